Source: an optimization exercise on an open RTL-to-GDS flow (aim: small area). Production flows keep margins and buffers that such runs may drop.
Only simulation tests tie the RTL to the original design; equivalence was not proved.
The runs stand in the order in which they began. Some may have run side by side, so a run need not build on the results above it, and the first need not be the original design.
Some runs may be left out. An edit can pass the tests and still lose a function that they never use.

<file path="run.sh">
#!/bin/bash
# synth_recipe.tcl (not shown) runs the flow's synth.tcl, then flattens the netlist and writes it again
# the make line also repeats each setting of config.mk as NAME=value (left out here)
make -C /OpenROAD-flow-scripts/flow DESIGN_CONFIG=/design/flow/config.mk WORK_HOME=/design/flow/orfs CLKGATE_MAP_FILE= SYNTH_SCRIPT=/design/flow/synth_recipe.tcl finish
</file>
<file path="config.mk">
export PLATFORM = sky130hd
export DESIGN_NAME = game
export DESIGN_NICKNAME = game
export VERILOG_FILES = /design/flow/design.v
export SDC_FILE = /design/flow/constraint.sdc
export NUM_CORES = 4
export LEC_CHECK = 0
export CAP_MARGIN = 20
export CORE_MARGIN = 2
export CORE_UTILIZATION = 40
export PLACE_DENSITY = 0.6
export SLEW_MARGIN = 20
</file>
<file path="constraint.sdc">
create_clock -name core_clock -period 10.0 [get_ports {clk}]
set_input_delay 2.0000 -clock core_clock [delete_from_list [all_inputs] [get_ports {clk}]]
set_output_delay 2.0000 -clock core_clock [all_outputs]
set_load 0.01 [all_outputs]
</file>
<file path="design.v">
`timescale 1ns / 1ps
module debounce(rst, in, master_clk, out);
    input rst;  
    input in;  
    input master_clk;
    output out;  
    reg meta_sync0;  
    reg meta_sync1;
    reg debouncer;  
    reg [15:0] cnt;  
    always @ (posedge master_clk) begin
        if (rst) meta_sync0 <= 1'b0;
        else meta_sync0 <= in;
    end
    always @ (posedge master_clk) begin
        if (rst) meta_sync1 <= 1'b0;
        else meta_sync1 <= meta_sync0;
    end
    always @ (posedge master_clk) begin
        if (rst) begin
            cnt <= 16'd0;
            debouncer <= 1'b0;
        end
        else if (debouncer == meta_sync1) begin
            cnt <= 16'd0;
        end
        else begin
            cnt <= cnt + 1'b1;
            if (cnt == 16'hffff) begin
                    debouncer <= ~out;
            end
        end
    end
    assign out = debouncer;
endmodule
`timescale 1ns / 1ps
module clocks(master_clk, rst, RESET, fast_clk, fast_tick);
    input master_clk;
    input rst;  
    input RESET;
    output wire fast_clk;
    output wire fast_tick;  
    reg [31:0] fast_clk_counter;
    reg curr_fast_clk;
    always @ (posedge master_clk) begin
        if (rst == 1'b1 || RESET == 1'b1) begin
            curr_fast_clk <= 1'b0;
            fast_clk_counter <= 32'd0;
        end
        else if (fast_clk_counter == 32'd83333 - 32'd1) begin
            curr_fast_clk <= ~fast_clk;
            fast_clk_counter <= 32'd0;
        end
        else begin
            fast_clk_counter <= fast_clk_counter + 1;
            curr_fast_clk <= fast_clk;
        end
    end
    assign fast_clk = curr_fast_clk;
    assign fast_tick = (RESET == 1'b0) && (fast_clk_counter == 32'd83333 - 32'd1) && (curr_fast_clk == 1'b0);
endmodule
module control(
    clk,
    rst,
    RESET,
    PROCEED,
    CONFIRM,
    num_0_db,
    num_1_db,
    num_2_db,
    num_3_db,
    num_4_db,
    num_5_db,
    num_6_db,
    num_7_db,
    num_8_db,
    num_9_db,
    dig1,
    dig2,
    dig3,
    dig4
);
input clk;
input rst;  
input PROCEED;
input RESET;
input CONFIRM;
input num_0_db;
input num_1_db;
input num_2_db;
input num_3_db;
input num_4_db;
input num_5_db;
input num_6_db;
input num_7_db;
input num_8_db;
input num_9_db;
output wire [6:0] dig1;
output wire [6:0] dig2;
output wire [6:0] dig3;
output wire [6:0] dig4;
reg [6:0] dig1_reg;
reg [6:0] dig2_reg;
reg [6:0] dig3_reg;
reg [6:0] dig4_reg;
reg [3:0] lfsr_state;  
reg [3:0] secret_reg;
reg [3:0] guess; 
reg [2:0] numTry;
localparam IDLE = 2'b00;
localparam CONFIRM_PRESSED = 2'b01;
localparam FAIL = 2'b10;
localparam SUCCESS = 2'b11;        
reg [1:0] state;
always @ (posedge clk) begin
    if (rst) begin
        dig1_reg <= 7'b0000000;
        dig2_reg <= 7'b0000000;
        dig3_reg <= 7'b0000000;
        dig4_reg <= 7'b0000000;
        state <= IDLE;
        numTry <= 0;
        lfsr_state <= 4'b1101;
        secret_reg <= 0;
        guess <= 0;
    end
    else if (RESET) begin
        dig1_reg <= 7'b1111111;
        dig2_reg <= 7'b1111111;
        dig3_reg <= 7'b1111111;
        dig4_reg <= 7'b1111111;
        state <= IDLE;
        numTry <= 4;
        lfsr_state <= lfsr_state ^ (lfsr_state << 1) ^(lfsr_state << 3);
        secret_reg <= lfsr_state % 10;
        guess <= 12;  
    end
    else begin
        case (state)
            SUCCESS: 
                begin 
                    dig1_reg <= 7'b0010010;  
                    dig2_reg <= 7'b1000110;  
                    dig3_reg <= 7'b1111111;
                    case (numTry)
                            3:
                                dig4_reg <= 7'b0110000;
                            2:
                                dig4_reg <= 7'b0100100;
                            1:
                                dig4_reg <= 7'b1111001;
                            0:                
                                dig4_reg <= 7'b1000000;    
                    endcase
                end
            FAIL:
                begin
                    dig1_reg <= 7'b0000000;
                    dig2_reg <= 7'b0000000;
                    dig3_reg <= 7'b0000000;
                    dig4_reg <= 7'b0000000;
                 end
            IDLE:
                begin
                    if(CONFIRM && guess != 12) begin
                        numTry <= numTry - 1;
                        state <= CONFIRM_PRESSED;  
                    end
                    dig1_reg <= 7'b1111111;
                    dig2_reg <= 7'b1111111;
                    if (num_0_db == 1'b1) begin
                        dig4_reg <= 7'b1000000;
                        guess <= 0;
                    end
                    else if (num_1_db == 1'b1) begin 
                        dig4_reg <= 7'b1111001;
                        guess <= 1;
                    end 
                    else if (num_2_db == 1'b1) begin 
                        dig4_reg <= 7'b0100100;
                        guess <= 2;
                    end     
                    else if (num_3_db == 1'b1) begin 
                        dig4_reg <= 7'b0110000;
                        guess <= 3;
                    end 
                    else if (num_4_db == 1'b1) begin 
                        dig4_reg <= 7'b0011001;
                        guess <= 4;
                    end     
                    else if (num_5_db == 1'b1) begin 
                        dig4_reg <= 7'b0010010;
                        guess <= 5;
                    end     
                    else if (num_6_db == 1'b1) begin 
                        dig4_reg <= 7'b0000010;
                        guess <= 6;
                    end     
                    else if (num_7_db == 1'b1) begin 
                        dig4_reg <= 7'b1111000;
                        guess <= 7;
                    end 
                    else if (num_8_db == 1'b1) begin 
                        dig4_reg <= 7'b0000000;
                        guess <= 8;
                    end     
                    else if (num_9_db == 1'b1) begin 
                        dig4_reg <= 7'b0010000;
                        guess <= 9;
                    end 
                    else begin
                        dig4_reg <= 7'b1111111;
                        guess <= 12;
                    end 
                end
            CONFIRM_PRESSED:
                begin
                    if (guess == secret_reg) begin
                        state <= SUCCESS;  
                    end
                    else if (numTry == 0) begin
                        state <= FAIL;  
                    end
                    if(PROCEED) begin
                        state <= IDLE;  
                    end
                    else if (guess < secret_reg) begin 
                        dig1_reg <= 7'b1000111;  
                        dig2_reg <= 7'b1000000;  
                        dig3_reg <= 7'b1111111;
                        dig4_reg <= 7'b1111111;         
                    end
                    else if (guess > secret_reg) begin 
                        dig1_reg <= 7'b0001001;  
                        dig2_reg <= 7'b1111001;  
                        dig3_reg <= 7'b1111111;
                        dig4_reg <= 7'b1111111;         
                    end
                 end
             endcase
        end                
    end
assign dig1 = dig1_reg;
assign dig2 = dig2_reg;
assign dig3 = dig3_reg;
assign dig4 = dig4_reg;
endmodule
`timescale 1ns / 1ps
module cathode_and_anode(clk,rst,fast_tick,dig1,dig2,dig3,dig4,cathode, anode);
    input clk;
    input rst;  
    input fast_tick;  
    input [6:0] dig1;
    input [6:0] dig2;
    input [6:0] dig3;
    input [6:0] dig4;
    output [6:0] cathode;
    output [3:0] anode;
    reg [6:0] cathode_reg; 
    reg [3:0] anode_reg;
    reg [1:0] itr;
    always @(posedge clk) begin
        if (rst) begin
            itr <= 2'b00;
            anode_reg <= 4'b0000;
            cathode_reg <= 7'b0000000;
        end
        else if (!fast_tick) begin
        end
        else if(itr == 0) begin
            itr <= itr + 2'b1;
            anode_reg <= 4'b0111;
            cathode_reg <= dig1;
        end
        else if (itr == 1) begin
            itr <= itr + 2'b1;
            anode_reg <= 4'b1011;
                cathode_reg <= dig2;
        end
        else if (itr == 2) begin
            itr <= itr + 2'b1;
            anode_reg <= 4'b1101;
                cathode_reg <= dig3;
        end
        else if (itr == 3) begin
            itr <= 2'b00;
            anode_reg <= 4'b1110;
                cathode_reg <= dig4;
        end
    end
    assign cathode = cathode_reg;
    assign anode = anode_reg;
endmodule
module game(clk,rst,btnU,btnR,btnL,sw,an,seg);
    input clk;
    input rst;  
    input btnR;
    input btnL;
    input btnU;
    input [9:0] sw;
    output [3:0] an;
    output [6:0] seg;
    wire debounced0;
    wire debounced1;
    wire debounced2;
    wire debounced3;
    wire debounced4;
    wire debounced5;
    wire debounced6;
    wire debounced7;
    wire debounced8;
    wire debounced9;
    wire debouncedRst;
    wire debouncedCfm;
    wire debouncedPcd;
    debounce debounce0(.rst(rst),.in(sw[0]),.master_clk(clk),.out(debounced0));
    debounce debounce1(.rst(rst),.in(sw[1]),.master_clk(clk),.out(debounced1));
    debounce debounce2(.rst(rst),.in(sw[2]),.master_clk(clk),.out(debounced2));
    debounce debounce3(.rst(rst),.in(sw[3]),.master_clk(clk),.out(debounced3));
    debounce debounce4(.rst(rst),.in(sw[4]),.master_clk(clk),.out(debounced4));
    debounce debounce5(.rst(rst),.in(sw[5]),.master_clk(clk),.out(debounced5));
    debounce debounce6(.rst(rst),.in(sw[6]),.master_clk(clk),.out(debounced6));
    debounce debounce7(.rst(rst),.in(sw[7]),.master_clk(clk),.out(debounced7));
    debounce debounce8(.rst(rst),.in(sw[8]),.master_clk(clk),.out(debounced8));
    debounce debounce9(.rst(rst),.in(sw[9]),.master_clk(clk),.out(debounced9));
    debounce debounceRst(.rst(rst),.in(btnR),.master_clk(clk),.out(debouncedRst));
    debounce debounceCfm(.rst(rst),.in(btnL),.master_clk(clk),.out(debouncedCfm));
    debounce debouncePcd(.rst(rst),.in(btnU),.master_clk(clk),.out(debouncedPcd));
    wire fast_clk;
    wire fast_tick;
    clocks clk_div(.master_clk(clk),.rst(rst),.RESET(debouncedRst),.fast_clk(fast_clk),.fast_tick(fast_tick));
    wire [6:0] dig1;
    wire [6:0] dig2;
    wire [6:0] dig3;
    wire [6:0] dig4;
    control controlUnit(.clk(clk),.rst(rst),.CONFIRM(debouncedCfm),.RESET(debouncedRst),.PROCEED(debouncedPcd),.num_0_db(debounced0),.num_1_db(debounced1),.num_2_db(debounced2),.num_3_db(debounced3),
    .num_4_db(debounced4),.num_5_db(debounced5),.num_6_db(debounced6),.num_7_db(debounced7),.num_8_db(debounced8),
    .num_9_db(debounced9),.dig1(dig1),.dig2(dig2),.dig3(dig3),.dig4(dig4));
    cathode_and_anode display(.clk(clk),.rst(rst),.fast_tick(fast_tick),.dig1(dig1),.dig2(dig2),.dig3(dig3),.dig4(dig4),.cathode(seg),.anode(an));
endmodule
</file>
==> results of run 1 <==
## stage by stage
stage / setup slack, ns / utilization (%) / area, sq um / std cells / hold slack, ns
floorplan: 6.699 / - / 13920 / 1558 / 0.4129
global placement: 6.034 / 42.23 / 14520 / 1984 / 0.4166
detailed placement: 5.994 / 42.23 / 14520 / 1984 / 0.4212
CTS: 6.533 / 45.81 / 15750 / 2046 / 0.4397
global route: 6.316 / 45.81 / 15750 / 2046 / 0.4591
finish: 6.561 / 45.81 / 15750 / 2046 / 0.4279
## worst paths after layout
| path | startpoint | slack (ns) | cells past startpoint | end |
|---|---|---|---|---|
| max | rst | 6.56 | 6 | clk_div.fast_clk_counter[31]$_SDFF_PP0_ |
| max reg2reg | display.itr[0]$_SDFFE_PP0P_ | 7.12 | 7 | display.itr[0]$_SDFFE_PP0P_ |
| min reg2reg | debounce5.meta_sync0$_SDFF_PP0_ | 0.43 | 1 | debounce5.meta_sync1$_SDFF_PP0_ |
| min | debounce5.meta_sync0$_SDFF_PP0_ | 0.43 | 1 | debounce5.meta_sync1$_SDFF_PP0_ |
## synthesized netlist by cell type, types with 2 or more instances
cell type  number
dfxtp_1       324
nor2_1        276
xor2_1        138
nand2_1        96
nand3_1        93
xnor2_1        70
and3_1         52
nand4_1        48
nor3_1         45
a21oi_1        44
clkbuf_1       43
inv_1          43
ha_1           39
o21ai_0        35
nor2b_1        33
and4_1         24
or3_1          22
mux2i_1        20
nor4_1         12
a211oi_2        9
a221oi_1        7
a311oi_1        6
buf_2           6
a211oi_1        5
o21bai_1        5
a21o_1          4
and2_1          4
nand2b_1        4
nor3b_1         4
o211a_1         4
o211ai_1        4
a31o_2          3
buf_1           3
buf_4           3
nor4bb_1        3
nand3b_1        2
o21a_1          2
o311ai_0        2
or4_1           2
## cell type report
cell class | count | area, sq um
Multi-Input combinational cell | 1134 | 7033
Clock inverter | 14 | 178.9
Inverter | 44 | 165.2
Clock buffer | 48 | 1050
Fill cell | 3343 | 18630
Sequential cell | 324 | 6486
Tap cell | 455 | 569.3
Timing Repair Buffer | 27 | 262.8
## routing by layer
| metal | vias to the layer above | global-route usage (%) | share of wire [%] |
|---|---|---|---|
| met5 | - | 0 | 0 |
| met4 | 0 | 4.502 | 1.9 |
| met3 | 41 | 2.963 | 3.8 |
| met2 | 121 | 23.79 | 44 |
| met1 | 4692 | 19.82 | 50 |
| li1 | 5329 | - | - |
## kinds of logic (layout without fill, tap and decap cells)
logic type	after synthesis	count (layout)	synth area share, %
and+or+nand+nor	728	728	25.68
DFF	324	324	46.59
xor gates and xnor gates	208	208	13.09
AOI/OAI and AO/OA	139	139	6.813
buffers and inverters	100	133	2.885
adders and majority gates	39	39	3.505
muxes	20	20	1.438
## worst max-delay path: cells and delay by family
family	cells	cell delay (ns)
compound gates	1	0.21
buf+inv	3	1.21
simple gates	2	0.39
==> impl_metrics.csv, run 1 <==
group,metric,value,unit
run_status,status,"finished clean",
drt,viasPerCell,4.977,
timing,timing.slew.headroom,26.22,%
min_path,worst_hold_path_type,"register to register",
clock_tree,hold_buffers,0,
floorplanning,fp.dieW,190.6,microns
setup_path,worstPathCellList,"buf_4, clkinv_1, buf_4, nand2_1, nor4_1, a31o_2",
timing,tightestPinTransition,1.098,ns
finish,top_register,"clk_div.fast_clk_counter",
setup_path,startpoint_type,"primary input",
drt,route.vias.total,10180,
clock_tree,clock-root-buffer,"clkbuf_16",
synthesis,syn-cell-area,13920,sq um
synthesis,synth_top_area_cell,"dfxtp_1",
setup_path,critPathKind,"primary input to register",
finish,nNetsFinal,1622,
setup_path,critPathSlowestCell,"buf_4",
setup_path,path_common_cell,"buf_4",
clock_tree,post-cts-setup-buffers,0,
drt,drt_iter0_drc,529,
clock_tree,post_cts_resized,0,
place,dp_hpwl,17150,microns
clock_tree,numCtsBuffers,37,
timing,final.period_utilization,34.39,%
clock_tree,htreeDepth,2,
clock_tree,cts.sinks,324,
timing,hold_viol_final,0,
timing,slew_viol_final,0,
setup_path,cp-end-kind,"register",
timing,max_freq,0.2908,GHz
setup_path,worstPathArrival,3.85,ns
timing,tns,0,ns
clock_tree,cts_tree,"built",
floorplanning,fp.dieArea,36310,sq um
global_route,antenna_found_initial,0,
synthesis,yosys_warnings,4,
clock_tree,clkTransAtPathRegs,0.06,ns
floorplanning,core_area,34370,sq um
drt,avgRoutedWirePerCell,12.65,microns
place,gp_congestion,0.8188,
finish,area_growth,13.10,%
global_route,overflow,0,
synthesis,synth_top_area_share,46.59,%
global_route,grt_pass1_wl,45480,microns
setup_path,max_stage_delay,0.60,ns
run,cap_viol_max_count,0,
synthesis,synth_area_leaders,"dfxtp_1 (47%), xor2_1 (8.7%), nor2_1 (7.4%), xnor2_1 (4.4%), ha_1 (3.5%)",
synthesis,synth.net_count,1612,
finish,final_common_cell,"dfxtp_1",
timing,rsz0062_at_grt,"no",
finish,antenna_cells,0,
synthesis,syn_inst,1558,
floorplanning,start_util,40.50,%
synthesis,async_flop_share,0,%
drt,drt_pass1_iterations,5,
finish,drive_gt1_share,5.091,%
drt,wl,25870,microns
setup_path,crit_required,10.41,ns
synthesis,seq_area_frac_synth,46.59,%
synthesis,synth-main-ff-cell,"dfxtp_1",
setup_path,cp_max_fo,72,
timing,fin_skew,0.01694,ns
clock_tree,clk_latency,0.52,ns
synthesis,ys_types,58,
global_route,grtUsageTotal,14.73,%
finish,largest_reg_flops,32,
floorplanning,ios,26,
clock_tree,clockBufferDepth,3,
global_route,grt_start_max_net_pins,73,
synthesis,ys_ff_latch,324,
timing,period_needed,3.439,ns
finish,final_cell_mix,"dfxtp_1 (324), nor2_1 (276), xor2_1 (138)",
global_route,grt_pass1_vias,9893,
synthesis,synth_edf_count,0,
timing,setup_violations,0,
place,io_buffers,25,
floorplanning,dieHeight,190.6,microns
drt,final_antenna_net_count,0,
floorplanning,fp-row-count,68,
synthesis,avgSynthCellArea,8.935,sq um
drt,drcViolationCount,0,
Power of run 1 is not shown: the default activity estimate is doubtful for this run.
==> inputs of run 2 (changes only) <==
==> design.v (replaced) <==
module debounce(rst, in, master_clk, out);
    input rst;
    input in;
    input master_clk;
    output out;
    localparam [15:0] POL = 16'hAAAA;
    reg s0n, s1n;         
    reg d;                
    reg [15:0] r;         
    wire [15:0] c = r ^ POL;
    wire mm = d ^ ~s1n;   
    wire low_zero = ~|c[14:0];
    wire fb = c[15] ^ c[13] ^ c[12] ^ c[10] ^ low_zero;
    wire term = low_zero & ~c[15];
    wire [15:0] c_next = mm ? {c[14:0], fb} : 16'h0001;
    always @(posedge master_clk) begin
        s0n <= rst | ~in;
        s1n <= s0n;
        r <= c_next ^ POL;
        d <= ~rst & (d ^ (mm & term));
    end
    assign out = d;
endmodule
module clocks(master_clk, rst, RESET, fast_tick);
    input master_clk;
    input rst;
    input RESET;
    output fast_tick;
    localparam [16:0] POL = 17'h0AAAA;
    localparam [16:0] C0 = 17'h00001;
    localparam [16:0] T  = 17'h0B4C5;    
    reg [16:0] r;       
    reg fclk;
    wire [16:0] c = r ^ POL;
    wire term = (c == T);
    wire clr = rst | RESET;
    wire [16:0] c_next = (clr | term) ? C0 : {c[15:0], c[16] ^ c[13]};
    always @(posedge master_clk) begin
        r <= c_next ^ POL;
        fclk <= ~clr & (fclk ^ term);
    end
    assign fast_tick = ~RESET & term & ~fclk;
endmodule
module control(clk, rst, RESET, PROCEED, CONFIRM, num_db, sym1, sym2, sym3, sym4);
    input clk;
    input rst;
    input RESET;
    input PROCEED;
    input CONFIRM;
    input [9:0] num_db;
    output reg [3:0] sym1;
    output reg [3:0] sym2;
    output reg [3:0] sym3;
    output reg [3:0] sym4;
    localparam IDLE = 2'b00;
    localparam CONFIRM_PRESSED = 2'b01;
    localparam FAIL = 2'b10;
    localparam SUCCESS = 2'b11;
    localparam M_ALL   = 3'd0;   
    localparam M_BALL  = 3'd1;   
    localparam M_BLANK = 3'd2;   
    localparam M_SC    = 3'd3;   
    localparam M_LO    = 3'd4;   
    localparam M_HI    = 3'd5;   
    localparam P_INIT = 3'd0;
    localparam P_A = 3'd1;
    localparam P_B = 3'd2;
    localparam P_C = 3'd3;
    localparam P_D = 3'd4;
    reg [1:0] state;
    reg [2:0] numTry;
    reg [3:0] guess;      
    reg [2:0] pos;
    reg [2:0] mode;
    reg [3:0] secret;
    reg [2:0] pos_next;
    always @(*) begin
        case (pos)
            P_A: begin secret = 4'd3; pos_next = P_B; end
            P_B: begin secret = 4'd5; pos_next = P_C; end
            P_C: begin secret = 4'd9; pos_next = P_D; end
            P_D: begin secret = 4'd3; pos_next = P_A; end
            default: begin secret = 4'd0; pos_next = P_A; end
        endcase
    end
    reg [3:0] sel;
    always @(*) begin
        if (num_db[0]) sel = 4'd0;
        else if (num_db[1]) sel = 4'd1;
        else if (num_db[2]) sel = 4'd2;
        else if (num_db[3]) sel = 4'd3;
        else if (num_db[4]) sel = 4'd4;
        else if (num_db[5]) sel = 4'd5;
        else if (num_db[6]) sel = 4'd6;
        else if (num_db[7]) sel = 4'd7;
        else if (num_db[8]) sel = 4'd8;
        else if (num_db[9]) sel = 4'd9;
        else sel = 4'd12;
    end
    always @(posedge clk) begin
        if (rst) begin
            state <= IDLE;
            numTry <= 3'd0;
            guess <= 4'd0;
            pos <= P_INIT;
            mode <= M_ALL;
        end
        else if (RESET) begin
            state <= IDLE;
            numTry <= 3'd4;
            guess <= 4'd12;
            pos <= pos_next;
            mode <= M_BLANK;
        end
        else begin
            case (state)
                SUCCESS: mode <= M_SC;
                FAIL: mode <= M_ALL;
                IDLE: begin
                    if (CONFIRM && guess != 4'd12) begin
                        numTry <= numTry - 3'd1;
                        state <= CONFIRM_PRESSED;
                    end
                    mode <= (mode == M_ALL || mode == M_BALL) ? M_BALL : M_BLANK;
                    guess <= sel;
                end
                CONFIRM_PRESSED: begin
                    if (guess == secret) state <= SUCCESS;
                    else if (numTry == 3'd0) state <= FAIL;
                    if (PROCEED) state <= IDLE;
                    else if (guess < secret) mode <= M_LO;
                    else if (guess > secret) mode <= M_HI;
                end
            endcase
        end
    end
    always @(*) begin
        case (mode)
            M_BALL:  begin sym1 = 4'd12; sym2 = 4'd12; sym3 = 4'd8;  sym4 = guess; end
            M_BLANK: begin sym1 = 4'd12; sym2 = 4'd12; sym3 = 4'd12; sym4 = guess; end
            M_SC:    begin sym1 = 4'd5;  sym2 = 4'd13; sym3 = 4'd12;
                           sym4 = numTry[2] ? guess : {2'b00, numTry[1:0]}; end
            M_LO:    begin sym1 = 4'd10; sym2 = 4'd0;  sym3 = 4'd12; sym4 = 4'd12; end
            M_HI:    begin sym1 = 4'd11; sym2 = 4'd1;  sym3 = 4'd12; sym4 = 4'd12; end
            default: begin sym1 = 4'd8;  sym2 = 4'd8;  sym3 = 4'd8;  sym4 = 4'd8; end
        endcase
    end
endmodule
module cathode_and_anode(clk, rst, fast_tick, sym1, sym2, sym3, sym4, cathode, anode);
    input clk;
    input rst;
    input fast_tick;
    input [3:0] sym1;
    input [3:0] sym2;
    input [3:0] sym3;
    input [3:0] sym4;
    output reg [6:0] cathode;
    output reg [3:0] anode;
    reg [1:0] itr;
    reg started;
    reg [3:0] sym;
    always @(posedge clk) begin
        if (rst) begin
            itr <= 2'd0;
            started <= 1'b0;
            sym <= 4'd8;
        end
        else if (fast_tick) begin
            itr <= itr + 2'd1;
            started <= 1'b1;
            case (itr)
                2'd0: sym <= sym1;
                2'd1: sym <= sym2;
                2'd2: sym <= sym3;
                default: sym <= sym4;
            endcase
        end
    end
    always @(*) begin
        if (!started) anode = 4'b0000;
        else case (itr)
            2'd1: anode = 4'b0111;
            2'd2: anode = 4'b1011;
            2'd3: anode = 4'b1101;
            default: anode = 4'b1110;
        endcase
    end
    localparam [15:0] SEG0 = 16'hDC12;
    localparam [15:0] SEG1 = 16'hF460;
    localparam [15:0] SEG2 = 16'hF404;
    localparam [15:0] SEG3 = 16'hD892;
    localparam [15:0] SEG4 = 16'hD2BA;
    localparam [15:0] SEG5 = 16'hD08E;
    localparam [15:0] SEG6 = 16'hF483;
    always @(*) begin
        cathode = {SEG6[sym], SEG5[sym], SEG4[sym], SEG3[sym], SEG2[sym], SEG1[sym], SEG0[sym]};
    end
endmodule
module game(clk,rst,btnU,btnR,btnL,sw,an,seg);
    input clk;
    input rst;  
    input btnR;
    input btnL;
    input btnU;
    input [9:0] sw;
    output [3:0] an;
    output [6:0] seg;
    wire [9:0] num_db;
    wire debouncedRst;
    wire debouncedCfm;
    wire debouncedPcd;
    genvar i;
    generate
        for (i = 0; i < 10; i = i + 1) begin : db_sw
            debounce u(.rst(rst), .in(sw[i]), .master_clk(clk), .out(num_db[i]));
        end
    endgenerate
    debounce debounceRst(.rst(rst),.in(btnR),.master_clk(clk),.out(debouncedRst));
    debounce debounceCfm(.rst(rst),.in(btnL),.master_clk(clk),.out(debouncedCfm));
    debounce debouncePcd(.rst(rst),.in(btnU),.master_clk(clk),.out(debouncedPcd));
    wire fast_tick;
    clocks clk_div(.master_clk(clk),.rst(rst),.RESET(debouncedRst),.fast_tick(fast_tick));
    wire [3:0] sym1, sym2, sym3, sym4;
    control controlUnit(.clk(clk),.rst(rst),.RESET(debouncedRst),.PROCEED(debouncedPcd),
        .CONFIRM(debouncedCfm),.num_db(num_db),.sym1(sym1),.sym2(sym2),.sym3(sym3),.sym4(sym4));
    cathode_and_anode display(.clk(clk),.rst(rst),.fast_tick(fast_tick),.sym1(sym1),.sym2(sym2),
        .sym3(sym3),.sym4(sym4),.cathode(seg),.anode(an));
endmodule
==> run 2 against run 1 <==
Compared with the run above: final area is 31% lower; synthesized cell count is 40% lower; wire length is 38% lower; largest cell class is now flip-flops and latches; die area is 32% lower; via count is 40% lower; setup slack worse by 0.87 ns; clock skew is 0.0012 ns higher; non-clock buffer count is 2 lower.
==> impl_metrics.csv, run 2 <==
group,metric,value,unit
floorplanning,fp.dieArea,24730,sq um
clock_tree,clock-root-buffer,"clkbuf_16",
synthesis,ys_ff_latch,287,
drt,route.vias.total,6139,
global_route,grt_start_max_net_pins,43,
drt,drt_pass1_iterations,4,
setup_path,worstRegToRegCells,5,
clock_tree,cts.sinks,287,
synthesis,async_flop_share,0,%
floorplanning,core_area,23260,sq um
synthesis,synth_top_area_cell,"dfxtp_1",
synthesis,avgSynthCellArea,10.00,sq um
timing,setup_ws,5.688,ns
finish,final_common_cell,"dfxtp_1",
drt,wl,15980,microns
finish,antenna_cells,0,
run,cap_viol_max_count,0,
global_route,grt_pass1_wl,27950,microns
timing,timing.slew.headroom,41.64,%
synthesis,yosys_warnings,4,
clock_tree,clk_latency,0.55,ns
timing,slew_viol_final,0,
floorplanning,ios,26,
min_path,hold_start,"db_sw[7].u.s0n$_DFF_P_",
setup_path,cp-end-kind,"output pin",
synthesis,ys_types,47,
synthesis,synth_top_area_share,61.16,%
place,gp_congestion,0.7632,
setup_path,crit_required,8.00,ns
setup_path,cp_max_fo,7,
clock_tree,htreeDepth,1,
finish,area_growth,16.45,%
clock_tree,clkTransAtPathRegs,0.06,ns
floorplanning,dieHeight,157.3,microns
synthesis,seq_area_frac_synth,61.16,%
finish,drive_gt1_share,7.315,%
synthesis,synth_area_leaders,"dfxtp_1 (61%), nand2_1 (6.3%), nor2_1 (5.3%), xnor2_1 (4.1%), xor2_1 (2.8%)",
timing,holdWs,0.3199,ns
setup_path,reg2reg_to,"display.sym[1]$_SDFFE_PP0P_",
timing,rsz0062_at_grt,"no",
global_route,overflow,0,
floorplanning,start_util,40.38,%
global_route,antenna_found_initial,0,
setup_path,startpoint_type,"register",
global_route,grtUsageTotal,13.41,%
timing,max_freq,0.2319,GHz
place,dp_hpwl,10770,microns
synthesis,syn_inst,939,
setup_path,r2r_slack,7.84,ns
place,place_area,9957,sq um
setup_path,rr_startpoint,"clk_div.r[13]$_DFF_P_",
clock_tree,post-cts-setup-buffers,0,
drt,drt_iter0_drc,286,
finish,top_register,"db_sw.u.r",
run_status,status,"finished clean",
setup_path,critPathKind,"register to output pin",
min_path,worst_hold_path_type,"register to register",
drt,viasPerCell,4.661,
finish,final_cell_mix,"dfxtp_1 (287), nand2_1 (158), nor2_1 (133)",
drt,drcViolationCount,0,
timing,final.period_utilization,43.12,%
timing,tightestPinTransition,0.8754,ns
synthesis,synth.most_common_cell,"dfxtp_1",
synthesis,syn-cell-area,9394,sq um
finish,nNetsFinal,1007,
finish,top_regs,"db_sw.u.r: 160 flops, clk_div.r: 17 flops",
finish,multiInputGateArea,3488,sq um
synthesis,synth-main-ff-cell,"dfxtp_1",
setup_path,endpoint,"seg[0]",
finish,n_fill_cell,2250,
setup_path,critPathLaunch,"display.sym[0]$_SDFFE_PP0P_",
floorplanning,fp.dieW,157.3,microns
timing,hold_viol_final,0,
clock_tree,hold_buffers,0,
clock_tree,numCtsBuffers,30,
global_route,grt_pass1_vias,6089,
drt,final_antenna_net_count,0,
clock_tree,post_cts_resized,0,
finish,seqCellArea,5746,sq um
drt,avgRoutedWirePerCell,12.13,microns
place,io_buffers,25,
finish,finalInstanceArea,10940,sq um
timing,fin_skew,0.01810,ns
timing,period_needed,4.312,ns
timing,tns,0,ns
clock_tree,clockBufferDepth,3,
place,dp_slack,6.223,ns
finish,largest_reg_flops,160,
synthesis,synth_edf_count,0,
floorplanning,fp-row-count,56,
synthesis,synth.net_count,971,
setup_path,worstPathArrival,2.31,ns
timing,setup_violations,0,
clock_tree,cts_tree,"built",
synthesis,yosys-top-cells-count,"dfxtp_1 (287), nand2_1 (158), nor2_1 (133)",
## run 2: cell types whose count changed after synthesis, sizes merged, moves of 26 or more
cell,before,now
dfxtp,324,287
nand2,96,158
nand3,93,5
and3,52,0
nor2,276,133
xor2,138,30
nor2b,34,7
xnor2,70,44
nand4,48,17
nor3,47,14
## run 2: worst min path at each step
stage	depth (start not counted)	end
finish	0	db_sw[7].u.s1n$_DFF_P_
global route	0	db_sw[7].u.s1n$_DFF_P_
CTS	0	db_sw[7].u.s1n$_DFF_P_
detailed placement	0	db_sw[7].u.s1n$_DFF_P_
global placement	0	debounceCfm.s1n$_DFF_P_
floorplan	0	db_sw[0].u.s1n$_DFF_P_
## run 2: layout make-up
class / count / share of cell area [%]
Sequential cell: 287 / 52.52
Multi-Input combinational cell: 610 / 31.89
Clock buffer: 44 / 8.258
Tap cell: 319 / 3.649
Timing Repair Buffer: 25 / 2.242
Clock inverter: 11 / 0.7206
Inverter: 21 / 0.7206
## run 2: kinds of logic (layout without fill, tap and decap cells)
| kind of cell | count (synthesis) | count (layout) | share of synthesized area (%) |
|---|---|---|---|
| simple gates | 440 | 440 | 22.47 |
| flops | 287 | 287 | 61.16 |
| compound gates | 75 | 75 | 4.795 |
| xor+xnor | 74 | 74 | 6.899 |
| buf+inv | 42 | 101 | 1.705 |
| fa+ha+maj | 17 | 17 | 2.264 |
| mux | 4 | 4 | 0.7059 |
## run 2: layer usage
layer / share of wire [%] / global-route usage (%)
met2: 44 / 21.83
met5: 0 / 0
met1: 50 / 17.79
met3: 3.5 / 2.506
met4: 2.7 / 4.892
## run 2: critical path, stage by stage (launching register included)
cell and delay (ns):
dfxtp_1 0.45, inv_1 0.16, ha_1 0.23, mux4_2 0.44, clkdlybuf4s50_1 0.49
## run 2: through the flow
step	cells	utilization (%)
final	1317	47.03
after global placement	1262	42.80
after detailed placement	1262	42.80
after floorplan	939	-
after global routing	1317	47.03
after CTS	1317	47.03
Power of run 2 is not shown: the default activity estimate is doubtful for this run.
==> inputs of run 3 (changes only) <==
--- a/config.mk
+++ b/config.mk
@@ -9,4 +9,7 @@
 export CORE_MARGIN = 2
 export CORE_UTILIZATION = 40
+export CTS_BUF_LIST = sky130_fd_sc_hd__clkbuf_8
+export CTS_CLUSTER_DIAMETER = 60
+export CTS_CLUSTER_SIZE = 20
 export PLACE_DENSITY = 0.6
 export SLEW_MARGIN = 20
==> run 3 against run 2 <==
Compared with the run above: non-clock buffer count did not move; die area did not move; critical path depth did not move; hold slack improved by 0.019 ns; final area fell by 6.1%; synthesized cell count did not move; clock skew fell by 0.0054 ns; register-to-register slack barely moved; largest cell class unchanged; highest routed layer unchanged.
==> impl_metrics.csv, run 3 <==
group,metric,value,unit
drt,avgRoutedWirePerCell,12.08,microns
place,io_buffers,25,
drt,final_antenna_net_count,0,
synthesis,ys_ff_latch,287,
synthesis,avgSynthCellArea,10.00,sq um
floorplanning,dieHeight,157.3,microns
finish,fin_cells,1290,
finish,top_regs,"db_sw.u.r: 160 flops, clk_div.r: 17 flops",
drt,drcViolationCount,0,
min_path,hold_start,"db_sw[7].u.s0n$_DFF_P_",
floorplanning,start_util,40.38,%
setup_path,crit_required,8.00,ns
timing,tightestPinTransition,0.8699,ns
place,dp_slack,6.223,ns
finish,seqCellArea,5746,sq um
drt,route.vias.total,6035,
setup_path,cp-end-kind,"output pin",
finish,finalInstanceArea,10280,sq um
clock_tree,numCtsBuffers,19,
global_route,overflow,0,
clock_tree,htreeDepth,1,
place,dp.cells,1262,
synthesis,yosys-top-cells-count,"dfxtp_1 (287), nand2_1 (158), nor2_1 (133)",
clock_tree,cts_tree,"built",
synthesis,synth_edf_count,0,
timing,max_freq,0.2317,GHz
global_route,antenna_found_initial,0,
floorplanning,fp.dieArea,24730,sq um
timing,final.period_utilization,43.17,%
finish,multiInputGateArea,3488,sq um
clock_tree,post_cts_resized,0,
synthesis,ys_types,47,
clock_tree,clock-root-buffer,"clkbuf_8",
setup_path,cp_max_fo,7,
synthesis,async_flop_share,0,%
timing,fin_skew,0.01268,ns
finish,final_cell_mix,"dfxtp_1 (287), nand2_1 (158), nor2_1 (133)",
drt,wl,15580,microns
clock_tree,post-cts-setup-buffers,0,
drt,viasPerCell,4.678,
setup_path,critPathLaunch,"display.sym[0]$_SDFFE_PP0P_",
floorplanning,ios,26,
setup_path,startpoint_type,"register",
finish,final_common_cell,"dfxtp_1",
clock_tree,clkTransAtPathRegs,0.11,ns
synthesis,synth_top_area_share,61.16,%
synthesis,synth.most_common_cell,"dfxtp_1",
synthesis,synth_top_area_cell,"dfxtp_1",
timing,period_needed,4.317,ns
drt,drt_pass1_iterations,4,
run,cap_viol_max_count,0,
synthesis,synth.net_count,971,
place,place_area,9957,sq um
timing,hold_viol_final,0,
finish,top_register,"db_sw.u.r",
global_route,grt_start_max_net_pins,43,
timing,tns,0,ns
synthesis,syn-cell-area,9394,sq um
global_route,grt_pass1_vias,5947,
floorplanning,fp.dieW,157.3,microns
setup_path,critPathKind,"register to output pin",
run_status,status,"finished clean",
finish,largest_reg_flops,160,
place,dp_hpwl,10770,microns
setup_path,worstPathArrival,2.32,ns
global_route,grtUsageTotal,13.12,%
finish,n_fill_cell,2304,
clock_tree,hold_buffers,0,
clock_tree,cts.sinks,287,
finish,drive_gt1_share,4.840,%
finish,antenna_cells,0,
timing,slew_viol_final,0,
synthesis,yosys_warnings,4,
place,gp_congestion,0.7632,
timing,timing.slew.headroom,42.00,%
finish,area_growth,9.390,%
synthesis,synth-main-ff-cell,"dfxtp_1",
synthesis,synth_area_leaders,"dfxtp_1 (61%), nand2_1 (6.3%), nor2_1 (5.3%), xnor2_1 (4.1%), xor2_1 (2.8%)",
timing,setup_ws,5.683,ns
finish,nNetsFinal,996,
setup_path,rr_startpoint,"clk_div.r[13]$_DFF_P_",
timing,rsz0062_at_grt,"no",
global_route,grt_pass1_wl,27340,microns
synthesis,syn_inst,939,
timing,setup_violations,0,
min_path,worst_hold_path_type,"register to register",
floorplanning,fp-row-count,56,
clock_tree,clockBufferDepth,3,
floorplanning,core_area,23260,sq um
drt,drt_iter0_drc,237,
clock_tree,clk_latency,0.53,ns
synthesis,seq_area_frac_synth,61.16,%
run 3: final cells by class:
class / count / share of cell area [%]
Clock buffer: 19 / 2.545
Clock inverter: 9 / 0.5601
Inverter: 21 / 0.7671
Multi-Input combinational cell: 610 / 33.95
Sequential cell: 287 / 55.91
Tap cell: 319 / 3.884
Timing Repair Buffer: 25 / 2.386
run 3: per-stage QoR:
stage               utilization [%]  hold WS (ns)
floorplan                         -        0.3096
global placement              42.80        0.3110
detailed placement            42.80        0.3121
CTS                           44.17        0.3396
global route                  44.17        0.3434
finish                        44.17        0.3385
run 3: final timing paths:
check / to / slack (ns) / depth (start not counted)
worst max-delay path: seg[0] / 5.68 / 4
worst min-delay path: db_sw[7].u.s1n$_DFF_P_ / 0.34 / 0
worst max register to register: display.sym[1]$_SDFFE_PP0P_ / 7.84 / 5
worst min register to register: db_sw[7].u.s1n$_DFF_P_ / 0.34 / 0
run 3: kinds of logic (layout without fill, tap and decap cells):
| logic type | after synthesis | in the layout | synth area share (%) |
|---|---|---|---|
| compound gates | 75 | 75 | 4.795 |
| xor+xnor | 74 | 74 | 6.899 |
| fa+ha+maj | 17 | 17 | 2.264 |
| buf+inv | 42 | 74 | 1.705 |
| flops | 287 | 287 | 61.16 |
| mux | 4 | 4 | 0.7059 |
| simple gates | 440 | 440 | 22.47 |
run 3: critical path: stages, from the launching register on:
cell and delay, ns:
dfxtp_1 0.47, inv_1 0.16, ha_1 0.23, mux4_2 0.44, clkdlybuf4s50_1 0.49
run 3: layer usage:
| layer | track usage (%) | vias to the layer above | wire [microns] |
|---|---|---|---|
| li1 | - | 3173 | - |
| met1 | 17.67 | 2789 | 7981 |
| met2 | 21.65 | 49 | 6863 |
| met3 | 2.450 | 24 | 436 |
| met4 | 3.550 | 0 | 299 |
| met5 | 0 | - | 0 |
Power of run 3 is not shown: the default activity estimate is doubtful for this run.
==> inputs of run 4 (changes only) <==
==> config.mk (replaced) <==
export PLATFORM = sky130hd
export DESIGN_NAME = game
export DESIGN_NICKNAME = game
export VERILOG_FILES = /design/flow/design.v
export SDC_FILE = /design/flow/constraint.sdc
export NUM_CORES = 4
export LEC_CHECK = 0
export CAP_MARGIN = 20
export CORE_MARGIN = 2
export CORE_UTILIZATION = 65
export CTS_BUF_LIST = sky130_fd_sc_hd__clkbuf_4
export CTS_CLUSTER_DIAMETER = 40
export CTS_CLUSTER_SIZE = 12
export PLACE_DENSITY = 0.8
export SLEW_MARGIN = 20
==> run 4 against run 3 <==
Compared with the run above: utilization rose by 29 points; still clean; fmax fell by 2.3%; critical path type unchanged; clock skew rose by 0.0034 ns.
==> impl_metrics.csv, run 4 <==
group,metric,value,unit
global_route,grtUsageTotal,20.31,%
timing,final.period_utilization,44.17,%
global_route,grt_pass1_wl,27010,microns
global_route,antenna_found_initial,1,
finish,n_fill_cell,1037,
synthesis,synth-main-ff-cell,"dfxtp_1",
drt,viasPerCell,5.275,
synthesis,yosys-top-cells-count,"dfxtp_1 (287), nand2_1 (158), nor2_1 (133)",
min_path,hold_start,"debouncePcd.s0n$_DFF_P_",
synthesis,yosys_warnings,4,
clock_tree,cts.sinks,287,
setup_path,worstPathArrival,2.42,ns
setup_path,worstPathCellList,"inv_1, ha_1, mux4_2, clkdlybuf4s50_1",
place,io_buffers,25,
run_status,status,"finished clean",
finish,top_regs,"db_sw.u.r: 160 flops, clk_div.r: 17 flops",
setup_path,cp-end-kind,"output pin",
floorplanning,fp.dieArea,15430,sq um
setup_path,cp_max_fo,7,
drt,final_antenna_net_count,0,
global_route,overflow,0,
finish,nNetsFinal,1011,
global_route,grt.met1_usage,27.67,%
place,dp_hpwl,10560,microns
clock_tree,hold_buffers,0,
min_path,worst_hold_path_type,"register to register",
timing,tns,0,ns
synthesis,synth_edf_count,0,
synthesis,ys_types,47,
drt,wl,15440,microns
clock_tree,clk_latency,0.60,ns
timing,period_needed,4.417,ns
synthesis,syn-cell-area,9394,sq um
drt,route.vias.total,6214,
floorplanning,start_util,67.16,%
synthesis,synth_top_area_share,61.16,%
timing,hold_viol_final,0,
synthesis,ys_ff_latch,287,
setup_path,critPathSlowestCell,"clkdlybuf4s50_1",
finish,final_common_cell,"dfxtp_1",
global_route,use_met3,3.787,%
setup_path,critPathKind,"register to output pin",
clock_tree,clockBufferDepth,3,
finish,final_cell_mix,"dfxtp_1 (287), nand2_1 (158), nor2_1 (133)",
finish,largest_reg_flops,160,
finish,area_growth,8.551,%
drt,avgRoutedWirePerCell,13.11,microns
synthesis,syn_inst,939,
timing,tightestPinTransition,0.8575,ns
clock_tree,cts_tree,"built",
timing,slew_viol_final,0,
global_route,grt_pass1_vias,6078,
floorplanning,fp-row-count,43,
finish,finalInstanceArea,10200,sq um
clock_tree,clkTransAtPathRegs,0.11,ns
timing,fin_skew,0.01604,ns
setup_path,rr_startpoint,"clk_div.r[13]$_DFF_P_",
floorplanning,dieHeight,124.2,microns
setup_path,max_stage_delay,0.50,ns
synthesis,seq_area_frac_synth,61.16,%
timing,timing.slew.headroom,42.83,%
clock_tree,clock-root-buffer,"clkbuf_4",
finish,drive_gt1_share,7.523,%
floorplanning,core_area,13990,sq um
timing,rsz0062_at_grt,"no",
place,gp_congestion,0.7914,
floorplanning,ios,26,
synthesis,synth.net_count,971,
timing,setup_violations,0,
synthesis,synth_top_area_cell,"dfxtp_1",
run,cap_viol_max_count,0,
synthesis,synth_area_leaders,"dfxtp_1 (61%), nand2_1 (6.3%), nor2_1 (5.3%), xnor2_1 (4.1%), xor2_1 (2.8%)",
floorplanning,fp.dieW,124.2,microns
clock_tree,numCtsBuffers,34,
global_route,use_met2,33.27,%
synthesis,avgSynthCellArea,10.00,sq um
drt,drt_pass1_iterations,4,
setup_path,critPathLaunch,"display.sym[1]$_SDFFE_PP0P_",
drt,drcViolationCount,0,
setup_path,startpoint_type,"register",
global_route,top_usage_layer,"met2",
synthesis,synth.most_common_cell,"dfxtp_1",
setup_path,crit_required,8.00,ns
clock_tree,post_cts_resized,0,
clock_tree,post-cts-setup-buffers,0,
global_route,grt_start_max_net_pins,43,
finish,top_register,"db_sw.u.r",
synthesis,async_flop_share,0,%
drt,drt_iter0_drc,328,
clock_tree,htreeDepth,2,
place,place_area,9783,sq um
timing,max_freq,0.2264,GHz
-- run 4: cell counts after synthesis --
Identical to the previous run, type by type.
-- run 4: through the flow --
| step | utilization [%] | std cells | hold slack (ns) | setup slack (ns) |
|---|---|---|---|---|
| finish | 72.90 | 1178 | 0.3362 | 5.583 |
| global route | 72.90 | 1178 | 0.3289 | 5.470 |
| CTS | 72.88 | 1177 | 0.3287 | 5.556 |
| detailed placement | 69.94 | 1123 | 0.3121 | 6.211 |
| global placement | 69.94 | 1123 | 0.3104 | 6.265 |
| floorplan | - | 939 | 0.3096 | 6.811 |
-- run 4: cells by family after synthesis --
group / share of synthesized area [%]
xor+xnor: 6.899
buf+inv: 1.705
fa+ha+maj: 2.264
simple gates: 22.47
flops: 61.16
mux: 0.7059
compound gates: 4.795
-- run 4: critical path: cells and delay by family (launching register included) --
| family | cells | cell delay [ns] |
|---|---|---|
| adder cells (fa/ha/maj) | 1 | 0.24 |
| buffers and inverters | 2 | 0.66 |
| multiplexers | 1 | 0.47 |
| flip-flops | 1 | 0.47 |
-- run 4: cell type report --
type	count	area, sq um	area share (%)
diodes	1	2.502	0.02454
clock buffers	40	300.3	2.945
clock inverters	14	111.4	1.092
inverters	21	78.83	0.7730
multi-input cells	610	3488	34.21
flip-flops and latches	287	5746	56.34
well taps	180	225.2	2.209
repair buffers	25	245.2	2.405
-- run 4: final timing paths --
check,end,slack (ns),cells past startpoint
setup / recovery,seg[0],5.58,4
hold / removal,debouncePcd.s1n$_DFF_P_,0.34,0
setup reg to reg,display.sym[1]$_SDFFE_PP0P_,7.71,5
hold reg to reg,debouncePcd.s1n$_DFF_P_,0.34,0
-- run 4: metal layers --
metal	routed length [microns]	vias to the layer above
li1	-	3209
met1	7647	2906
met2	7050	77
met3	515	22
met4	231	0
met5	0	-
Power of run 4 is not shown: the default activity estimate is doubtful for this run.
==> inputs of run 5 (changes only) <==
--- a/design.v
+++ b/design.v
@@ -5,9 +5,10 @@
     output out;
     localparam [15:0] POL = 16'hAAAA;
-    reg s0n, s1n;         
-    reg d;                
-    reg [15:0] r;         
+    reg s0n, s1n;
+    reg d;
+    reg [15:0] r;
     wire [15:0] c = r ^ POL;
-    wire mm = d ^ ~s1n;   
+    wire s1 = ~s1n;
+    wire mm = d ^ s1;
     wire low_zero = ~|c[14:0];
     wire fb = c[15] ^ c[13] ^ c[12] ^ c[10] ^ low_zero;
@@ -18,5 +19,5 @@
         s1n <= s0n;
         r <= c_next ^ POL;
-        d <= ~rst & (d ^ (mm & term));
+        d <= ~rst & (term ? s1 : d);
     end
     assign out = d;
@@ -73,15 +74,9 @@
     reg [2:0] pos;
     reg [2:0] mode;
-    reg [3:0] secret;
-    reg [2:0] pos_next;
-    always @(*) begin
-        case (pos)
-            P_A: begin secret = 4'd3; pos_next = P_B; end
-            P_B: begin secret = 4'd5; pos_next = P_C; end
-            P_C: begin secret = 4'd9; pos_next = P_D; end
-            P_D: begin secret = 4'd3; pos_next = P_A; end
-            default: begin secret = 4'd0; pos_next = P_A; end
-        endcase
-    end
+    localparam [127:0] LT = 128'h000000000000000701FF001F00070000;
+    localparam [127:0] EQ = 128'h00010001000100080200002000080001;
+    wire g_lt = LT[{pos, guess}];
+    wire g_eq = EQ[{pos, guess}];
+    wire [2:0] pos_next = (pos == P_C) ? P_D : (pos == P_B) ? P_C : (pos == P_A) ? P_B : P_A;
     reg [3:0] sel;
     always @(*) begin
@@ -126,9 +121,9 @@
                 end
                 CONFIRM_PRESSED: begin
-                    if (guess == secret) state <= SUCCESS;
+                    if (g_eq) state <= SUCCESS;
                     else if (numTry == 3'd0) state <= FAIL;
                     if (PROCEED) state <= IDLE;
-                    else if (guess < secret) mode <= M_LO;
-                    else if (guess > secret) mode <= M_HI;
+                    else if (g_lt) mode <= M_LO;
+                    else if (!g_eq) mode <= M_HI;
                 end
             endcase
@@ -162,15 +157,15 @@
     always @(posedge clk) begin
         if (rst) begin
-            itr <= 2'd0;
+            itr <= 2'b00;
             started <= 1'b0;
             sym <= 4'd8;
         end
         else if (fast_tick) begin
-            itr <= itr + 2'd1;
+            itr <= {itr[0], ~itr[1]};
             started <= 1'b1;
             case (itr)
-                2'd0: sym <= sym1;
-                2'd1: sym <= sym2;
-                2'd2: sym <= sym3;
+                2'b00: sym <= sym1;
+                2'b01: sym <= sym2;
+                2'b11: sym <= sym3;
                 default: sym <= sym4;
             endcase
@@ -180,19 +175,25 @@
         if (!started) anode = 4'b0000;
         else case (itr)
-            2'd1: anode = 4'b0111;
-            2'd2: anode = 4'b1011;
-            2'd3: anode = 4'b1101;
+            2'b01: anode = 4'b0111;
+            2'b11: anode = 4'b1011;
+            2'b10: anode = 4'b1101;
             default: anode = 4'b1110;
         endcase
     end
-    localparam [15:0] SEG0 = 16'hDC12;
-    localparam [15:0] SEG1 = 16'hF460;
-    localparam [15:0] SEG2 = 16'hF404;
-    localparam [15:0] SEG3 = 16'hD892;
-    localparam [15:0] SEG4 = 16'hD2BA;
-    localparam [15:0] SEG5 = 16'hD08E;
-    localparam [15:0] SEG6 = 16'hF483;
-    always @(*) begin
-        cathode = {SEG6[sym], SEG5[sym], SEG4[sym], SEG3[sym], SEG2[sym], SEG1[sym], SEG0[sym]};
+    always @(*) begin
+        cathode = 7'b1111111;
+        if (sym == 4'd0)  cathode = 7'b1000000;
+        if (sym == 4'd1)  cathode = 7'b1111001;
+        if (sym == 4'd2)  cathode = 7'b0100100;
+        if (sym == 4'd3)  cathode = 7'b0110000;
+        if (sym == 4'd4)  cathode = 7'b0011001;
+        if (sym == 4'd5)  cathode = 7'b0010010;
+        if (sym == 4'd6)  cathode = 7'b0000010;
+        if (sym == 4'd7)  cathode = 7'b1111000;
+        if (sym == 4'd8)  cathode = 7'b0000000;
+        if (sym == 4'd9)  cathode = 7'b0010000;
+        if (sym == 4'd10) cathode = 7'b1000111;
+        if (sym == 4'd11) cathode = 7'b0001001;
+        if (sym == 4'd13) cathode = 7'b1000110;
     end
 endmodule
==> config.mk (replaced) <==
export PLATFORM = sky130hd
export DESIGN_NAME = game
export DESIGN_NICKNAME = game
export VERILOG_FILES = /design/flow/design.v
export SDC_FILE = /design/flow/constraint.sdc
export NUM_CORES = 4
export LEC_CHECK = 0
export CAP_MARGIN = 20
export CORE_MARGIN = 2
export CORE_UTILIZATION = 40
export CTS_BUF_LIST = sky130_fd_sc_hd__clkbuf_8
export CTS_CLUSTER_DIAMETER = 60
export CTS_CLUSTER_SIZE = 20
export PLACE_DENSITY = 0.6
export SLEW_MARGIN = 20
==> run 5 against run 4 <==
Compared with the run above: sequential share of layout area down 0.90 points; global-route usage down 6.8 points; first-iteration DRC count down 14%; hold slack worse by 0.0064 ns; cell count up 8.2%; critical path type unchanged; clock skew up 0.0049 ns; via count down 3.2%; still clean on timing, DRC and antenna; die area up 59%.
==> impl_metrics.csv, run 5 <==
group,metric,value,unit
min_path,worst_hold_path_type,"register to register",
timing,fin_skew,0.02096,ns
floorplanning,start_util,40.98,%
min_path,worst_hold_path.endpoint,"db_sw[3].u.s1n$_DFF_P_",
timing,rsz0062_at_grt,"no",
clock_tree,clock-root-buffer,"clkbuf_8",
floorplanning,fp-row-count,55,
clock_tree,post-cts-setup-buffers,0,
clock_tree,cts_tree,"built",
drt,drt_pass1_iterations,4,
min_path,hold_start,"db_sw[3].u.s0n$_DFF_P_",
global_route,overflow,0,
setup_path,critPathKind,"register to output pin",
timing,tns,0,ns
setup_path,worstRegToRegCells,5,
synthesis,synth.net_count,939,
timing,period_needed,4.110,ns
clock_tree,cts.sinks,287,
setup_path,r2r_slack,8.08,ns
clock_tree,clockBufferDepth,3,
finish,top_regs,"db_sw.u.r: 160 flops, clk_div.r: 17 flops",
drt,viasPerCell,4.718,
timing,setup_violations,0,
finish,final_cell_mix,"dfxtp_1 (287), nand2_1 (169), nor2_1 (132)",
finish,nNetsFinal,967,
synthesis,synth-main-ff-cell,"dfxtp_1",
timing,max_freq,0.2433,GHz
setup_path,cp-end-kind,"output pin",
floorplanning,core_area,22780,sq um
synthesis,yosys-top-cells-count,"dfxtp_1 (287), nand2_1 (169), nor2_1 (132)",
finish,area_growth,11.00,%
global_route,grt_pass1_vias,5818,
floorplanning,ios,26,
global_route,antenna_found_initial,0,
synthesis,avgSynthCellArea,10.12,sq um
synthesis,synth_top_area_share,61.55,%
place,gp_congestion,0.7829,
drt,avgRoutedWirePerCell,12.38,microns
drt,drt_iter0_drc,282,
synthesis,syn-cell-area,9335,sq um
synthesis,synth_top_area_cell,"dfxtp_1",
drt,wl,15790,microns
drt,route.vias.total,6016,
clock_tree,post_cts_resized,0,
timing,timing.slew.headroom,47.17,%
clock_tree,htreeDepth,1,
synthesis,seq_area_frac_synth,61.55,%
clock_tree,hold_buffers,0,
setup_path,worstPathArrival,2.11,ns
finish,largest_reg_flops,160,
min_path,min_path_cells,0,
synthesis,syn_inst,922,
floorplanning,dieHeight,156.8,microns
setup_path,reg2reg_to,"display.sym[0]$_SDFFE_PP0P_",
synthesis,ys_ff_latch,287,
synthesis,yosys_warnings,4,
global_route,grtUsageTotal,13.49,%
global_route,grt_start_max_net_pins,26,
finish,seqCellArea,5746,sq um
clock_tree,clkTransAtPathRegs,0.12,ns
synthesis,synth_area_leaders,"dfxtp_1 (62%), nand2_1 (6.8%), nor2_1 (5.3%), xnor2_1 (4.2%), xor2_1 (3.0%)",
synthesis,ys_types,62,
finish,n_fill_cell,2167,
timing,slew_viol_final,0,
synthesis,synth.most_common_cell,"dfxtp_1",
drt,final_antenna_net_count,0,
finish,final_common_cell,"dfxtp_1",
setup_path,cp_max_fo,7,
place,dp_hpwl,10950,microns
drt,drcViolationCount,0,
finish,multiInputGateArea,3450,sq um
place,io_buffers,25,
floorplanning,fp.dieW,156.8,microns
setup_path,rr_startpoint,"clk_div.r[7]$_DFF_P_",
floorplanning,fp.dieArea,24580,sq um
finish,top_register,"db_sw.u.r",
run,cap_viol_max_count,0,
run_status,status,"finished clean",
clock_tree,clk_latency,0.55,ns
finish,antenna_cells,0,
finish,drive_gt1_share,5.405,%
timing,tightestPinTransition,0.7868,ns
global_route,grt_pass1_wl,27510,microns
timing,final.period_utilization,41.10,%
clock_tree,numCtsBuffers,21,
synthesis,synth_edf_count,0,
setup_path,crit_required,8.00,ns
setup_path,startpoint_type,"register",
timing,hold_viol_final,0,
synthesis,async_flop_share,0,%
==> run 5: layout make-up <==
class	count	share of cell area, %
Timing Repair Buffer	26	2.487
Inverter	16	0.5796
Clock buffer	22	2.922
Multi-Input combinational cell	598	33.29
Sequential cell	287	55.45
Clock inverter	13	1.497
Tap cell	313	3.779
==> run 5: routing by layer <==
metal,vias to the layer above,GRT usage [%],share of wire [%]
li1,3144,-,-
met1,2793,19.24,52
met2,59,20.82,44
met3,20,2.049,2.8
met4,0,4.587,2.0
met5,-,0,0
==> run 5: how the worst max path moves through the flow <==
stage,start,endpoint,slack [ns],depth (start not counted)
2_1_floorplan,display.sym[2]$_SDFFE_PP0P_,seg[3],6.88,3
3_3_place_gp,rst,clk_div.r[3]$_DFF_P_,5.72,6
3_5_place_dp,rst,clk_div.r[13]$_DFF_P_,5.64,6
4_1_cts,display.sym[2]$_SDFFE_PP0P_,seg[3],5.86,3
5_1_grt,display.sym[1]$_SDFFE_PP0P_,seg[3],5.73,4
6_report,display.sym[1]$_SDFFE_PP0P_,seg[3],5.89,4
==> run 5: metrics by stage <==
stage | setup slack [ns] | hold WS (ns) | cell area, sq um | utilization [%] | std cells
5_1_grt | 5.733 | 0.3477 | 10360 | 45.49 | 1275
4_1_cts | 5.861 | 0.3207 | 10360 | 45.49 | 1275
6_report | 5.890 | 0.3297 | 10360 | 45.49 | 1275
3_3_place_gp | 5.723 | 0.3111 | 9905 | 43.48 | 1240
2_1_floorplan | 6.879 | 0.3096 | 9335 | - | 922
3_5_place_dp | 5.644 | 0.3121 | 9905 | 43.48 | 1240
==> run 5: critical path, stage by stage (launching register included) <==
cell	delay, ns
dfxtp_1	0.37
inv_1	0.19
nor2_1	0.11
a221oi_1	0.31
clkdlybuf4s50_1	0.59
==> run 5: cell families (layout without fill, tap and decap cells) <==
family	after synthesis	after routing	synth area share, %
adders and majority gates	2	2	0.2680
and+or+nand+nor	426	426	22.69
DFF	287	287	61.55
AOI/OAI and AO/OA	87	87	6.125
buffers and inverters	37	77	1.501
xor gates and xnor gates	77	77	7.224
muxes	6	6	0.6434
Power of run 5 is not shown: the default activity estimate is doubtful for this run.
==> inputs of run 6 (changes only) <==
==> flow/run.sh (new file) <==
#!/bin/bash
# Layout flow: the standard flow with the port buffers and clock tree
# made of small cells.
set -e
bash standard.sh > standard.log 2>&1
==> standard.sh (new file) <==
#!/bin/bash
# synth_recipe.tcl (not shown) runs the flow's synth.tcl, then flattens the netlist and writes it again
# the make line also repeats each setting of config.mk as NAME=value (left out here)
make -C /OpenROAD-flow-scripts/flow DESIGN_CONFIG=/design/flow/config.mk WORK_HOME=/design/flow/orfs CLKGATE_MAP_FILE= SYNTH_SCRIPT=/design/flow/synth_recipe.tcl "${@:-finish}"
removed: run.sh
==> run 6 against run 5 <==
Compared with the run above: still clean; synthesized area unchanged; critical endpoint unchanged; register-to-register slack about the same; clock skew stayed put; first-iteration DRC count did not move; synthesized cell count unchanged; largest cell class unchanged; setup slack is the same; sequential cell count is the same.
==> impl_metrics.csv, run 6 <==
group,metric,value,unit
run_status,status,"finished clean",
drt,wl,15790,microns
timing,holdWs,0.3297,ns
drt,drt_iter0_drc,282,
clock_tree,clockBufferDepth,3,
finish,final_common_cell,"dfxtp_1",
timing,hold_viol_final,0,
floorplanning,core_area,22780,sq um
drt,avgRoutedWirePerCell,12.38,microns
clock_tree,clkTransAtPathRegs,0.12,ns
clock_tree,cts_tree,"built",
clock_tree,post-cts-setup-buffers,0,
setup_path,rr_startpoint,"clk_div.r[7]$_DFF_P_",
global_route,grt_pass1_wl,27510,microns
timing,rsz0062_at_grt,"no",
synthesis,ys_ff_latch,287,
setup_path,critPathKind,"register to output pin",
min_path,worst_hold_path_type,"register to register",
synthesis,ys_types,62,
drt,route.vias.total,6016,
floorplanning,fp.dieW,156.8,microns
synthesis,syn_inst,922,
synthesis,synth_top_area_cell,"dfxtp_1",
clock_tree,clk_latency,0.55,ns
synthesis,synth_top_area_share,61.55,%
setup_path,startpoint_type,"register",
clock_tree,clock-root-buffer,"clkbuf_8",
setup_path,reg2reg_to,"display.sym[0]$_SDFFE_PP0P_",
min_path,min_path_cells,0,
floorplanning,dieHeight,156.8,microns
drt,viasPerCell,4.718,
setup_path,worstPathArrival,2.11,ns
floorplanning,ios,26,
timing,tns,0,ns
run,cap_viol_max_count,0,
place,io_buffers,25,
min_path,hold_start,"db_sw[3].u.s0n$_DFF_P_",
finish,drive_gt1_share,5.405,%
synthesis,avgSynthCellArea,10.12,sq um
synthesis,synth-main-ff-cell,"dfxtp_1",
drt,final_antenna_net_count,0,
clock_tree,cts.sinks,287,
clock_tree,post_cts_resized,0,
setup_path,r2r_slack,8.08,ns
finish,antenna_cells,0,
finish,largest_reg_flops,160,
clock_tree,hold_buffers,0,
finish,area_growth,11.00,%
setup_path,crit_required,8.00,ns
synthesis,synth_area_leaders,"dfxtp_1 (62%), nand2_1 (6.8%), nor2_1 (5.3%), xnor2_1 (4.2%), xor2_1 (3.0%)",
synthesis,syn-cell-area,9335,sq um
clock_tree,numCtsBuffers,21,
finish,top_regs,"db_sw.u.r: 160 flops, clk_div.r: 17 flops",
place,gp_congestion,0.7829,
floorplanning,fp-row-count,55,
drt,drcViolationCount,0,
setup_path,cp-end-kind,"output pin",
place,dp_hpwl,10950,microns
global_route,grt_start_max_net_pins,26,
synthesis,synth_edf_count,0,
place,place_area,9905,sq um
timing,timing.slew.headroom,47.17,%
global_route,overflow,0,
timing,max_freq,0.2433,GHz
synthesis,yosys_warnings,4,
timing,period_needed,4.110,ns
floorplanning,start_util,40.98,%
timing,tightestPinTransition,0.7868,ns
finish,top_register,"db_sw.u.r",
finish,final_cell_mix,"dfxtp_1 (287), nand2_1 (169), nor2_1 (132)",
synthesis,yosys-top-cells-count,"dfxtp_1 (287), nand2_1 (169), nor2_1 (132)",
synthesis,seq_area_frac_synth,61.55,%
timing,setup_violations,0,
finish,finalInstanceArea,10360,sq um
min_path,worst_hold_path.endpoint,"db_sw[3].u.s1n$_DFF_P_",
timing,slew_viol_final,0,
synthesis,synth.net_count,939,
setup_path,worstRegToRegCells,5,
finish,final_util,45.49,%
setup_path,cp_max_fo,7,
synthesis,async_flop_share,0,%
finish,nNetsFinal,967,
synthesis,synth.most_common_cell,"dfxtp_1",
floorplanning,fp.dieArea,24580,sq um
global_route,grtUsageTotal,13.49,%
global_route,antenna_found_initial,0,
timing,fin_skew,0.02096,ns
clock_tree,htreeDepth,1,
timing,final.period_utilization,41.10,%
drt,drt_pass1_iterations,4,
global_route,grt_pass1_vias,5818,
run 6: cell counts after synthesis:
Identical to the previous run, type by type.
run 6: final cells by class:
| type | instances | area, sq um |
|---|---|---|
| Clock buffer | 22 | 302.8 |
| Sequential cell | 287 | 5746 |
| Inverter | 16 | 60.06 |
| Fill cell | 2167 | 12420 |
| Multi-Input combinational cell | 598 | 3450 |
| Tap cell | 313 | 391.6 |
| Clock inverter | 13 | 155.1 |
| Timing Repair Buffer | 26 | 257.7 |
run 6: worst max-delay path by stage:
stage	startpoint	endpoint	slack (ns)	cells past startpoint
6_report	display.sym[1]$_SDFFE_PP0P_	seg[3]	5.89	4
5_1_grt	display.sym[1]$_SDFFE_PP0P_	seg[3]	5.73	4
4_1_cts	display.sym[2]$_SDFFE_PP0P_	seg[3]	5.86	3
3_5_place_dp	rst	clk_div.r[13]$_DFF_P_	5.64	6
3_3_place_gp	rst	clk_div.r[3]$_DFF_P_	5.72	6
2_1_floorplan	display.sym[2]$_SDFFE_PP0P_	seg[3]	6.88	3
run 6: worst max-delay path, stage by stage, from the launching register on:
cell,delay [ns]
dfxtp_1,0.37
inv_1,0.19
nor2_1,0.11
a221oi_1,0.31
clkdlybuf4s50_1,0.59
run 6: routing by layer:
| layer | global-route usage [%] | part of all wire [%] | up-vias |
|---|---|---|---|
| met5 | 0 | 0 | - |
| met4 | 4.587 | 2.0 | 0 |
| met3 | 2.049 | 2.8 | 20 |
| met2 | 20.82 | 44 | 59 |
| met1 | 19.24 | 52 | 2793 |
| li1 | - | - | 3144 |
run 6: logic make-up (layout without fill, tap and decap cells):
kind of cell	Yosys count	in the layout	synth area share [%]
AND/OR/NAND/NOR	426	426	22.69
multiplexers	6	6	0.6434
AO/OA/AOI/OAI	87	87	6.125
buffers and inverters	37	77	1.501
XOR/XNOR	77	77	7.224
adder cells (fa/ha/maj)	2	2	0.2680
flip-flops	287	287	61.55
run 6: through the flow:
| step | worst slack [ns] | cells |
|---|---|---|
| detailed placement | 5.644 | 1240 |
| CTS | 5.861 | 1275 |
| floorplan | 6.879 | 922 |
| global route | 5.733 | 1275 |
| global placement | 5.723 | 1240 |
| finish | 5.890 | 1275 |
Power of run 6 is not shown: the default activity estimate is doubtful for this run.
==> inputs of run 7 (changes only) <==
==> flow/run.sh (replaced) <==
#!/bin/bash
# Layout flow: the standard flow (standard.sh, unchanged synthesis), with
# the port buffers made of buf_1 cells and a clock tree without dummy loads.
set -e
bash standard.sh \
  BUFFER_PORTS_ARGS="-buffer_cell sky130_fd_sc_hd__buf_1" \
  CTS_ARGS="-sink_clustering_enable -repair_clock_nets -sink_clustering_size 20 -sink_clustering_max_diameter 60 -buf_list sky130_fd_sc_hd__clkbuf_8 -dont_use_dummy_load" \
  finish > standard.log 2>&1
==> run 7 against run 6 <==
Compared with the run above: non-clock buffer count grew 1; synthesized area is the same; sequential cell count is the same; hold slack gained 0.0068 ns; setup slack gained 0.47 ns; critical path depth grew 1; final area shrank 3.2%; utilization shrank 1.5 points; die area is the same; fmax grew 13%; register-to-register slack is essentially flat; largest cell class unchanged; highest routed layer unchanged.
==> impl_metrics.csv, run 7 <==
group,metric,value,unit
global_route,overflow,0,
setup_path,crit_buf_inv,2,
floorplanning,dieHeight,156.8,microns
drt,wl,15710,microns
timing,max_freq,0.2750,GHz
clock_tree,clock-root-buffer,"clkbuf_8",
synthesis,synth_area_leaders,"dfxtp_1 (62%), nand2_1 (6.8%), nor2_1 (5.3%), xnor2_1 (4.2%), xor2_1 (3.0%)",
drt,avgRoutedWirePerCell,12.46,microns
setup_path,r2r_slack,8.09,ns
timing,timing.slew.headroom,47.43,%
clock_tree,post_cts_resized,0,
global_route,grt_start_max_net_pins,26,
synthesis,yosys-top-cells-count,"dfxtp_1 (287), nand2_1 (169), nor2_1 (132)",
min_path,min_path_cells,0,
setup_path,reg2reg_to,"display.sym[0]$_SDFFE_PP0P_",
timing,slew_viol_final,0,
min_path,worst_hold_path_type,"register to register",
clock_tree,cts.sinks,287,
global_route,grt_pass1_vias,5648,
floorplanning,fp.dieArea,24580,sq um
synthesis,synth.net_count,939,
global_route,grt_pass1_wl,26790,microns
setup_path,critPathSlowestCell,"dfxtp_1",
timing,tightestPinTransition,0.7829,ns
setup_path,cp-end-kind,"output pin",
synthesis,synth_top_area_share,61.55,%
synthesis,syn_inst,922,
clock_tree,clkTransAtPathRegs,0.09,ns
finish,area_growth,7.452,%
synthesis,synth-main-ff-cell,"dfxtp_1",
drt,route.vias.total,5981,
finish,nNetsFinal,967,
setup_path,critPathLaunch,"display.sym[1]$_SDFFE_PP0P_",
synthesis,async_flop_share,0,%
setup_path,crit_cells,5,
place,dp_hpwl,10840,microns
synthesis,ys_ff_latch,287,
setup_path,worstRegToRegCells,5,
floorplanning,ios,26,
finish,multiInputGateArea,3450,sq um
floorplanning,fp-row-count,55,
clock_tree,clockBufferDepth,3,
floorplanning,core_area,22780,sq um
timing,holdWs,0.3365,ns
global_route,antenna_found_initial,0,
synthesis,synth_top_family_by_area,"simple AND/OR/NAND/NOR gates",
synthesis,synthSimpleGateAreaFrac,22.69,%
setup_path,startpoint_type,"register",
finish,top_regs,"db_sw.u.r: 160 flops, clk_div.r: 17 flops",
finish,largest_reg_flops,160,
synthesis,seq_area_frac_synth,61.55,%
setup_path,endpoint,"seg[5]",
synthesis,synth_compound_area_share,6.125,%
floorplanning,start_util,40.98,%
synthesis,synth.most_common_cell,"dfxtp_1",
setup_path,max_stage_delay,0.43,ns
clock_tree,clk_latency,0.54,ns
timing,period_needed,3.636,ns
setup_path,crit_family,"flip-flops",
synthesis,synth_top_area_cell,"dfxtp_1",
clock_tree,htreeDepth,1,
setup_path,worstPathCellList,"inv_1, nor2_1, o21ai_0, o22ai_1, buf_1",
timing,hold_viol_final,0,
setup_path,rr_startpoint,"clk_div.r[4]$_SDFF_PP0_",
drt,drt_pass1_iterations,4,
place,gp_congestion,0.7424,
setup_path,worstPathArrival,1.64,ns
place,io_buffers,25,
clock_tree,hold_buffers,0,
clock_tree,numCtsBuffers,20,
timing,fin_skew,0.04734,ns
finish,n_fill_cell,2236,
finish,drive_gt1_share,4.325,%
setup_path,critPathKind,"register to output pin",
synthesis,synthAdderAreaFrac,0.2681,%
run_status,status,"finished clean",
finish,final_cell_mix,"dfxtp_1 (287), nand2_1 (169), nor2_1 (132)",
run,cap_viol_max_count,0,
timing,rsz0062_at_grt,"no",
finish,top_register,"db_sw.u.r",
drt,drcViolationCount,0,
synthesis,synth_xor_area_share,7.224,%
synthesis,syn-cell-area,9335,sq um
synthesis,avgSynthCellArea,10.12,sq um
setup_path,crit_required,8.00,ns
synthesis,synth_edf_count,0,
global_route,grtUsageTotal,13.11,%
synthesis,synth_mux_area_share,0.6433,%
setup_path,cp_max_fo,7,
floorplanning,fp.dieW,156.8,microns
finish,seqCellArea,5746,sq um
clock_tree,cts_tree,"built",
finish,antenna_cells,0,
timing,tns,0,ns
drt,drt_iter0_drc,305,
drt,viasPerCell,4.743,
timing,setup_violations,0,
finish,final_common_cell,"dfxtp_1",
synthesis,yosys_warnings,4,
drt,final_antenna_net_count,0,
clock_tree,post-cts-setup-buffers,0,
timing,final.period_utilization,36.36,%
synthesis,ys_types,62,
-- run 7: cell count changes in the layout (fill, tap and decap cells not counted), sizes merged --
cell,delta
buf,+26
bufinv,-2
clkbuf,-2
clkdlybuf4s50,-25
clkinv,-1
clkinvlp,-3
inv,-7
-- run 7: cell families (layout without fill, tap and decap cells) --
logic type / after synthesis / count (layout)
fa+ha+maj: 2 / 2
buf+inv: 37 / 63
mux: 6 / 6
xor+xnor: 77 / 77
compound gates: 87 / 87
flops: 287 / 287
simple gates: 426 / 426
-- run 7: how the worst min path moves through the flow --
stage,startpoint,endpoint
floorplan,db_sw[0].u.s0n$_DFF_P_,db_sw[0].u.s1n$_DFF_P_
global placement,db_sw[5].u.s0n$_DFF_P_,db_sw[5].u.s1n$_DFF_P_
detailed placement,db_sw[5].u.s0n$_DFF_P_,db_sw[5].u.s1n$_DFF_P_
CTS,db_sw[3].u.s0n$_DFF_P_,db_sw[3].u.s1n$_DFF_P_
global route,debouncePcd.s0n$_DFF_P_,debouncePcd.s1n$_DFF_P_
finish,db_sw[8].u.s0n$_DFF_P_,db_sw[8].u.s1n$_DFF_P_
-- run 7: routing by layer --
layer	vias up	global-route usage, %	wire [microns]
li1	3122	-	-
met1	2780	18.80	8021
met2	55	20.28	6868
met3	24	2.299	544
met4	0	3.670	276
met5	-	0	0
-- run 7: worst register-to-register path: cells and delay by family (launching register included) --
| kind | cells | cell delay (ns) |
|---|---|---|
| and+or+nand+nor | 4 | 1.11 |
| DFF | 1 | 0.34 |
| AOI/OAI and AO/OA | 1 | 0.31 |
-- run 7: layout make-up --
type,instances,area share (%)
clock buffers,20,2.744
inverters,16,0.5987
multi-input cells,598,34.39
flip-flops and latches,287,57.28
well taps,313,3.904
repair buffers,27,1.085
-- run 7: stage by stage --
stage / util, % / std cells / worst slack, ns / area, sq um
2_1_floorplan: - / 922 / 6.879 / 9335
3_3_place_gp: 42.83 / 1241 / 6.771 / 9756
3_5_place_dp: 42.83 / 1241 / 6.746 / 9756
4_1_cts: 44.04 / 1261 / 6.337 / 10030
5_1_grt: 44.04 / 1261 / 6.168 / 10030
6_report: 44.04 / 1261 / 6.364 / 10030
Power of run 7 is not shown: the default activity estimate is doubtful for this run.
==> inputs of run 8 (changes only) <==
==> flow/run.sh (replaced) <==
#!/bin/bash
# Layout flow: the standard flow (standard.sh, unchanged synthesis), with
# the port buffers made of buf_1 cells and a clock tree without dummy loads.
set -e
bash standard.sh \
  BUFFER_PORTS_ARGS="-buffer_cell sky130_fd_sc_hd__buf_1" \
  CTS_ARGS="-sink_clustering_enable -repair_clock_nets -sink_clustering_size 10 -sink_clustering_max_diameter 40 -buf_list sky130_fd_sc_hd__clkbuf_4 -dont_use_dummy_load" \
  finish > standard.log 2>&1
--- a/config.mk
+++ b/config.mk
@@ -8,8 +8,8 @@
 export CAP_MARGIN = 20
 export CORE_MARGIN = 2
-export CORE_UTILIZATION = 40
+export CORE_UTILIZATION = 65
 export CTS_BUF_LIST = sky130_fd_sc_hd__clkbuf_8
 export CTS_CLUSTER_DIAMETER = 60
 export CTS_CLUSTER_SIZE = 20
-export PLACE_DENSITY = 0.6
+export PLACE_DENSITY = 0.8
 export SLEW_MARGIN = 20
==> run 8 against run 7 <==
Compared with the run above: critical endpoint is now seg[3]; first-iteration DRC count down 4.3%; synthesized area unchanged; largest cell class unchanged; global-route usage grew 8.3 points; clock-buffer cell count rose by 16.
==> impl_metrics.csv, run 8 <==
group,metric,value,unit
synthesis,async_flop_share,0,%
global_route,grt_start_max_net_pins,26,
global_route,use_met3,4.899,%
floorplanning,fp.dieW,123.8,microns
synthesis,ys_ff_latch,287,
synthesis,synth_top_area_share,61.55,%
timing,tightestPinTransition,0.7823,ns
finish,top_register,"db_sw.u.r",
finish,area_growth,5.562,%
finish,drive_gt1_share,5.815,%
clock_tree,numCtsBuffers,36,
run,cap_viol_max_count,0,
synthesis,syn_inst,922,
clock_tree,cts.sinks,287,
floorplanning,core_area,13930,sq um
floorplanning,start_util,66.99,%
finish,top_regs,"db_sw.u.r: 160 flops, clk_div.r: 17 flops",
drt,final_antenna_net_count,0,
timing,setup_violations,0,
synthesis,synth_top_area_cell,"dfxtp_1",
timing,slew_viol_final,0,
timing,tns,0,ns
finish,final_common_cell,"dfxtp_1",
timing,final.period_utilization,37.78,%
finish,nNetsFinal,982,
timing,rsz0062_at_grt,"no",
clock_tree,cts_tree,"built",
timing,max_freq,0.2647,GHz
setup_path,critPathKind,"register to output pin",
clock_tree,clockBufferDepth,3,
timing,hold_viol_final,0,
setup_path,crit_required,8.00,ns
global_route,grt_pass1_vias,5860,
synthesis,synth-main-ff-cell,"dfxtp_1",
global_route,top_usage_layer,"met2",
synthesis,ys_types,62,
clock_tree,post_cts_resized,0,
timing,fin_skew,0.03293,ns
place,dp_hpwl,10790,microns
floorplanning,ios,26,
global_route,antenna_found_initial,1,
global_route,grt.met1_usage,29.36,%
clock_tree,post-cts-setup-buffers,0,
setup_path,startpoint_type,"register",
drt,avgRoutedWirePerCell,13.55,microns
global_route,use_met2,33.34,%
synthesis,synth_edf_count,0,
synthesis,avgSynthCellArea,10.12,sq um
clock_tree,htreeDepth,2,
synthesis,seq_area_frac_synth,61.55,%
clock_tree,clk_latency,0.60,ns
setup_path,worstPathArrival,1.78,ns
global_route,grtUsageTotal,21.39,%
place,io_buffers,25,
run_status,status,"finished clean",
clock_tree,clkTransAtPathRegs,0.10,ns
synthesis,syn-cell-area,9335,sq um
setup_path,cp_max_fo,14,
drt,drt_iter0_drc,292,
clock_tree,clock-root-buffer,"clkbuf_4",
floorplanning,fp.dieArea,15340,sq um
min_path,worst_hold_path_type,"register to register",
synthesis,synth.most_common_cell,"dfxtp_1",
timing,timing.slew.headroom,47.47,%
finish,largest_reg_flops,160,
global_route,overflow,0,
drt,route.vias.total,6182,
synthesis,yosys-top-cells-count,"dfxtp_1 (287), nand2_1 (169), nor2_1 (132)",
drt,drt_pass1_iterations,4,
synthesis,synth_area_leaders,"dfxtp_1 (62%), nand2_1 (6.8%), nor2_1 (5.3%), xnor2_1 (4.2%), xor2_1 (3.0%)",
synthesis,yosys_warnings,4,
global_route,grt_pass1_wl,26460,microns
clock_tree,hold_buffers,0,
floorplanning,fp-row-count,43,
synthesis,synth.net_count,939,
place,gp_congestion,0.8396,
setup_path,cp-end-kind,"output pin",
drt,wl,15500,microns
drt,viasPerCell,5.404,
timing,period_needed,3.778,ns
drt,drcViolationCount,0,
floorplanning,dieHeight,123.8,microns
finish,final_cell_mix,"dfxtp_1 (287), nand2_1 (169), nor2_1 (132)",
run 8: cell count changes in the layout (fill, tap and decap cells not counted):
cell,previous run,this run
clkbuf_4,0,36
clkbuf_8,20,0
buf_4,2,1
diode_2,0,1
run 8: worst max-delay path, stage by stage (launching register included):
cell	delay, ns
dfxtp_1	0.59
nand2_1	0.13
a221oi_1	0.29
buf_1	0.18
run 8: cell type report:
type / instances / area, sq um
Sequential cell: 287 / 5746
Fill cell: 1051 / 4080
Multi-Input combinational cell: 598 / 3450
Clock buffer: 36 / 270.3
Tap cell: 180 / 225.2
Timing Repair Buffer: 26 / 101.3
Inverter: 16 / 60.06
Antenna cell: 1 / 2.502
run 8: path summary, 6_finish.rpt:
check	startpoint	depth (start not counted)	slack (ns)	to
min	db_sw[5].u.s0n$_DFF_P_	0	0.32	db_sw[5].u.s1n$_DFF_P_
max	display.sym[2]$_SDFFE_PP0P_	3	6.22	seg[3]
min reg2reg	db_sw[5].u.s0n$_DFF_P_	0	0.32	db_sw[5].u.s1n$_DFF_P_
max reg2reg	clk_div.r[7]$_DFF_P_	5	8.10	display.sym[0]$_SDFFE_PP0P_
run 8: cell families (layout without fill, tap and decap cells):
logic type      Yosys count  in the layout  synth area share (%)
mux                       6              6                0.6434
simple gates            426            426                 22.69
fa+ha+maj                 2              2                0.2680
other cells               0              1                     0
compound gates           87             87                 6.125
xor+xnor                 77             77                 7.224
buf+inv                  37             78                 1.501
flops                   287            287                 61.55
run 8: per-stage QoR:
step | cells | worst slack, ns | hold slack, ns | area (sq um) | util, %
2_1_floorplan | 922 | 6.879 | 0.3096 | 9335 | -
5_1_grt | 1144 | 6.072 | 0.3205 | 9854 | 70.72
3_3_place_gp | 1107 | 6.213 | 0.3100 | 9582 | 68.76
4_1_cts | 1143 | 6.181 | 0.3194 | 9852 | 70.70
6_report | 1144 | 6.222 | 0.3158 | 9854 | 70.72
3_5_place_dp | 1107 | 6.150 | 0.3136 | 9582 | 68.76
run 8: routing by layer:
metal,vias up,routed length (microns)
met5,-,0
met4,0,306
li1,3174,-
met1,2884,7535
met3,26,766
met2,98,6891
Power of run 8 is not shown: the default activity estimate is doubtful for this run.
==> inputs of run 9 (changes only) <==
==> flow/run.sh (replaced) <==
#!/bin/bash
# Layout flow: the standard flow (standard.sh, unchanged synthesis), with
# the port buffers made of buf_1 cells and a clock tree without dummy loads.
set -e
bash standard.sh \
  BUFFER_PORTS_ARGS="-buffer_cell sky130_fd_sc_hd__buf_1" \
  CTS_ARGS="-sink_clustering_enable -repair_clock_nets -sink_clustering_size 20 -sink_clustering_max_diameter 60 -buf_list sky130_fd_sc_hd__clkbuf_8 -dont_use_dummy_load" \
  finish > standard.log 2>&1
--- a/config.mk
+++ b/config.mk
@@ -8,8 +8,8 @@
 export CAP_MARGIN = 20
 export CORE_MARGIN = 2
-export CORE_UTILIZATION = 65
+export CORE_UTILIZATION = 80
 export CTS_BUF_LIST = sky130_fd_sc_hd__clkbuf_8
 export CTS_CLUSTER_DIAMETER = 60
 export CTS_CLUSTER_SIZE = 20
-export PLACE_DENSITY = 0.8
+export PLACE_DENSITY = 0.9
 export SLEW_MARGIN = 20
==> run 9 against run 8 <==
Compared with the run above: final area is 0.72% lower; setup slack better by 0.10 ns; highest routed layer unchanged; die area is 18% lower; sequential share of layout area is 0.43 points higher; hold slack better by 0.0086 ns; still clean; first-iteration DRC count is 76% higher; cell count is 4.9% lower.
==> impl_metrics.csv, run 9 <==
group,metric,value,unit
synthesis,syn_inst,922,
finish,final_common_cell,"dfxtp_1",
synthesis,synth-main-ff-cell,"dfxtp_1",
min_path,worst_hold_path_type,"register to register",
clock_tree,numCtsBuffers,18,
timing,final.period_utilization,36.73,%
run,cap_viol_max_count,0,
clock_tree,hold_buffers,0,
timing,period_needed,3.673,ns
synthesis,synth.most_common_cell,"dfxtp_1",
global_route,grt_start_max_net_pins,26,
min_path,min_path_cells,0,
setup_path,rr_startpoint,"clk_div.r[7]$_DFF_P_",
synthesis,ys_types,62,
global_route,antenna_found_initial,0,
setup_path,crit_required,8.00,ns
clock_tree,clockBufferDepth,3,
timing,fin_skew,0.03723,ns
setup_path,critPathLaunch,"display.sym[1]$_SDFFE_PP0P_",
drt,drt_iter0_drc,514,
clock_tree,cts.sinks,287,
synthesis,synth_top_area_cell,"dfxtp_1",
drt,drcViolationCount,0,
clock_tree,clock-root-buffer,"clkbuf_8",
timing,rsz0062_at_grt,"no",
synthesis,yosys_warnings,4,
drt,drt_pass1_iterations,5,
setup_path,critPathKind,"register to output pin",
finish,largest_reg_flops,160,
place,gp_congestion,0.8750,
synthesis,ys_ff_latch,287,
finish,top_regs,"db_sw.u.r: 160 flops, clk_div.r: 17 flops",
floorplanning,fp.dieArea,12550,sq um
synthesis,synth.net_count,939,
synthesis,synth_edf_count,0,
timing,timing.slew.headroom,48.55,%
global_route,grt_pass1_vias,6318,
setup_path,cp-end-kind,"output pin",
floorplanning,fp-row-count,39,
synthesis,synth_top_area_share,61.55,%
drt,final_antenna_net_count,0,
finish,area_growth,4.798,%
synthesis,seq_area_frac_synth,61.55,%
synthesis,syn-cell-area,9335,sq um
clock_tree,cts_tree,"built",
synthesis,synth_area_leaders,"dfxtp_1 (62%), nand2_1 (6.8%), nor2_1 (5.3%), xnor2_1 (4.2%), xor2_1 (3.0%)",
drt,route.vias.total,6394,
run_status,status,"finished clean",
timing,tightestPinTransition,0.7662,ns
floorplanning,ios,26,
synthesis,avgSynthCellArea,10.12,sq um
setup_path,startpoint_type,"register",
place,io_buffers,25,
global_route,grt_pass1_wl,29000,microns
floorplanning,start_util,81.76,%
synthesis,async_flop_share,0,%
drt,viasPerCell,5.877,
drt,avgRoutedWirePerCell,15.75,microns
synthesis,yosys-top-cells-count,"dfxtp_1 (287), nand2_1 (169), nor2_1 (132)",
floorplanning,core_area,11420,sq um
min_path,hold_start,"db_sw[1].u.s0n$_DFF_P_",
floorplanning,fp.dieW,112.0,microns
timing,slew_viol_final,0,
timing,hold_viol_final,0,
finish,final_cell_mix,"dfxtp_1 (287), nand2_1 (169), nor2_1 (132)",
clock_tree,clk_latency,0.51,ns
clock_tree,clkTransAtPathRegs,0.11,ns
finish,antenna_cells,0,
finish,nNetsFinal,964,
floorplanning,dieHeight,112.0,microns
clock_tree,post-cts-setup-buffers,0,
timing,tns,0,ns
clock_tree,htreeDepth,1,
finish,top_register,"db_sw.u.r",
finish,drive_gt1_share,4.021,%
drt,wl,17140,microns
timing,max_freq,0.2723,GHz
setup_path,cp_max_fo,7,
clock_tree,post_cts_resized,0,
timing,setup_violations,0,
global_route,grtUsageTotal,27.56,%
global_route,overflow,0,
place,dp_hpwl,12020,microns
setup_path,worstPathArrival,1.67,ns
setup_path,worstRegToRegCells,5,
run 9: cell count changes in the layout (fill, tap and decap cells not counted):
cell and delta:
clkbuf_8 +18, diode_2 -1, clkbuf_4 -36
run 9: logic make-up after synthesis:
family	count (synthesis)	synth area share [%]
mux	6	0.6434
xor+xnor	77	7.224
buf+inv	37	1.501
simple gates	426	22.69
flops	287	61.55
fa+ha+maj	2	0.2680
compound gates	87	6.125
run 9: cell type report:
type                            count  area (sq um)
Fill cell                         606          1635
Clock buffer                       18         247.7
Tap cell                          143         178.9
Sequential cell                   287          5746
Inverter                           16         60.06
Multi-Input combinational cell    598          3450
Timing Repair Buffer               26         101.3
run 9: path summary, 6_finish.rpt:
| kind | slack, ns | to |
|---|---|---|
| min reg2reg | 0.32 | db_sw[1].u.s1n$_DFF_P_ |
| min | 0.32 | db_sw[1].u.s1n$_DFF_P_ |
| max reg2reg | 8.16 | display.sym[0]$_SDFFE_PP0P_ |
| max | 6.33 | seg[5] |
run 9: worst max-delay path, cell delays in order, from the launching register on:
cell and delay [ns]:
dfxtp_1 0.43, inv_1 0.15, nor2_1 0.18, o21ai_0 0.10, o22ai_1 0.15, buf_1 0.17
run 9: metrics by stage:
| stage | worst slack (ns) | hold slack [ns] | area (sq um) | instances | utilization (%) |
|---|---|---|---|---|---|
| final | 6.327 | 0.3245 | 9783 | 1088 | 85.68 |
| after global routing | 6.217 | 0.3308 | 9783 | 1088 | 85.68 |
| after CTS | 6.312 | 0.3331 | 9783 | 1088 | 85.68 |
| after detailed placement | 6.183 | 0.3121 | 9535 | 1070 | 83.51 |
| after global placement | 6.271 | 0.3108 | 9535 | 1070 | 83.51 |
| after floorplan | 6.879 | 0.3096 | 9335 | 922 | - |
run 9: layer usage:
metal / GRT usage, % / vias to the layer above / part of all wire (%)
li1: - / 3120 / -
met1: 34.90 / 3091 / 44
met2: 49.49 / 148 / 51
met3: 4.482 / 35 / 3.9
met4: 7.398 / 0 / 2.0
met5: 0 / - / 0
Power of run 9 is not shown: the default activity estimate is doubtful for this run.
==> inputs of run 10 (changes only) <==
--- a/config.mk
+++ b/config.mk
@@ -8,8 +8,8 @@
 export CAP_MARGIN = 20
 export CORE_MARGIN = 2
-export CORE_UTILIZATION = 80
+export CORE_UTILIZATION = 65
 export CTS_BUF_LIST = sky130_fd_sc_hd__clkbuf_8
 export CTS_CLUSTER_DIAMETER = 60
 export CTS_CLUSTER_SIZE = 20
-export PLACE_DENSITY = 0.9
+export PLACE_DENSITY = 0.8
 export SLEW_MARGIN = 20
==> run 10 against run 9 <==
Compared with the run above: still clean on timing, DRC and antenna; die area up 22%; cell count up 3.4%; critical path depth down 2; hold slack better by 0.013 ns; sequential cell count unchanged; synthesized cell count unchanged; register-to-register slack worse by 0.04 ns; sequential share of layout area down 0.28 points; synthesized area unchanged; clock-buffer cell count unchanged; largest cell class unchanged.
==> impl_metrics.csv, run 10 <==
group,metric,value,unit
synthesis,ys_ff_latch,287,
setup_path,critPathKind,"register to output pin",
floorplanning,ios,26,
synthesis,synth_compound_area_share,6.125,%
synthesis,synth_mux_area_share,0.6433,%
clock_tree,post_cts_resized,0,
finish,final_common_cell,"dfxtp_1",
synthesis,ys_types,62,
synthesis,async_flop_share,0,%
finish,fin_cells,1125,
finish,nNetsFinal,964,
min_path,hold_start,"db_sw[8].u.s0n$_DFF_P_",
setup_path,cp_max_fo,14,
timing,period_needed,3.687,ns
setup_path,crit_family,"flip-flops",
synthesis,synth_top_family_by_area,"simple AND/OR/NAND/NOR gates",
setup_path,reg2reg_to,"display.sym[0]$_SDFFE_PP0P_",
drt,avgRoutedWirePerCell,13.73,microns
clock_tree,clockBufferDepth,3,
setup_path,max_stage_delay,0.59,ns
clock_tree,clkTransAtPathRegs,0.11,ns
synthesis,yosys_warnings,4,
synthesis,synthAdderAreaFrac,0.2681,%
setup_path,startpoint_type,"register",
drt,viasPerCell,5.370,
global_route,grt_pass1_vias,5777,
setup_path,rr_startpoint,"clk_div.r[7]$_DFF_P_",
global_route,grtUsageTotal,20.91,%
clock_tree,numCtsBuffers,18,
timing,rsz0062_at_grt,"no",
finish,area_growth,5.294,%
place,io_buffers,25,
synthesis,syn-cell-area,9335,sq um
finish,drive_gt1_share,4.021,%
setup_path,critPathSlowestCell,"dfxtp_1",
synthesis,synthSimpleGateAreaFrac,22.69,%
synthesis,synth.net_count,939,
run,cap_viol_max_count,0,
run_status,status,"finished clean",
clock_tree,clock-root-buffer,"clkbuf_8",
timing,setup_ws,6.313,ns
floorplanning,fp.dieW,123.8,microns
clock_tree,cts_tree,"built",
drt,drt_pass1_iterations,4,
setup_path,cp-end-kind,"output pin",
setup_path,crit_required,8.00,ns
floorplanning,dieHeight,123.8,microns
timing,setup_violations,0,
timing,max_freq,0.2712,GHz
place,dp.cells,1107,
setup_path,worstRegToRegCells,5,
drt,wl,15440,microns
clock_tree,cts.sinks,287,
place,dp_hpwl,10790,microns
global_route,overflow,0,
global_route,grt_start_max_net_pins,26,
finish,final_cell_mix,"dfxtp_1 (287), nand2_1 (169), nor2_1 (132)",
timing,slew_viol_final,0,
finish,top_register,"db_sw.u.r",
drt,route.vias.total,6041,
drt,drcViolationCount,0,
synthesis,seq_area_frac_synth,61.55,%
synthesis,yosys-top-cells-count,"dfxtp_1 (287), nand2_1 (169), nor2_1 (132)",
floorplanning,core_area,13930,sq um
synthesis,synth_top_area_cell,"dfxtp_1",
timing,final.period_utilization,36.87,%
drt,drt_iter0_drc,319,
setup_path,worstPathCellList,"nand2_1, a221oi_1, buf_1",
place,dp_slack,6.150,ns
synthesis,synth_area_leaders,"dfxtp_1 (62%), nand2_1 (6.8%), nor2_1 (5.3%), xnor2_1 (4.2%), xor2_1 (3.0%)",
timing,tns,0,ns
timing,tightestPinTransition,0.7651,ns
finish,top_regs,"db_sw.u.r: 160 flops, clk_div.r: 17 flops",
synthesis,synth_edf_count,0,
floorplanning,fp.dieArea,15340,sq um
finish,largest_reg_flops,160,
min_path,worst_hold_path_type,"register to register",
setup_path,worstPathArrival,1.69,ns
setup_path,r2r_slack,8.12,ns
global_route,antenna_found_initial,0,
synthesis,avgSynthCellArea,10.12,sq um
floorplanning,fp-row-count,43,
timing,fin_skew,0.02480,ns
setup_path,crit_buf_inv,1,
floorplanning,start_util,66.99,%
global_route,grt_pass1_wl,26220,microns
clock_tree,clk_latency,0.50,ns
clock_tree,post-cts-setup-buffers,0,
min_path,min_path_cells,0,
min_path,worst_hold_path.endpoint,"db_sw[8].u.s1n$_DFF_P_",
synthesis,synth-main-ff-cell,"dfxtp_1",
timing,timing.slew.headroom,48.63,%
synthesis,synth_top_area_share,61.55,%
synthesis,syn_inst,922,
finish,antenna_cells,0,
timing,hold_viol_final,0,
clock_tree,htreeDepth,1,
synthesis,synth.most_common_cell,"dfxtp_1",
drt,final_antenna_net_count,0,
place,gp_congestion,0.8396,
clock_tree,hold_buffers,0,
synthesis,synth_xor_area_share,7.224,%
run 10: how the worst max path moves through the flow:
stage / from / to / slack (ns) / cells past startpoint
floorplan: display.sym[2]$_SDFFE_PP0P_ / seg[3] / 6.88 / 3
global placement: rst / clk_div.r[11]$_DFF_P_ / 6.21 / 6
detailed placement: rst / clk_div.r[1]$_DFF_P_ / 6.15 / 6
CTS: display.sym[2]$_SDFFE_PP0P_ / seg[3] / 6.30 / 3
global route: display.sym[2]$_SDFFE_PP0P_ / seg[3] / 6.18 / 3
finish: display.sym[2]$_SDFFE_PP0P_ / seg[3] / 6.31 / 3
run 10: worst register-to-register path: cells and delay by family (launching register included):
family	cells	cell delay [ns]
simple gates	4	1.14
flops	1	0.33
compound gates	1	0.30
run 10: area by class of cell:
class / instances / area [sq um]
Tap cell: 180 / 225.2
Fill cell: 1046 / 4105
Timing Repair Buffer: 26 / 101.3
Clock buffer: 18 / 247.7
Inverter: 16 / 60.06
Multi-Input combinational cell: 598 / 3450
Sequential cell: 287 / 5746
run 10: layer usage:
| layer | global-route usage (%) | wire length [microns] | up-vias | share of wire [%] |
|---|---|---|---|---|
| li1 | - | - | 3117 | - |
| met5 | 0 | 0 | - | 0 |
| met2 | 33.65 | 7048 | 53 | 46 |
| met3 | 3.709 | 479 | 18 | 3.1 |
| met4 | 4.688 | 211 | 0 | 1.4 |
| met1 | 29.60 | 7704 | 2853 | 50 |
run 10: cell families (layout without fill, tap and decap cells):
group                    count (synthesis)  in the layout
XOR/XNOR                                77             77
multiplexers                             6              6
adder cells (fa/ha/maj)                  2              2
buffers and inverters                   37             60
AND/OR/NAND/NOR                        426            426
flip-flops                             287            287
AO/OA/AOI/OAI                           87             87
run 10: metrics by stage:
| step | utilization (%) | hold WS, ns | instance area (sq um) |
|---|---|---|---|
| finish | 70.54 | 0.3371 | 9829 |
| global route | 70.54 | 0.3466 | 9829 |
| CTS | 70.54 | 0.3396 | 9829 |
| detailed placement | 68.76 | 0.3136 | 9582 |
| floorplan | - | 0.3096 | 9335 |
| global placement | 68.76 | 0.3100 | 9582 |
Power of run 10 is not shown: the default activity estimate is doubtful for this run.
==> inputs of run 11 (changes only) <==
==> flow/run.sh (replaced) <==
#!/bin/bash
# Layout flow: the standard flow (standard.sh), with three changes:
#  - after the standard synthesis, the combinational logic between the
#    registers is mapped again by ABC for area (flow/reopt.abc); the
#    registers, their cells, instance names and output nets are kept;
#  - the port buffers are buf_1 cells;
#  - the clock tree is built from clkbuf_8 without dummy loads.
# Each tool writes its full output to its own log file here.
set -euo pipefail
R=orfs/results/sky130hd/game/base
LIB=$FLOW_HOME/platforms/sky130hd/lib/sky130_fd_sc_hd__tt_025C_1v80.lib
YOSYS=$(command -v yosys || echo "$FLOW_HOME/../tools/install/yosys/bin/yosys")

bash standard.sh synth > synth.log 2>&1

cp $R/1_2_yosys.v $R/1_2_yosys_standard.v
DONT_USE=""
for c in $(sed -n '/^export DONT_USE_CELLS/,/^$/p' $FLOW_HOME/platforms/sky130hd/config.mk | grep -o 'sky130_fd_sc_hd__[a-z0-9_]*'); do
  DONT_USE="$DONT_USE -dont_use $c"
done
cat > reopt.ys <<EOS
read_liberty -wb -ignore_miss_func $LIB
read_verilog $R/1_2_yosys_standard.v
hierarchy -top $FLOW_TOP
setattr -mod -unset whitebox -set blackbox 1 =sky130_fd_sc_hd__dfxtp_1 =sky130_fd_sc_hd__edfxtp_1 =sky130_fd_sc_hd__conb_1
rename -hide c:* t:sky130_fd_sc_hd__dfxtp_1 t:sky130_fd_sc_hd__edfxtp_1 %u %d
rename -hide w:_*_
flatten -wb
opt_clean -purge
tee -o reopt_stat_before.txt stat -liberty $LIB
abc -liberty $LIB -script flow/reopt.abc $DONT_USE
opt_clean -purge
hilomap -singleton -hicell sky130_fd_sc_hd__conb_1 HI -locell sky130_fd_sc_hd__conb_1 LO
splitnets
opt_clean -purge
write_verilog -noattr -nohex -nodec reopt.v
EOS
"$YOSYS" -l reopt.log -q reopt.ys > /dev/null 2>&1
# check the new netlist against the library as the standard synthesis does
cat > reopt_check.ys <<EOS
read_liberty -lib $LIB
read_verilog reopt.v
hierarchy -check -top $FLOW_TOP
check -assert -mapped
tee -o reopt_stat_after.txt stat -liberty $LIB
EOS
"$YOSYS" -l reopt_check.log -q reopt_check.ys > /dev/null 2>&1
cp reopt.v $R/1_2_yosys.v
touch $R/1_2_yosys.v

bash standard.sh \
  BUFFER_PORTS_ARGS="-buffer_cell sky130_fd_sc_hd__buf_1" \
  CTS_ARGS="-sink_clustering_enable -repair_clock_nets -sink_clustering_size 30 -sink_clustering_max_diameter 80 -buf_list sky130_fd_sc_hd__clkbuf_16 -dont_use_dummy_load" \
  finish > standard.log 2>&1
==> flow/reopt.abc (new file) <==
strash
ifraig
balance
rewrite
refactor
balance
rewrite
rewrite -z
balance
refactor -z
rewrite -z
balance
balance
rewrite
refactor
balance
rewrite
rewrite -z
balance
refactor -z
rewrite -z
balance
dch -f
map -a
topo
strash
balance
rewrite
refactor
balance
rewrite
rewrite -z
balance
refactor -z
rewrite -z
balance
dch -f
map -a
==> run 11 against run 10 <==
Compared with the run above: synthesized cell count up 7.3%; non-clock buffer count down 1; synthesized area down 3.8%; sequential cell count unchanged; clock-buffer cell count down 5; global-route usage down 0.40 points; register-to-register slack worse by 0.39 ns; highest routed layer unchanged; critical path type unchanged; utilization up 1.6 points; clock skew up 0.00080 ns.
==> impl_metrics.csv, run 11 <==
group,metric,value,unit
global_route,overflow,0,
timing,tns,0,ns
finish,n_fill_cell,1019,
min_path,hold_start,"db_sw[6].u.s0n$_DFF_P_",
setup_path,startpoint_type,"register",
place,io_buffers,25,
drt,drt_iter0_drc,348,
clock_tree,htreeDepth,1,
drt,final_antenna_net_count,0,
synthesis,yosys_warnings,4,
setup_path,rr_startpoint,"debounceRst.d$_DFF_P_",
timing,slew_viol_final,0,
synthesis,syn_inst,989,
drt,wl,14750,microns
floorplanning,start_util,67.31,%
timing,hold_viol_final,0,
finish,drive_gt1_share,2.629,%
place,dp.cells,1190,
place,dp_hpwl,10310,microns
timing,tightestPinTransition,0.8477,ns
timing,setup_violations,0,
finish,final_cell_mix,"dfxtp_1 (287), nand2_1 (215), nor2_1 (150)",
finish,nNetsFinal,1044,
finish,finalInstanceArea,9624,sq um
drt,drt_pass1_iterations,5,
clock_tree,cts.sinks,287,
clock_tree,post_cts_resized,0,
finish,area_growth,7.116,%
clock_tree,clockBufferDepth,3,
finish,top_regs,"db_sw.u.r: 160 flops, clk_div.r: 17 flops",
floorplanning,core_area,13350,sq um
timing,max_freq,0.2712,GHz
global_route,grtUsageTotal,20.51,%
finish,top_register,"db_sw.u.r",
timing,rsz0062_at_grt,"no",
setup_path,worstRegToRegCells,6,
clock_tree,numCtsBuffers,13,
synthesis,syn-cell-area,8985,sq um
synthesis,avgSynthCellArea,9.085,sq um
floorplanning,ios,26,
finish,fin_cells,1203,
global_route,grt_pass1_vias,5813,
setup_path,critPathKind,"register to output pin",
min_path,worst_hold_path.endpoint,"db_sw[6].u.s1n$_DFF_P_",
floorplanning,dieHeight,121.6,microns
setup_path,crit_required,8.00,ns
clock_tree,cts_tree,"built",
timing,fin_skew,0.02560,ns
min_path,worst_hold_path_type,"register to register",
finish,final_common_cell,"dfxtp_1",
run,cap_viol_max_count,0,
clock_tree,clock-root-buffer,"clkbuf_16",
finish,largest_reg_flops,160,
drt,drcViolationCount,0,
floorplanning,fp.dieArea,14780,sq um
clock_tree,post-cts-setup-buffers,0,
global_route,antenna_found_initial,0,
finish,antenna_cells,0,
timing,period_needed,3.688,ns
drt,viasPerCell,5.183,
place,gp_congestion,0.9330,
drt,route.vias.total,6235,
clock_tree,clkTransAtPathRegs,0.10,ns
min_path,min_path_cells,0,
global_route,grt_start_max_net_pins,33,
drt,avgRoutedWirePerCell,12.26,microns
floorplanning,fp-row-count,42,
synthesis,synth.net_count,1004,
timing,timing.slew.headroom,43.13,%
setup_path,cp-end-kind,"output pin",
setup_path,reg2reg_to,"clk_div.r[0]$_SDFF_PP1_",
setup_path,worstPathArrival,1.69,ns
timing,final.period_utilization,36.88,%
setup_path,r2r_slack,7.73,ns
place,place_area,9299,sq um
setup_path,cp_max_fo,7,
clock_tree,clk_latency,0.47,ns
floorplanning,fp.dieW,121.6,microns
clock_tree,hold_buffers,0,
run_status,status,"finished clean",
global_route,grt_pass1_wl,25470,microns
==> run 11: layout make-up <==
type,instances,area [sq um],area share (%)
Multi-Input combinational cell,619,2928,30.42
Clock buffer,13,325.3,3.380
Timing Repair Buffer,25,93.84,0.9750
Sequential cell,287,5746,59.70
Tap cell,176,220.2,2.288
Inverter,83,311.5,3.237
==> run 11: worst max-delay path by stage <==
stage | startpoint | end | slack, ns | depth (start not counted)
after floorplan | rst | clk_div.r[0]$_SDFF_PP1_ | 6.61 | 6
after global placement | rst | clk_div.r[0]$_SDFF_PP1_ | 6.01 | 7
after detailed placement | rst | clk_div.r[0]$_SDFF_PP1_ | 5.95 | 7
after CTS | display.sym[1]$_SDFFE_PP0P_ | seg[6] | 6.30 | 5
after global routing | rst | clk_div.r[0]$_SDFF_PP1_ | 6.10 | 7
final | display.sym[1]$_SDFFE_PP0P_ | seg[6] | 6.31 | 5
==> run 11: layer usage <==
| layer | vias to the layer above | GRT usage (%) | share of wire, % |
|---|---|---|---|
| met3 | 17 | 2.809 | 3.2 |
| met5 | - | 0 | 0 |
| met4 | 0 | 4.095 | 1.5 |
| met1 | 2846 | 28.97 | 51 |
| li1 | 3290 | - | - |
| met2 | 82 | 34.16 | 45 |
==> run 11: critical path, cell delays in order, from the launching register on <==
cell and delay, ns:
dfxtp_1 0.45, clkinv_1 0.16, nor2_1 0.18, o21ai_0 0.15
o21ai_0 0.12, buf_1 0.17
==> run 11: stage by stage <==
stage          setup slack, ns  utilization (%)  hold WS (ns)
3_5_place_dp             5.946            69.67        0.3132
5_1_grt                  6.103            72.10        0.3166
4_1_cts                  6.303            72.10        0.3089
2_1_floorplan            6.612                -        0.3096
6_report                 6.312            72.10        0.3025
3_3_place_gp             6.011            69.67        0.3097
Power of run 11 is not shown: the default activity estimate is doubtful for this run.
==> inputs of run 12 (changes only) <==
--- a/flow/run.sh
+++ b/flow/run.sh
@@ -51,4 +51,4 @@
 bash standard.sh \
   BUFFER_PORTS_ARGS="-buffer_cell sky130_fd_sc_hd__buf_1" \
-  CTS_ARGS="-sink_clustering_enable -repair_clock_nets -sink_clustering_size 30 -sink_clustering_max_diameter 80 -buf_list sky130_fd_sc_hd__clkbuf_16 -dont_use_dummy_load" \
+  CTS_ARGS="-sink_clustering_enable -repair_clock_nets -sink_clustering_size 20 -sink_clustering_max_diameter 60 -buf_list sky130_fd_sc_hd__clkbuf_8 -dont_use_dummy_load" \
   finish > standard.log 2>&1
==> run 12 against run 11 <==
Compared with the run above: still clean on timing, DRC and antenna; clock-buffer cell count grew 5; cell count grew 0.42%; critical path depth is the same; final area shrank 0.81%; setup slack lost 0.055 ns; register-to-register slack is essentially flat.
==> impl_metrics.csv, run 12 <==
group,metric,value,unit
drt,avgRoutedWirePerCell,12.25,microns
timing,timing.slew.headroom,43.43,%
floorplanning,fp-row-count,42,
clock_tree,cts_tree,"built",
global_route,overflow,0,
floorplanning,start_util,67.31,%
setup_path,worstPathArrival,1.74,ns
setup_path,cp_max_fo,7,
finish,seqCellArea,5746,sq um
setup_path,rr_startpoint,"debounceRst.d$_DFF_P_",
synthesis,yosys_warnings,4,
synthesis,avgSynthCellArea,9.085,sq um
min_path,min_path_cells,0,
drt,final_antenna_net_count,0,
global_route,grt_pass1_vias,5776,
finish,final_common_cell,"dfxtp_1",
setup_path,critPathKind,"register to output pin",
timing,rsz0062_at_grt,"no",
timing,final.period_utilization,37.42,%
timing,fin_skew,0.03430,ns
floorplanning,fp.dieW,121.6,microns
drt,drt_iter0_drc,296,
clock_tree,hold_buffers,0,
finish,n_fill_cell,1040,
global_route,grt_pass1_wl,25390,microns
finish,area_growth,6.253,%
drt,drt_pass1_iterations,4,
min_path,worst_hold_path_type,"register to register",
floorplanning,dieHeight,121.6,microns
timing,tightestPinTransition,0.8433,ns
place,dp_hpwl,10310,microns
clock_tree,post_cts_resized,0,
timing,period_needed,3.742,ns
clock_tree,clk_latency,0.52,ns
finish,multiInputGateArea,2928,sq um
run_status,status,"finished clean",
clock_tree,clockBufferDepth,3,
setup_path,startpoint_type,"register",
min_path,worst_hold_path.endpoint,"db_sw[6].u.s1n$_DFF_P_",
setup_path,crit_required,8.00,ns
floorplanning,ios,26,
global_route,grtUsageTotal,20.59,%
setup_path,r2r_slack,7.74,ns
finish,largest_reg_flops,160,
finish,nNetsFinal,1049,
clock_tree,clock-root-buffer,"clkbuf_8",
clock_tree,post-cts-setup-buffers,0,
clock_tree,cts.sinks,287,
finish,drive_gt1_share,3.101,%
setup_path,cp-end-kind,"output pin",
setup_path,reg2reg_to,"clk_div.r[0]$_SDFF_PP1_",
floorplanning,fp.dieArea,14780,sq um
drt,wl,14800,microns
synthesis,synth.net_count,1004,
finish,top_regs,"db_sw.u.r: 160 flops, clk_div.r: 17 flops",
finish,final_cell_mix,"dfxtp_1 (287), nand2_1 (215), nor2_1 (150)",
finish,top_register,"db_sw.u.r",
run,cap_viol_max_count,0,
timing,setup_violations,0,
clock_tree,numCtsBuffers,18,
min_path,hold_start,"db_sw[6].u.s0n$_DFF_P_",
drt,route.vias.total,6212,
finish,antenna_cells,0,
timing,tns,0,ns
place,io_buffers,25,
drt,viasPerCell,5.142,
global_route,grt_start_max_net_pins,33,
drt,drcViolationCount,0,
place,gp_congestion,0.9330,
synthesis,syn-cell-area,8985,sq um
global_route,antenna_found_initial,0,
timing,max_freq,0.2672,GHz
synthesis,syn_inst,989,
clock_tree,htreeDepth,1,
setup_path,worstRegToRegCells,6,
timing,slew_viol_final,0,
floorplanning,core_area,13350,sq um
timing,hold_viol_final,0,
clock_tree,clkTransAtPathRegs,0.11,ns
-- run 12: cell count changes in the layout (fill, tap and decap cells not counted), sizes merged --
cell	change
clkbuf	+5
-- run 12: final cells by class --
| type | instances | share of cell area (%) |
|---|---|---|
| tap | 176 | 2.307 |
| inverter | 83 | 3.263 |
| sequential | 287 | 60.18 |
| timing repair buffer | 25 | 0.9830 |
| clock buffer | 18 | 2.595 |
| multi-input combinational | 619 | 30.67 |
-- run 12: metrics by stage --
stage	util [%]	cells	hold WS, ns	setup slack [ns]	instance area, sq um
after floorplan	-	989	0.3096	6.612	8985
after global placement	69.67	1190	0.3097	6.011	9299
after detailed placement	69.67	1190	0.3132	5.946	9299
after CTS	71.52	1208	0.3277	6.244	9547
after global routing	71.52	1208	0.3309	6.053	9547
final	71.52	1208	0.3214	6.258	9547
-- run 12: critical path: stages, from the launching register on --
cell and delay, ns:
dfxtp_1 0.45, clkinv_1 0.16, nor2_1 0.18, o21ai_0 0.15, o21ai_0 0.12, buf_1 0.17
-- run 12: worst max path at each step --
stage	depth (start not counted)	slack, ns	startpoint	to
finish	5	6.26	display.sym[1]$_SDFFE_PP0P_	seg[6]
global route	5	6.05	display.sym[1]$_SDFFE_PP0P_	seg[6]
CTS	5	6.24	display.sym[1]$_SDFFE_PP0P_	seg[6]
detailed placement	7	5.95	rst	clk_div.r[0]$_SDFF_PP1_
global placement	7	6.01	rst	clk_div.r[0]$_SDFF_PP1_
floorplan	6	6.61	rst	clk_div.r[0]$_SDFF_PP1_
-- run 12: metal layers --
metal	GRT usage [%]	share of wire, %	vias up
met1	29.17	51	2818
li1	-	-	3299
met4	5.388	2.0	0
met3	3.418	3.5	22
met2	33.15	44	73
met5	0	0	-
Power of run 12 is not shown: the default activity estimate is doubtful for this run.
==> inputs of run 13 (changes only) <==
--- a/design.v
+++ b/design.v
@@ -5,10 +5,10 @@
     output out;
     localparam [15:0] POL = 16'hAAAA;
-    reg s0n, s1n;
-    reg d;
-    reg [15:0] r;
+    reg s0n, s1n;         
+    reg d;                
+    reg [15:0] r;         
     wire [15:0] c = r ^ POL;
     wire s1 = ~s1n;
-    wire mm = d ^ s1;
+    wire mm = d ^ s1;     
     wire low_zero = ~|c[14:0];
     wire fb = c[15] ^ c[13] ^ c[12] ^ c[10] ^ low_zero;
@@ -54,19 +54,33 @@
     output reg [3:0] sym3;
     output reg [3:0] sym4;
-    localparam IDLE = 2'b00;
-    localparam CONFIRM_PRESSED = 2'b01;
-    localparam FAIL = 2'b10;
-    localparam SUCCESS = 2'b11;
-    localparam M_ALL   = 3'd0;   
-    localparam M_BALL  = 3'd1;   
-    localparam M_BLANK = 3'd2;   
-    localparam M_SC    = 3'd3;   
-    localparam M_LO    = 3'd4;   
-    localparam M_HI    = 3'd5;   
-    localparam P_INIT = 3'd0;
-    localparam P_A = 3'd1;
-    localparam P_B = 3'd2;
-    localparam P_C = 3'd3;
-    localparam P_D = 3'd4;
+    localparam [3:0] SYM_0 = 4'd0;
+    localparam [3:0] SYM_1 = 4'd1;
+    localparam [3:0] SYM_2 = 4'd2;
+    localparam [3:0] SYM_3 = 4'd3;
+    localparam [3:0] SYM_4 = 4'd4;
+    localparam [3:0] SYM_5 = 4'd5;
+    localparam [3:0] SYM_6 = 4'd6;
+    localparam [3:0] SYM_7 = 4'd7;
+    localparam [3:0] SYM_8 = 4'd8;
+    localparam [3:0] SYM_9 = 4'd9;
+    localparam [3:0] SYM_L = 4'd10;
+    localparam [3:0] SYM_H = 4'd11;
+    localparam [3:0] SYM_B = 4'd12;
+    localparam [3:0] SYM_C = 4'd13;
+    localparam [1:0] IDLE = 2'd0;
+    localparam [1:0] CONFIRM_PRESSED = 2'd1;
+    localparam [1:0] FAIL = 2'd2;
+    localparam [1:0] SUCCESS = 2'd3;
+    localparam [2:0] M_ALL = 3'd1;
+    localparam [2:0] M_BALL = 3'd0;
+    localparam [2:0] M_BLANK = 3'd6;
+    localparam [2:0] M_SC = 3'd3;
+    localparam [2:0] M_LO = 3'd4;
+    localparam [2:0] M_HI = 3'd5;
+    localparam [2:0] P_INIT = 3'd0;
+    localparam [2:0] P_A = 3'd1;
+    localparam [2:0] P_B = 3'd2;
+    localparam [2:0] P_C = 3'd3;
+    localparam [2:0] P_D = 3'd4;
     reg [1:0] state;
     reg [2:0] numTry;
@@ -75,5 +89,5 @@
     reg [2:0] mode;
     localparam [127:0] LT = 128'h000000000000000701FF001F00070000;
-    localparam [127:0] EQ = 128'h00010001000100080200002000080001;
+    localparam [127:0] EQ = 128'h00000000000000080200002000080001;
     wire g_lt = LT[{pos, guess}];
     wire g_eq = EQ[{pos, guess}];
@@ -81,15 +95,15 @@
     reg [3:0] sel;
     always @(*) begin
-        if (num_db[0]) sel = 4'd0;
-        else if (num_db[1]) sel = 4'd1;
-        else if (num_db[2]) sel = 4'd2;
-        else if (num_db[3]) sel = 4'd3;
-        else if (num_db[4]) sel = 4'd4;
-        else if (num_db[5]) sel = 4'd5;
-        else if (num_db[6]) sel = 4'd6;
-        else if (num_db[7]) sel = 4'd7;
-        else if (num_db[8]) sel = 4'd8;
-        else if (num_db[9]) sel = 4'd9;
-        else sel = 4'd12;
+        if (num_db[0]) sel = SYM_0;
+        else if (num_db[1]) sel = SYM_1;
+        else if (num_db[2]) sel = SYM_2;
+        else if (num_db[3]) sel = SYM_3;
+        else if (num_db[4]) sel = SYM_4;
+        else if (num_db[5]) sel = SYM_5;
+        else if (num_db[6]) sel = SYM_6;
+        else if (num_db[7]) sel = SYM_7;
+        else if (num_db[8]) sel = SYM_8;
+        else if (num_db[9]) sel = SYM_9;
+        else sel = SYM_B;
     end
     always @(posedge clk) begin
@@ -97,5 +111,4 @@
             state <= IDLE;
             numTry <= 3'd0;
-            guess <= 4'd0;
             pos <= P_INIT;
             mode <= M_ALL;
@@ -104,5 +117,4 @@
             state <= IDLE;
             numTry <= 3'd4;
-            guess <= 4'd12;
             pos <= pos_next;
             mode <= M_BLANK;
@@ -113,12 +125,11 @@
                 FAIL: mode <= M_ALL;
                 IDLE: begin
-                    if (CONFIRM && guess != 4'd12) begin
+                    if (CONFIRM && guess != SYM_B) begin
                         numTry <= numTry - 3'd1;
                         state <= CONFIRM_PRESSED;
                     end
                     mode <= (mode == M_ALL || mode == M_BALL) ? M_BALL : M_BLANK;
-                    guess <= sel;
                 end
-                CONFIRM_PRESSED: begin
+                default: begin  
                     if (g_eq) state <= SUCCESS;
                     else if (numTry == 3'd0) state <= FAIL;
@@ -129,15 +140,16 @@
             endcase
         end
-    end
-    always @(*) begin
-        case (mode)
-            M_BALL:  begin sym1 = 4'd12; sym2 = 4'd12; sym3 = 4'd8;  sym4 = guess; end
-            M_BLANK: begin sym1 = 4'd12; sym2 = 4'd12; sym3 = 4'd12; sym4 = guess; end
-            M_SC:    begin sym1 = 4'd5;  sym2 = 4'd13; sym3 = 4'd12;
-                           sym4 = numTry[2] ? guess : {2'b00, numTry[1:0]}; end
-            M_LO:    begin sym1 = 4'd10; sym2 = 4'd0;  sym3 = 4'd12; sym4 = 4'd12; end
-            M_HI:    begin sym1 = 4'd11; sym2 = 4'd1;  sym3 = 4'd12; sym4 = 4'd12; end
-            default: begin sym1 = 4'd8;  sym2 = 4'd8;  sym3 = 4'd8;  sym4 = 4'd8; end
-        endcase
+        if (RESET) guess <= SYM_B;
+        else if (state == IDLE) guess <= sel;
+    end
+    wire [3:0] nt_sym = (numTry[1:0] == 2'd0) ? SYM_0 : (numTry[1:0] == 2'd1) ? SYM_1 :
+                        (numTry[1:0] == 2'd2) ? SYM_2 : SYM_3;
+    always @(*) begin
+        sym1 = SYM_8; sym2 = SYM_8; sym3 = SYM_8; sym4 = SYM_8;
+        if (mode == M_BALL) begin sym1 = SYM_B; sym2 = SYM_B; sym3 = SYM_8; sym4 = guess; end
+        if (mode == M_BLANK) begin sym1 = SYM_B; sym2 = SYM_B; sym3 = SYM_B; sym4 = guess; end
+        if (mode == M_SC) begin sym1 = SYM_5; sym2 = SYM_C; sym3 = SYM_B; sym4 = numTry[2] ? guess : nt_sym; end
+        if (mode == M_LO) begin sym1 = SYM_L; sym2 = SYM_0; sym3 = SYM_B; sym4 = SYM_B; end
+        if (mode == M_HI) begin sym1 = SYM_H; sym2 = SYM_1; sym3 = SYM_B; sym4 = SYM_B; end
     end
 endmodule
@@ -164,33 +176,26 @@
             itr <= {itr[0], ~itr[1]};
             started <= 1'b1;
-            case (itr)
-                2'b00: sym <= sym1;
-                2'b01: sym <= sym2;
-                2'b11: sym <= sym3;
-                default: sym <= sym4;
-            endcase
+            sym <= (itr == 2'b00) ? sym1 : (itr == 2'b01) ? sym2 : (itr == 2'b11) ? sym3 : sym4;
         end
     end
     always @(*) begin
         if (!started) anode = 4'b0000;
-        else case (itr)
-            2'b01: anode = 4'b0111;
-            2'b11: anode = 4'b1011;
-            2'b10: anode = 4'b1101;
-            default: anode = 4'b1110;
-        endcase
+        else if (itr == 2'b01) anode = 4'b0111;
+        else if (itr == 2'b11) anode = 4'b1011;
+        else if (itr == 2'b10) anode = 4'b1101;
+        else anode = 4'b1110;
     end
     always @(*) begin
         cathode = 7'b1111111;
-        if (sym == 4'd0)  cathode = 7'b1000000;
-        if (sym == 4'd1)  cathode = 7'b1111001;
-        if (sym == 4'd2)  cathode = 7'b0100100;
-        if (sym == 4'd3)  cathode = 7'b0110000;
-        if (sym == 4'd4)  cathode = 7'b0011001;
-        if (sym == 4'd5)  cathode = 7'b0010010;
-        if (sym == 4'd6)  cathode = 7'b0000010;
-        if (sym == 4'd7)  cathode = 7'b1111000;
-        if (sym == 4'd8)  cathode = 7'b0000000;
-        if (sym == 4'd9)  cathode = 7'b0010000;
+        if (sym == 4'd0) cathode = 7'b1000000;
+        if (sym == 4'd1) cathode = 7'b1111001;
+        if (sym == 4'd2) cathode = 7'b0100100;
+        if (sym == 4'd3) cathode = 7'b0110000;
+        if (sym == 4'd4) cathode = 7'b0011001;
+        if (sym == 4'd5) cathode = 7'b0010010;
+        if (sym == 4'd6) cathode = 7'b0000010;
+        if (sym == 4'd7) cathode = 7'b1111000;
+        if (sym == 4'd8) cathode = 7'b0000000;
+        if (sym == 4'd9) cathode = 7'b0010000;
         if (sym == 4'd10) cathode = 7'b1000111;
         if (sym == 4'd11) cathode = 7'b0001001;
==> run 13 against run 12 <==
Compared with the run above: die area fell by 0.44%; still clean on timing, DRC and antenna; fmax rose by 1.7%; clock-buffer cell count did not move; wire length shrank 2.3%; critical path depth is the same; cell count down 0.58%; hold slack got worse by 0.012 ns; final area is 0.43% lower; register-to-register slack improved by 0.17 ns; synthesized cell count is 0.71% lower; global-route usage is 0.057 points lower; critical path type unchanged; non-clock buffer count is the same.
==> impl_metrics.csv, run 13 <==
group,metric,value,unit
drt,drt_pass1_iterations,5,
finish,largest_reg_flops,160,
setup_path,critPathKind,"register to output pin",
global_route,antenna_found_initial,0,
clock_tree,post-cts-setup-buffers,0,
global_route,grt_pass1_vias,5823,
timing,fin_skew,0.02185,ns
timing,tns,0,ns
place,dp_hpwl,10100,microns
finish,top_regs,"db_sw.u.r: 160 flops, clk_div.r: 17 flops",
synthesis,synth.net_count,997,
setup_path,cp-end-kind,"output pin",
drt,route.met2.wl,6372,microns
drt,m1WireLength,7157,microns
synthesis,syn-cell-area,8944,sq um
synthesis,yosys_warnings,4,
timing,rsz0062_at_grt,"no",
finish,final_cell_mix,"dfxtp_1 (287), nand2_1 (205), nor2_1 (160)",
timing,slew_viol_final,0,
place,dp.cells,1183,
global_route,grtUsageTotal,20.53,%
floorplanning,core_area,13350,sq um
clock_tree,clkTransAtPathRegs,0.11,ns
clock_tree,hold_buffers,0,
timing,period_needed,3.681,ns
floorplanning,ios,26,
clock_tree,htreeDepth,1,
clock_tree,clk_latency,0.51,ns
timing,hold_viol_final,0,
clock_tree,clockBufferDepth,3,
drt,wl,14460,microns
finish,drive_gt1_share,2.829,%
timing,tightestPinTransition,0.8347,ns
timing,max_freq,0.2716,GHz
place,gp_congestion,0.8288,
place,io_buffers,25,
timing,timing.slew.headroom,44.01,%
synthesis,syn_inst,982,
drt,viasPerCell,5.196,
global_route,overflow,0,
drt,top_layer_used,"met4",
setup_path,startpoint_type,"register",
setup_path,worstRegToRegCells,10,
min_path,min_path_cells,0,
floorplanning,dieHeight,121.3,microns
setup_path,worstPathArrival,1.68,ns
drt,avgRoutedWirePerCell,12.04,microns
drt,drcViolationCount,0,
setup_path,cp_max_fo,6,
finish,top_register,"db_sw.u.r",
drt,met3_length,606,microns
drt,route.vias.total,6240,
finish,final_util,71.21,%
floorplanning,fp-row-count,42,
global_route,grt_start_max_net_pins,28,
drt,drt_iter0_drc,381,
place,dp_slack,5.834,ns
drt,final_antenna_net_count,0,
min_path,worst_hold_path_type,"register to register",
setup_path,crit_required,8.00,ns
finish,final_common_cell,"dfxtp_1",
synthesis,avgSynthCellArea,9.108,sq um
floorplanning,fp.dieArea,14710,sq um
clock_tree,clock-root-buffer,"clkbuf_8",
global_route,grt_pass1_wl,25410,microns
timing,setup_ws,6.319,ns
finish,fin_cells,1201,
run,cap_viol_max_count,0,
finish,antenna_cells,0,
clock_tree,numCtsBuffers,18,
finish,nNetsFinal,1042,
clock_tree,cts.sinks,287,
finish,area_growth,6.282,%
run_status,status,"finished clean",
timing,final.period_utilization,36.81,%
clock_tree,post_cts_resized,0,
clock_tree,cts_tree,"built",
floorplanning,fp.dieW,121.3,microns
timing,setup_violations,0,
floorplanning,start_util,67.00,%
run 13: cell count changes in the layout (fill, tap and decap cells not counted), moves of 4 or more:
cell and delta:
o22ai_1 +6, nand3_1 -4, nor2_1 +10, a31oi_1 +4, or2_2 -5, xor2_1 -4, a21oi_1 -7, nand2_1 -10
o21ai_0 -6
run 13: layer usage:
metal | vias up | global-route usage, %
met5 | - | 0
met3 | 29 | 3.524
li1 | 3285 | -
met1 | 2819 | 28.44
met2 | 107 | 33.64
met4 | 0 | 5.172
run 13: stage by stage:
step | hold slack [ns] | instance area (sq um)
2_1_floorplan | 0.3096 | 8944
3_3_place_gp | 0.3098 | 9258
3_5_place_dp | 0.3121 | 9258
4_1_cts | 0.3111 | 9505
5_1_grt | 0.3229 | 9505
6_report | 0.3096 | 9505
run 13: cell type report:
type,count,area (sq um)
multi-input combinational,609,2875
tap,176,220.2
timing repair buffer,25,93.84
inverter,86,322.8
clock buffer,18,247.7
sequential,287,5746
fill,1056,3842
run 13: final timing paths:
kind                                         to  slack (ns)                              start
min reg2reg              db_sw[6].u.s1n$_DFF_P_        0.31             db_sw[6].u.s0n$_DFF_P_
max                                      seg[6]        6.32        display.sym[1]$_SDFFE_PP0P_
min                      db_sw[6].u.s1n$_DFF_P_        0.31             db_sw[6].u.s0n$_DFF_P_
max reg2reg  controlUnit.numTry[2]$_SDFFE_PP0P_        7.91  controlUnit.state[1]$_SDFFE_PP0P_
run 13: critical path: stages (launching register included):
cell	delay, ns
dfxtp_1	0.43
clkinv_1	0.16
nor2_1	0.18
o21ai_0	0.14
o21ai_0	0.10
buf_1	0.16
Power of run 13 is not shown: the default activity estimate is doubtful for this run.
==> inputs of run 14 (changes only) <==
==> design.v: back to that of run 5 <==
--- a/flow/run.sh
+++ b/flow/run.sh
@@ -51,4 +51,4 @@
 bash standard.sh \
   BUFFER_PORTS_ARGS="-buffer_cell sky130_fd_sc_hd__buf_1" \
-  CTS_ARGS="-sink_clustering_enable -repair_clock_nets -sink_clustering_size 20 -sink_clustering_max_diameter 60 -buf_list sky130_fd_sc_hd__clkbuf_8 -dont_use_dummy_load" \
+  CTS_ARGS="-sink_clustering_enable -repair_clock_nets -sink_clustering_size 13 -sink_clustering_max_diameter 45 -buf_list sky130_fd_sc_hd__clkbuf_4 -dont_use_dummy_load" \
   finish > standard.log 2>&1
==> run 14 against run 13 <==
Compared with the run above: synthesized cell count is 0.71% higher; critical path depth unchanged; via count up 1.2%; cell count up 1.6%; clock-buffer cell count up 11; sequential share of layout area decreased by 0.087 points; synthesized area is 0.46% higher; first-iteration DRC count fell by 18%.
==> impl_metrics.csv, run 14 <==
group,metric,value,unit
run_status,status,"finished clean",
clock_tree,hold_buffers,0,
setup_path,critPathKind,"register to output pin",
setup_path,endpoint,"seg[3]",
place,dp_hpwl,10310,microns
finish,final_cell_mix,"dfxtp_1 (287), nand2_1 (215), nor2_1 (150)",
finish,top_regs,"db_sw.u.r: 160 flops, clk_div.r: 17 flops",
clock_tree,cts.sinks,287,
global_route,antenna_found_initial,1,
setup_path,startpoint_type,"register",
finish,n_fill_cell,1045,
setup_path,cp-end-kind,"output pin",
finish,final_common_cell,"dfxtp_1",
place,io_buffers,25,
drt,route.vias.total,6315,
global_route,grt_start_max_net_pins,33,
timing,hold_viol_final,0,
timing,setup_violations,0,
clock_tree,clk_latency,0.66,ns
timing,max_freq,0.2568,GHz
timing,timing.slew.headroom,42.04,%
drt,wl,14690,microns
global_route,overflow,0,
clock_tree,clock-root-buffer,"clkbuf_4",
clock_tree,htreeDepth,1,
timing,fin_skew,0.04653,ns
drt,drt_iter0_drc,314,
synthesis,yosys_warnings,4,
setup_path,worstPathArrival,1.89,ns
drt,viasPerCell,5.176,
clock_tree,cts_tree,"built",
synthesis,syn-cell-area,8985,sq um
min_path,worst_hold_path_type,"register to register",
drt,drt_pass1_iterations,5,
setup_path,rr_startpoint,"debounceRst.d$_DFF_P_",
place,gp_congestion,0.9330,
setup_path,reg2reg_to,"clk_div.r[0]$_SDFF_PP1_",
global_route,grtUsageTotal,20.52,%
finish,area_growth,5.946,%
floorplanning,ios,26,
floorplanning,dieHeight,121.6,microns
min_path,min_path_cells,0,
finish,largest_reg_flops,160,
synthesis,syn_inst,989,
clock_tree,numCtsBuffers,29,
floorplanning,core_area,13350,sq um
finish,top_register,"db_sw.u.r",
drt,avgRoutedWirePerCell,12.04,microns
timing,final.period_utilization,38.94,%
synthesis,avgSynthCellArea,9.085,sq um
drt,drcViolationCount,0,
setup_path,critPathLaunch,"display.sym[2]$_SDFFE_PP0P_",
setup_path,worstRegToRegCells,6,
clock_tree,post_cts_resized,0,
setup_path,crit_required,8.00,ns
timing,rsz0062_at_grt,"no",
synthesis,synth.net_count,1004,
drt,final_antenna_net_count,0,
global_route,grt_pass1_wl,25450,microns
floorplanning,fp.dieW,121.6,microns
global_route,grt_pass1_vias,5859,
finish,nNetsFinal,1060,
setup_path,cp_max_fo,7,
timing,tightestPinTransition,0.8640,ns
timing,slew_viol_final,0,
timing,tns,0,ns
setup_path,r2r_slack,7.80,ns
run,cap_viol_max_count,0,
floorplanning,start_util,67.31,%
floorplanning,fp-row-count,42,
clock_tree,clockBufferDepth,3,
finish,drive_gt1_share,4.123,%
clock_tree,post-cts-setup-buffers,0,
timing,period_needed,3.894,ns
floorplanning,fp.dieArea,14780,sq um
clock_tree,clkTransAtPathRegs,0.12,ns
==> run 14: metrics by stage <==
stage	setup WS [ns]	instance area [sq um]	utilization [%]	hold WS (ns)	instances
3_5_place_dp	5.946	9299	69.67	0.3132	1190
5_1_grt	5.880	9519	71.32	0.2884	1220
6_report	6.106	9519	71.32	0.2946	1220
4_1_cts	6.071	9517	71.30	0.2963	1219
3_3_place_gp	6.011	9299	69.67	0.3097	1190
2_1_floorplan	6.612	8985	-	0.3096	989
==> run 14: worst min-delay path by stage <==
stage / start / endpoint
after floorplan: db_sw[0].u.s0n$_DFF_P_ / db_sw[0].u.s1n$_DFF_P_
after global placement: debounceRst.s0n$_DFF_P_ / debounceRst.s1n$_DFF_P_
after detailed placement: debounceRst.s0n$_DFF_P_ / debounceRst.s1n$_DFF_P_
after CTS: db_sw[0].u.s0n$_DFF_P_ / db_sw[0].u.s1n$_DFF_P_
after global routing: db_sw[0].u.s0n$_DFF_P_ / db_sw[0].u.s1n$_DFF_P_
final: db_sw[0].u.s0n$_DFF_P_ / db_sw[0].u.s1n$_DFF_P_
==> run 14: worst max-delay path, stage by stage (launching register included) <==
cell and delay [ns]:
dfxtp_1 0.47, clkinv_1 0.15, nor2_1 0.14, nor2_1 0.07, a211oi_1 0.22, buf_1 0.18
==> run 14: area by class of cell <==
cell class                      instances  area [sq um]  area share (%)
Inverter                               83         311.5           3.273
Multi-Input combinational cell        619          2928           30.76
Antenna cell                            1         2.502         0.02629
Sequential cell                       287          5746           60.36
Clock buffer                           29         217.7           2.287
Timing Repair Buffer                   25         93.84          0.9858
Tap cell                              176         220.2           2.313
==> run 14: routing by layer <==
metal  wire length [microns]  vias up  track usage, %
met2                    6372       89           33.18
met4                     319        0           5.675
met5                       0        -               0
met1                    7432     2863           28.66
li1                        -     3334               -
met3                     563       29           3.652
Power of run 14 is not shown: the default activity estimate is doubtful for this run.
==> inputs of run 15 (changes only) <==
--- a/flow/run.sh
+++ b/flow/run.sh
@@ -51,4 +51,4 @@
 bash standard.sh \
   BUFFER_PORTS_ARGS="-buffer_cell sky130_fd_sc_hd__buf_1" \
-  CTS_ARGS="-sink_clustering_enable -repair_clock_nets -sink_clustering_size 13 -sink_clustering_max_diameter 45 -buf_list sky130_fd_sc_hd__clkbuf_4 -dont_use_dummy_load" \
+  CTS_ARGS="-sink_clustering_enable -repair_clock_nets -sink_clustering_size 12 -sink_clustering_max_diameter 50 -buf_list sky130_fd_sc_hd__clkbuf_4 -dont_use_dummy_load" \
   finish > standard.log 2>&1
==> run 15 against run 14 <==
Compared with the run above: wire length is 0.17% lower; clock-buffer cell count is 1 lower; critical path depth stayed put; non-clock buffer count stayed put; register-to-register slack worse by 0.11 ns; utilization is 0.056 points lower; global-route usage is 0.10 points lower; first-iteration DRC count is 18% lower; highest routed layer unchanged.
==> impl_metrics.csv, run 15 <==
group,metric,value,unit
floorplanning,core_area,13350,sq um
timing,fin_skew,0.05911,ns
clock_tree,post_cts_resized,0,
clock_tree,cts_tree,"built",
drt,avgRoutedWirePerCell,12.03,microns
setup_path,critPathKind,"register to output pin",
floorplanning,dieHeight,121.6,microns
drt,drcViolationCount,0,
timing,setup_violations,0,
global_route,antenna_found_initial,1,
clock_tree,hold_buffers,0,
timing,hold_viol_final,0,
global_route,grt_pass1_vias,5836,
synthesis,avgSynthCellArea,9.085,sq um
drt,route.vias.total,6317,
clock_tree,post-cts-setup-buffers,0,
setup_path,worstRegToRegCells,6,
min_path,worst_hold_path_type,"register to register",
timing,timing.slew.headroom,42.42,%
timing,final.period_utilization,38.50,%
setup_path,startpoint_type,"register",
drt,viasPerCell,5.182,
timing,rsz0062_at_grt,"no",
clock_tree,clockBufferDepth,3,
place,io_buffers,25,
floorplanning,fp.dieW,121.6,microns
finish,drive_gt1_share,4.031,%
timing,max_freq,0.2597,GHz
finish,nNetsFinal,1059,
clock_tree,clock-root-buffer,"clkbuf_4",
synthesis,syn-cell-area,8985,sq um
setup_path,crit_required,8.00,ns
synthesis,yosys_warnings,4,
floorplanning,ios,26,
finish,fin_cells,1219,
global_route,grt_pass1_wl,25330,microns
global_route,grtUsageTotal,20.42,%
min_path,min_path_cells,0,
finish,top_regs,"db_sw.u.r: 160 flops, clk_div.r: 17 flops",
finish,final_cell_mix,"dfxtp_1 (287), nand2_1 (215), nor2_1 (150)",
global_route,overflow,0,
floorplanning,start_util,67.31,%
run,cap_viol_max_count,0,
floorplanning,fp.dieArea,14780,sq um
drt,wl,14660,microns
timing,tightestPinTransition,0.8584,ns
global_route,grt_start_max_net_pins,33,
place,dp_hpwl,10310,microns
timing,tns,0,ns
finish,final_common_cell,"dfxtp_1",
timing,period_needed,3.850,ns
drt,final_antenna_net_count,0,
finish,area_growth,5.863,%
setup_path,worstPathArrival,1.85,ns
finish,top_register,"db_sw.u.r",
drt,drt_pass1_iterations,5,
setup_path,cp-end-kind,"output pin",
place,dp.cells,1190,
floorplanning,fp-row-count,42,
clock_tree,clk_latency,0.68,ns
synthesis,synth.net_count,1004,
clock_tree,numCtsBuffers,28,
timing,slew_viol_final,0,
clock_tree,htreeDepth,1,
setup_path,cp_max_fo,7,
clock_tree,cts.sinks,287,
synthesis,syn_inst,989,
drt,drt_iter0_drc,259,
place,gp_congestion,0.9330,
finish,largest_reg_flops,160,
clock_tree,clkTransAtPathRegs,0.12,ns
run_status,status,"finished clean",
run 15: routing by layer:
layer | global-route usage (%) | vias up | wire [microns]
met4 | 5.532 | 0 | 253
met1 | 28.72 | 2867 | 7402
li1 | - | 3330 | -
met2 | 32.51 | 98 | 6411
met5 | 0 | - | 0
met3 | 4.073 | 22 | 594
run 15: worst paths after layout:
path / slack [ns] / end / startpoint
worst max register to register: 7.69 / clk_div.r[0]$_SDFF_PP1_ / debounceRst.d$_DFF_P_
worst max-delay path: 6.15 / seg[6] / display.sym[1]$_SDFFE_PP0P_
worst min register to register: 0.33 / db_sw[0].u.s1n$_DFF_P_ / db_sw[0].u.s0n$_DFF_P_
worst min-delay path: 0.33 / db_sw[0].u.s1n$_DFF_P_ / db_sw[0].u.s0n$_DFF_P_
run 15: layout make-up:
type	count	area (sq um)
diodes	1	2.502
clock buffers	28	210.2
repair buffers	25	93.84
inverters	83	311.5
fillers	1040	3836
flip-flops and latches	287	5746
multi-input cells	619	2928
well taps	176	220.2
run 15: worst max-delay path: stages, from the launching register on:
cell      delay [ns]
dfxtp_1         0.45
clkinv_1        0.16
nor2_1          0.18
o21ai_0         0.15
o21ai_0         0.12
buf_1           0.17
run 15: per-stage QoR:
stage	utilization, %	instance area, sq um	hold slack (ns)	setup WS, ns
after floorplan	-	8985	0.3096	6.612
after global placement	69.67	9299	0.3097	6.011
after detailed placement	69.67	9299	0.3132	5.946
after CTS	71.24	9509	0.3341	6.085
after global routing	71.26	9512	0.3399	5.896
final	71.26	9512	0.3302	6.150
Power of run 15 is not shown: the default activity estimate is doubtful for this run.
==> inputs of run 16 (changes only) <==
--- a/flow/run.sh
+++ b/flow/run.sh
@@ -51,4 +51,4 @@
 bash standard.sh \
   BUFFER_PORTS_ARGS="-buffer_cell sky130_fd_sc_hd__buf_1" \
-  CTS_ARGS="-sink_clustering_enable -repair_clock_nets -sink_clustering_size 12 -sink_clustering_max_diameter 50 -buf_list sky130_fd_sc_hd__clkbuf_4 -dont_use_dummy_load" \
+  CTS_ARGS="-sink_clustering_enable -repair_clock_nets -sink_clustering_size 11 -sink_clustering_max_diameter 50 -buf_list sky130_fd_sc_hd__clkbuf_4 -dont_use_dummy_load" \
   finish > standard.log 2>&1
==> run 16 against run 15 <==
Compared with the run above: still clean on timing, DRC and antenna; sequential cell count stayed put; synthesized area stayed put; cell count increased by 0.16%; global-route usage barely moved; hold slack about the same; setup slack improved by 0.013 ns; first-iteration DRC count increased by 14%; non-clock buffer count is the same; die area did not move; wire length is 0.44% higher; critical path type unchanged; highest routed layer unchanged.
==> impl_metrics.csv, run 16 <==
group,metric,value,unit
run_status,status,"finished clean",
timing,hold_viol_final,0,
finish,final_common_cell,"dfxtp_1",
setup_path,critPathKind,"register to output pin",
clock_tree,post-cts-setup-buffers,0,
setup_path,cp-end-kind,"output pin",
drt,drcViolationCount,0,
floorplanning,dieHeight,121.6,microns
setup_path,startpoint_type,"register",
clock_tree,numCtsBuffers,30,
setup_path,worstPathArrival,1.84,ns
drt,wl,14730,microns
synthesis,syn_inst,989,
clock_tree,clk_latency,0.67,ns
drt,avgRoutedWirePerCell,12.06,microns
finish,area_growth,6.030,%
timing,period_needed,3.837,ns
synthesis,synth.net_count,1004,
synthesis,avgSynthCellArea,9.085,sq um
drt,final_antenna_net_count,0,
min_path,worst_hold_path_type,"register to register",
timing,tightestPinTransition,0.8499,ns
timing,fin_skew,0.06973,ns
drt,viasPerCell,5.160,
global_route,antenna_found_initial,1,
place,gp_congestion,0.9330,
place,dp.cells,1190,
timing,rsz0062_at_grt,"no",
synthesis,yosys_warnings,4,
floorplanning,fp.dieArea,14780,sq um
drt,route.vias.total,6300,
clock_tree,clockBufferDepth,3,
global_route,grt_start_max_net_pins,33,
finish,largest_reg_flops,160,
finish,n_fill_cell,1047,
floorplanning,fp.dieW,121.6,microns
floorplanning,start_util,67.31,%
place,dp_hpwl,10310,microns
place,io_buffers,25,
clock_tree,htreeDepth,1,
finish,nNetsFinal,1061,
setup_path,crit_required,8.00,ns
timing,slew_viol_final,0,
finish,fin_cells,1221,
setup_path,cp_max_fo,7,
floorplanning,core_area,13350,sq um
finish,final_cell_mix,"dfxtp_1 (287), nand2_1 (215), nor2_1 (150)",
timing,final.period_utilization,38.37,%
global_route,grt_pass1_wl,25270,microns
global_route,overflow,0,
synthesis,syn-cell-area,8985,sq um
clock_tree,hold_buffers,0,
finish,drive_gt1_share,4.215,%
finish,top_register,"db_sw.u.r",
run,cap_viol_max_count,0,
finish,multiInputGateArea,2928,sq um
timing,max_freq,0.2606,GHz
clock_tree,cts.sinks,287,
finish,top_regs,"db_sw.u.r: 160 flops, clk_div.r: 17 flops",
finish,seqCellArea,5746,sq um
floorplanning,fp-row-count,42,
timing,tns,0,ns
global_route,grtUsageTotal,20.38,%
floorplanning,ios,26,
clock_tree,post_cts_resized,0,
drt,drt_pass1_iterations,5,
clock_tree,clock-root-buffer,"clkbuf_4",
clock_tree,clkTransAtPathRegs,0.12,ns
global_route,grt_pass1_vias,5853,
timing,timing.slew.headroom,42.99,%
clock_tree,cts_tree,"built",
drt,drt_iter0_drc,294,
timing,setup_violations,0,
run 16: cell types whose count changed in the layout (fill, tap and decap cells not counted), sizes merged:
| cell | delta |
|---|---|
| clkbuf | +2 |
run 16: worst max-delay path, stage by stage, from the launching register on:
cell,delay (ns)
dfxtp_1,0.46
clkinv_1,0.14
nor2_1,0.14
nor2_1,0.07
a211oi_1,0.21
buf_1,0.18
run 16: through the flow:
stage	hold WS (ns)	utilization [%]	setup slack (ns)	instance area, sq um
2_1_floorplan	0.3096	-	6.612	8985
3_3_place_gp	0.3097	69.67	6.011	9299
3_5_place_dp	0.3132	69.67	5.946	9299
4_1_cts	0.3342	71.35	6.106	9524
5_1_grt	0.3429	71.37	5.932	9527
6_report	0.3298	71.37	6.163	9527
run 16: final cells by class:
cell class | count | share of cell area [%]
sequential | 287 | 60.31
antenna | 1 | 0.02627
inverter | 83 | 3.270
multi-input combinational | 619 | 30.73
tap | 176 | 2.312
timing repair buffer | 25 | 0.9850
clock buffer | 30 | 2.364
run 16: worst paths after layout:
| check | slack, ns | cells after the start | end | startpoint |
|---|---|---|---|---|
| setup / recovery | 6.16 | 5 | seg[3] | display.sym[2]$_SDFFE_PP0P_ |
| hold / removal | 0.33 | 0 | db_sw[6].u.s1n$_DFF_P_ | db_sw[6].u.s0n$_DFF_P_ |
| setup reg to reg | 7.69 | 6 | clk_div.r[0]$_SDFF_PP1_ | debounceRst.d$_DFF_P_ |
| hold reg to reg | 0.33 | 0 | db_sw[6].u.s1n$_DFF_P_ | db_sw[6].u.s0n$_DFF_P_ |
run 16: layer usage:
metal,vias up,part of all wire (%),track usage (%),routed length [microns]
met1,2833,50,28.32,7312
li1,3341,-,-,-
met5,-,0,0,0
met2,103,44,33.11,6460
met4,0,1.8,5.316,270
met3,23,4.6,3.839,682
Power of run 16 is not shown: the default activity estimate is doubtful for this run.
==> inputs of run 17 (changes only) <==
--- a/flow/run.sh
+++ b/flow/run.sh
@@ -51,4 +51,4 @@
 bash standard.sh \
   BUFFER_PORTS_ARGS="-buffer_cell sky130_fd_sc_hd__buf_1" \
-  CTS_ARGS="-sink_clustering_enable -repair_clock_nets -sink_clustering_size 11 -sink_clustering_max_diameter 50 -buf_list sky130_fd_sc_hd__clkbuf_4 -dont_use_dummy_load" \
+  CTS_ARGS="-sink_clustering_enable -repair_clock_nets -sink_clustering_size 12 -sink_clustering_max_diameter 50 -buf_list \"sky130_fd_sc_hd__clkbuf_4 sky130_fd_sc_hd__clkbuf_8\" -dont_use_dummy_load" \
   finish > standard.log 2>&1
==> run 17 against run 16 <==
Compared with the run above: synthesized area is the same; the run now fails in 4_1_cts; synthesized cell count is the same.
==> impl_metrics.csv, run 17 <==
group,metric,value,unit
synthesis,yosys_warnings,4,
synthesis,syn-cell-area,8985,sq um
run_status,status,"did not finish",
floorplanning,start_util,67.31,%
synthesis,avgSynthCellArea,9.085,sq um
place,io_buffers,25,
floorplanning,dieHeight,121.6,microns
floorplanning,fp.dieW,121.6,microns
floorplanning,ios,26,
place,gp_congestion,0.9330,
synthesis,syn_inst,989,
synthesis,synth.net_count,1004,
floorplanning,fp-row-count,42,
place,dp_hpwl,10310,microns
run_status,haltStage,"4_1_cts",
run_status,tool.error,"[ERROR STA-0564] clock_tree_synthesis positional arguments not supported.",
[run 17: how the worst max path moves through the flow]
stage | startpoint | end | slack [ns]
floorplan | rst | clk_div.r[0]$_SDFF_PP1_ | 6.61
global placement | rst | clk_div.r[0]$_SDFF_PP1_ | 6.01
detailed placement | rst | clk_div.r[0]$_SDFF_PP1_ | 5.95
[run 17: per-stage QoR]
step | utilization (%) | setup WS, ns | cell area (sq um) | cells
3_5_place_dp | 69.67 | 5.946 | 9299 | 1190
3_3_place_gp | 69.67 | 6.011 | 9299 | 1190
2_1_floorplan | - | 6.612 | 8985 | 989
==> inputs of run 18 (changes only) <==
--- a/flow/run.sh
+++ b/flow/run.sh
@@ -51,4 +51,4 @@
 bash standard.sh \
   BUFFER_PORTS_ARGS="-buffer_cell sky130_fd_sc_hd__buf_1" \
-  CTS_ARGS="-sink_clustering_enable -repair_clock_nets -sink_clustering_size 12 -sink_clustering_max_diameter 50 -buf_list \"sky130_fd_sc_hd__clkbuf_4 sky130_fd_sc_hd__clkbuf_8\" -dont_use_dummy_load" \
+  CTS_ARGS="-sink_clustering_enable -repair_clock_nets -sink_clustering_size 12 -sink_clustering_max_diameter 50 -buf_list {sky130_fd_sc_hd__clkbuf_4 sky130_fd_sc_hd__clkbuf_8} -dont_use_dummy_load" \
   finish > standard.log 2>&1
==> run 18 against run 17 <==
Compared with the run above: now clean on timing, DRC and antenna; synthesized cell count unchanged; synthesized area unchanged.
==> impl_metrics.csv, run 18 <==
group,metric,value,unit
timing,timing.slew.headroom,42.60,%
setup_path,startpoint_type,"register",
clock_tree,htreeDepth,1,
global_route,antenna_found_initial,0,
run_status,status,"finished clean",
clock_tree,post-cts-setup-buffers,0,
drt,wl,14810,microns
timing,max_freq,0.2673,GHz
place,gp_congestion,0.9330,
timing,rsz0062_at_grt,"no",
drt,drt_iter0_drc,294,
drt,route.vias.total,6305,
clock_tree,cts_tree,"built",
finish,top_regs,"db_sw.u.r: 160 flops, clk_div.r: 17 flops",
finish,final_common_cell,"dfxtp_1",
place,place_area,9299,sq um
setup_path,critPathKind,"register to output pin",
setup_path,worstPathArrival,1.74,ns
global_route,grtUsageTotal,20.67,%
run,cap_viol_max_count,0,
global_route,grt_pass1_vias,5878,
timing,final.period_utilization,37.41,%
timing,hold_viol_final,0,
floorplanning,start_util,67.31,%
min_path,worst_hold_path_type,"register to register",
place,dp_hpwl,10310,microns
clock_tree,clock-root-buffer,"clkbuf_8",
timing,setup_violations,0,
synthesis,yosys_warnings,4,
floorplanning,fp.dieW,121.6,microns
floorplanning,core_area,13350,sq um
drt,final_antenna_net_count,0,
clock_tree,clockBufferDepth,3,
synthesis,syn-cell-area,8985,sq um
floorplanning,fp-row-count,42,
finish,n_fill_cell,1020,
finish,largest_reg_flops,160,
finish,final_cell_mix,"dfxtp_1 (287), nand2_1 (215), nor2_1 (150)",
drt,drcViolationCount,0,
timing,fin_skew,0.02395,ns
clock_tree,hold_buffers,0,
clock_tree,post_cts_resized,0,
global_route,grt_pass1_wl,25680,microns
timing,tightestPinTransition,0.8557,ns
floorplanning,dieHeight,121.6,microns
clock_tree,cts.sinks,287,
setup_path,cp_max_fo,7,
synthesis,syn_inst,989,
clock_tree,clkTransAtPathRegs,0.08,ns
global_route,overflow,0,
setup_path,cp-end-kind,"output pin",
drt,viasPerCell,5.177,
timing,period_needed,3.741,ns
synthesis,avgSynthCellArea,9.085,sq um
finish,nNetsFinal,1059,
timing,tns,0,ns
setup_path,crit_required,8.00,ns
finish,drive_gt1_share,4.031,%
drt,drt_pass1_iterations,5,
floorplanning,fp.dieArea,14780,sq um
finish,top_register,"db_sw.u.r",
finish,finalInstanceArea,9684,sq um
drt,avgRoutedWirePerCell,12.16,microns
place,io_buffers,25,
finish,area_growth,7.784,%
clock_tree,numCtsBuffers,28,
clock_tree,clk_latency,0.55,ns
global_route,grt_start_max_net_pins,33,
timing,slew_viol_final,0,
finish,antenna_cells,0,
synthesis,synth.net_count,1004,
floorplanning,ios,26,
## run 18: final cells by class
class                           instances  area, sq um  area share, %
Sequential cell                       287         5746          59.33
Multi-Input combinational cell        619         2928          30.23
Clock buffer                           28        385.4          3.979
Inverter                               83        311.5          3.217
Tap cell                              176        220.2          2.274
Timing Repair Buffer                   25        93.84         0.9690
## run 18: metal layers
layer | global-route usage [%] | share of wire (%)
met4 | 6.178 | 2.6
met2 | 33.15 | 43
met5 | 0 | 0
met1 | 28.97 | 50
met3 | 3.605 | 3.8
## run 18: critical path, stage by stage (launching register included)
cell	delay, ns
dfxtp_1	0.44
clkinv_1	0.16
nor2_1	0.18
o21ai_0	0.15
o21ai_0	0.11
buf_1	0.17
## run 18: metrics by stage
step                      util, %  setup WS, ns  hold WS, ns  instances
after global routing        72.55         6.049       0.3365       1218
final                       72.55         6.259       0.3268       1218
after global placement      69.67         6.011       0.3097       1190
after CTS                   72.55         6.229       0.3310       1218
after floorplan                 -         6.612       0.3096        989
after detailed placement    69.67         5.946       0.3132       1190
## run 18: path summary, 6_finish.rpt
check	endpoint	cells past startpoint	slack, ns	start
worst min-delay path	db_sw[0].u.s1n$_DFF_P_	0	0.33	db_sw[0].u.s0n$_DFF_P_
worst max-delay path	seg[6]	5	6.26	display.sym[1]$_SDFFE_PP0P_
worst max register to register	clk_div.r[0]$_SDFF_PP1_	6	7.72	debounceRst.d$_DFF_P_
worst min register to register	db_sw[0].u.s1n$_DFF_P_	0	0.33	db_sw[0].u.s0n$_DFF_P_
Power of run 18 is not shown: the default activity estimate is doubtful for this run.
==> inputs of run 19 (changes only) <==
==> design.v: back to that of run 13 <==
--- a/flow/run.sh
+++ b/flow/run.sh
@@ -5,5 +5,5 @@
 #    registers, their cells, instance names and output nets are kept;
 #  - the port buffers are buf_1 cells;
-#  - the clock tree is built from clkbuf_8 without dummy loads.
+#  - the clock tree is built from clkbuf_4 without dummy loads.
 # Each tool writes its full output to its own log file here.
 set -euo pipefail
@@ -51,4 +51,4 @@
 bash standard.sh \
   BUFFER_PORTS_ARGS="-buffer_cell sky130_fd_sc_hd__buf_1" \
-  CTS_ARGS="-sink_clustering_enable -repair_clock_nets -sink_clustering_size 12 -sink_clustering_max_diameter 50 -buf_list {sky130_fd_sc_hd__clkbuf_4 sky130_fd_sc_hd__clkbuf_8} -dont_use_dummy_load" \
+  CTS_ARGS="-sink_clustering_enable -repair_clock_nets -sink_clustering_size 12 -sink_clustering_max_diameter 50 -buf_list sky130_fd_sc_hd__clkbuf_4 -dont_use_dummy_load" \
   finish > standard.log 2>&1
==> run 19 against run 18 <==
Compared with the run above: clock skew is 0.016 ns higher; register-to-register slack better by 0.19 ns; first-iteration DRC count grew 16%; setup slack got worse by 0.085 ns; die area decreased by 0.44%; synthesized area decreased by 0.46%; critical path depth is the same; wire length shrank 2.3%; via count decreased by 0.22%; sequential share of layout area increased by 1.4 points; non-clock buffer count unchanged.
==> impl_metrics.csv, run 19 <==
group,metric,value,unit
global_route,grt_pass1_wl,25670,microns
global_route,grtUsageTotal,20.81,%
run,cap_viol_max_count,0,
min_path,worst_hold_path_type,"register to register",
setup_path,cp-end-kind,"output pin",
finish,area_growth,5.862,%
setup_path,crit_required,8.00,ns
clock_tree,clock-root-buffer,"clkbuf_4",
synthesis,syn-cell-area,8944,sq um
setup_path,startpoint_type,"register",
floorplanning,fp.dieW,121.3,microns
floorplanning,dieHeight,121.3,microns
clock_tree,htreeDepth,1,
setup_path,worstPathArrival,1.83,ns
global_route,use_met3,3.712,%
finish,multiInputGateArea,2875,sq um
global_route,overflow,0,
global_route,use_met2,34.02,%
global_route,antenna_found_initial,0,
setup_path,worstRegToRegCells,10,
min_path,worst_hold_path.endpoint,"debouncePcd.s1n$_DFF_P_",
clock_tree,cts.sinks,287,
finish,finalInstanceArea,9468,sq um
synthesis,avgSynthCellArea,9.108,sq um
min_path,hold_start,"debouncePcd.s0n$_DFF_P_",
finish,seqCellArea,5746,sq um
timing,period_needed,3.826,ns
timing,rsz0062_at_grt,"no",
place,io_buffers,25,
drt,drcViolationCount,0,
finish,top_register,"db_sw.u.r",
timing,max_freq,0.2614,GHz
place,gp_congestion,0.8288,
drt,drt_pass1_iterations,8,
global_route,top_usage_layer,"met2",
place,place_area,9258,sq um
timing,timing.slew.headroom,43.12,%
place,dp.cells,1183,
synthesis,syn_inst,982,
synthesis,yosys_warnings,4,
timing,slew_viol_final,0,
finish,drive_gt1_share,3.768,%
floorplanning,core_area,13350,sq um
timing,final.period_utilization,38.26,%
drt,avgRoutedWirePerCell,11.95,microns
clock_tree,clockBufferDepth,3,
finish,final_cell_mix,"dfxtp_1 (287), nand2_1 (205), nor2_1 (160)",
synthesis,synth.net_count,997,
floorplanning,start_util,67.00,%
setup_path,rr_startpoint,"controlUnit.state[1]$_SDFFE_PP0P_",
setup_path,cp_max_fo,6,
drt,final_antenna_net_count,0,
timing,setup_ws,6.174,ns
clock_tree,numCtsBuffers,28,
global_route,grt.met1_usage,28.33,%
clock_tree,hold_buffers,0,
setup_path,critPathKind,"register to output pin",
global_route,grt_pass1_vias,5911,
finish,fin_cells,1211,
finish,antenna_cells,0,
floorplanning,fp.dieArea,14710,sq um
drt,route.vias.total,6291,
clock_tree,clk_latency,0.65,ns
timing,tns,0,ns
place,dp_slack,5.834,ns
clock_tree,post-cts-setup-buffers,0,
floorplanning,ios,26,
finish,largest_reg_flops,160,
setup_path,reg2reg_to,"controlUnit.numTry[2]$_SDFFE_PP0P_",
drt,viasPerCell,5.195,
finish,top_regs,"db_sw.u.r: 160 flops, clk_div.r: 17 flops",
run_status,status,"finished clean",
finish,final_common_cell,"dfxtp_1",
clock_tree,clkTransAtPathRegs,0.11,ns
timing,fin_skew,0.04027,ns
drt,drt_iter0_drc,341,
timing,setup_violations,0,
timing,hold_viol_final,0,
finish,n_fill_cell,1071,
clock_tree,cts_tree,"built",
timing,tightestPinTransition,0.8480,ns
place,dp_hpwl,10100,microns
setup_path,r2r_slack,7.91,ns
drt,wl,14470,microns
min_path,min_path_cells,0,
finish,nNetsFinal,1052,
global_route,grt_start_max_net_pins,28,
clock_tree,post_cts_resized,0,
floorplanning,fp-row-count,42,
==> run 19: cell count changes in the layout (fill, tap and decap cells not counted), sizes merged, moves of 4 or more <==
cell and delta:
nand2 -10, nor2 +10, a21oi -7, o21ai -6, o22ai +6, or2 -5, a31oi +4, nand3 -4
xor2 -4
==> run 19: final cells by class <==
| class | count | share of cell area [%] |
|---|---|---|
| multi-input combinational | 609 | 30.37 |
| timing repair buffer | 25 | 0.9911 |
| tap | 176 | 2.326 |
| sequential | 287 | 60.68 |
| clock buffer | 28 | 2.220 |
| inverter | 86 | 3.410 |
==> run 19: worst max path at each step <==
stage                                      from                           to  slack, ns  depth (start not counted)
floorplan           display.sym[2]$_SDFFE_PP0P_                       seg[3]       7.04                          3
global placement                            rst  display.sym[1]$_SDFFE_PP0P_       5.86                          4
detailed placement                          rst  display.sym[0]$_SDFFE_PP0P_       5.83                          4
CTS                 display.sym[1]$_SDFFE_PP0P_                       seg[6]       6.14                          5
global route        display.sym[1]$_SDFFE_PP0P_                       seg[6]       5.97                          5
finish              display.sym[1]$_SDFFE_PP0P_                       seg[6]       6.17                          5
==> run 19: worst max-delay path, cell delays in order, from the launching register on <==
cell,delay (ns)
dfxtp_1,0.43
clkinv_1,0.17
nor2_1,0.18
o21ai_0,0.14
o21ai_0,0.10
buf_1,0.16
==> run 19: stage by stage <==
| stage | utilization, % | hold slack [ns] |
|---|---|---|
| floorplan | - | 0.3096 |
| CTS | 70.93 | 0.3392 |
| global route | 70.93 | 0.3404 |
| global placement | 69.36 | 0.3098 |
| detailed placement | 69.36 | 0.3121 |
| finish | 70.93 | 0.3380 |
==> run 19: per-layer routing <==
layer	vias up	wire length [microns]
met5	-	0
met4	0	390
met3	33	587
met2	113	6368
met1	2825	7123
li1	3320	-
Power of run 19 is not shown: the default activity estimate is doubtful for this run.
==> inputs of run 20 (changes only) <==
--- a/flow/run.sh
+++ b/flow/run.sh
@@ -51,4 +51,4 @@
 bash standard.sh \
   BUFFER_PORTS_ARGS="-buffer_cell sky130_fd_sc_hd__buf_1" \
-  CTS_ARGS="-sink_clustering_enable -repair_clock_nets -sink_clustering_size 12 -sink_clustering_max_diameter 50 -buf_list sky130_fd_sc_hd__clkbuf_4 -dont_use_dummy_load" \
+  CTS_ARGS="-sink_clustering_enable -repair_clock_nets -sink_clustering_size 11 -sink_clustering_max_diameter 50 -buf_list sky130_fd_sc_hd__clkbuf_4 -dont_use_dummy_load" \
   finish > standard.log 2>&1
==> run 20 against run 19 <==
Compared with the run above: final area increased by 0.16%; die area is the same; critical endpoint unchanged; clock skew is 0.0016 ns higher; wire length is 0.69% lower; still clean; clock-buffer cell count increased by 2; via count fell by 0.14%; largest cell class unchanged; register-to-register slack is essentially flat.
==> impl_metrics.csv, run 20 <==
group,metric,value,unit
clock_tree,cts.sinks,287,
floorplanning,fp.dieW,121.3,microns
clock_tree,htreeDepth,1,
place,io_buffers,25,
drt,wl,14370,microns
floorplanning,fp-row-count,42,
setup_path,cp-end-kind,"output pin",
setup_path,crit_required,8.00,ns
place,dp_hpwl,10100,microns
clock_tree,post_cts_resized,0,
finish,final_cell_mix,"dfxtp_1 (287), nand2_1 (205), nor2_1 (160)",
finish,largest_reg_flops,160,
finish,final_common_cell,"dfxtp_1",
setup_path,worstPathArrival,1.82,ns
timing,final.period_utilization,38.16,%
timing,tightestPinTransition,0.8457,ns
clock_tree,cts_tree,"built",
timing,hold_viol_final,0,
clock_tree,hold_buffers,0,
setup_path,worstRegToRegCells,10,
timing,slew_viol_final,0,
floorplanning,dieHeight,121.3,microns
timing,period_needed,3.816,ns
clock_tree,numCtsBuffers,30,
finish,nNetsFinal,1054,
run,cap_viol_max_count,0,
timing,tns,0,ns
global_route,grt_pass1_vias,5927,
floorplanning,start_util,67.00,%
setup_path,startpoint_type,"register",
clock_tree,clockBufferDepth,3,
finish,top_register,"db_sw.u.r",
clock_tree,post-cts-setup-buffers,0,
finish,antenna_cells,0,
timing,fin_skew,0.04190,ns
place,gp_congestion,0.8288,
finish,n_fill_cell,1070,
drt,final_antenna_net_count,0,
global_route,antenna_found_initial,0,
synthesis,syn-cell-area,8944,sq um
min_path,min_path_cells,0,
floorplanning,ios,26,
clock_tree,clk_latency,0.65,ns
finish,area_growth,6.030,%
synthesis,avgSynthCellArea,9.108,sq um
drt,viasPerCell,5.179,
drt,drcViolationCount,0,
drt,route.vias.total,6282,
run_status,status,"finished clean",
global_route,grt_start_max_net_pins,28,
global_route,overflow,0,
synthesis,syn_inst,982,
timing,setup_violations,0,
drt,drt_iter0_drc,399,
synthesis,synth.net_count,997,
floorplanning,core_area,13350,sq um
clock_tree,clock-root-buffer,"clkbuf_4",
min_path,worst_hold_path_type,"register to register",
timing,timing.slew.headroom,43.27,%
timing,max_freq,0.2620,GHz
global_route,grtUsageTotal,20.48,%
synthesis,yosys_warnings,4,
finish,top_regs,"db_sw.u.r: 160 flops, clk_div.r: 17 flops",
global_route,grt_pass1_wl,25410,microns
drt,drt_pass1_iterations,5,
floorplanning,fp.dieArea,14710,sq um
drt,avgRoutedWirePerCell,11.85,microns
setup_path,cp_max_fo,6,
finish,drive_gt1_share,3.954,%
setup_path,critPathKind,"register to output pin",
clock_tree,clkTransAtPathRegs,0.11,ns
timing,rsz0062_at_grt,"no",
run 20: path summary, 6_finish.rpt:
path                                                   startpoint                            endpoint  slack [ns]
worst max-delay path                  display.sym[1]$_SDFFE_PP0P_                              seg[6]        6.18
worst min-delay path                       db_sw[9].u.s0n$_DFF_P_              db_sw[9].u.s1n$_DFF_P_        0.33
worst max register to register  controlUnit.state[1]$_SDFFE_PP0P_  controlUnit.numTry[2]$_SDFFE_PP0P_        7.91
worst min register to register             db_sw[9].u.s0n$_DFF_P_              db_sw[9].u.s1n$_DFF_P_        0.33
run 20: per-stage QoR:
| stage | instance area (sq um) | setup WS (ns) | instances | hold slack (ns) | utilization (%) |
|---|---|---|---|---|---|
| 4_1_cts | 9483 | 6.135 | 1213 | 0.3305 | 71.04 |
| 3_3_place_gp | 9258 | 5.857 | 1183 | 0.3098 | 69.36 |
| 2_1_floorplan | 8944 | 7.038 | 982 | 0.3096 | - |
| 6_report | 9483 | 6.184 | 1213 | 0.3329 | 71.04 |
| 5_1_grt | 9483 | 5.986 | 1213 | 0.3432 | 71.04 |
| 3_5_place_dp | 9258 | 5.834 | 1183 | 0.3121 | 69.36 |
run 20: critical path: stages, from the launching register on:
cell and delay, ns:
dfxtp_1 0.42, clkinv_1 0.16, nor2_1 0.18, o21ai_0 0.14, o21ai_0 0.10, buf_1 0.16
run 20: final cells by class:
class / instances / area, sq um / share of cell area (%)
clock buffers: 30 / 225.2 / 2.375
inverters: 86 / 322.8 / 3.404
multi-input cells: 609 / 2875 / 30.32
flip-flops and latches: 287 / 5746 / 60.59
well taps: 176 / 220.2 / 2.322
repair buffers: 25 / 93.84 / 0.9896
run 20: metal layers:
layer,vias up,GRT usage [%],wire (microns)
met5,-,0,0
met4,0,5.532,308
met3,27,3.947,573
met2,111,33.39,6388
met1,2828,28.08,7099
li1,3316,-,-
Power of run 20 is not shown: the default activity estimate is doubtful for this run.
==> inputs of run 21 (changes only) <==
==> flow/run.sh (replaced) <==
#!/bin/bash
# Layout flow: the standard flow (standard.sh), with three changes:
#  - after the standard synthesis, the combinational logic between the
#    registers is mapped again by ABC for area, with each script in flow/abc/;
#    the smallest netlist that passes the library check is kept. The
#    registers, their cells, instance names and output nets are unchanged;
#  - the port buffers are buf_1 cells;
#  - the clock tree is built from small clock buffers without dummy loads.
# Each tool writes its full output to its own log file here.
set -euo pipefail
R=orfs/results/sky130hd/game/base
LIB=$FLOW_HOME/platforms/sky130hd/lib/sky130_fd_sc_hd__tt_025C_1v80.lib
YOSYS=$(command -v yosys || echo "$FLOW_HOME/../tools/install/yosys/bin/yosys")
JOBS=${NUM_CORES:-4}

bash standard.sh synth > synth.log 2>&1

cp $R/1_2_yosys.v $R/1_2_yosys_standard.v
DONT_USE=""
for c in $(sed -n '/^export DONT_USE_CELLS/,/^$/p' $FLOW_HOME/platforms/sky130hd/config.mk | grep -o 'sky130_fd_sc_hd__[a-z0-9_]*'); do
  DONT_USE="$DONT_USE -dont_use $c"
done

mkdir -p reopt
# one remapping per ABC script
n_run=0
for s in flow/abc/*.abc; do
  n=$(basename "$s" .abc)
  cat > reopt/$n.ys <<EOS
read_liberty -wb -ignore_miss_func $LIB
read_verilog $R/1_2_yosys_standard.v
hierarchy -top $FLOW_TOP
setattr -mod -unset whitebox -set blackbox 1 =sky130_fd_sc_hd__dfxtp_1 =sky130_fd_sc_hd__edfxtp_1 =sky130_fd_sc_hd__conb_1
rename -hide c:* t:sky130_fd_sc_hd__dfxtp_1 t:sky130_fd_sc_hd__edfxtp_1 %u %d
rename -hide w:_*_
flatten -wb
opt_clean -purge
abc -liberty $LIB -script $s $DONT_USE
opt_clean -purge
hilomap -singleton -hicell sky130_fd_sc_hd__conb_1 HI -locell sky130_fd_sc_hd__conb_1 LO
splitnets
opt_clean -purge
write_verilog -noattr -nohex -nodec reopt/$n.v
EOS
  # check each result against the library as the standard synthesis does
  cat > reopt/$n.check.ys <<EOS
read_liberty -lib $LIB
read_verilog reopt/$n.v
hierarchy -check -top $FLOW_TOP
check -assert -mapped
tee -q -o reopt/$n.stat stat -liberty $LIB
EOS
  ( "$YOSYS" -l reopt/$n.log -q reopt/$n.ys > /dev/null 2>&1 && \
    "$YOSYS" -l reopt/$n.check.log -q reopt/$n.check.ys > /dev/null 2>&1 ) || rm -f reopt/$n.stat &
  n_run=$((n_run + 1))
  if (( n_run % JOBS == 0 )); then wait; fi
done
wait

best=""
best_area=""
for f in reopt/*.stat; do
  [[ -f "$f" ]] || continue
  a=$(grep 'Chip area for module' "$f" | awk '{print $NF}')
  [[ -n "$a" ]] || continue
  if [[ -z "$best" ]] || awk -v a="$a" -v b="$best_area" 'BEGIN{exit !(a < b)}'; then
    best=$(basename "$f" .stat); best_area=$a
  fi
done
{
  echo "standard synthesis: $(grep 'Chip area for' $R/../../../../reports/sky130hd/game/base/synth_stat.txt 2>/dev/null | awk '{print $NF}')"
  for f in reopt/*.stat; do echo "$(basename "$f" .stat): $(grep 'Chip area for module' "$f" | awk '{print $NF}')"; done
  echo "kept: ${best:-standard synthesis}"
} > reopt_summary.txt
if [[ -n "$best" ]]; then
  cp reopt/$best.v $R/1_2_yosys.v
  touch $R/1_2_yosys.v
fi

bash standard.sh \
  BUFFER_PORTS_ARGS="-buffer_cell sky130_fd_sc_hd__buf_1" \
  CTS_ARGS="-sink_clustering_enable -repair_clock_nets -sink_clustering_size 12 -sink_clustering_max_diameter 50 -buf_list sky130_fd_sc_hd__clkbuf_4 -dont_use_dummy_load" \
  finish > standard.log 2>&1
==> flow/abc/a_r2r2.abc (new file) <==
strash
ifraig
balance
rewrite
refactor
balance
rewrite
rewrite -z
balance
refactor -z
rewrite -z
balance
balance
rewrite
refactor
balance
rewrite
rewrite -z
balance
refactor -z
rewrite -z
balance
dch -f
map -a
topo
strash
balance
rewrite
refactor
balance
rewrite
rewrite -z
balance
refactor -z
rewrite -z
balance
dch -f
map -a
==> flow/abc/b_r2dc2.abc (new file) <==
strash
ifraig
balance
rewrite
refactor
balance
rewrite
rewrite -z
balance
refactor -z
rewrite -z
balance
dc2
dch -f
map -a
==> flow/abc/c_r2dc2x2.abc (new file) <==
strash
ifraig
balance
rewrite
refactor
balance
rewrite
rewrite -z
balance
refactor -z
rewrite -z
balance
dc2
balance
rewrite
refactor
balance
rewrite
rewrite -z
balance
refactor -z
rewrite -z
balance
dc2
dch -f
map -a
==> flow/abc/d_noif.abc (new file) <==
strash
balance
rewrite
refactor
balance
rewrite
rewrite -z
balance
refactor -z
rewrite -z
balance
dc2
balance
rewrite
refactor
balance
rewrite
rewrite -z
balance
refactor -z
rewrite -z
balance
dc2
dch -f
map -a
==> flow/abc/e_x2map.abc (new file) <==
strash
ifraig
balance
rewrite
refactor
balance
rewrite
rewrite -z
balance
refactor -z
rewrite -z
balance
dc2
balance
rewrite
refactor
balance
rewrite
rewrite -z
balance
refactor -z
rewrite -z
balance
dc2
dch -f
map -a
topo
strash
balance
rewrite
refactor
balance
rewrite
rewrite -z
balance
refactor -z
rewrite -z
balance
dc2
balance
rewrite
refactor
balance
rewrite
rewrite -z
balance
refactor -z
rewrite -z
balance
dc2
dch -f
map -a
==> flow/abc/f_x3map.abc (new file) <==
strash
ifraig
balance
rewrite
refactor
balance
rewrite
rewrite -z
balance
refactor -z
rewrite -z
balance
dc2
dch -f
map -a
topo
strash
ifraig
balance
rewrite
refactor
balance
rewrite
rewrite -z
balance
refactor -z
rewrite -z
balance
dc2
dch -f
map -a
topo
strash
ifraig
balance
rewrite
refactor
balance
rewrite
rewrite -z
balance
refactor -z
rewrite -z
balance
dc2
dch -f
map -a
==> flow/abc/g_r2x4.abc (new file) <==
strash
ifraig
balance
rewrite
refactor
balance
rewrite
rewrite -z
balance
refactor -z
rewrite -z
balance
balance
rewrite
refactor
balance
rewrite
rewrite -z
balance
refactor -z
rewrite -z
balance
dch -f
map -a
topo
strash
balance
rewrite
refactor
balance
rewrite
rewrite -z
balance
refactor -z
rewrite -z
balance
dch -f
map -a
topo
strash
balance
rewrite
refactor
balance
rewrite
rewrite -z
balance
refactor -z
rewrite -z
balance
dch -f
map -a
topo
strash
balance
rewrite
refactor
balance
rewrite
rewrite -z
balance
refactor -z
rewrite -z
balance
dch -f
map -a
==> flow/abc/h_dch.abc (new file) <==
strash
ifraig
balance
rewrite
refactor
balance
rewrite
rewrite -z
balance
refactor -z
rewrite -z
balance
dc2
balance
rewrite
refactor
balance
rewrite
rewrite -z
balance
refactor -z
rewrite -z
balance
dc2
dch
map -a
==> flow/abc/i_r2dc2map2.abc (new file) <==
strash
ifraig
balance
rewrite
refactor
balance
rewrite
rewrite -z
balance
refactor -z
rewrite -z
balance
dc2
dch -f
map -a
topo
strash
balance
rewrite
refactor
balance
rewrite
rewrite -z
balance
refactor -z
rewrite -z
balance
dc2
dch -f
map -a
==> flow/abc/j_dc2r2.abc (new file) <==
strash
ifraig
dc2
balance
rewrite
refactor
balance
rewrite
rewrite -z
balance
refactor -z
rewrite -z
balance
dch -f
map -a
removed: flow/reopt.abc
==> run 21 against run 20 <==
Compared with the run above: critical endpoint unchanged; sequential share of layout area up 0.39 points; final area down 0.65%; cell count down 0.82%; setup slack better by 0.019 ns; still clean on timing, DRC and antenna; clock skew down 0.0026 ns; global-route usage up 1.5 points; die area down 0.61%.
==> impl_metrics.csv, run 21 <==
group,metric,value,unit
run_status,status,"finished clean",
synthesis,syn_inst,972,
setup_path,critPathSlowestCell,"dfxtp_1",
synthesis,synth.net_count,987,
finish,final_cell_mix,"dfxtp_1 (287), nand2_1 (208), nor2_1 (156)",
floorplanning,start_util,66.85,%
global_route,grt_start_max_net_pins,21,
setup_path,crit_required,8.00,ns
setup_path,cp_max_fo,6,
drt,drt_pass1_iterations,5,
timing,max_freq,0.2633,GHz
clock_tree,post_cts_resized,0,
timing,timing.slew.headroom,60.31,%
setup_path,max_stage_delay,0.42,ns
clock_tree,numCtsBuffers,28,
finish,area_growth,6.012,%
finish,nNetsFinal,1043,
setup_path,startpoint_type,"register",
finish,top_register,"db_sw.u.r",
finish,multiInputGateArea,2841,sq um
finish,seqCellArea,5746,sq um
drt,avgRoutedWirePerCell,12.67,microns
clock_tree,clock-root-buffer,"clkbuf_4",
timing,holdWs,0.3349,ns
clock_tree,clockBufferDepth,3,
clock_tree,hold_buffers,0,
timing,tns,0,ns
drt,drt_iter0_drc,357,
clock_tree,cts_tree,"built",
setup_path,crit_buf_inv,2,
floorplanning,fp.dieW,120.9,microns
floorplanning,ios,26,
drt,viasPerCell,5.202,
timing,rsz0062_at_grt,"no",
global_route,grtUsageTotal,21.95,%
timing,slew_viol_final,0,
timing,period_needed,3.797,ns
drt,wl,15240,microns
timing,setup_violations,0,
floorplanning,dieHeight,120.9,microns
finish,largest_reg_flops,160,
place,io_buffers,25,
synthesis,yosys_warnings,4,
clock_tree,clkTransAtPathRegs,0.10,ns
setup_path,worstPathCellList,"clkinv_1, nor2_1, o21ai_0, o21ai_0, buf_1",
clock_tree,clk_latency,0.64,ns
finish,final_common_cell,"dfxtp_1",
timing,tightestPinTransition,0.5917,ns
setup_path,worstPathArrival,1.80,ns
synthesis,avgSynthCellArea,9.143,sq um
floorplanning,fp.dieArea,14620,sq um
clock_tree,cts.sinks,287,
setup_path,path_common_cell,"o21ai_0",
global_route,overflow,0,
finish,n_fill_cell,1031,
setup_path,critPathKind,"register to output pin",
global_route,antenna_found_initial,1,
timing,final.period_utilization,37.97,%
clock_tree,htreeDepth,1,
finish,top_regs,"db_sw.u.r: 160 flops, clk_div.r: 17 flops",
min_path,worst_hold_path_type,"register to register",
drt,drcViolationCount,0,
setup_path,cp-end-kind,"output pin",
synthesis,syn-cell-area,8887,sq um
global_route,grt_pass1_wl,26740,microns
floorplanning,core_area,13300,sq um
timing,hold_viol_final,0,
place,dp_hpwl,10730,microns
timing,fin_skew,0.03929,ns
drt,route.vias.total,6258,
clock_tree,post-cts-setup-buffers,0,
run,cap_viol_max_count,0,
global_route,grt_pass1_vias,6171,
floorplanning,fp-row-count,42,
finish,drive_gt1_share,4.288,%
drt,final_antenna_net_count,0,
place,gp_congestion,0.9007,
setup_path,crit_family,"flip-flops",
## run 21: worst register-to-register path, delay by kind of cell, from the launching register on
kind	cells	cell delay, ns
buffers and inverters	3	0.44
and+or+nand+nor	3	0.63
DFF	1	0.41
AOI/OAI and AO/OA	2	0.61
## run 21: worst paths after layout
kind / cells past startpoint / end / slack, ns / start
setup reg to reg: 8 / controlUnit.mode[0]$_SDFFE_PP1P_ / 7.78 / controlUnit.pos[0]$_SDFFE_PP0P_
hold reg to reg: 0 / db_sw[8].u.s1n$_DFF_P_ / 0.33 / db_sw[8].u.s0n$_DFF_P_
hold / removal: 0 / db_sw[8].u.s1n$_DFF_P_ / 0.33 / db_sw[8].u.s0n$_DFF_P_
setup / recovery: 5 / seg[6] / 6.20 / display.sym[1]$_SDFFE_PP0P_
## run 21: layout make-up
type / count / area share [%]
flip-flops and latches: 287 / 60.98
multi-input cells: 605 / 30.16
inverters: 80 / 3.187
well taps: 176 / 2.337
clock buffers: 28 / 2.231
repair buffers: 26 / 1.076
diodes: 1 / 0.02656
## run 21: layer usage
layer,GRT usage (%),vias up,routed length [microns],share of wire [%]
li1,-,3283,-,-
met1,30.40,2841,7503,49
met2,35.39,105,6806,45
met3,3.477,29,586,3.8
met4,7.195,0,343,2.3
met5,0,-,0,0
## run 21: per-stage QoR
| step | setup slack, ns | area, sq um | utilization [%] | cells |
|---|---|---|---|---|
| after floorplan | 7.038 | 8887 | - | 972 |
| after global placement | 6.254 | 9209 | 69.26 | 1174 |
| after detailed placement | 6.239 | 9209 | 69.26 | 1174 |
| after CTS | 6.145 | 9419 | 70.85 | 1202 |
| after global routing | 5.970 | 9422 | 70.86 | 1203 |
| final | 6.203 | 9422 | 70.86 | 1203 |
Power of run 21 is not shown: the default activity estimate is doubtful for this run.
==> inputs of run 22 (changes only) <==
--- a/flow/run.sh
+++ b/flow/run.sh
@@ -80,4 +80,4 @@
 bash standard.sh \
   BUFFER_PORTS_ARGS="-buffer_cell sky130_fd_sc_hd__buf_1" \
-  CTS_ARGS="-sink_clustering_enable -repair_clock_nets -sink_clustering_size 12 -sink_clustering_max_diameter 50 -buf_list sky130_fd_sc_hd__clkbuf_4 -dont_use_dummy_load" \
+  CTS_ARGS="-sink_clustering_enable -repair_clock_nets -sink_clustering_size 11 -sink_clustering_max_diameter 50 -buf_list sky130_fd_sc_hd__clkbuf_4 -dont_use_dummy_load" \
   finish > standard.log 2>&1
==> run 22 against run 21 <==
Compared with the run above: synthesized area stayed put; sequential cell count stayed put; non-clock buffer count stayed put; first-iteration DRC count is 3.6% lower; die area stayed put; cell count is 0.17% higher; synthesized cell count stayed put; clock skew is 0.013 ns higher; utilization is 0.11 points higher.
==> impl_metrics.csv, run 22 <==
group,metric,value,unit
timing,timing.slew.headroom,59.75,%
setup_path,startpoint_type,"register",
place,dp_hpwl,10730,microns
floorplanning,fp.dieW,120.9,microns
setup_path,critPathKind,"register to output pin",
synthesis,avgSynthCellArea,9.143,sq um
setup_path,crit_buf_inv,2,
floorplanning,core_area,13300,sq um
clock_tree,cts.sinks,287,
place,dp_slack,6.239,ns
floorplanning,dieHeight,120.9,microns
timing,hold_viol_final,0,
clock_tree,numCtsBuffers,30,
global_route,grt_pass1_vias,6155,
setup_path,cp-end-kind,"output pin",
timing,tns,0,ns
synthesis,yosys_warnings,4,
synthesis,syn-cell-area,8887,sq um
floorplanning,fp.dieArea,14620,sq um
timing,tightestPinTransition,0.6001,ns
global_route,antenna_found_initial,1,
clock_tree,post_cts_resized,0,
clock_tree,htreeDepth,1,
synthesis,synth.net_count,987,
clock_tree,cts_tree,"built",
min_path,worst_hold_path_type,"register to register",
setup_path,rr_startpoint,"controlUnit.pos[0]$_SDFFE_PP0P_",
setup_path,path_common_cell,"o21ai_0",
drt,final_antenna_net_count,0,
drt,route.vias.total,6306,
setup_path,worstPathArrival,1.81,ns
timing,fin_skew,0.05191,ns
drt,route.met2.wl,7013,microns
setup_path,crit_cells,5,
clock_tree,clockBufferDepth,3,
floorplanning,fp-row-count,42,
clock_tree,clock-root-buffer,"clkbuf_4",
clock_tree,clk_latency,0.66,ns
drt,top_layer_used,"met4",
finish,largest_reg_flops,160,
timing,period_needed,3.813,ns
clock_tree,clkTransAtPathRegs,0.12,ns
min_path,worst_hold_path.endpoint,"debouncePcd.s1n$_DFF_P_",
timing,setup_violations,0,
drt,met3_length,660,microns
timing,rsz0062_at_grt,"no",
setup_path,crit_family,"flip-flops",
setup_path,crit_required,8.00,ns
finish,drive_gt1_share,4.475,%
finish,nNetsFinal,1045,
timing,setup_ws,6.187,ns
global_route,grt_pass1_wl,26630,microns
min_path,min_path_cells,0,
timing,final.period_utilization,38.13,%
clock_tree,hold_buffers,0,
drt,drt_iter0_drc,344,
finish,top_register,"db_sw.u.r",
setup_path,r2r_slack,7.89,ns
drt,avgRoutedWirePerCell,12.67,microns
run,cap_viol_max_count,0,
drt,drt_pass1_iterations,5,
setup_path,max_stage_delay,0.42,ns
global_route,grt_start_max_net_pins,21,
setup_path,cp_max_fo,6,
drt,drcViolationCount,0,
finish,finalInstanceArea,9437,sq um
finish,final_common_cell,"dfxtp_1",
floorplanning,ios,26,
drt,viasPerCell,5.233,
setup_path,critPathLaunch,"display.sym[1]$_SDFFE_PP0P_",
drt,wl,15270,microns
place,io_buffers,25,
timing,holdWs,0.3245,ns
finish,final_cell_mix,"dfxtp_1 (287), nand2_1 (208), nor2_1 (156)",
timing,slew_viol_final,0,
drt,m1WireLength,7185,microns
place,gp_congestion,0.9007,
setup_path,worstPathCellList,"clkinv_1, nor2_1, o21ai_0, o21ai_0, buf_1",
synthesis,syn_inst,972,
finish,area_growth,6.180,%
timing,max_freq,0.2623,GHz
place,place_area,9209,sq um
setup_path,worstRegToRegCells,8,
finish,top_regs,"db_sw.u.r: 160 flops, clk_div.r: 17 flops",
global_route,overflow,0,
finish,n_fill_cell,1034,
run_status,status,"finished clean",
setup_path,reg2reg_to,"controlUnit.mode[0]$_SDFFE_PP1P_",
setup_path,critPathSlowestCell,"dfxtp_1",
floorplanning,start_util,66.85,%
min_path,hold_start,"debouncePcd.s0n$_DFF_P_",
clock_tree,post-cts-setup-buffers,0,
global_route,grtUsageTotal,21.87,%
run 22: changes by cell type in the layout (fill, tap and decap cells not counted):
| cell | delta |
|---|---|
| clkbuf_4 | +2 |
run 22: worst max-delay path by stage:
stage                                        endpoint  slack [ns]
after floorplan                                seg[3]        7.04
after global placement    display.sym[1]$_SDFFE_PP0P_        6.25
after detailed placement  display.sym[1]$_SDFFE_PP0P_        6.24
after CTS                                      seg[6]        6.17
after global routing                           seg[6]        5.97
final                                          seg[6]        6.19
run 22: per-stage QoR:
step,instances,util [%]
floorplan,972,-
detailed placement,1174,69.26
CTS,1204,70.96
global route,1205,70.98
finish,1205,70.98
global placement,1174,69.26
run 22: cell type report:
class	instances	area, sq um	area share [%]
clock buffers	30	225.2	2.387
diodes	1	2.502	0.02652
flip-flops and latches	287	5746	60.89
multi-input cells	605	2841	30.11
inverters	80	300.3	3.182
repair buffers	26	101.3	1.074
well taps	176	220.2	2.334
run 22: layer usage:
layer	vias to the layer above	track usage, %
met2	132	36.31
met1	2854	29.54
met5	-	0
li1	3293	-
met4	0	6.831
met3	27	3.430
Power of run 22 is not shown: the default activity estimate is doubtful for this run.
==> inputs of run 23 (changes only) <==
--- a/flow/run.sh
+++ b/flow/run.sh
@@ -80,4 +80,4 @@
 bash standard.sh \
   BUFFER_PORTS_ARGS="-buffer_cell sky130_fd_sc_hd__buf_1" \
-  CTS_ARGS="-sink_clustering_enable -repair_clock_nets -sink_clustering_size 11 -sink_clustering_max_diameter 50 -buf_list sky130_fd_sc_hd__clkbuf_4 -dont_use_dummy_load" \
+  CTS_ARGS="-sink_clustering_enable -repair_clock_nets -sink_clustering_size 11 -sink_clustering_max_diameter 35 -buf_list sky130_fd_sc_hd__clkbuf_4 -dont_use_dummy_load" \
   finish > standard.log 2>&1
==> run 23 against run 22 <==
Compared with the run above: still clean; synthesized area is the same; register-to-register slack gained 0.03 ns; global-route usage grew 0.40 points; setup slack gained 0.029 ns; final area grew 0.64%; cell count grew 0.66%; sequential cell count is the same; die area is the same; utilization grew 0.45 points; wire length is essentially flat; sequential share of layout area shrank 0.39 points; critical path type unchanged; critical endpoint unchanged.
==> impl_metrics.csv, run 23 <==
group,metric,value,unit
min_path,worst_hold_path_type,"register to register",
global_route,overflow,0,
synthesis,yosys_warnings,4,
setup_path,r2r_slack,7.92,ns
timing,max_freq,0.2643,GHz
finish,top_regs,"db_sw.u.r: 160 flops, clk_div.r: 17 flops",
global_route,grt_pass1_wl,26710,microns
setup_path,worstRegToRegCells,8,
timing,tns,0,ns
floorplanning,fp.dieArea,14620,sq um
global_route,grt_start_max_net_pins,21,
synthesis,syn-cell-area,8887,sq um
drt,drt_pass1_iterations,7,
global_route,grt_pass1_vias,6177,
setup_path,max_stage_delay,0.41,ns
finish,final_common_cell,"dfxtp_1",
setup_path,crit_buf_inv,2,
clock_tree,clock-root-buffer,"clkbuf_4",
run_status,status,"finished clean",
clock_tree,cts_tree,"built",
timing,final.period_utilization,37.84,%
timing,setup_violations,0,
setup_path,cp-end-kind,"output pin",
setup_path,worstPathArrival,1.78,ns
place,place_area,9209,sq um
timing,timing.slew.headroom,59.42,%
floorplanning,fp.dieW,120.9,microns
run,cap_viol_max_count,0,
place,dp_hpwl,10730,microns
clock_tree,hold_buffers,0,
clock_tree,htreeDepth,2,
synthesis,avgSynthCellArea,9.143,sq um
drt,drt_iter0_drc,375,
setup_path,crit_family,"flip-flops",
synthesis,syn_inst,972,
drt,route.vias.total,6331,
global_route,grt.met1_usage,29.66,%
finish,finalInstanceArea,9497,sq um
setup_path,critPathSlowestCell,"dfxtp_1",
finish,largest_reg_flops,160,
setup_path,crit_cells,5,
setup_path,crit_required,8.00,ns
floorplanning,dieHeight,120.9,microns
clock_tree,post_cts_resized,0,
finish,nNetsFinal,1053,
global_route,antenna_found_initial,1,
setup_path,reg2reg_to,"controlUnit.mode[0]$_SDFFE_PP1P_",
clock_tree,post-cts-setup-buffers,0,
finish,top_register,"db_sw.u.r",
synthesis,synth.net_count,987,
finish,area_growth,6.856,%
clock_tree,clkTransAtPathRegs,0.10,ns
timing,fin_skew,0.05097,ns
clock_tree,numCtsBuffers,38,
floorplanning,ios,26,
timing,tightestPinTransition,0.6049,ns
floorplanning,start_util,66.85,%
drt,viasPerCell,5.219,
global_route,use_met2,35.46,%
setup_path,path_common_cell,"o21ai_0",
setup_path,cp_max_fo,6,
finish,drive_gt1_share,5.212,%
drt,final_antenna_net_count,0,
floorplanning,core_area,13300,sq um
place,gp_congestion,0.9007,
timing,hold_viol_final,0,
setup_path,rr_startpoint,"controlUnit.pos[0]$_SDFFE_PP0P_",
global_route,top_usage_layer,"met2",
drt,wl,15260,microns
global_route,use_met3,5.686,%
drt,avgRoutedWirePerCell,12.58,microns
clock_tree,clockBufferDepth,3,
setup_path,critPathLaunch,"display.sym[1]$_SDFFE_PP0P_",
timing,slew_viol_final,0,
floorplanning,fp-row-count,42,
setup_path,worstPathCellList,"clkinv_1, nor2_1, o21ai_0, o21ai_0, buf_1",
setup_path,critPathKind,"register to output pin",
setup_path,startpoint_type,"register",
drt,drcViolationCount,0,
clock_tree,cts.sinks,287,
finish,n_fill_cell,1033,
timing,rsz0062_at_grt,"no",
place,io_buffers,25,
setup_path,endpoint,"seg[6]",
timing,period_needed,3.784,ns
finish,final_cell_mix,"dfxtp_1 (287), nand2_1 (208), nor2_1 (156)",
clock_tree,clk_latency,0.64,ns
global_route,grtUsageTotal,22.27,%
-- run 23: routing by layer --
layer  vias to the layer above  wire [microns]
li1                       3310               -
met1                      2862            7288
met2                       133            6935
met3                        26             754
met4                         0             280
met5                         -               0
-- run 23: how the worst min path moves through the flow --
stage / from / to / slack [ns] / cells after the start
global route: debounceRst.s0n$_DFF_P_ / debounceRst.s1n$_DFF_P_ / 0.33 / 0
CTS: debounceRst.s0n$_DFF_P_ / debounceRst.s1n$_DFF_P_ / 0.32 / 0
global placement: db_sw[7].u.s0n$_DFF_P_ / db_sw[7].u.s1n$_DFF_P_ / 0.31 / 0
detailed placement: debounceRst.s0n$_DFF_P_ / debounceRst.s1n$_DFF_P_ / 0.31 / 0
finish: debounceRst.s0n$_DFF_P_ / debounceRst.s1n$_DFF_P_ / 0.32 / 0
floorplan: db_sw[0].u.s0n$_DFF_P_ / db_sw[0].u.s1n$_DFF_P_ / 0.31 / 0
-- run 23: layout make-up --
cell class / count / area [sq um] / share of cell area, %
multi-input combinational: 605 / 2841 / 29.92
inverter: 80 / 300.3 / 3.162
tap: 176 / 220.2 / 2.319
timing repair buffer: 26 / 101.3 / 1.067
antenna: 1 / 2.502 / 0.02635
clock buffer: 38 / 285.3 / 3.004
sequential: 287 / 5746 / 60.50
-- run 23: worst reg2reg max path, cell delays in order, from the launching register on --
cell and delay (ns):
dfxtp_1 0.39, clkinv_1 0.14, o21ai_0 0.24, clkinv_1 0.09, nor4_1 0.40, clkinv_1 0.16, nand2_1 0.11, nand2_1 0.07
a221o_2 0.35
-- run 23: stage by stage --
step / util [%] / worst slack [ns] / std cells / hold slack (ns)
2_1_floorplan: - / 7.038 / 972 / 0.3096
3_3_place_gp: 69.26 / 6.254 / 1174 / 0.3106
4_1_cts: 71.41 / 6.184 / 1212 / 0.3245
6_report: 71.43 / 6.216 / 1213 / 0.3210
3_5_place_dp: 69.26 / 6.239 / 1174 / 0.3121
5_1_grt: 71.43 / 5.980 / 1213 / 0.3323
Power of run 23 is not shown: the default activity estimate is doubtful for this run.
==> inputs of run 24 (changes only) <==
--- a/flow/run.sh
+++ b/flow/run.sh
@@ -80,4 +80,4 @@
 bash standard.sh \
   BUFFER_PORTS_ARGS="-buffer_cell sky130_fd_sc_hd__buf_1" \
-  CTS_ARGS="-sink_clustering_enable -repair_clock_nets -sink_clustering_size 11 -sink_clustering_max_diameter 35 -buf_list sky130_fd_sc_hd__clkbuf_4 -dont_use_dummy_load" \
+  CTS_ARGS="-sink_clustering_enable -repair_clock_nets -sink_clustering_size 10 -sink_clustering_max_diameter 40 -buf_list sky130_fd_sc_hd__clkbuf_4 -dont_use_dummy_load" \
   finish > standard.log 2>&1
==> run 24 against run 23 <==
Compared with the run above: global-route usage rose by 0.10 points; still clean on timing, DRC and antenna; final area fell by 0.16%; fmax rose by 0.73%; synthesized cell count did not move; clock skew fell by 0.0076 ns; highest routed layer unchanged; setup slack improved by 0.027 ns; critical path type unchanged; hold slack got worse by 0.027 ns.
==> impl_metrics.csv, run 24 <==
group,metric,value,unit
clock_tree,clk_latency,0.63,ns
finish,nNetsFinal,1051,
clock_tree,cts.sinks,287,
synthesis,yosys_warnings,4,
timing,hold_viol_final,0,
clock_tree,numCtsBuffers,36,
setup_path,crit_family,"flip-flops",
setup_path,crit_required,8.00,ns
clock_tree,post-cts-setup-buffers,0,
setup_path,crit_buf_inv,2,
global_route,grt_pass1_wl,26830,microns
global_route,grt_start_max_net_pins,21,
synthesis,synth.net_count,987,
drt,avgRoutedWirePerCell,12.62,microns
floorplanning,core_area,13300,sq um
finish,largest_reg_flops,160,
setup_path,critPathSlowestCell,"dfxtp_1",
clock_tree,clockBufferDepth,3,
global_route,overflow,0,
setup_path,startpoint_type,"register",
timing,fin_skew,0.04338,ns
timing,slew_viol_final,0,
setup_path,worstPathArrival,1.76,ns
floorplanning,fp.dieArea,14620,sq um
floorplanning,dieHeight,120.9,microns
global_route,antenna_found_initial,1,
finish,drive_gt1_share,5.029,%
floorplanning,start_util,66.85,%
drt,wl,15280,microns
global_route,grtUsageTotal,22.37,%
place,dp_slack,6.239,ns
synthesis,syn_inst,972,
drt,final_antenna_net_count,0,
place,gp_congestion,0.9007,
run_status,status,"finished clean",
timing,max_freq,0.2662,GHz
clock_tree,cts_tree,"built",
drt,drt_pass1_iterations,5,
place,dp_hpwl,10730,microns
finish,final_common_cell,"dfxtp_1",
finish,area_growth,6.687,%
setup_path,cp-end-kind,"output pin",
timing,setup_ws,6.243,ns
drt,viasPerCell,5.206,
drt,route.vias.total,6304,
setup_path,worstPathCellList,"clkinv_1, nor2_1, o21ai_0, o21ai_0, buf_1",
finish,top_regs,"db_sw.u.r: 160 flops, clk_div.r: 17 flops",
clock_tree,post_cts_resized,0,
finish,final_cell_mix,"dfxtp_1 (287), nand2_1 (208), nor2_1 (156)",
run,cap_viol_max_count,0,
finish,top_register,"db_sw.u.r",
clock_tree,htreeDepth,2,
place,io_buffers,25,
timing,timing.slew.headroom,59.83,%
clock_tree,clkTransAtPathRegs,0.10,ns
global_route,grt_pass1_vias,6220,
floorplanning,fp-row-count,42,
timing,period_needed,3.757,ns
timing,tightestPinTransition,0.5989,ns
setup_path,path_common_cell,"o21ai_0",
drt,drt_iter0_drc,395,
finish,final_util,71.32,%
synthesis,avgSynthCellArea,9.143,sq um
floorplanning,fp.dieW,120.9,microns
floorplanning,ios,26,
setup_path,max_stage_delay,0.41,ns
synthesis,syn-cell-area,8887,sq um
timing,tns,0,ns
timing,setup_violations,0,
timing,rsz0062_at_grt,"no",
min_path,worst_hold_path_type,"register to register",
timing,final.period_utilization,37.57,%
setup_path,cp_max_fo,6,
setup_path,critPathKind,"register to output pin",
clock_tree,clock-root-buffer,"clkbuf_4",
clock_tree,hold_buffers,0,
drt,drcViolationCount,0,
[run 24: layout make-up]
class | count | area [sq um]
Tap cell | 176 | 220.2
Clock buffer | 36 | 270.3
Multi-Input combinational cell | 605 | 2841
Antenna cell | 1 | 2.502
Fill cell | 1033 | 3814
Inverter | 80 | 300.3
Timing Repair Buffer | 26 | 101.3
Sequential cell | 287 | 5746
[run 24: stage by stage]
stage / hold WS (ns) / cells / area, sq um
2_1_floorplan: 0.3096 / 972 / 8887
3_3_place_gp: 0.3106 / 1174 / 9209
3_5_place_dp: 0.3121 / 1174 / 9209
4_1_cts: 0.2921 / 1210 / 9479
5_1_grt: 0.2888 / 1211 / 9482
6_report: 0.2938 / 1211 / 9482
[run 24: worst reg2reg max path: stages, from the launching register on]
cell and delay, ns:
dfxtp_1 0.40, clkinv_1 0.16, o21ai_0 0.25, clkinv_1 0.09, nor4_1 0.40, clkinv_1 0.16
nand2_1 0.11, nand2_1 0.07, a221o_2 0.35
[run 24: per-layer routing]
metal,GRT usage [%],vias up,share of wire (%)
li1,-,3313,-
met5,0,-,0
met3,5.451,35,5.0
met2,35.67,126,45
met1,29.85,2830,48
met4,7.849,0,2.2
[run 24: worst paths after layout]
check / to / from / slack (ns) / cells past startpoint
hold reg to reg: db_sw[1].u.s1n$_DFF_P_ / db_sw[1].u.s0n$_DFF_P_ / 0.29 / 0
setup reg to reg: controlUnit.mode[0]$_SDFFE_PP1P_ / controlUnit.pos[0]$_SDFFE_PP0P_ / 7.89 / 8
hold / removal: db_sw[1].u.s1n$_DFF_P_ / db_sw[1].u.s0n$_DFF_P_ / 0.29 / 0
setup / recovery: seg[6] / display.sym[1]$_SDFFE_PP0P_ / 6.24 / 5
Power of run 24 is not shown: the default activity estimate is doubtful for this run.
==> inputs of run 25 (changes only) <==
--- a/flow/run.sh
+++ b/flow/run.sh
@@ -80,4 +80,4 @@
 bash standard.sh \
   BUFFER_PORTS_ARGS="-buffer_cell sky130_fd_sc_hd__buf_1" \
-  CTS_ARGS="-sink_clustering_enable -repair_clock_nets -sink_clustering_size 10 -sink_clustering_max_diameter 40 -buf_list sky130_fd_sc_hd__clkbuf_4 -dont_use_dummy_load" \
+  CTS_ARGS="-sink_clustering_enable -repair_clock_nets -sink_clustering_size 20 -sink_clustering_max_diameter 60 -buf_list sky130_fd_sc_hd__clkbuf_8 -dont_use_dummy_load" \
   finish > standard.log 2>&1
==> run 25 against run 24 <==
Compared with the run above: largest cell class unchanged; critical path type unchanged; still clean on timing, DRC and antenna; first-iteration DRC count increased by 11%; utilization down 0.19 points; cell count down 1.6%; wire length is 1.1% lower.
==> impl_metrics.csv, run 25 <==
group,metric,value,unit
drt,met3_length,633,microns
setup_path,r2r_slack,7.85,ns
drt,wl,15110,microns
global_route,grt_pass1_vias,6050,
floorplanning,core_area,13300,sq um
setup_path,cp_max_fo,6,
finish,nNetsFinal,1033,
synthesis,avgSynthCellArea,9.143,sq um
finish,drive_gt1_share,3.346,%
finish,final_cell_mix,"dfxtp_1 (287), nand2_1 (208), nor2_1 (156)",
min_path,worst_hold_path_type,"register to register",
place,dp_hpwl,10730,microns
setup_path,crit_cells,5,
synthesis,synth.net_count,987,
setup_path,rr_startpoint,"controlUnit.pos[0]$_SDFFE_PP0P_",
floorplanning,dieHeight,120.9,microns
setup_path,startpoint_type,"register",
drt,final_antenna_net_count,0,
global_route,grtUsageTotal,21.49,%
timing,tns,0,ns
setup_path,worstPathArrival,1.65,ns
timing,final.period_utilization,36.52,%
global_route,overflow,0,
setup_path,critPathLaunch,"display.sym[1]$_SDFFE_PP0P_",
finish,area_growth,6.406,%
timing,tightestPinTransition,0.6076,ns
clock_tree,hold_buffers,0,
clock_tree,htreeDepth,1,
timing,fin_skew,0.04034,ns
setup_path,crit_required,8.00,ns
synthesis,yosys_warnings,4,
min_path,min_path_cells,0,
floorplanning,fp.dieArea,14620,sq um
timing,timing.slew.headroom,59.24,%
place,io_buffers,25,
global_route,antenna_found_initial,0,
clock_tree,post_cts_resized,0,
drt,route.vias.total,6244,
drt,m1WireLength,7346,microns
setup_path,worstRegToRegCells,8,
run,cap_viol_max_count,0,
clock_tree,clk_latency,0.51,ns
synthesis,syn-cell-area,8887,sq um
synthesis,syn_inst,972,
timing,rsz0062_at_grt,"no",
finish,largest_reg_flops,160,
drt,drt_pass1_iterations,5,
setup_path,reg2reg_to,"controlUnit.mode[0]$_SDFFE_PP1P_",
clock_tree,cts.sinks,287,
finish,final_common_cell,"dfxtp_1",
floorplanning,fp-row-count,42,
floorplanning,ios,26,
drt,avgRoutedWirePerCell,12.68,microns
clock_tree,post-cts-setup-buffers,0,
setup_path,critPathSlowestCell,"dfxtp_1",
setup_path,crit_family,"flip-flops",
clock_tree,clock-root-buffer,"clkbuf_8",
place,gp_congestion,0.9007,
timing,slew_viol_final,0,
setup_path,max_stage_delay,0.42,ns
timing,max_freq,0.2739,GHz
global_route,grt_pass1_wl,26230,microns
setup_path,endpoint,"seg[6]",
floorplanning,start_util,66.85,%
timing,period_needed,3.652,ns
run_status,status,"finished clean",
global_route,grt_start_max_net_pins,21,
timing,hold_viol_final,0,
setup_path,worstPathCellList,"clkinv_1, nor2_1, o21ai_0, o21ai_0, buf_1",
setup_path,crit_buf_inv,2,
clock_tree,clkTransAtPathRegs,0.12,ns
drt,top_layer_used,"met4",
drt,route.met2.wl,6865,microns
finish,antenna_cells,0,
clock_tree,numCtsBuffers,18,
drt,viasPerCell,5.238,
setup_path,cp-end-kind,"output pin",
clock_tree,cts_tree,"built",
finish,top_register,"db_sw.u.r",
timing,setup_violations,0,
floorplanning,fp.dieW,120.9,microns
drt,drcViolationCount,0,
setup_path,path_common_cell,"o21ai_0",
clock_tree,clockBufferDepth,3,
finish,top_regs,"db_sw.u.r: 160 flops, clk_div.r: 17 flops",
setup_path,critPathKind,"register to output pin",
drt,drt_iter0_drc,437,
[run 25: worst reg2reg max path, stage by stage (launching register included)]
cell and delay (ns):
dfxtp_1 0.41, clkinv_1 0.15, o21ai_0 0.25, clkinv_1 0.09, nor4_1 0.41, clkinv_1 0.17
nand2_1 0.11, nand2_1 0.07, a221o_2 0.35
[run 25: worst min-delay path by stage]
stage | endpoint | startpoint | slack, ns
after global placement | db_sw[7].u.s1n$_DFF_P_ | db_sw[7].u.s0n$_DFF_P_ | 0.31
after CTS | debounceCfm.s1n$_DFF_P_ | debounceCfm.s0n$_DFF_P_ | 0.33
after detailed placement | debounceRst.s1n$_DFF_P_ | debounceRst.s0n$_DFF_P_ | 0.31
after floorplan | db_sw[0].u.s1n$_DFF_P_ | db_sw[0].u.s0n$_DFF_P_ | 0.31
after global routing | debounceCfm.s1n$_DFF_P_ | debounceCfm.s0n$_DFF_P_ | 0.34
final | debounceCfm.s1n$_DFF_P_ | debounceCfm.s0n$_DFF_P_ | 0.33
[run 25: layout make-up]
class,instances,area (sq um)
inverter,80,300.3
sequential,287,5746
timing repair buffer,26,101.3
clock buffer,18,247.7
multi-input combinational,605,2841
tap,176,220.2
fill,1021,3839
[run 25: routing by layer]
metal	up-vias	track usage, %
met5	-	0
met4	0	5.160
met3	23	3.289
met2	122	35.64
met1	2849	29.75
li1	3250	-
[run 25: metrics by stage]
stage                     hold WS [ns]  std cells  area, sq um  worst slack (ns)  util (%)
after global routing            0.3417       1192         9457             6.143     71.13
after CTS                       0.3323       1192         9457             6.329     71.13
after global placement          0.3106       1174         9209             6.254     69.26
final                           0.3271       1192         9457             6.348     71.13
after detailed placement        0.3121       1174         9209             6.239     69.26
after floorplan                 0.3096        972         8887             7.038         -
Power of run 25 is not shown: the default activity estimate is doubtful for this run.
==> inputs of run 26 (changes only) <==
--- a/flow/run.sh
+++ b/flow/run.sh
@@ -80,4 +80,4 @@
 bash standard.sh \
   BUFFER_PORTS_ARGS="-buffer_cell sky130_fd_sc_hd__buf_1" \
-  CTS_ARGS="-sink_clustering_enable -repair_clock_nets -sink_clustering_size 20 -sink_clustering_max_diameter 60 -buf_list sky130_fd_sc_hd__clkbuf_8 -dont_use_dummy_load" \
+  CTS_ARGS="-sink_clustering_enable -repair_clock_nets -sink_clustering_size 12 -sink_clustering_max_diameter 42 -buf_list sky130_fd_sc_hd__clkbuf_4 -dont_use_dummy_load" \
   finish > standard.log 2>&1
==> run 26 against run 25 <==
Compared with the run above: clock-buffer cell count grew 13; first-iteration DRC count fell by 23%; die area stayed put; register-to-register slack improved by 0.02 ns; fmax shrank 3.6%; sequential share of layout area grew 0.080 points.
==> impl_metrics.csv, run 26 <==
group,metric,value,unit
timing,rsz0062_at_grt,"no",
global_route,grt_start_max_net_pins,21,
finish,n_fill_cell,1032,
drt,wl,15210,microns
timing,slew_viol_final,0,
setup_path,critPathKind,"register to output pin",
run,cap_viol_max_count,0,
global_route,overflow,0,
setup_path,crit_required,8.00,ns
setup_path,startpoint_type,"register",
setup_path,worstRegToRegCells,8,
drt,drt_iter0_drc,338,
clock_tree,htreeDepth,1,
drt,final_antenna_net_count,0,
global_route,grt_pass1_wl,26790,microns
timing,timing.slew.headroom,58.75,%
timing,period_needed,3.789,ns
clock_tree,post_cts_resized,0,
place,gp_congestion,0.9007,
floorplanning,fp.dieArea,14620,sq um
clock_tree,numCtsBuffers,31,
finish,area_growth,6.265,%
drt,viasPerCell,5.246,
timing,hold_viol_final,0,
setup_path,rr_startpoint,"controlUnit.pos[0]$_SDFFE_PP0P_",
clock_tree,clk_latency,0.66,ns
floorplanning,fp.dieW,120.9,microns
floorplanning,start_util,66.85,%
clock_tree,clkTransAtPathRegs,0.12,ns
place,io_buffers,25,
finish,drive_gt1_share,4.568,%
floorplanning,core_area,13300,sq um
synthesis,synth.net_count,987,
synthesis,avgSynthCellArea,9.143,sq um
clock_tree,cts.sinks,287,
clock_tree,clock-root-buffer,"clkbuf_4",
clock_tree,cts_tree,"built",
run_status,status,"finished clean",
setup_path,reg2reg_to,"controlUnit.mode[0]$_SDFFE_PP1P_",
finish,final_common_cell,"dfxtp_1",
timing,fin_skew,0.04877,ns
min_path,hold_start,"db_sw[1].u.s0n$_DFF_P_",
finish,top_regs,"db_sw.u.r: 160 flops, clk_div.r: 17 flops",
setup_path,cp_max_fo,6,
place,dp_hpwl,10730,microns
timing,tns,0,ns
synthesis,syn-cell-area,8887,sq um
finish,top_register,"db_sw.u.r",
drt,route.vias.total,6327,
global_route,grt_pass1_vias,6178,
finish,largest_reg_flops,160,
finish,multiInputGateArea,2841,sq um
min_path,worst_hold_path.endpoint,"db_sw[1].u.s1n$_DFF_P_",
finish,nNetsFinal,1046,
min_path,worst_hold_path_type,"register to register",
synthesis,yosys_warnings,4,
setup_path,worstPathArrival,1.79,ns
drt,drcViolationCount,0,
drt,avgRoutedWirePerCell,12.61,microns
timing,setup_violations,0,
finish,final_cell_mix,"dfxtp_1 (287), nand2_1 (208), nor2_1 (156)",
timing,tightestPinTransition,0.6150,ns
clock_tree,clockBufferDepth,3,
floorplanning,dieHeight,120.9,microns
clock_tree,hold_buffers,0,
drt,drt_pass1_iterations,4,
floorplanning,fp-row-count,42,
setup_path,cp-end-kind,"output pin",
timing,max_freq,0.2639,GHz
floorplanning,ios,26,
min_path,min_path_cells,0,
global_route,grtUsageTotal,21.95,%
clock_tree,post-cts-setup-buffers,0,
timing,final.period_utilization,37.89,%
finish,seqCellArea,5746,sq um
synthesis,syn_inst,972,
setup_path,r2r_slack,7.87,ns
global_route,antenna_found_initial,1,
[run 26: cell count changes in the layout (fill, tap and decap cells not counted)]
cell      before  now
diode_2        0    1
clkbuf_8      18    0
clkbuf_4       0   31
[run 26: how the worst max path moves through the flow]
stage,slack [ns],startpoint,depth (start not counted),endpoint
2_1_floorplan,7.04,display.sym[2]$_SDFFE_PP0P_,3,seg[3]
3_3_place_gp,6.25,rst,7,display.sym[1]$_SDFFE_PP0P_
3_5_place_dp,6.24,rst,7,display.sym[1]$_SDFFE_PP0P_
4_1_cts,6.16,display.sym[1]$_SDFFE_PP0P_,5,seg[6]
5_1_grt,5.97,display.sym[1]$_SDFFE_PP0P_,5,seg[6]
6_report,6.21,display.sym[1]$_SDFFE_PP0P_,5,seg[6]
[run 26: worst max-delay path: stages, from the launching register on]
cell and delay, ns:
dfxtp_1 0.41, clkinv_1 0.17, nor2_1 0.18, o21ai_0 0.15
o21ai_0 0.10, buf_1 0.16
[run 26: metal layers]
layer / up-vias / wire [microns] / track usage, %
met5: - / 0 / 0
met4: 0 / 344 / 7.049
met3: 32 / 591 / 3.430
met2: 123 / 6998 / 36.03
met1: 2871 / 7271 / 29.94
li1: 3301 / - / -
[run 26: area by class of cell]
cell class	count	share of cell area, %
Sequential cell	287	60.84
Antenna cell	1	0.02650
Multi-Input combinational cell	605	30.09
Tap cell	176	2.332
Clock buffer	31	2.464
Timing Repair Buffer	26	1.073
Inverter	80	3.180
[run 26: through the flow]
step	hold slack (ns)	setup slack [ns]	std cells	utilization [%]	area, sq um
6_report	0.2770	6.211	1206	71.03	9444
5_1_grt	0.2691	5.967	1206	71.03	9444
4_1_cts	0.2800	6.158	1205	71.01	9442
3_5_place_dp	0.3121	6.239	1174	69.26	9209
3_3_place_gp	0.3106	6.254	1174	69.26	9209
2_1_floorplan	0.3096	7.038	972	-	8887
Power of run 26 is not shown: the default activity estimate is doubtful for this run.
==> inputs of run 27 (changes only) <==
--- a/flow/run.sh
+++ b/flow/run.sh
@@ -2,6 +2,8 @@
 # Layout flow: the standard flow (standard.sh), with three changes:
 #  - after the standard synthesis, the combinational logic between the
-#    registers is mapped again by ABC for area, with each script in flow/abc/;
-#    the smallest netlist that passes the library check is kept. The
+#    registers is mapped again by ABC for area, with each script in flow/abc/
+#    (the k_deepsyn* scripts run &deepsyn for 60 s, so their results depend
+#    on the machine's speed); the smallest netlist that passes the library
+#    check is kept. The
 #    registers, their cells, instance names and output nets are unchanged;
 #  - the port buffers are buf_1 cells;
==> flow/abc/k_deepsyn1.abc (new file) <==
strash
ifraig
balance
rewrite
refactor
balance
rewrite
rewrite -z
balance
refactor -z
rewrite -z
balance
dc2
balance
rewrite
refactor
balance
rewrite
rewrite -z
balance
refactor -z
rewrite -z
balance
dc2
&get -n
&deepsyn -T 60 -S 1
&put
dch -f
map -a
==> flow/abc/k_deepsyn2.abc (new file) <==
strash
ifraig
balance
rewrite
refactor
balance
rewrite
rewrite -z
balance
refactor -z
rewrite -z
balance
dc2
balance
rewrite
refactor
balance
rewrite
rewrite -z
balance
refactor -z
rewrite -z
balance
dc2
&get -n
&deepsyn -T 60 -S 2
&put
dch -f
map -a
==> flow/abc/k_deepsyn3.abc (new file) <==
strash
ifraig
balance
rewrite
refactor
balance
rewrite
rewrite -z
balance
refactor -z
rewrite -z
balance
dc2
balance
rewrite
refactor
balance
rewrite
rewrite -z
balance
refactor -z
rewrite -z
balance
dc2
&get -n
&deepsyn -T 60 -S 3
&put
dch -f
map -a
==> flow/abc/k_deepsyn4.abc (new file) <==
strash
ifraig
balance
rewrite
refactor
balance
rewrite
rewrite -z
balance
refactor -z
rewrite -z
balance
dc2
balance
rewrite
refactor
balance
rewrite
rewrite -z
balance
refactor -z
rewrite -z
balance
dc2
&get -n
&deepsyn -T 60 -S 4
&put
dch -f
map -a
==> flow/abc/k_deepsyn5.abc (new file) <==
strash
ifraig
balance
rewrite
refactor
balance
rewrite
rewrite -z
balance
refactor -z
rewrite -z
balance
dc2
balance
rewrite
refactor
balance
rewrite
rewrite -z
balance
refactor -z
rewrite -z
balance
dc2
&get -n
&deepsyn -T 60 -S 5
&put
dch -f
map -a
==> flow/abc/k_deepsyn6.abc (new file) <==
strash
ifraig
balance
rewrite
refactor
balance
rewrite
rewrite -z
balance
refactor -z
rewrite -z
balance
dc2
balance
rewrite
refactor
balance
rewrite
rewrite -z
balance
refactor -z
rewrite -z
balance
dc2
&get -n
&deepsyn -T 60 -S 6
&put
dch -f
map -a
==> flow/abc/k_deepsyn7.abc (new file) <==
strash
ifraig
balance
rewrite
refactor
balance
rewrite
rewrite -z
balance
refactor -z
rewrite -z
balance
dc2
balance
rewrite
refactor
balance
rewrite
rewrite -z
balance
refactor -z
rewrite -z
balance
dc2
&get -n
&deepsyn -T 60 -S 7
&put
dch -f
map -a
==> flow/abc/k_deepsyn8.abc (new file) <==
strash
ifraig
balance
rewrite
refactor
balance
rewrite
rewrite -z
balance
refactor -z
rewrite -z
balance
dc2
balance
rewrite
refactor
balance
rewrite
rewrite -z
balance
refactor -z
rewrite -z
balance
dc2
&get -n
&deepsyn -T 60 -S 8
&put
dch -f
map -a
==> run 27 against run 26 <==
Compared with the run above: wire length decreased by 3.7%; sequential share of layout area increased by 0.64 points; utilization decreased by 0.46 points; largest cell class unchanged; via count decreased by 2.6%; setup slack got worse by 0.34 ns; synthesized cell count decreased by 1.6%; die area decreased by 0.87%; still clean; clock skew increased by 0.012 ns.
==> impl_metrics.csv, run 27 <==
group,metric,value,unit
run_status,status,"finished clean",
setup_path,critPathLaunch,"display.sym[2]$_SDFFE_PP0P_",
clock_tree,post-cts-setup-buffers,0,
global_route,grt_pass1_wl,25850,microns
finish,antenna_cells,0,
clock_tree,clock-root-buffer,"clkbuf_4",
timing,final.period_utilization,41.34,%
clock_tree,numCtsBuffers,30,
place,gp_congestion,0.8183,
setup_path,crit_family,"compound AO/OA/AOI/OAI gates",
timing,fin_skew,0.06058,ns
finish,nNetsFinal,1028,
clock_tree,clk_latency,0.66,ns
setup_path,startpoint_type,"register",
clock_tree,clkTransAtPathRegs,0.11,ns
finish,top_regs,"db_sw.u.r: 160 flops, clk_div.r: 17 flops",
floorplanning,start_util,66.51,%
setup_path,worstPathArrival,2.13,ns
place,place_area,9121,sq um
global_route,grtUsageTotal,21.09,%
clock_tree,clockBufferDepth,3,
setup_path,rr_startpoint,"debounceRst.d$_DFF_P_",
setup_path,cp-end-kind,"output pin",
finish,finalInstanceArea,9346,sq um
timing,setup_ws,5.866,ns
finish,seqCellArea,5746,sq um
global_route,overflow,0,
global_route,grt_start_max_net_pins,32,
drt,final_antenna_net_count,0,
min_path,worst_hold_path_type,"register to register",
run,cap_viol_max_count,0,
drt,route.vias.total,6162,
timing,tightestPinTransition,0.9274,ns
timing,hold_viol_final,0,
timing,rsz0062_at_grt,"no",
timing,setup_violations,0,
floorplanning,fp.dieW,120.4,microns
synthesis,avgSynthCellArea,9.213,sq um
drt,drt_pass1_iterations,4,
synthesis,syn-cell-area,8807,sq um
floorplanning,ios,26,
min_path,hold_start,"db_sw[7].u.s0n$_DFF_P_",
floorplanning,dieHeight,120.4,microns
floorplanning,core_area,13240,sq um
timing,tns,0,ns
setup_path,path_common_cell,"nand2_1",
setup_path,critPathSlowestCell,"dfxtp_1",
floorplanning,fp-row-count,42,
place,dp_slack,6.095,ns
setup_path,worstPathCellList,"clkinv_1, nand2_1, o21ai_0, nand2_1, nand2_1, nand2_1, o21ai_0, o21ai_0, buf_1",
timing,max_freq,0.2419,GHz
drt,drcViolationCount,0,
global_route,antenna_found_initial,0,
drt,wl,14640,microns
finish,n_fill_cell,1082,
setup_path,crit_buf_inv,2,
finish,multiInputGateArea,2765,sq um
setup_path,max_stage_delay,0.39,ns
drt,viasPerCell,5.191,
clock_tree,cts.sinks,287,
place,dp_hpwl,10230,microns
setup_path,crit_required,8.00,ns
clock_tree,htreeDepth,1,
synthesis,syn_inst,956,
timing,period_needed,4.134,ns
finish,top_register,"db_sw.u.r",
global_route,grt_pass1_vias,5926,
finish,area_growth,6.123,%
drt,drt_iter0_drc,350,
finish,final_cell_mix,"dfxtp_1 (287), nand2_1 (222), nor2_1 (133)",
finish,drive_gt1_share,3.462,%
setup_path,critPathKind,"register to output pin",
floorplanning,fp.dieArea,14500,sq um
clock_tree,cts_tree,"built",
clock_tree,hold_buffers,0,
clock_tree,post_cts_resized,0,
synthesis,yosys_warnings,4,
finish,largest_reg_flops,160,
place,io_buffers,25,
timing,timing.slew.headroom,37.79,%
synthesis,synth.net_count,971,
setup_path,cp_max_fo,5,
drt,avgRoutedWirePerCell,12.33,microns
finish,final_common_cell,"dfxtp_1",
timing,slew_viol_final,0,
[run 27: cell count changes in the layout (fill, tap and decap cells not counted), moves of 4 or more]
| cell | delta |
|---|---|
| or2_2 | -6 |
| o221ai_1 | +4 |
| nand2_1 | +14 |
| xor2_1 | +4 |
| nand4_1 | +8 |
| nor2_1 | -23 |
| a211oi_1 | -14 |
| o21ai_0 | +10 |
| nor3_1 | -5 |
[run 27: path summary, 6_finish.rpt]
check             slack, ns                          end  depth (start not counted)
hold reg to reg        0.32       db_sw[7].u.s1n$_DFF_P_                          0
setup reg to reg       7.80  display.sym[0]$_SDFFE_PP0P_                          8
setup / recovery       5.87                       seg[1]                          9
hold / removal         0.32       db_sw[7].u.s1n$_DFF_P_                          0
[run 27: per-layer routing]
layer / share of wire, % / track usage (%) / vias up
li1: - / - / 3230
met1: 49 / 28.30 / 2821
met2: 46 / 35.10 / 87
met3: 3.6 / 4.104 / 24
met4: 1.3 / 5.741 / 0
met5: 0 / 0 / -
[run 27: area by class of cell]
type                       instances  share of cell area, %
timing repair buffer              25                  1.004
multi-input combinational        590                  29.58
clock buffer                      30                  2.410
sequential                       287                  61.47
tap                              176                  2.356
inverter                          79                  3.173
[run 27: stage by stage]
stage               instances  utilization, %  hold WS, ns
floorplan                 956               -       0.3096
global placement         1157           68.88       0.3107
CTS                      1187           70.58       0.3185
finish                   1187           70.58       0.3193
detailed placement       1157           68.88       0.3121
global route             1187           70.58       0.3281
Power of run 27 is not shown: the default activity estimate is doubtful for this run.
==> inputs of run 28 (changes only) <==
==> flow/abc/k_deepsyn10.abc (new file) <==
strash
ifraig
balance
rewrite
refactor
balance
rewrite
rewrite -z
balance
refactor -z
rewrite -z
balance
dc2
balance
rewrite
refactor
balance
rewrite
rewrite -z
balance
refactor -z
rewrite -z
balance
dc2
&get -n
&deepsyn -T 60 -S 10
&put
dch -f
map -a
==> flow/abc/k_deepsyn11.abc (new file) <==
strash
ifraig
balance
rewrite
refactor
balance
rewrite
rewrite -z
balance
refactor -z
rewrite -z
balance
dc2
balance
rewrite
refactor
balance
rewrite
rewrite -z
balance
refactor -z
rewrite -z
balance
dc2
&get -n
&deepsyn -T 60 -S 11
&put
dch -f
map -a
==> flow/abc/k_deepsyn12.abc (new file) <==
strash
ifraig
balance
rewrite
refactor
balance
rewrite
rewrite -z
balance
refactor -z
rewrite -z
balance
dc2
balance
rewrite
refactor
balance
rewrite
rewrite -z
balance
refactor -z
rewrite -z
balance
dc2
&get -n
&deepsyn -T 60 -S 12
&put
dch -f
map -a
==> flow/abc/k_deepsyn13.abc (new file) <==
strash
ifraig
balance
rewrite
refactor
balance
rewrite
rewrite -z
balance
refactor -z
rewrite -z
balance
dc2
balance
rewrite
refactor
balance
rewrite
rewrite -z
balance
refactor -z
rewrite -z
balance
dc2
&get -n
&deepsyn -T 60 -S 13
&put
dch -f
map -a
==> flow/abc/k_deepsyn14.abc (new file) <==
strash
ifraig
balance
rewrite
refactor
balance
rewrite
rewrite -z
balance
refactor -z
rewrite -z
balance
dc2
balance
rewrite
refactor
balance
rewrite
rewrite -z
balance
refactor -z
rewrite -z
balance
dc2
&get -n
&deepsyn -T 60 -S 14
&put
dch -f
map -a
==> flow/abc/k_deepsyn15.abc (new file) <==
strash
ifraig
balance
rewrite
refactor
balance
rewrite
rewrite -z
balance
refactor -z
rewrite -z
balance
dc2
balance
rewrite
refactor
balance
rewrite
rewrite -z
balance
refactor -z
rewrite -z
balance
dc2
&get -n
&deepsyn -T 60 -S 15
&put
dch -f
map -a
==> flow/abc/k_deepsyn16.abc (new file) <==
strash
ifraig
balance
rewrite
refactor
balance
rewrite
rewrite -z
balance
refactor -z
rewrite -z
balance
dc2
balance
rewrite
refactor
balance
rewrite
rewrite -z
balance
refactor -z
rewrite -z
balance
dc2
&get -n
&deepsyn -T 60 -S 16
&put
dch -f
map -a
==> flow/abc/k_deepsyn9.abc (new file) <==
strash
ifraig
balance
rewrite
refactor
balance
rewrite
rewrite -z
balance
refactor -z
rewrite -z
balance
dc2
balance
rewrite
refactor
balance
rewrite
rewrite -z
balance
refactor -z
rewrite -z
balance
dc2
&get -n
&deepsyn -T 60 -S 9
&put
dch -f
map -a
==> run 28 against run 27 <==
Compared with the run above: still clean on timing, DRC and antenna; register-to-register slack better by 0.21 ns; critical path depth up 2; fmax down 4.7%; clock-buffer cell count down 1; utilization down 0.085 points; setup slack worse by 0.20 ns; die area about the same; clock skew down 0.025 ns; critical endpoint is now seg[0].
==> impl_metrics.csv, run 28 <==
group,metric,value,unit
run_status,status,"finished clean",
clock_tree,numCtsBuffers,29,
timing,slew_viol_final,0,
timing,period_needed,4.336,ns
clock_tree,clk_latency,0.66,ns
global_route,grt_start_max_net_pins,30,
min_path,worst_hold_path_type,"register to register",
setup_path,worstRegToRegCells,7,
setup_path,reg2reg_to,"display.sym[0]$_SDFFE_PP0P_",
global_route,grt_pass1_vias,5836,
finish,final_common_cell,"dfxtp_1",
setup_path,cp-end-kind,"output pin",
timing,rsz0062_at_grt,"no",
synthesis,synth.net_count,971,
setup_path,critPathSlowestCell,"dfxtp_1",
drt,route.vias.total,6232,
global_route,overflow,0,
setup_path,critPathKind,"register to output pin",
clock_tree,clock-root-buffer,"clkbuf_4",
finish,nNetsFinal,1027,
run,cap_viol_max_count,0,
clock_tree,post_cts_resized,0,
timing,max_freq,0.2306,GHz
min_path,min_path_cells,0,
place,io_buffers,25,
global_route,grtUsageTotal,20.42,%
place,dp_hpwl,10010,microns
drt,wl,14200,microns
setup_path,crit_cells,11,
clock_tree,clockBufferDepth,3,
finish,top_regs,"db_sw.u.r: 160 flops, clk_div.r: 17 flops",
finish,largest_reg_flops,160,
floorplanning,start_util,66.46,%
synthesis,syn-cell-area,8801,sq um
timing,setup_violations,0,
clock_tree,hold_buffers,0,
setup_path,endpoint,"seg[0]",
finish,top_register,"db_sw.u.r",
drt,avgRoutedWirePerCell,11.96,microns
floorplanning,fp.dieW,120.4,microns
drt,viasPerCell,5.250,
floorplanning,ios,26,
finish,n_fill_cell,1063,
setup_path,worstPathArrival,2.34,ns
timing,tns,0,ns
drt,final_antenna_net_count,0,
timing,hold_viol_final,0,
setup_path,worstPathCellList,"clkinv_1, nor2_1, clkinv_1, o22ai_1, nand2_1, nand2_1, nand2_1, nand3_1, clkinv_1, o21bai_1, buf_1",
finish,drive_gt1_share,3.267,%
setup_path,rr_startpoint,"debounceRst.d$_DFF_P_",
setup_path,crit_buf_inv,4,
finish,area_growth,6.070,%
floorplanning,core_area,13240,sq um
timing,final.period_utilization,43.36,%
setup_path,r2r_slack,8.01,ns
timing,timing.slew.headroom,39.87,%
synthesis,syn_inst,956,
drt,drt_iter0_drc,308,
setup_path,startpoint_type,"register",
clock_tree,cts_tree,"built",
setup_path,cp_max_fo,4,
global_route,grt_pass1_wl,25120,microns
setup_path,crit_required,8.00,ns
timing,fin_skew,0.03528,ns
floorplanning,dieHeight,120.4,microns
floorplanning,fp-row-count,42,
finish,final_cell_mix,"dfxtp_1 (287), nand2_1 (221), nor2_1 (128)",
timing,tightestPinTransition,0.8965,ns
synthesis,yosys_warnings,4,
global_route,antenna_found_initial,1,
floorplanning,fp.dieArea,14490,sq um
drt,drt_pass1_iterations,5,
clock_tree,cts.sinks,287,
setup_path,crit_family,"simple AND/OR/NAND/NOR gates",
synthesis,avgSynthCellArea,9.206,sq um
setup_path,max_stage_delay,0.40,ns
drt,drcViolationCount,0,
clock_tree,htreeDepth,1,
setup_path,critPathLaunch,"display.sym[1]$_SDFFE_PP0P_",
clock_tree,clkTransAtPathRegs,0.12,ns
clock_tree,post-cts-setup-buffers,0,
place,gp_congestion,0.8240,
==> run 28: area by class of cell <==
cell class | instances | area, sq um | share of cell area (%)
Clock buffer | 29 | 217.7 | 2.332
Multi-Input combinational cell | 588 | 2751 | 29.47
Inverter | 81 | 304.0 | 3.257
Tap cell | 176 | 220.2 | 2.359
Timing Repair Buffer | 25 | 93.84 | 1.005
Sequential cell | 287 | 5746 | 61.55
Antenna cell | 1 | 2.502 | 0.02681
==> run 28: how the worst min path moves through the flow <==
stage | start | endpoint | slack, ns
finish | db_sw[9].u.s0n$_DFF_P_ | db_sw[9].u.s1n$_DFF_P_ | 0.30
global route | db_sw[9].u.s0n$_DFF_P_ | db_sw[9].u.s1n$_DFF_P_ | 0.31
CTS | db_sw[9].u.s0n$_DFF_P_ | db_sw[9].u.s1n$_DFF_P_ | 0.31
detailed placement | db_sw[4].u.s0n$_DFF_P_ | db_sw[4].u.s1n$_DFF_P_ | 0.31
global placement | db_sw[6].u.s0n$_DFF_P_ | db_sw[6].u.s1n$_DFF_P_ | 0.31
floorplan | db_sw[0].u.s0n$_DFF_P_ | db_sw[0].u.s1n$_DFF_P_ | 0.31
==> run 28: through the flow <==
stage	utilization, %	hold WS, ns	setup slack (ns)	cells	cell area (sq um)
floorplan	-	0.3096	6.410	956	8801
global placement	68.83	0.3100	6.329	1157	9115
CTS	70.47	0.3051	5.636	1186	9333
global route	70.49	0.3086	5.453	1187	9335
detailed placement	68.83	0.3135	6.251	1157	9115
finish	70.49	0.3019	5.664	1187	9335
==> run 28: metal layers <==
layer	vias to the layer above	wire [microns]	global-route usage (%)
li1	3246	-	-
met1	2847	7039	28.30
met2	113	6323	32.59
met3	26	581	3.962
met4	0	253	6.250
met5	-	0	0
Power of run 28 is not shown: the default activity estimate is doubtful for this run.
==> inputs of run 29 (changes only) <==
--- a/flow/run.sh
+++ b/flow/run.sh
@@ -82,4 +82,4 @@
 bash standard.sh \
   BUFFER_PORTS_ARGS="-buffer_cell sky130_fd_sc_hd__buf_1" \
-  CTS_ARGS="-sink_clustering_enable -repair_clock_nets -sink_clustering_size 12 -sink_clustering_max_diameter 42 -buf_list sky130_fd_sc_hd__clkbuf_4 -dont_use_dummy_load" \
+  CTS_ARGS="-sink_clustering_enable -repair_clock_nets -sink_clustering_size 11 -sink_clustering_max_diameter 42 -buf_list sky130_fd_sc_hd__clkbuf_4 -dont_use_dummy_load" \
   finish > standard.log 2>&1
==> run 29 against run 28 <==
Compared with the run above: still clean; sequential share of layout area shrank 0.25 points; first-iteration DRC count grew 0.32%; clock-buffer cell count grew 5; die area is the same; non-clock buffer count is the same; via count shrank 0.40%; final area grew 0.40%; sequential cell count is the same; utilization grew 0.28 points; clock skew grew 0.0020 ns; critical path depth shrank 2; largest cell class unchanged; highest routed layer unchanged.
==> impl_metrics.csv, run 29 <==
group,metric,value,unit
clock_tree,numCtsBuffers,34,
global_route,grt_start_max_net_pins,28,
floorplanning,start_util,66.46,%
setup_path,reg2reg_to,"clk_div.fclk$_DFF_P_",
floorplanning,fp.dieW,120.4,microns
setup_path,startpoint_type,"register",
setup_path,worstPathArrival,2.08,ns
global_route,overflow,0,
place,gp_congestion,0.8653,
setup_path,r2r_slack,7.98,ns
timing,timing.slew.headroom,48.85,%
drt,drt_pass1_iterations,4,
finish,fin_cells,1188,
setup_path,crit_cells,9,
clock_tree,post_cts_resized,0,
global_route,antenna_found_initial,1,
drt,route.vias.total,6207,
timing,hold_viol_final,0,
timing,rsz0062_at_grt,"no",
clock_tree,clockBufferDepth,3,
finish,top_register,"db_sw.u.r",
synthesis,syn-cell-area,8801,sq um
min_path,hold_start,"db_sw[3].u.s0n$_DFF_P_",
finish,finalInstanceArea,9373,sq um
finish,final_cell_mix,"dfxtp_1 (287), nand2_1 (221), nor2_1 (135)",
timing,tightestPinTransition,0.7626,ns
timing,max_freq,0.2454,GHz
setup_path,critPathSlowestCell,"dfxtp_1",
finish,area_growth,6.497,%
floorplanning,fp.dieArea,14490,sq um
drt,drt_iter0_drc,309,
clock_tree,htreeDepth,2,
timing,tns,0,ns
finish,final_common_cell,"dfxtp_1",
drt,drcViolationCount,0,
drt,avgRoutedWirePerCell,12.15,microns
clock_tree,hold_buffers,0,
clock_tree,cts.sinks,287,
run_status,status,"finished clean",
place,io_buffers,25,
setup_path,max_stage_delay,0.41,ns
global_route,grtUsageTotal,21.41,%
finish,drive_gt1_share,4.055,%
setup_path,crit_buf_inv,2,
drt,final_antenna_net_count,0,
finish,n_fill_cell,1067,
setup_path,crit_required,8.00,ns
finish,seqCellArea,5746,sq um
synthesis,avgSynthCellArea,9.245,sq um
drt,wl,14440,microns
finish,multiInputGateArea,2751,sq um
global_route,grt_pass1_wl,25710,microns
floorplanning,fp-row-count,42,
synthesis,syn_inst,952,
timing,final.period_utilization,40.75,%
min_path,worst_hold_path_type,"register to register",
clock_tree,clock-root-buffer,"clkbuf_4",
floorplanning,dieHeight,120.4,microns
floorplanning,ios,26,
clock_tree,post-cts-setup-buffers,0,
timing,period_needed,4.075,ns
setup_path,worstRegToRegCells,5,
run,cap_viol_max_count,0,
timing,fin_skew,0.03730,ns
timing,slew_viol_final,0,
synthesis,yosys_warnings,4,
setup_path,path_common_cell,"nand2_1",
place,place_area,9115,sq um
setup_path,critPathKind,"register to output pin",
floorplanning,core_area,13240,sq um
setup_path,endpoint,"seg[1]",
clock_tree,cts_tree,"built",
clock_tree,clk_latency,0.61,ns
setup_path,worstPathCellList,"clkinv_1, nand2_1, o21ai_0, nand2_1, nand2_1, nand2_1, o21ai_0, o21ai_0, buf_1",
drt,viasPerCell,5.225,
setup_path,rr_startpoint,"debounceRst.d$_DFF_P_",
setup_path,cp_max_fo,4,
synthesis,synth.net_count,967,
finish,largest_reg_flops,160,
place,dp_hpwl,10250,microns
place,dp.cells,1153,
setup_path,cp-end-kind,"output pin",
clock_tree,clkTransAtPathRegs,0.11,ns
setup_path,crit_family,"flip-flops",
finish,nNetsFinal,1028,
finish,top_regs,"db_sw.u.r: 160 flops, clk_div.r: 17 flops",
timing,setup_violations,0,
setup_path,critPathLaunch,"display.sym[2]$_SDFFE_PP0P_",
global_route,grt_pass1_vias,6024,
## run 29: per-stage QoR
stage,hold slack (ns),util [%],worst slack (ns)
3_5_place_dp,0.3121,68.83,6.178
4_1_cts,0.3327,70.76,5.876
3_3_place_gp,0.3105,68.83,6.264
6_report,0.3343,70.78,5.925
2_1_floorplan,0.3096,-,6.470
5_1_grt,0.3451,70.78,5.702
## run 29: worst min-delay path by stage
stage / to / slack [ns] / depth (start not counted)
6_report: db_sw[3].u.s1n$_DFF_P_ / 0.33 / 0
5_1_grt: debounceRst.s1n$_DFF_P_ / 0.35 / 0
4_1_cts: db_sw[0].u.s1n$_DFF_P_ / 0.33 / 0
3_5_place_dp: db_sw[0].u.s1n$_DFF_P_ / 0.31 / 0
3_3_place_gp: db_sw[4].u.s1n$_DFF_P_ / 0.31 / 0
2_1_floorplan: db_sw[0].u.s1n$_DFF_P_ / 0.31 / 0
## run 29: final cells by class
cell class,instances,area share (%)
repair buffers,25,1.001
flip-flops and latches,287,61.30
multi-input cells,584,29.36
clock buffers,34,2.723
well taps,176,2.349
inverters,81,3.244
diodes,1,0.02670
## run 29: per-layer routing
layer,global-route usage (%),up-vias,routed length (microns)
met5,0,-,0
met1,28.18,2841,7024
met3,4.292,28,595
li1,-,3234,-
met2,34.85,104,6491
met4,8.503,0,328
## run 29: worst register-to-register path: stages, from the launching register on
cell and delay [ns]:
dfxtp_1 0.45, nor2_1 0.28, clkinv_1 0.27, nor2_1 0.42, clkinv_1 0.32, o21ai_0 0.21
Power of run 29 is not shown: the default activity estimate is doubtful for this run.
==> inputs of run 30 (changes only) <==
--- a/flow/run.sh
+++ b/flow/run.sh
@@ -82,4 +82,4 @@
 bash standard.sh \
   BUFFER_PORTS_ARGS="-buffer_cell sky130_fd_sc_hd__buf_1" \
-  CTS_ARGS="-sink_clustering_enable -repair_clock_nets -sink_clustering_size 11 -sink_clustering_max_diameter 42 -buf_list sky130_fd_sc_hd__clkbuf_4 -dont_use_dummy_load" \
+  CTS_ARGS="-sink_clustering_enable -repair_clock_nets -sink_clustering_size 12 -sink_clustering_max_diameter 38 -buf_list sky130_fd_sc_hd__clkbuf_4 -dont_use_dummy_load" \
   finish > standard.log 2>&1
==> run 30 against run 29 <==
Compared with the run above: still clean on timing, DRC and antenna; die area unchanged; clock-buffer cell count decreased by 3; first-iteration DRC count fell by 7.4%; via count grew 0.58%; non-clock buffer count is the same; critical endpoint unchanged.
==> impl_metrics.csv, run 30 <==
group,metric,value,unit
synthesis,syn-cell-area,8801,sq um
finish,nNetsFinal,1025,
drt,route.vias.total,6243,
drt,drt_iter0_drc,286,
clock_tree,clkTransAtPathRegs,0.11,ns
timing,rsz0062_at_grt,"no",
synthesis,synth.net_count,967,
setup_path,path_common_cell,"nand2_1",
timing,max_freq,0.2417,GHz
setup_path,critPathSlowestCell,"dfxtp_1",
global_route,grt_start_max_net_pins,28,
drt,wl,14320,microns
drt,m1WireLength,7008,microns
timing,fin_skew,0.04213,ns
global_route,antenna_found_initial,1,
floorplanning,ios,26,
min_path,worst_hold_path_type,"register to register",
finish,final_common_cell,"dfxtp_1",
timing,setup_ws,5.863,ns
drt,final_antenna_net_count,0,
setup_path,startpoint_type,"register",
timing,period_needed,4.137,ns
drt,viasPerCell,5.268,
synthesis,yosys_warnings,4,
floorplanning,fp.dieW,120.4,microns
floorplanning,dieHeight,120.4,microns
clock_tree,numCtsBuffers,31,
place,gp_congestion,0.8653,
synthesis,syn_inst,952,
timing,timing.slew.headroom,48.41,%
place,dp_slack,6.178,ns
clock_tree,clock-root-buffer,"clkbuf_4",
floorplanning,core_area,13240,sq um
clock_tree,post-cts-setup-buffers,0,
drt,top_layer_used,"met4",
run,cap_viol_max_count,0,
setup_path,cp_max_fo,4,
setup_path,crit_buf_inv,2,
setup_path,crit_required,8.00,ns
synthesis,avgSynthCellArea,9.245,sq um
floorplanning,fp-row-count,42,
timing,setup_violations,0,
finish,final_cell_mix,"dfxtp_1 (287), nand2_1 (221), nor2_1 (135)",
finish,area_growth,6.241,%
finish,top_regs,"db_sw.u.r: 160 flops, clk_div.r: 17 flops",
global_route,overflow,0,
clock_tree,post_cts_resized,0,
global_route,grt_pass1_wl,25590,microns
global_route,grt_pass1_vias,5961,
finish,drive_gt1_share,3.770,%
drt,met3_length,609,microns
timing,slew_viol_final,0,
drt,drcViolationCount,0,
setup_path,cp-end-kind,"output pin",
setup_path,worstPathCellList,"clkinv_1, nand2_1, o21ai_0, nand2_1, nand2_1, nand2_1, o21ai_0, o21ai_0, buf_1",
drt,drt_pass1_iterations,4,
floorplanning,fp.dieArea,14490,sq um
floorplanning,start_util,66.46,%
global_route,grtUsageTotal,20.95,%
run_status,status,"finished clean",
setup_path,critPathKind,"register to output pin",
timing,hold_viol_final,0,
clock_tree,clk_latency,0.66,ns
finish,top_register,"db_sw.u.r",
place,io_buffers,25,
drt,route.met2.wl,6446,microns
place,dp_hpwl,10250,microns
setup_path,crit_family,"flip-flops",
timing,tns,0,ns
setup_path,max_stage_delay,0.41,ns
clock_tree,htreeDepth,1,
timing,tightestPinTransition,0.7690,ns
clock_tree,clockBufferDepth,3,
setup_path,worstPathArrival,2.14,ns
finish,largest_reg_flops,160,
clock_tree,hold_buffers,0,
clock_tree,cts_tree,"built",
clock_tree,cts.sinks,287,
drt,avgRoutedWirePerCell,12.08,microns
timing,final.period_utilization,41.37,%
[run 30: path summary, 6_finish.rpt]
kind                                    start                      to  slack (ns)  depth (start not counted)
hold reg to reg        db_sw[3].u.s0n$_DFF_P_  db_sw[3].u.s1n$_DFF_P_        0.31                          0
setup reg to reg        debounceRst.d$_DFF_P_    clk_div.fclk$_DFF_P_        7.97                          5
setup / recovery  display.sym[2]$_SDFFE_PP0P_                  seg[1]        5.86                          9
hold / removal         db_sw[3].u.s0n$_DFF_P_  db_sw[3].u.s1n$_DFF_P_        0.31                          0
[run 30: final cells by class]
class	instances	area [sq um]
fill	1058	3892
multi-input combinational	584	2751
clock buffer	31	232.7
timing repair buffer	25	93.84
inverter	81	304.0
antenna	1	2.502
tap	176	220.2
sequential	287	5746
[run 30: through the flow]
stage	hold WS, ns	instances	utilization [%]	instance area (sq um)
2_1_floorplan	0.3096	952	-	8801
3_3_place_gp	0.3105	1153	68.83	9115
3_5_place_dp	0.3121	1153	68.83	9115
4_1_cts	0.3198	1184	70.59	9348
5_1_grt	0.3395	1185	70.61	9350
6_report	0.3131	1185	70.61	9350
[run 30: worst reg2reg max path, delay by kind of cell (launching register included)]
family	cells	cell delay, ns
simple gates	2	0.70
buf+inv	2	0.59
flops	1	0.45
compound gates	1	0.21
[run 30: per-layer routing]
metal | global-route usage (%) | vias to the layer above
li1 | - | 3234
met1 | 28.21 | 2876
met2 | 34.50 | 105
met3 | 4.009 | 28
met4 | 6.323 | 0
met5 | 0 | -
Power of run 30 is not shown: the default activity estimate is doubtful for this run.
==> inputs of run 31 (changes only) <==
--- a/flow/run.sh
+++ b/flow/run.sh
@@ -3,6 +3,7 @@
 #  - after the standard synthesis, the combinational logic between the
 #    registers is mapped again by ABC for area, with each script in flow/abc/
-#    (the k_deepsyn* scripts run &deepsyn for 60 s, so their results depend
-#    on the machine's speed); the smallest netlist that passes the library
+#    (the k_deepsyn* and l_deepsyn* scripts run &deepsyn for 60 s and 300 s,
+#    so their results depend on the machine's speed); the smallest netlist
+#    that passes the library
 #    check is kept. The
 #    registers, their cells, instance names and output nets are unchanged;
@@ -82,4 +83,4 @@
 bash standard.sh \
   BUFFER_PORTS_ARGS="-buffer_cell sky130_fd_sc_hd__buf_1" \
-  CTS_ARGS="-sink_clustering_enable -repair_clock_nets -sink_clustering_size 12 -sink_clustering_max_diameter 38 -buf_list sky130_fd_sc_hd__clkbuf_4 -dont_use_dummy_load" \
+  CTS_ARGS="-sink_clustering_enable -repair_clock_nets -sink_clustering_size 12 -sink_clustering_max_diameter 42 -buf_list sky130_fd_sc_hd__clkbuf_4 -dont_use_dummy_load" \
   finish > standard.log 2>&1
==> flow/abc/l_deepsyn300_17.abc (new file) <==
strash
ifraig
balance
rewrite
refactor
balance
rewrite
rewrite -z
balance
refactor -z
rewrite -z
balance
dc2
balance
rewrite
refactor
balance
rewrite
rewrite -z
balance
refactor -z
rewrite -z
balance
dc2
&get -n
&deepsyn -T 300 -S 17
&put
dch -f
map -a
==> flow/abc/l_deepsyn300_21.abc (new file) <==
strash
ifraig
balance
rewrite
refactor
balance
rewrite
rewrite -z
balance
refactor -z
rewrite -z
balance
dc2
balance
rewrite
refactor
balance
rewrite
rewrite -z
balance
refactor -z
rewrite -z
balance
dc2
&get -n
&deepsyn -T 300 -S 21
&put
dch -f
map -a
==> flow/abc/l_deepsyn300_25.abc (new file) <==
strash
ifraig
balance
rewrite
refactor
balance
rewrite
rewrite -z
balance
refactor -z
rewrite -z
balance
dc2
balance
rewrite
refactor
balance
rewrite
rewrite -z
balance
refactor -z
rewrite -z
balance
dc2
&get -n
&deepsyn -T 300 -S 25
&put
dch -f
map -a
==> flow/abc/l_deepsyn300_9.abc (new file) <==
strash
ifraig
balance
rewrite
refactor
balance
rewrite
rewrite -z
balance
refactor -z
rewrite -z
balance
dc2
balance
rewrite
refactor
balance
rewrite
rewrite -z
balance
refactor -z
rewrite -z
balance
dc2
&get -n
&deepsyn -T 300 -S 9
&put
dch -f
map -a
removed: flow/abc/k_deepsyn10.abc
removed: flow/abc/k_deepsyn11.abc
removed: flow/abc/k_deepsyn12.abc
removed: flow/abc/k_deepsyn13.abc
removed: flow/abc/k_deepsyn14.abc
removed: flow/abc/k_deepsyn15.abc
removed: flow/abc/k_deepsyn16.abc
removed: flow/abc/k_deepsyn9.abc
==> run 31 against run 30 <==
Compared with the run above: sequential cell count did not move; synthesized area down 0.18%; synthesized cell count stayed put; still clean on timing, DRC and antenna; largest cell class unchanged; setup slack gained 0.021 ns; sequential share of layout area rose by 0.21 points; register-to-register slack worse by 0.33 ns; die area down 0.17%; hold slack improved by 0.0041 ns; via count fell by 0.42%.
==> impl_metrics.csv, run 31 <==
group,metric,value,unit
clock_tree,clockBufferDepth,3,
run_status,status,"finished clean",
global_route,antenna_found_initial,1,
floorplanning,ios,26,
global_route,grtUsageTotal,21.89,%
clock_tree,post-cts-setup-buffers,0,
timing,tightestPinTransition,0.8632,ns
finish,final_common_cell,"dfxtp_1",
synthesis,avgSynthCellArea,9.228,sq um
clock_tree,cts_tree,"built",
global_route,grt_pass1_vias,6056,
drt,drt_iter0_drc,324,
setup_path,worstPathArrival,2.12,ns
finish,area_growth,6.082,%
place,dp.cells,1153,
timing,final.period_utilization,41.16,%
clock_tree,cts.sinks,287,
drt,avgRoutedWirePerCell,12.63,microns
global_route,grt_start_max_net_pins,29,
clock_tree,hold_buffers,0,
setup_path,startpoint_type,"register",
floorplanning,start_util,66.34,%
run,cap_viol_max_count,0,
drt,viasPerCell,5.255,
finish,final_cell_mix,"dfxtp_1 (287), nand2_1 (230), nor2_1 (127)",
clock_tree,post_cts_resized,0,
min_path,worst_hold_path_type,"register to register",
floorplanning,fp-row-count,42,
floorplanning,fp.dieW,120.3,microns
global_route,grt_pass1_wl,26480,microns
setup_path,crit_required,8.00,ns
timing,setup_violations,0,
timing,max_freq,0.2429,GHz
setup_path,critPathKind,"register to output pin",
clock_tree,clock-root-buffer,"clkbuf_4",
place,gp_congestion,0.8668,
place,dp_hpwl,10620,microns
drt,drcViolationCount,0,
setup_path,crit_family,"compound AO/OA/AOI/OAI gates",
timing,period_needed,4.116,ns
finish,drive_gt1_share,3.280,%
synthesis,syn-cell-area,8785,sq um
timing,hold_viol_final,0,
setup_path,max_stage_delay,0.37,ns
global_route,overflow,0,
clock_tree,clkTransAtPathRegs,0.12,ns
finish,nNetsFinal,1023,
timing,rsz0062_at_grt,"no",
finish,top_regs,"db_sw.u.r: 160 flops, clk_div.r: 17 flops",
drt,final_antenna_net_count,0,
timing,timing.slew.headroom,42.10,%
setup_path,crit_buf_inv,2,
setup_path,critPathSlowestCell,"dfxtp_1",
setup_path,path_common_cell,"nand2_1",
drt,route.vias.total,6217,
setup_path,worstPathCellList,"clkinv_1, nand2_1, o21ai_0, nand2_1, nand2_1, nand2_1, o21ai_0, o21ai_0, buf_1",
synthesis,syn_inst,952,
setup_path,cp_max_fo,5,
setup_path,cp-end-kind,"output pin",
finish,top_register,"db_sw.u.r",
floorplanning,fp.dieArea,14460,sq um
synthesis,synth.net_count,967,
clock_tree,numCtsBuffers,29,
timing,slew_viol_final,0,
floorplanning,dieHeight,120.3,microns
timing,tns,0,ns
drt,drt_pass1_iterations,6,
synthesis,yosys_warnings,4,
clock_tree,htreeDepth,1,
drt,wl,14940,microns
finish,fin_cells,1183,
timing,holdWs,0.3172,ns
timing,fin_skew,0.05641,ns
floorplanning,core_area,13240,sq um
clock_tree,clk_latency,0.66,ns
finish,largest_reg_flops,160,
place,io_buffers,25,
-- run 31: final cells by class --
cell class | instances | area, sq um
Clock buffer | 29 | 217.7
Tap cell | 176 | 220.2
Sequential cell | 287 | 5746
Inverter | 82 | 307.8
Timing Repair Buffer | 25 | 93.84
Antenna cell | 1 | 2.502
Multi-Input combinational cell | 583 | 2731
Fill cell | 1025 | 3924
-- run 31: final timing paths --
kind	slack [ns]	depth (start not counted)	from	endpoint
setup reg to reg	7.64	7	debounceRst.d$_DFF_P_	display.sym[1]$_SDFFE_PP0P_
hold reg to reg	0.32	0	db_sw[0].u.s0n$_DFF_P_	db_sw[0].u.s1n$_DFF_P_
hold / removal	0.32	0	db_sw[0].u.s0n$_DFF_P_	db_sw[0].u.s1n$_DFF_P_
setup / recovery	5.88	9	display.sym[2]$_SDFFE_PP0P_	seg[1]
-- run 31: through the flow --
step           instance area (sq um)  setup slack (ns)  util (%)
6_report                        9319             5.884     70.37
3_5_place_dp                    9099             5.905     68.71
2_1_floorplan                   8785             6.469         -
3_3_place_gp                    9099             6.041     68.71
5_1_grt                         9319             5.592     70.37
4_1_cts                         9316             5.871     70.35
-- run 31: metal layers --
metal  wire (microns)  part of all wire (%)  up-vias  global-route usage, %
li1                 -                     -     3234                      -
met1             7105                    48     2838                  29.28
met2             6806                    46      109                  36.29
met3              651                   4.4       36                  4.104
met4              377                   2.5        0                  6.904
met5                0                     0        -                      0
Power of run 31 is not shown: the default activity estimate is doubtful for this run.

-- what the ideal ports hide --
Ports are ideal in the flow. The routed layouts listed here were re-timed in OpenROAD.
Step 1, drivers: a clkbuf_16 drives clk and a buf_2 each remaining input, both assumed.
Step 2 also shifts input and output timing later by t, the mid clock arrival at the registers, as if the neighbouring blocks saw the same clock.
Three values: ideal ports, drivers, drivers and shift; two values: the first two.
run | t, ns | slack for setup (ns) | hold WS [ns] | worst data-port slew with drivers (ns)
run 1 | 0.558 | 6.561 / 6.536 / 6.019 | 0.428 / 0.428 / 0.428 | 0.04
run 2 | 0.583 | 5.688 / 5.644 / 6.228 | 0.320 / 0.320 / 0.320 | 0.04
run 3 | 0.568 | 5.683 / 5.643 / 6.210 | 0.338 / 0.338 / 0.338 | 0.04
run 4 | 0.628 | 5.583 / 5.543 / 6.171 | 0.336 / 0.336 / 0.336 | 0.04
run 5 | 0.577 | 5.890 / 5.851 / 5.747 | 0.330 / 0.330 / 0.330 | 0.07
run 6 | 0.577 | 5.890 / 5.851 / 5.747 | 0.330 / 0.330 / 0.330 | 0.07
run 7 | 0.554 | 6.364 / 6.323 / 6.703 | 0.337 / 0.337 / 0.337 | 0.05
run 8 | 0.621 | 6.222 / 6.185 / 6.148 | 0.316 / 0.316 / 0.316 | 0.06
run 9 | 0.536 | 6.327 / 6.289 / 6.111 | 0.324 / 0.324 / 0.324 | 0.06
run 10 | 0.532 | 6.313 / 6.273 / 6.178 | 0.337 / 0.337 / 0.337 | 0.06
run 11 | 0.502 | 6.312 / 6.270 / 5.911 | 0.303 / 0.303 / 0.303 | 0.05
run 12 | 0.538 | 6.258 / 6.220 / 5.948 | 0.321 / 0.321 / 0.321 | 0.05
run 13 | 0.537 | 6.319 / 6.283 / 5.765 | 0.310 / 0.310 / 0.310 | 0.05
run 14 | 0.674 | 6.106 / 6.072 / 5.952 | 0.295 / 0.295 / 0.295 | 0.04
run 15 | 0.674 | 6.150 / 6.111 / 5.906 | 0.330 / 0.330 / 0.330 | 0.05
run 16 | 0.676 | 6.163 / 6.126 / 5.895 | 0.330 / 0.330 / 0.330 | 0.04
run 18 | 0.568 | 6.259 / 6.222 / 5.910 | 0.327 / 0.327 / 0.327 | 0.05
run 19 | 0.668 | 6.174 / 6.141 / 5.775 | 0.338 / 0.338 / 0.338 | 0.05
run 20 | 0.664 | 6.184 / 6.151 / 5.800 | 0.333 / 0.333 / 0.333 | 0.05
run 21 | 0.663 | 6.203 / 6.165 / 6.224 | 0.335 / 0.335 / 0.335 | 0.04
run 22 | 0.666 | 6.187 / 6.153 / 6.216 | 0.324 / 0.324 / 0.324 | 0.04
run 23 | 0.653 | 6.216 / 6.181 / 6.205 | 0.321 / 0.321 / 0.321 | 0.04
run 24 | 0.639 | 6.243 / 6.208 / 6.204 | 0.294 / 0.294 / 0.294 | 0.04
run 25 | 0.528 | 6.348 / 6.312 / 6.198 | 0.327 / 0.327 / 0.327 | 0.04
run 26 | 0.671 | 6.211 / 6.174 / 6.185 | 0.277 / 0.277 / 0.277 | 0.04
run 27 | 0.662 | 5.866 / 5.832 / 6.087 | 0.319 / 0.319 / 0.319 | 0.05
run 28 | 0.664 | 5.664 / 5.629 / 6.265 | 0.302 / 0.302 / 0.302 | 0.04
run 29 | 0.629 | 5.925 / 5.890 / 6.171 | 0.334 / 0.334 / 0.334 | 0.05
run 30 | 0.678 | 5.863 / 5.829 / 6.178 | 0.313 / 0.313 / 0.313 | 0.04
run 31 | 0.665 | 5.884 / 5.850 / 5.811 | 0.317 / 0.317 / 0.317 | 0.06
After both steps setup and hold are still met in every run listed. For run 13, which loses most, drivers alone change the setup slack by -0.036 ns; drivers and shift together by -0.554 ns.
